From an optimization exercise on the open Yosys and OpenROAD flow, aimed at small area, a short achievable clock period and few clock cycles per item; shortcuts taken in it are not production practice. In this exercise RTL edits were held to simulation tests only and were not proved equivalent to the original. The runs stand in the order in which they began. Some may have run side by side, so a run need not build on the results above it, and the first need not be the original design. Some runs may be left out. An edit can pass the tests and still lose a function that they never use.

**flow/run.sh**
```bash
#!/bin/bash
# synth_recipe.tcl (not shown) runs the flow's synth.tcl, then flattens the netlist and writes it again
# the make line also repeats each setting of config.mk as NAME=value (left out here)
make -C /OpenROAD-flow-scripts/flow DESIGN_CONFIG=/design/flow/config.mk WORK_HOME=/design/flow/orfs CLKGATE_MAP_FILE= SYNTH_SCRIPT=/design/flow/synth_recipe.tcl finish
```
**flow/config.mk**
```make
export PLATFORM = sky130hd
export DESIGN_NAME = div
export DESIGN_NICKNAME = div
export VERILOG_FILES = /design/flow/design.v
export SDC_FILE = /design/flow/constraint.sdc
export NUM_CORES = 4
export LEC_CHECK = 0
export CAP_MARGIN = 20
export CORE_MARGIN = 2
export CORE_UTILIZATION = 40
export SLEW_MARGIN = 20
```
**flow/constraint.sdc**
```tcl
create_clock -name core_clock -period 200.0 [get_ports {clk}]
set_input_delay 40.0000 -clock core_clock [delete_from_list [all_inputs] [get_ports {clk}]]
set_output_delay 40.0000 -clock core_clock [all_outputs]
set_load 0.01 [all_outputs]
```
**flow/design.v**
```verilog
module div_pipe_u #(
  parameter WIDTH = 32
)(
  input  logic             clk,
  input  logic             en,
  input  logic [WIDTH-1:0] a,
  input  logic [WIDTH-1:0] b,
  output logic [WIDTH-1:0] quotient,
  output logic [WIDTH-1:0] remainder,
  output logic             divide_by_0
);
  logic [WIDTH-1:0] q_c, r_c;
  logic [WIDTH:0]   rem;
  logic [WIDTH:0]   diff;
  always_comb begin
    rem = '0;
    q_c = '0;
    for (integer i = WIDTH-1; i >= 0; i--) begin
      rem  = {rem[WIDTH-1:0], a[i]};
      diff = rem - {1'b0, b};
      if (!diff[WIDTH]) begin
        rem    = diff;
        q_c[i] = 1'b1;
      end
    end
    r_c = rem[WIDTH-1:0];
  end
  always_ff @(posedge clk) begin
    if (en) begin
      quotient    <= q_c;
      remainder   <= r_c;
      divide_by_0 <= (b == '0);
    end
  end
endmodule
module div
#(
  parameter XLEN = 32,
  localparam integer NUM_ROB_ENTRIES = 32,
  localparam integer ARCH_REG_IDX    = 4,
  localparam integer PHYS_REG_IDX    = 5
)(
  input  logic clk,
  input  logic rst,
  input  logic        req_valid,
  output logic        req_ready,
  input  logic [XLEN-1:0] op_a,
  input  logic [XLEN-1:0] op_b,
  input  logic [ARCH_REG_IDX:0] rd_arch,
  input  logic [PHYS_REG_IDX:0] pd_phys,
  input  logic [$clog2(NUM_ROB_ENTRIES)-1:0] rob_idx,
  input  logic        dest_we,
  input  logic [2:0]    sub_op,
  output logic        resp_valid,
  input  logic        resp_ready,
  output logic [XLEN-1:0] resp_value,
  output logic [ARCH_REG_IDX:0] resp_rd,
  output logic [PHYS_REG_IDX:0] resp_pd,
  output logic [$clog2(NUM_ROB_ENTRIES)-1:0] resp_rob_idx,
  output logic        resp_dest_we
);
  localparam integer STAGES = 2;
  logic [XLEN-1:0] q_s, r_s;  logic div0_s;
  logic [XLEN-1:0] q_u, r_u;  logic div0_u;
  logic [2:0]       subop_pipe_q[STAGES], subop_pipe_d[STAGES];
  logic [XLEN-1:0]  a_pipe_q   [STAGES], a_pipe_d   [STAGES];
  logic             a_intmin_q [STAGES], a_intmin_d [STAGES];
  logic             b_neg1_q   [STAGES], b_neg1_d   [STAGES];
  logic             sign_a_pipe_q[STAGES], sign_a_pipe_d[STAGES];
  logic             sign_b_pipe_q[STAGES], sign_b_pipe_d[STAGES];
  logic [STAGES-1:0] valid_pipe_q, valid_pipe_d;
  logic [ARCH_REG_IDX:0] rd_pipe_q[STAGES], rd_pipe_d[STAGES];
  logic [PHYS_REG_IDX:0] pd_pipe_q[STAGES], pd_pipe_d[STAGES];
  logic [$clog2(NUM_ROB_ENTRIES)-1:0] rob_pipe_q[STAGES], rob_pipe_d[STAGES];
  logic we_pipe_q[STAGES], we_pipe_d[STAGES];
  logic buf_value_q, buf_value_d;
  logic [XLEN-1:0] buf_val_q, buf_val_d;
  logic [ARCH_REG_IDX:0] buf_rd_q, buf_rd_d;
  logic [PHYS_REG_IDX:0] buf_pd_q, buf_pd_d;
  logic [$clog2(NUM_ROB_ENTRIES)-1:0] buf_rob_q, buf_rob_d;
  logic buf_we_q, buf_we_d;
  logic [XLEN-1:0] a_q, a_d;
  logic [XLEN-1:0] b_q, b_d;
  wire pipe_out_v = valid_pipe_q[STAGES-1];
  wire stall_out = pipe_out_v && buf_value_q && !resp_ready;
  wire adv_pipe = (|valid_pipe_q || (req_valid && !stall_out)) && !stall_out;
  wire req_fire = req_valid && !stall_out;
  wire signed_op = (sub_op == 3'b100) || (sub_op == 3'b110);
  always_comb begin
    a_d = a_q;
    b_d = b_q;
    if (req_fire) begin
      if (signed_op) begin
        a_d = op_a[XLEN-1] ? -op_a : op_a;
        b_d = op_b[XLEN-1] ? -op_b : op_b;
      end else begin
        a_d = op_a;
        b_d = op_b;
      end
    end
  end
  div_pipe_u #(
    .WIDTH      (XLEN)
  ) U_div (
    .clk        (clk),
    .en         (adv_pipe),
    .a          (a_q),
    .b          (b_q),
    .quotient   (q_u),
    .remainder  (r_u),
    .divide_by_0(div0_u)
  );
  always_comb begin
    valid_pipe_d = valid_pipe_q;
    for (integer i = 0; i < STAGES; i++) begin
      rd_pipe_d[i] = rd_pipe_q[i];
      pd_pipe_d[i] = pd_pipe_q[i];
      rob_pipe_d[i] = rob_pipe_q[i];
      we_pipe_d[i] = we_pipe_q[i];
      subop_pipe_d[i] = subop_pipe_q[i];
      a_pipe_d[i] = a_pipe_q[i];
      a_intmin_d[i] = a_intmin_q[i];
      b_neg1_d[i] = b_neg1_q[i];
      sign_a_pipe_d[i] = sign_a_pipe_q[i];
      sign_b_pipe_d[i] = sign_b_pipe_q[i];
    end
    if (adv_pipe) begin
      for (integer i = STAGES-1; i > 0; i--) begin
        rd_pipe_d[i] = rd_pipe_q[i-1];
        pd_pipe_d[i] = pd_pipe_q[i-1];
        rob_pipe_d[i] = rob_pipe_q[i-1];
        we_pipe_d[i] = we_pipe_q[i-1];
        subop_pipe_d[i] = subop_pipe_q[i-1];
        a_pipe_d[i] = a_pipe_q[i-1];
        a_intmin_d[i] = a_intmin_q[i-1];
        b_neg1_d[i] = b_neg1_q[i-1];
        sign_a_pipe_d[i] = sign_a_pipe_q[i-1];
        sign_b_pipe_d[i] = sign_b_pipe_q[i-1];
      end
      if (req_fire) begin
        rd_pipe_d[0] = rd_arch;
        pd_pipe_d[0] = pd_phys;
        rob_pipe_d[0] = rob_idx;
        we_pipe_d[0] = dest_we;
        subop_pipe_d[0] = sub_op;
        a_pipe_d[0] = op_a;
        a_intmin_d[0] = (op_a == 32'h80000000);
        b_neg1_d[0] = (op_b == 32'hFFFFFFFF);
        sign_a_pipe_d[0] = op_a[XLEN-1];
        sign_b_pipe_d[0] = op_b[XLEN-1];
      end
      valid_pipe_d = {valid_pipe_q[STAGES-2:0], req_fire};
    end
  end
  wire pop = buf_value_q && resp_ready;
  wire push = pipe_out_v && (!buf_value_q || resp_ready);
  logic            is_div0_s, is_div0_u, ovf_s;
  assign is_div0_s = div0_s;
  assign is_div0_u = div0_u;
  assign ovf_s     = a_intmin_q[STAGES-1] & b_neg1_q[STAGES-1]; 
  always_comb begin
    div0_s = div0_u;
    q_s = q_u;
    r_s = r_u;
    if (!div0_u && !ovf_s) begin
      if (sign_a_pipe_q[STAGES-1] ^ sign_b_pipe_q[STAGES-1]) begin
        q_s = -q_u;
      end
      if (sign_a_pipe_q[STAGES-1]) begin
        r_s = -r_u;
      end
    end
  end
  always_comb begin
    buf_value_d = (buf_value_q & ~pop) | push;
    buf_val_d = buf_val_q;
    buf_rd_d = buf_rd_q;
    buf_pd_d = buf_pd_q;
    buf_rob_d = buf_rob_q;
    buf_we_d = buf_we_q;
    if (push) begin
      unique case(subop_pipe_q[STAGES-1])
      3'b100: begin  
        buf_val_d = is_div0_s ? 32'hFFFF_FFFF : (ovf_s ? 32'h8000_0000 : q_s);
      end
      3'b101: begin  
        buf_val_d = is_div0_u ? {XLEN{1'b1}} : q_u;
      end
      3'b110: begin  
        buf_val_d = is_div0_s ? a_pipe_q[STAGES-1] : (ovf_s ? '0 : r_s);
      end
      3'b111: begin  
        buf_val_d = is_div0_u ? a_pipe_q[STAGES-1] : r_u;
      end 
      default: ;  
      endcase
      buf_rd_d = rd_pipe_q[STAGES-1];
      buf_pd_d = pd_pipe_q[STAGES-1];
      buf_rob_d = rob_pipe_q[STAGES-1];
      buf_we_d = we_pipe_q[STAGES-1];
    end
  end
  always_ff @(posedge clk) begin
    if (rst) begin
      valid_pipe_q <= '0;
      for (integer i = 0; i < STAGES; i++) begin
        rd_pipe_q[i] <= '0;
        pd_pipe_q[i] <= '0;
        rob_pipe_q[i] <= '0;
        we_pipe_q[i] <= 1'b0;
        subop_pipe_q[i] <= '0;
        a_pipe_q[i] <= '0;
        a_intmin_q[i] <= 1'b0;
        b_neg1_q[i] <= 1'b0;
        sign_a_pipe_q[i] <= 1'b0;
        sign_b_pipe_q[i] <= 1'b0;
      end
      buf_value_q <= 1'b0;
      buf_val_q <= '0;
      buf_rd_q <= '0;
      buf_pd_q <= '0;
      buf_rob_q <= '0;
      buf_we_q <= 1'b0;
      a_q <= '0;
      b_q <= '0;
    end else begin
      valid_pipe_q <= valid_pipe_d;
      for (integer i = 0; i < STAGES; i++) begin
        rd_pipe_q[i] <= rd_pipe_d[i];
        pd_pipe_q[i] <= pd_pipe_d[i];
        rob_pipe_q[i] <= rob_pipe_d[i];
        we_pipe_q[i] <= we_pipe_d[i];
        subop_pipe_q[i] <= subop_pipe_d[i];
        a_pipe_q[i] <= a_pipe_d[i];
        a_intmin_q[i] <= a_intmin_d[i];
        b_neg1_q[i] <= b_neg1_d[i];
        sign_a_pipe_q[i] <= sign_a_pipe_d[i];
        sign_b_pipe_q[i] <= sign_b_pipe_d[i];
      end
      buf_value_q <= buf_value_d;
      buf_val_q <= buf_val_d;
      buf_rd_q <= buf_rd_d;
      buf_pd_q <= buf_pd_d;
      buf_rob_q <= buf_rob_d;
      buf_we_q <= buf_we_d;
      a_q <= a_d;
      b_q <= b_d;
    end
  end
  assign resp_valid   = buf_value_q;
  assign req_ready    = !stall_out;
  assign resp_value   = buf_val_q;
  assign resp_rd      = buf_rd_q;
  assign resp_pd      = buf_pd_q;
  assign resp_rob_idx = buf_rob_q;
  assign resp_dest_we = buf_we_q;
endmodule
```
==> results of run 1 <==
registers in the layout, indices dropped and copies added, names as in the netlist, 2 cells and up:
register	cells
a_pipe_q	64
U_div.quotient	32
U_div.remainder	32
b_q	32
buf_val_q	32
a_q	31
pd_pipe_q	12
rd_pipe_q	10
rob_pipe_q	10
buf_pd_q	6
subop_pipe_q	6
buf_rd_q	5
buf_rob_q	5
a_intmin_q	2
b_neg1_q	2
sign_b_pipe_q	2
valid_pipe_q	2
we_pipe_q	2
repair_timing:
action	in CTS	in global routing
resized for setup	0	161
hold buffers	0	0
setup buffers	0	19
endpoints found under the setup margin	0	34
per-layer routing:
layer  track usage, %  wire [µm]  vias up
met2             42.4     107000     1952
met5                0         12        -
met1             33.7     108000    33600
met4             9.22       9800        2
met3             2.34      12800      381
li1                 -          -    35800
final cells by class:
class / count / area [µm²] / share of cell area (%)
Multi-Input combinational cell: 8711 / 60200 / 79.3
Sequential cell: 290 / 6460 / 8.51
Timing Repair inverter: 3 / 15.0 / 0.0198
Timing Repair Buffer: 279 / 2620 / 3.45
Tap cell: 2325 / 2910 / 3.83
Inverter: 618 / 2380 / 3.14
Clock buffer: 48 / 1090 / 1.44
Clock inverter: 18 / 215 / 0.284
cells in the final DEF, fill, tap and decap left out, types with 51 or more instances in the layout:
cell type	synthesis	final
a31oi_1	63	60
nor2b_1	113	113
o21ai_0	788	780
mux2_2	183	183
and3_1	65	64
a21boi_0	235	233
inv_1	602	565
xnor2_1	410	401
or3_1	59	58
nand2b_1	164	164
ha_1	998	996
o21ai_1	46	51
mux2i_1	112	112
nand3_1	174	174
dfxtp_1	225	223
nand2_1	1201	1198
nor3_1	135	129
a21o_1	572	571
o211ai_1	59	59
a22oi_1	78	78
edfxtp_1	65	65
a221o_1	63	63
clkdlybuf4s50_1	0	137
xor2_1	349	348
a211oi_1	108	103
o21a_1	75	75
buf_4	5	116
a21oi_1	751	740
and2_1	70	67
o31ai_1	144	139
nor2_1	1067	1061
cells by family after synthesis:
logic type / share of synthesized area [%]
buf+inv: 5.20
fa+ha+maj: 18.8
xor+xnor: 9.80
compound gates: 31.3
flops: 9.26
simple gates: 20.5
other cells: 0.00538
mux: 5.08
stage by stage:
step / TNS (ns) / hold WS [ns] / cell area [µm²] / std cells / utilization (%)
after detailed placement: 0 / 0.443 / 73800 / 12200 / 42.6
after CTS: 0 / 0.434 / 75100 / 12300 / 43.3
after global placement: 0 / 0.437 / 73800 / 12200 / 42.6
after global routing: -7.07 / 0.465 / 75900 / 12300 / 43.8
after floorplan: 0 / 0.431 / 69800 / 9955 / -
final: 0 / 0.445 / 75900 / 12300 / 43.8
==> impl_metrics.tcl, run 1 <==
set metrics [dict create \
    cts.sinks 290 \
    synthCells 9941 \
    maxCapViolCount 0 \
    setup_ws_ns 17.10 \
    boundaryPins 139 \
    wl_mm 238 \
    cts_buffers 36 \
    drt_pass1_iterations 6 \
    maxSlewHeadroom_pct 22.6 \
    slowest_delay_ns 0.69 \
    die_h_um 422 \
    max_freq_ghz 0.00547 \
    arrival_ns 183.22 \
    netlist_top_cells_count "nand2_1, nor2_1, ha_1" \
    startpoint "b_q[25]" \
    crit_cells 886 \
    drive_gt1_share_pct 6.13 \
    gp_congestion 0.945 \
    clockBufferDepth 3 \
    core_area_um2 173000 \
    insertedDiodeCount 0 \
    synth_top_area_share_pct 17.9 \
    drc 0 \
    yosys.cell_types.count 114 \
    die_area_um2 178000 \
    insertion_delay_ns 0.61 \
    areaGrowthSynthToFinish_pct 8.83 \
    cp_slowest_cell "a2111oi_0" \
    vias_per_cell 5.84 \
    critPathLaunchType "register" \
    setup_viol 0 \
    initial_utilization_pct 40.2 \
    synthTopCellsByArea "ha_1, nand2_1, dfxtp_1" \
    grt_pass1_wl_mm 370 \
    worst_pin_slew_ns 1.13 \
    grt_antenna_before_repair 4 \
    critPathKind "reg -> reg" \
    dp.final_hpwl_mm 184 \
    whs_endpoint "buf_pd_q[4]" \
    holdPathStages 2 \
    cp.required_ns 200.32 \
    grt-ovfl-total 0 \
    fin_nets 11100 \
    min_path_type "reg -> reg" \
    ys.flop_type "dfxtp_1" \
    synth_edf_count 65 \
    preCtsSetupSlack_ns 7.94 \
    vias 71800 \
    synth.cell_area_um2 69700 \
    syn_area_per_cell_um2 7.01 \
    final-max-slew-violation-count 0 \
    fp-row-count 153 \
    yosysSeqAreaShare_pct 9.26 \
    drt_iter0_drc 5542 \
    yosysMostFrequentCell "nand2_1" \
    critPathMaxFanout 64 \
    cts_tree "yes" \
    fin_crit_sh_pct 91.4 \
    async_reset_ff_share_pct 0 \
    critPathBufInv 60 \
    critPathMostFrequentCell "a21o_1" \
    grt_pass1_vias 66800 \
    die-width_um 422 \
    hold_viol 0 \
    rr_worst_depth 937 \
    critPathTopFamily "compound AO/OA/AOI/OAI gates" \
    clkTransAtPathRegs_ns 0.06 \
    wire_per_inst_um 19.3 \
    grt_use_total_pct 25.3 \
    synth-seq-cells 290 \
    end_kind "register" \
    yosysTopAreaCell "ha_1" \
    status "no timing/DRC/antenna violations" \
    yosysWarnings 22 \
    cts_max_level 2 \
    fin_crit_ns 182.90 \
    ant_nets 0 \
    fillers 17700 \
    r2r_end "U_div.remainder[7]" \
    crit_end "U_div.remainder[7]" \
    fin_skew_ns 0.0445 \
    portBuffers 138 \
    grt_max_degree 92 \
    timing.rr.start "b_q[25]" \
    hp-start "pd_pipe_q[1][4]" \
    cts_root_buf "clkbuf_16" \
    rrSetupSlack_ns 17.10 \
]
Testbench counts, summed over its fixed seeds: cycles 3,224, ops 3,200.
Power of run 1 is not shown: the default activity estimate is doubtful for this run.
==> inputs of run 2 (changes only) <==
==> flow/design.v (replaced) <==
module div_steps #(
  parameter WIDTH = 32,
  parameter K     = 4
)(
  input  logic [WIDTH-1:0] p_i,
  input  logic [WIDTH-1:0] a_i,
  input  logic [WIDTH-1:0] d_i,
  input  logic             cin,
  output logic [WIDTH-1:0] p_o,
  output logic [WIDTH-1:0] a_o
);
  always_comb begin
    logic [WIDTH:0]   t;
    logic [WIDTH+1:0] s;
    p_o = p_i;
    a_o = a_i;
    for (integer i = 0; i < K; i++) begin
      t   = {p_o, a_o[WIDTH-1]};
      s   = {t, 1'b1} + {1'b1, d_i, cin};
      a_o = {a_o[WIDTH-2:0], !s[WIDTH+1]};
      p_o = s[WIDTH+1] ? t[WIDTH-1:0] : s[WIDTH:1];
    end
  end
endmodule
module div
#(
  parameter XLEN = 32,
  localparam integer NUM_ROB_ENTRIES = 32,
  localparam integer ARCH_REG_IDX    = 4,
  localparam integer PHYS_REG_IDX    = 5
)(
  input  logic clk,
  input  logic rst,
  input  logic        req_valid,
  output logic        req_ready,
  input  logic [XLEN-1:0] op_a,
  input  logic [XLEN-1:0] op_b,
  input  logic [ARCH_REG_IDX:0] rd_arch,
  input  logic [PHYS_REG_IDX:0] pd_phys,
  input  logic [$clog2(NUM_ROB_ENTRIES)-1:0] rob_idx,
  input  logic        dest_we,
  input  logic [2:0]    sub_op,
  output logic        resp_valid,
  input  logic        resp_ready,
  output logic [XLEN-1:0] resp_value,
  output logic [ARCH_REG_IDX:0] resp_rd,
  output logic [PHYS_REG_IDX:0] resp_pd,
  output logic [$clog2(NUM_ROB_ENTRIES)-1:0] resp_rob_idx,
  output logic        resp_dest_we
);
  localparam integer K  = 4;             
  localparam integer NM = XLEN / K;      
  localparam integer CW = $clog2(NM);
  localparam integer TW = ARCH_REG_IDX + 1 + PHYS_REG_IDX + 1 + $clog2(NUM_ROB_ENTRIES) + 1;
  logic            busy_q, first_q, one_q;
  logic [CW-1:0]   cnt_q;               
  logic            isrem_q, sa_q, sb_q;
  logic [XLEN-1:0] p_q, a_q;            
  logic [XLEN-1:0] d_q;                 
  logic [TW-1:0]   tag_q;
  logic [1:0]      ov_q;
  logic            rp_q, wp_q;
  logic [XLEN-1:0] oval_q [2];
  logic [TW-1:0]   otag_q [2];
  wire last     = busy_q && (first_q ? one_q : (cnt_q == '0));
  wire finish   = last && !ov_q[wp_q];
  assign req_ready = !busy_q || finish;
  wire take     = req_valid && req_ready;
  wire pop      = ov_q[rp_q] && resp_ready;
  function automatic logic fits_k(input logic [XLEN-1:0] ax, input logic [XLEN-1:0] bx, input logic s);
    logic [XLEN:0] z;      
    fits_k = 1'b0;
    z[XLEN] = 1'b1;
    for (integer k = XLEN-1; k >= 0; k--)
      z[k] = z[k+1] && !ax[k];
    for (integer j = 0; j < XLEN; j++) begin
      if (j + K - 1 >= XLEN) fits_k = fits_k | (bx[j]);
      else if (s) fits_k = fits_k | (bx[j] && z[j + K - 1]);
      else        fits_k = fits_k | (bx[j] && z[j + K]);
    end
  endfunction
  function automatic logic [5:0] clz32(input logic [XLEN-1:0] x);
    clz32 = 6'd32;
    for (integer i = 0; i < XLEN; i++)
      if (x[i]) clz32 = 6'(XLEN-1-i);
  endfunction
  wire sgn  = !sub_op[0];
  wire in_sa = sgn && op_a[XLEN-1];
  wire in_sb = sgn && op_b[XLEN-1];
  wire in_one = fits_k(op_a ^ {XLEN{in_sa}}, op_b ^ {XLEN{in_sb}}, in_sa);
  logic [XLEN-1:0] ma;
  always_comb begin
    logic any_a;
    any_a = 1'b0;
    for (integer i = 0; i < XLEN; i++) begin
      ma[i] = a_q[i] ^ (sa_q && any_a);
      any_a = any_a | a_q[i];
    end
  end
  wire [XLEN-1:0] bx  = ~d_q;           
  wire [5:0] cza = clz32(a_q ^ {XLEN{sa_q}});
  wire [5:0] czb = clz32(bx);
  wire [6:0] n_off = {1'b0, czb} + 7'(XLEN + 1) + {6'b0, sa_q} - {1'b0, cza};
  logic [CW-1:0] m1;    
  always_comb begin
    if (one_q)                    m1 = '0;
    else if (czb == 6'd32)        m1 = CW'(NM-1);
    else if (n_off >= 7'(2*XLEN)) m1 = CW'(NM-1);
    else if (n_off <= 7'(XLEN))   m1 = '0;
    else                          m1 = CW'((n_off - 7'(XLEN + 1)) / K);
  end
  logic [XLEN-1:0] p_s, a_s;
  always_comb begin
    logic [2*XLEN-1:0] w;
    w = {{XLEN{1'b0}}, ma} << (XLEN - K*(m1+1));
    if (first_q) begin
      p_s = w[2*XLEN-1:XLEN];
      a_s = w[XLEN-1:0];
    end else begin
      p_s = p_q;
      a_s = a_q;
    end
  end
  logic [XLEN-1:0] p_n, a_n;
  div_steps #(.WIDTH(XLEN), .K(K)) U_steps (
    .p_i(p_s), .a_i(a_s), .d_i(d_q), .cin(!sb_q), .p_o(p_n), .a_o(a_n)
  );
  wire div0 = !sb_q && (&d_q);
  wire neg  = isrem_q ? sa_q : (sa_q ^ sb_q) && !div0;
  wire [XLEN-1:0] res  = isrem_q ? p_n : a_n;
  wire [XLEN-1:0] fres = neg ? -res : res;
  always_ff @(posedge clk) begin
    if (rst) begin
      busy_q <= 1'b0;
      ov_q   <= '0;
      rp_q   <= 1'b0;
      wp_q   <= 1'b0;
    end else begin
      if (take)
        busy_q <= 1'b1;
      else if (finish)
        busy_q <= 1'b0;
      if (finish) begin
        ov_q[wp_q] <= 1'b1;
        wp_q       <= !wp_q;
      end
      if (pop) begin
        ov_q[rp_q] <= 1'b0;
        rp_q       <= !rp_q;
      end
    end
  end
  always_ff @(posedge clk) begin
    if (take) begin
      first_q <= 1'b1;
      one_q   <= in_one;
      isrem_q <= sub_op[1];
      sa_q    <= in_sa;
      sb_q    <= in_sb;
      a_q     <= op_a;
      d_q     <= op_b ^ {XLEN{!in_sb}};
      tag_q   <= {rd_arch, pd_phys, rob_idx, dest_we};
    end else if (busy_q && !last) begin
      first_q <= 1'b0;
      cnt_q   <= first_q ? m1 - 1'b1 : cnt_q - 1'b1;
      p_q     <= p_n;
      a_q     <= a_n;
    end
    if (finish) begin
      oval_q[wp_q] <= fres;
      otag_q[wp_q] <= tag_q;
    end
  end
  assign resp_valid = ov_q[rp_q];
  assign resp_value = oval_q[rp_q];
  assign {resp_rd, resp_pd, resp_rob_idx, resp_dest_we} = otag_q[rp_q];
endmodule
==> run 2 against run 1 <==
Still clean on timing, DRC and antenna; final area decreased by 66%; global-route usage rose by 4.3 points; sequential share of layout area rose by 18 points; final cell count shrank 72%; maximum frequency rose to 4.1 times the previous value; flip-flop and latch count fell by 65; hold slack improved by 0.0045 ns; wire length decreased by 63%; area after synthesis shrank 68%; via count shrank 69%; setup slack improved by 140 ns.
==> impl_metrics.tcl, run 2 <==
set metrics [dict create \
    vias 21900 \
    die-width_um 241 \
    ys.flop_type "edfxtp_1" \
    fin_nets 2971 \
    wl_met2_mm 40.1 \
    initial_utilization_pct 40.7 \
    end_kind "register" \
    fillers 5420 \
    final_common_cell "nor2_1" \
    setup_viol 0 \
    min_path_type "reg -> reg" \
    crit_chain "clkdlybuf4s50_1, nor2b_4, buf_4, xnor2_1, o21a_1, o21ai_0, nand3_1, a21boi_0, o211ai_1, a21boi_0, o211ai_1, a32o_1, a21oi_1, nor2b_1, o21ai_0, nand2b_1, a211oi_1, nor3_1, o211ai_1, nand2_1, a31oi_1" \
    cts_resized 0 \
    cts_max_level 1 \
    drc 0 \
    drt_pass1_iterations 6 \
    largest_reg_flops 64 \
    wl_mm 88.9 \
    fin_skew_ns 0.0113 \
    hp-start "tag_q[15]" \
    grt_pass1_wl_mm 129 \
    startpoint "sub_op[0]" \
    maxSlewHeadroom_pct 19.9 \
    grt_antenna_before_repair 1 \
    yosysWarnings 2 \
    max_freq_ghz 0.0226 \
    die_area_um2 58200 \
    synthSimpleGateAreaFrac_pct 17.8 \
    portBuffers 137 \
    vias_per_cell 6.26 \
    layout.area.seq_um2 6690 \
    maxCapViolCount 0 \
    synth_edf_count 218 \
    critPathMostFrequentCell "o211ai_1" \
    async_reset_ff_share_pct 0 \
    cts_setup_buffers 0 \
    core_area_um2 55400 \
    cts_hold_buffers 0 \
    gp_congestion 0.984 \
    cts_root_buf "clkbuf_16" \
    drive_gt1_share_pct 8.98 \
    synthTopCellsByArea "edfxtp_1, ha_1, xnor2_1" \
    cp_slowest_cell "clkdlybuf4s50_1" \
    grt_pass1_vias 20300 \
    cts.sinks 225 \
    dp.final_hpwl_mm 69.8 \
    netlist_top_cells_count "nor2_1, nand2_1, edfxtp_1" \
    synth_mux_area_share_pct 6.59 \
    die_h_um 241 \
    grt_max_degree 84 \
    yosysSeqAreaShare_pct 29.7 \
    critPathLaunchType "input port" \
    areaGrowthSynthToFinish_pct 13.5 \
    worst_pin_slew_ns 1.19 \
    multiInputGateArea_um2 15000 \
    syn_area_per_cell_um2 8.51 \
    ant_nets 0 \
    yosysMostFrequentCell "nor2_1" \
    synth.cell_area_um2 22500 \
    synth-seq-cells 225 \
    clkTransAtPathRegs_ns 0.07 \
    synth_xor_area_share_pct 8.70 \
    timing.rr.start "sa_q" \
    synth_top_family_by_area "compound AO/OA/AOI/OAI gates" \
    drt_iter0_drc 2379 \
    synthCells 2648 \
    grt-ovfl-total 0 \
    top_register "oval_q" \
    wire_per_inst_um 25.4 \
    wl_met3_mm 5.82 \
    status "no timing/DRC/antenna violations" \
    cts_tree "yes" \
    synthAdderAreaFrac_pct 8.44 \
    grt_use_total_pct 29.6 \
    largest_registers "oval_q (64), otag_q (34)" \
    top_layer "met4" \
    final-max-slew-violation-count 0 \
    fin_crit_ns 44.21 \
    tns_ns 0 \
    critPathKind "in -> reg" \
    boundaryPins 139 \
    yosysTopAreaCell "edfxtp_1" \
    cp.required_ns 200.34 \
    cts_buffers 25 \
    synth-compound-area-share_pct 25.0 \
    final_cell_mix "nor2_1, nand2_1, edfxtp_1" \
    hold_viol 0 \
    fin_crit_sh_pct 22.1 \
    arrival_ns 44.55 \
    critPathMaxFanout 25 \
    rsz0062_at_grt "false" \
    insertion_delay_ns 0.56 \
    fp-row-count 86 \
    yosys.cell_types.count 95 \
    slowest_delay_ns 0.52 \
    synth_top_area_share_pct 29.1 \
    wl_met1_mm 38.5 \
    clockBufferDepth 3 \
]
==> run 2: final cells by class <==
class	count	share of cell area, %
multi-input cells	2205	58.8
flip-flops and latches	225	26.2
repair buffers	179	6.60
well taps	748	3.66
clock buffers	27	2.48
inverters	98	1.44
clock inverters	17	0.803
diodes	3	0.0294
==> run 2: metrics by stage <==
stage | utilization, % | setup slack [ns] | instances | hold slack (ns) | area [µm²]
floorplan | - | 157.15 | 2648 | 0.421 | 22500
global placement | 44.6 | 155.21 | 3455 | 0.424 | 24700
detailed placement | 44.6 | 155.25 | 3455 | 0.431 | 24700
CTS | 46.1 | 155.82 | 3499 | 0.445 | 25600
global route | 46.1 | 155.46 | 3500 | 0.449 | 25600
finish | 46.1 | 155.79 | 3502 | 0.450 | 25600
==> run 2: kinds of logic (layout without fill, tap and decap cells) <==
group / Yosys count / after routing
AO/OA/AOI/OAI: 842 / 842
XOR/XNOR: 223 / 223
adder cells (fa/ha/maj): 149 / 149
buffers and inverters: 218 / 321
flip-flops: 225 / 225
multiplexers: 134 / 134
other: 0 / 3
AND/OR/NAND/NOR: 857 / 857
==> run 2: critical path, delay by kind of cell <==
family / cells / cell delay, ns
AND/OR/NAND/NOR: 6 / 0.87
AO/OA/AOI/OAI: 12 / 2.45
XOR/XNOR: 1 / 0.21
buffers and inverters: 2 / 1.01
==> run 2: final timing paths <==
| check | slack [ns] | depth (start not counted) | endpoint |
|---|---|---|---|
| worst max-delay path | 155.79 | 21 | one_q |
| worst min-delay path | 0.45 | 0 | otag_q[1][15] |
| worst max register to register | 169.24 | 99 | oval_q[1][29] |
| worst min register to register | 0.45 | 0 | otag_q[1][15] |
==> run 2: routing by layer <==
layer / vias up / track usage (%)
met5: - / 0
met4: 0 / 13.4
met3: 188 / 2.75
met2: 972 / 46.8
met1: 10700 / 41.1
li1: 10100 / -
Testbench counts for the RTL of run 2, summed over its fixed seeds: cycles 6,775, ops 3,200.
Power of run 2 is not shown: default switching activity piles up to over one toggle a cycle in this logic, so the estimate is an artifact.
==> inputs of run 3 (changes only) <==
==> flow/design.v (replaced) <==
module div_steps #(
  parameter WIDTH = 32,
  parameter AW    = 32,
  parameter K     = 4
)(
  input  logic [WIDTH-1:0] p_i,
  input  logic [AW-1:0]    a_i,
  input  logic [WIDTH-1:0] d_i,
  input  logic             cin,
  output logic [WIDTH-1:0] p_o,
  output logic [AW-1:0]    a_o
);
  always_comb begin
    logic [WIDTH:0]   t;
    logic [WIDTH+1:0] s;
    p_o = p_i;
    a_o = a_i;
    for (integer i = 0; i < K; i++) begin
      t   = {p_o, a_o[AW-1]};
      s   = {t, 1'b1} + {1'b1, d_i, cin};
      a_o = {a_o[AW-2:0], !s[WIDTH+1]};
      p_o = s[WIDTH+1] ? t[WIDTH-1:0] : s[WIDTH:1];
    end
  end
endmodule
module div
#(
  parameter XLEN = 32,
  localparam integer NUM_ROB_ENTRIES = 32,
  localparam integer ARCH_REG_IDX    = 4,
  localparam integer PHYS_REG_IDX    = 5
)(
  input  logic clk,
  input  logic rst,
  input  logic        req_valid,
  output logic        req_ready,
  input  logic [XLEN-1:0] op_a,
  input  logic [XLEN-1:0] op_b,
  input  logic [ARCH_REG_IDX:0] rd_arch,
  input  logic [PHYS_REG_IDX:0] pd_phys,
  input  logic [$clog2(NUM_ROB_ENTRIES)-1:0] rob_idx,
  input  logic        dest_we,
  input  logic [2:0]    sub_op,
  output logic        resp_valid,
  input  logic        resp_ready,
  output logic [XLEN-1:0] resp_value,
  output logic [ARCH_REG_IDX:0] resp_rd,
  output logic [PHYS_REG_IDX:0] resp_pd,
  output logic [$clog2(NUM_ROB_ENTRIES)-1:0] resp_rob_idx,
  output logic        resp_dest_we
);
  localparam integer K  = 4;                   
  localparam integer NM = (XLEN + K - 1) / K;  
  localparam integer AW = K * NM;              
  localparam integer CW = $clog2(NM);
  localparam integer TW = ARCH_REG_IDX + 1 + PHYS_REG_IDX + 1 + $clog2(NUM_ROB_ENTRIES) + 1;
  logic            busy_q, first_q, one_q, endc_q;
  logic [CW-1:0]   cnt_q;               
  logic            isrem_q, sa_q, sb_q;
  logic [XLEN-1:0] p_q;                 
  logic [AW-1:0]   a_q;                 
  logic [XLEN-1:0] d_q;                 
  logic [TW-1:0]   tag_q;
  logic [1:0]      ov_q;
  logic            rp_q, wp_q, full_q;   
  logic [XLEN-1:0] oval_q [2];
  logic [TW-1:0]   otag_q [2];
  wire last     = busy_q && (first_q ? one_q : endc_q);
  wire finish   = last && !full_q;
  assign req_ready = !busy_q || ((first_q ? one_q : endc_q) && !full_q);
  wire take     = req_valid && req_ready;
  wire pop      = ov_q[rp_q] && resp_ready;
  function automatic logic [5:0] clz32(input logic [XLEN-1:0] x);
    logic [15:0] z1; logic [15:0]      c1;
    logic [7:0]  z2; logic [7:0][1:0]  c2;
    logic [3:0]  z3; logic [3:0][2:0]  c3;
    logic [1:0]  z4; logic [1:0][3:0]  c4;
    logic        z5; logic [4:0]       c5;
    for (integer g = 0; g < 16; g++) begin
      z1[g] = !x[2*g+1] && !x[2*g];
      c1[g] = !x[2*g+1];
    end
    for (integer g = 0; g < 8; g++) begin
      z2[g] = z1[2*g+1] && z1[2*g];
      c2[g] = z1[2*g+1] ? {1'b1, c1[2*g]} : {1'b0, c1[2*g+1]};
    end
    for (integer g = 0; g < 4; g++) begin
      z3[g] = z2[2*g+1] && z2[2*g];
      c3[g] = z2[2*g+1] ? {1'b1, c2[2*g]} : {1'b0, c2[2*g+1]};
    end
    for (integer g = 0; g < 2; g++) begin
      z4[g] = z3[2*g+1] && z3[2*g];
      c4[g] = z3[2*g+1] ? {1'b1, c3[2*g]} : {1'b0, c3[2*g+1]};
    end
    z5 = z4[1] && z4[0];
    c5 = z4[1] ? {1'b1, c4[0]} : {1'b0, c4[1]};
    clz32 = z5 ? 6'd32 : {1'b0, c5};
  endfunction
  function automatic logic above(input logic [XLEN-1:0] x, input logic [XLEN-1:0] y);
    logic [XLEN-1:0] f, zx, zy;    
    f  = x & ~y;
    zx = ~x;
    zy = ~y;
    for (integer w = 1; w < XLEN; w = w * 2)
      for (integer g = 0; g < XLEN; g = g + 2 * w) begin
        f[g]  = f[g + w] | (zx[g + w] & zy[g + w] & f[g]);
        zx[g] = zx[g + w] & zx[g];
        zy[g] = zy[g + w] & zy[g];
      end
    above = f[0];
  endfunction
  wire sgn   = !sub_op[0];
  wire in_sa = sgn && op_a[XLEN-1];
  wire in_sb = sgn && op_b[XLEN-1];
  wire [XLEN-1:0] in_u = in_sa ? (~op_a >> (K - 1)) : (op_a >> K);
  wire in_one = above(op_b ^ {XLEN{in_sb}}, in_u);
  logic [XLEN-1:0] ma;
  always_comb begin
    logic any_a;
    any_a = 1'b0;
    for (integer i = 0; i < XLEN; i++) begin
      ma[i] = a_q[i] ^ (sa_q && any_a);
      any_a = any_a | a_q[i];
    end
  end
  wire [5:0] cza = clz32(a_q[XLEN-1:0] ^ {XLEN{sa_q}});
  wire [5:0] czb = clz32(~d_q);         
  wire [6:0] n_off = {1'b0, czb} + 7'(XLEN + 1) + {6'b0, sa_q} - {1'b0, cza};
  logic [CW-1:0] m1;    
  always_comb begin
    if (one_q)                    m1 = '0;
    else if (czb == 6'd32)        m1 = CW'(NM-1);
    else if (n_off >= 7'(XLEN + K*(NM-1) + 1)) m1 = CW'(NM-1);
    else if (n_off <= 7'(XLEN + 2*K)) m1 = CW'(1);
    else                          m1 = CW'((n_off - 7'(XLEN + 1)) / K);
  end
  logic [XLEN-1:0] p_s;
  logic [AW-1:0]   a_s;
  always_comb begin
    logic [XLEN+AW-1:0] w;
    w = {{AW{1'b0}}, ma} << (AW - K*(m1+1));
    if (first_q) begin
      p_s = w[XLEN+AW-1:AW];
      a_s = w[AW-1:0];
    end else begin
      p_s = p_q;
      a_s = a_q;
    end
  end
  logic [XLEN-1:0] p_n;
  logic [AW-1:0]   a_n;
  div_steps #(.WIDTH(XLEN), .AW(AW), .K(K)) U_steps (
    .p_i(p_s), .a_i(a_s), .d_i(d_q), .cin(!sb_q), .p_o(p_n), .a_o(a_n)
  );
  wire div0 = !sb_q && (&d_q);
  wire neg  = isrem_q ? sa_q : (sa_q ^ sb_q) && !div0;
  wire [XLEN-1:0] res  = isrem_q ? p_n : a_n[XLEN-1:0];
  wire [XLEN-1:0] fres = neg ? -res : res;
  wire [CW-1:0] cnt_n = first_q ? m1 - 1'b1 : cnt_q - 1'b1;
  always_ff @(posedge clk) begin
    if (rst) begin
      busy_q <= 1'b0;
      ov_q   <= '0;
      rp_q   <= 1'b0;
      wp_q   <= 1'b0;
      full_q <= 1'b0;
    end else begin
      if (take)
        busy_q <= 1'b1;
      else if (finish)
        busy_q <= 1'b0;
      if (finish) begin
        ov_q[wp_q] <= 1'b1;
        wp_q       <= !wp_q;
      end
      if (pop) begin
        ov_q[rp_q] <= 1'b0;
        rp_q       <= !rp_q;
      end
      if (finish)
        full_q <= ov_q[!wp_q] && !(pop && rp_q != wp_q);
      else
        full_q <= ov_q[wp_q] && !(pop && rp_q == wp_q);
    end
  end
  always_ff @(posedge clk) begin
    if (req_ready) begin
      first_q <= 1'b1;
      one_q   <= in_one;
      isrem_q <= sub_op[1];
      sa_q    <= in_sa;
      sb_q    <= in_sb;
      a_q     <= AW'(op_a);
      d_q     <= op_b ^ {XLEN{!in_sb}};
      tag_q   <= {rd_arch, pd_phys, rob_idx, dest_we};
    end else if (busy_q && !last) begin
      first_q <= 1'b0;
      cnt_q   <= cnt_n;
      endc_q  <= (cnt_n == '0);
      p_q     <= p_n;
      a_q     <= a_n;
    end
    if (finish) begin
      oval_q[wp_q] <= fres;
      otag_q[wp_q] <= tag_q;
    end
  end
  assign resp_valid = ov_q[rp_q];
  assign resp_value = oval_q[rp_q];
  assign {resp_rd, resp_pd, resp_rob_idx, resp_dest_we} = otag_q[rp_q];
endmodule
--- a/flow/config.mk
+++ b/flow/config.mk
@@ -6,4 +6,5 @@
 export NUM_CORES = 4
 export LEC_CHECK = 0
+export ABC_AREA = 1
 export CAP_MARGIN = 20
 export CORE_MARGIN = 2
==> run 3 against run 2 <==
Utilization down 0.052 points; global-route usage decreased by 1.4 points; highest routed layer is now met5; maximum frequency increased by 1.6%; area after synthesis down 3.7%; largest cell class unchanged; final cell count increased by 6.1%; sequential share of layout area grew 1.1 points; critical path depth decreased by 6.
==> impl_metrics.tcl, run 3 <==
set metrics [dict create \
    placed_area_um2 23700 \
    dp.final_hpwl_mm 65.6 \
    clockBufferDepth 3 \
    clkTransAtPathRegs_ns 0.06 \
    cts_setup_buffers 0 \
    critPathMaxFanout 23 \
    yosysTopAreaCell "edfxtp_1" \
    drt_iter0_drc 2013 \
    largest_registers "oval_q (64), otag_q (34)" \
    tns_ns 0 \
    netlist_top_cells_count "nand2_1, inv_1, o21ai_0" \
    synthTopCellsByArea "edfxtp_1, nand2_1, ha_1" \
    fin_skew_ns 0.0246 \
    whs_endpoint "otag_q[0][0]" \
    core_area_um2 53700 \
    grt-ovfl-total 0 \
    synthCells 2900 \
    yosysSeqAreaShare_pct 31.1 \
    multiInputGateArea_um2 13300 \
    async_reset_ff_share_pct 0 \
    critPathKind "in -> reg" \
    hold_viol 0 \
    yosysWarnings 2 \
    largest_reg_flops 64 \
    synth_mux_area_share_pct 2.73 \
    max_freq_ghz 0.0230 \
    die-width_um 237 \
    arrival_ns 43.84 \
    critPathLaunchType "input port" \
    yosysMostFrequentCell "nand2_1" \
    grt_max_degree 62 \
    ant_nets 0 \
    cts_buffers 29 \
    areaGrowthSynthToFinish_pct 14.1 \
    synthAdderAreaFrac_pct 8.86 \
    synth_top_area_share_pct 30.3 \
    wire_per_inst_um 21.9 \
    syn_area_per_cell_um2 7.48 \
    final-max-slew-violation-count 0 \
    min_path_type "reg -> reg" \
    initial_utilization_pct 40.4 \
    cp.required_ns 200.34 \
    drc 0 \
    die_h_um 237 \
    synth_top_family_by_area "simple AND/OR/NAND/NOR gates" \
    fin_crit_sh_pct 21.7 \
    cts.sinks 227 \
    top_register "oval_q" \
    grt_use_total_pct 28.3 \
    grt_antenna_before_repair 5 \
    synthSimpleGateAreaFrac_pct 25.6 \
    vias_per_cell 5.58 \
    setup_viol 0 \
    fin_nets 3233 \
    cts_max_level 1 \
    cts_resized 0 \
    die_area_um2 56100 \
    hp-start "tag_q[0]" \
    cts_hold_buffers 0 \
    fillers 5298 \
    rrSetupSlack_ns 171.29 \
    final_cell_mix "nand2_1, inv_1, o21ai_0" \
    fin_area_um2 24700 \
    grt_pass1_wl_mm 120 \
    drive_gt1_share_pct 8.58 \
    worst_pin_slew_ns 1.34 \
    synth_edf_count 219 \
    end_kind "register" \
    maxSlewHeadroom_pct 9.45 \
    synth-compound-area-share_pct 15.8 \
    vias 20700 \
    status "no timing/DRC/antenna violations" \
    portBuffers 137 \
    cts_root_buf "clkbuf_16" \
    r2r_end "oval_q[0][30]" \
    synth-seq-cells 227 \
    fin_crit_ns 43.49 \
    holdPathStages 0 \
    gp_congestion 0.998 \
    synth.cell_area_um2 21700 \
    yosys.cell_types.count 59 \
    insertion_delay_ns 0.60 \
    rsz0062_at_grt "false" \
    rr_worst_depth 160 \
    layout.area.seq_um2 6740 \
    drt_pass1_iterations 5 \
    synth_xor_area_share_pct 8.28 \
    final_common_cell "nand2_1" \
    grt_pass1_vias 19500 \
    maxCapViolCount 0 \
    wl_mm 81.3 \
    timing.rr.start "sa_q" \
    cts_tree "yes" \
    ys.flop_type "edfxtp_1" \
    boundaryPins 139 \
    fp-row-count 85 \
]
[run 3: area by class of cell]
cell class	instances	share of cell area, %
Clock buffer	32	2.98
Antenna cell	3	0.0303
Tap cell	696	3.52
Sequential cell	227	27.2
Timing Repair Buffer	160	6.32
Multi-Input combinational cell	2255	53.9
Inverter	322	4.88
Clock inverter	22	1.14
[run 3: stage by stage]
stage	setup WS [ns]	util [%]	hold WS, ns	instances
2_1_floorplan	156.41	-	0.421	2900
3_3_place_gp	155.99	44.1	0.423	3659
3_5_place_dp	155.96	44.1	0.434	3659
4_1_cts	156.57	46.0	0.448	3713
5_1_grt	156.23	46.1	0.452	3715
6_report	156.51	46.1	0.447	3717
[run 3: how the worst max path moves through the flow]
| stage | slack, ns | start | endpoint |
|---|---|---|---|
| 2_1_floorplan | 156.41 | first_q | req_ready |
| 3_3_place_gp | 155.99 | sub_op[0] | one_q |
| 3_5_place_dp | 155.96 | sub_op[0] | one_q |
| 4_1_cts | 156.57 | sub_op[0] | one_q |
| 5_1_grt | 156.23 | sub_op[0] | one_q |
| 6_report | 156.51 | sub_op[0] | one_q |
[run 3: cell families (layout without fill, tap and decap cells)]
family | after synthesis | after routing
other | 0 | 3
DFF | 227 | 227
xor gates and xnor gates | 205 | 205
buffers and inverters | 418 | 536
adders and majority gates | 150 | 150
and+or+nand+nor | 1234 | 1234
muxes | 53 | 53
AOI/OAI and AO/OA | 613 | 613
[run 3: metal layers]
layer | wire length (µm) | vias up | global-route usage [%]
li1 | - | 10000 | -
met2 | 36500 | 704 | 45.5
met5 | 26 | - | 0
met3 | 5470 | 97 | 3.67
met1 | 37400 | 9920 | 40.2
met4 | 1880 | 4 | 6.96
[run 3: worst max-delay path, cell delays in order]
cell and delay [ns]:
clkdlybuf4s50_1 0.52, inv_1 0.08, nand2_2 0.58, xor2_1 0.25
a21oi_1 0.19, nor2_1 0.06, a21oi_1 0.11, a21boi_0 0.09
o21ai_0 0.18, a31oi_1 0.10, o41ai_1 0.41, nand4_1 0.14
a2111oi_0 0.39, nor2_1 0.25, o311ai_0 0.45
Testbench counts for the RTL of run 3, summed over its fixed seeds: cycles 6,775, ops 3,200.
Power of run 3 is left out for the same reason.
==> inputs of run 4 (changes only) <==
--- a/flow/design.v
+++ b/flow/design.v
@@ -50,5 +50,5 @@
   output logic        resp_dest_we
 );
-  localparam integer K  = 4;                   
+  localparam integer K  = 8;                   
   localparam integer NM = (XLEN + K - 1) / K;  
   localparam integer AW = K * NM;              
==> run 4 against run 3 <==
Flip-flop and latch count fell by 1; clock-buffer cell count up 1; critical path type is now reg -> out; final cell count rose by 47%; hold slack lost 0.0023 ns.
==> impl_metrics.tcl, run 4 <==
set metrics [dict create \
    grt_max_degree 93 \
    synth_top_area_share_pct 22.0 \
    rr_worst_depth 144 \
    maxCapViolCount 0 \
    rsz0062_at_grt "false" \
    tns_ns 0 \
    dp.final_hpwl_mm 86.1 \
    yosysWarnings 2 \
    fp-row-count 99 \
    wl_met2_mm 47.5 \
    insertion_delay_ns 0.53 \
    grt_pass1_wl_mm 162 \
    yosysSeqAreaShare_pct 22.6 \
    yosysTopAreaCell "edfxtp_1" \
    drive_gt1_share_pct 5.58 \
    cts_setup_buffers 0 \
    async_reset_ff_share_pct 0 \
    fin_util_pct 45.1 \
    top_layer "met4" \
    drt_pass1_iterations 6 \
    wire_per_inst_um 19.9 \
    drc 0 \
    synth.cell_area_um2 29700 \
    worst_pin_slew_ns 1.09 \
    multiInputGateArea_um2 20400 \
    top_register "oval_q" \
    min_path_type "reg -> reg" \
    fin_nets 4866 \
    cts.sinks 226 \
    largest_registers "oval_q (64), otag_q (34)" \
    grt_use_total_pct 27.4 \
    die_h_um 277 \
    maxSlewHeadroom_pct 27.2 \
    yosys.cell_types.count 67 \
    clkTransAtPathRegs_ns 0.06 \
    arrival_ns 3.44 \
    placed_area_um2 32200 \
    wl_met3_mm 9.93 \
    die-width_um 277 \
    critPathLaunchType "register" \
    areaGrowthSynthToFinish_pct 11.0 \
    fin_skew_ns 0.0197 \
    fillers 7646 \
    syn_area_per_cell_um2 6.76 \
    netlist_top_cells_count "nand2_1, inv_1, a21oi_1" \
    holdPathStages 0 \
    clockBufferDepth 3 \
    vias_per_cell 5.49 \
    vias 30100 \
    final-max-slew-violation-count 0 \
    final_cell_mix "nand2_1, inv_1, a21oi_1" \
    cts_root_buf "clkbuf_16" \
    cts_max_level 1 \
    core_area_um2 73200 \
    grt-ovfl-total 0 \
    die_area_um2 76500 \
    final_common_cell "nand2_1" \
    hold_viol 0 \
    fin_crit_ns 43.44 \
    portBuffers 137 \
    cts_resized 0 \
    drt_iter0_drc 3176 \
    max_freq_ghz 0.0230 \
    crit_chain "buf_4, clkinv_1, o21ai_0, nand2_1, nand2_4, clkdlybuf4s50_1" \
    grt_antenna_before_repair 9 \
    yosysMostFrequentCell "nand2_1" \
    setup_viol 0 \
    slowest_delay_ns 0.82 \
    status "no timing/DRC/antenna violations" \
    ys.flop_type "edfxtp_1" \
    gp_congestion 1.00 \
    cts_hold_buffers 0 \
    end_kind "primary output" \
    cp.required_ns 160.00 \
    cts_tree "yes" \
    largest_reg_flops 64 \
    layout.area.seq_um2 6710 \
    synth-seq-cells 226 \
    wl_mm 109 \
    grt_pass1_vias 27300 \
    fin_area_um2 33000 \
    synth_edf_count 218 \
    critPathMaxFanout 45 \
    whs_ns 0.444 \
    synthCells 4393 \
    synthTopCellsByArea "edfxtp_1, nand2_1, ha_1" \
    cts_buffers 24 \
    boundaryPins 139 \
    wl_met1_mm 49.6 \
    initial_utilization_pct 40.6 \
    critPathKind "reg -> out" \
    fin_crit_sh_pct 21.7 \
    cp_slowest_cell "o21ai_0" \
    ant_nets 0 \
]
[run 4: cell count changes in the layout (fill, tap and decap cells not counted), moves of 19 or more]
| cell | previous run | this run |
|---|---|---|
| nand3_1 | 150 | 232 |
| xnor2_1 | 63 | 144 |
| buf_4 | 22 | 51 |
| a31oi_1 | 14 | 34 |
| nor2_1 | 170 | 291 |
| inv_1 | 310 | 547 |
| nand2_1 | 732 | 1173 |
| nand4_1 | 20 | 61 |
| a21boi_0 | 3 | 22 |
| o21ai_0 | 224 | 297 |
| a21oi_1 | 193 | 360 |
| ha_1 | 144 | 269 |
| xor2_1 | 142 | 169 |
[run 4: area by class of cell]
cell class | instances | share of cell area, %
Clock buffer | 33 | 2.05
Clock inverter | 10 | 0.463
Tap cell | 959 | 3.64
Antenna cell | 3 | 0.0228
Inverter | 564 | 6.43
Multi-Input combinational cell | 3495 | 61.8
Timing Repair Buffer | 188 | 5.32
Sequential cell | 226 | 20.3
[run 4: metrics by stage]
| stage | instances | worst slack (ns) |
|---|---|---|
| floorplan | 4393 | 156.52 |
| global placement | 5432 | 156.05 |
| detailed placement | 5432 | 156.02 |
| CTS | 5475 | 156.56 |
| global route | 5478 | 156.32 |
| finish | 5478 | 156.56 |
[run 4: worst paths after layout]
check	slack (ns)	endpoint	from
worst max register to register	168.28	oval_q[0][29]	sa_q
worst min register to register	0.44	otag_q[0][16]	tag_q[16]
worst min-delay path	0.44	otag_q[0][16]	tag_q[16]
worst max-delay path	156.56	req_ready	first_q
[run 4: worst max-delay path: cells and delay by family, from the launching register on]
family                 cells  cell delay, ns
AOI/OAI and AO/OA          1            0.82
buffers and inverters      3            1.20
and+or+nand+nor            2            0.56
DFF                        1            0.32
[run 4: kinds of logic after synthesis]
logic type	count (synthesis)	synth area share, %
compound gates	939	18.0
xor+xnor	313	9.23
fa+ha+maj	279	12.0
buf+inv	672	9.01
flops	226	22.6
mux	50	1.89
simple gates	1914	27.3
[run 4: per-layer routing]
metal  GRT usage [%]  up-vias
li1                -    15000
met1            39.7    13900
met2            43.0     1068
met3            4.14      118
met4            5.09        0
met5               0        -
Testbench counts for the RTL of run 4, summed over its fixed seeds: cycles 4,782, ops 3,200.
Power of run 4 is left out for the same reason.
==> inputs of run 5 (changes only) <==
--- a/flow/design.v
+++ b/flow/design.v
@@ -50,5 +50,5 @@
   output logic        resp_dest_we
 );
-  localparam integer K  = 8;                   
+  localparam integer K  = 4;                   
   localparam integer NM = (XLEN + K - 1) / K;  
   localparam integer AW = K * NM;              
@@ -62,13 +62,18 @@
   logic [XLEN-1:0] d_q;                 
   logic [TW-1:0]   tag_q;
-  logic [1:0]      ov_q;
-  logic            rp_q, wp_q, full_q;   
-  logic [XLEN-1:0] oval_q [2];
-  logic [TW-1:0]   otag_q [2];
-  wire last     = busy_q && (first_q ? one_q : endc_q);
-  wire finish   = last && !full_q;
-  assign req_ready = !busy_q || ((first_q ? one_q : endc_q) && !full_q);
+  logic            ov_q;
+  logic [XLEN-1:0] oval_q;
+  logic [TW-1:0]   otag_q;
+  logic            pv_q;
+  logic [TW-1:0]   ptag_q;
+  wire last_c   = first_q ? one_q : endc_q;
+  wire last     = busy_q && last_c;
+  wire finish   = last && !pv_q;
+  assign req_ready = !busy_q || (last_c && !pv_q);
   wire take     = req_valid && req_ready;
-  wire pop      = ov_q[rp_q] && resp_ready;
+  wire step     = busy_q && !last_c && !pv_q;
+  wire out_free = !ov_q || resp_ready;
+  wire to_pend  = finish && !out_free;
+  wire load_out = out_free && (finish || pv_q);
   function automatic logic [5:0] clz32(input logic [XLEN-1:0] x);
     logic [15:0] z1; logic [15:0]      c1;
@@ -161,8 +166,6 @@
     if (rst) begin
       busy_q <= 1'b0;
-      ov_q   <= '0;
-      rp_q   <= 1'b0;
-      wp_q   <= 1'b0;
-      full_q <= 1'b0;
+      ov_q   <= 1'b0;
+      pv_q   <= 1'b0;
     end else begin
       if (take)
@@ -170,16 +173,12 @@
       else if (finish)
         busy_q <= 1'b0;
-      if (finish) begin
-        ov_q[wp_q] <= 1'b1;
-        wp_q       <= !wp_q;
-      end
-      if (pop) begin
-        ov_q[rp_q] <= 1'b0;
-        rp_q       <= !rp_q;
-      end
-      if (finish)
-        full_q <= ov_q[!wp_q] && !(pop && rp_q != wp_q);
-      else
-        full_q <= ov_q[wp_q] && !(pop && rp_q == wp_q);
+      if (load_out)
+        ov_q <= 1'b1;
+      else if (resp_ready)
+        ov_q <= 1'b0;
+      if (to_pend)
+        pv_q <= 1'b1;
+      else if (out_free)
+        pv_q <= 1'b0;
     end
   end
@@ -194,18 +193,22 @@
       d_q     <= op_b ^ {XLEN{!in_sb}};
       tag_q   <= {rd_arch, pd_phys, rob_idx, dest_we};
-    end else if (busy_q && !last) begin
+    end else if (step) begin
       first_q <= 1'b0;
       cnt_q   <= cnt_n;
       endc_q  <= (cnt_n == '0);
+      a_q     <= a_n;
+    end
+    if (to_pend) begin
+      p_q     <= fres;
+      ptag_q  <= tag_q;
+    end else if (step)
       p_q     <= p_n;
-      a_q     <= a_n;
-    end
-    if (finish) begin
-      oval_q[wp_q] <= fres;
-      otag_q[wp_q] <= tag_q;
-    end
-  end
-  assign resp_valid = ov_q[rp_q];
-  assign resp_value = oval_q[rp_q];
-  assign {resp_rd, resp_pd, resp_rob_idx, resp_dest_we} = otag_q[rp_q];
+    if (load_out) begin
+      oval_q  <= pv_q ? p_q : fres;
+      otag_q  <= pv_q ? ptag_q : tag_q;
+    end
+  end
+  assign resp_valid = ov_q;
+  assign resp_value = oval_q;
+  assign {resp_rd, resp_pd, resp_rob_idx, resp_dest_we} = otag_q;
 endmodule
==> run 5 against run 4 <==
Still clean on timing, DRC and antenna; clock-buffer cell count is 16 lower; register-to-register slack better by 3.8 ns; synthesized cell count is 31% lower; die area is 28% lower; critical path depth stayed put; sequential share of layout area is 3.8 points higher; first-iteration DRC count is 33% lower; critical endpoint unchanged; highest routed layer unchanged.
==> impl_metrics.tcl, run 5 <==
set metrics [dict create \
    status "no timing/DRC/antenna violations" \
    boundaryPins 139 \
    cts_hold_buffers 0 \
    grt-ovfl-total 0 \
    crit_chain "buf_4, clkinv_1, buf_4, a21oi_4, clkinv_2, clkdlybuf4s50_1" \
    drive_gt1_share_pct 6.55 \
    grt_max_degree 76 \
    yosysTopAreaCell "edfxtp_1" \
    cts_max_level 4 \
    fin_crit_ns 42.90 \
    layout.area.seq_um2 5700 \
    grt_pass1_vias 19600 \
    arrival_ns 2.90 \
    rsz0062_at_grt "false" \
    wl_mm 81.7 \
    r2r_end "p_q[21]" \
    drt_iter0_drc 2121 \
    setup_viol 0 \
    ant_nets 0 \
    fin_util_pct 45.0 \
    final_common_cell "nand2_1" \
    fin_cells 3817 \
    rrSetupSlack_ns 172.07 \
    timing.rr.start "sa_q" \
    tns_ns 0 \
    vias 21200 \
    end_kind "primary output" \
    yosysWarnings 2 \
    cp.required_ns 160.00 \
    dp.cells 3784 \
    placed_area_um2 23000 \
    critPathKind "reg -> out" \
    wire_per_inst_um 21.4 \
    worst_pin_slew_ns 1.03 \
    clockBufferDepth 2 \
    fillers 5343 \
    cp_slowest_cell "buf_4" \
    synth_top_area_share_pct 26.6 \
    fin_crit_sh_pct 21.5 \
    synthCells 3043 \
    critPathBufInv 5 \
    multiInputGateArea_um2 13600 \
    yosysSeqAreaShare_pct 26.9 \
    synth-seq-cells 191 \
    drc 0 \
    fp-row-count 84 \
    maxSlewHeadroom_pct 30.4 \
    cts_resized 0 \
    grt_pass1_wl_mm 121 \
    critPathLaunchType "register" \
    final-max-slew-violation-count 0 \
    gp_congestion 0.980 \
    min_path_type "reg -> reg" \
    fin_skew_ns 0.0133 \
    yosysMostFrequentCell "nand2_1" \
    final_cell_mix "nand2_1, inv_1, o21ai_0" \
    portBuffers 137 \
    slowest_delay_ns 0.57 \
    critPathTopFamily "buffers and inverters" \
    drt_pass1_iterations 5 \
    synth.cell_area_um2 21100 \
    cts_setup_buffers 0 \
    netlist_top_cells_count "nand2_1, inv_1, o21ai_0" \
    insertion_delay_ns 0.50 \
    vias_per_cell 5.56 \
    die_area_um2 54700 \
    startpoint "pv_q" \
    maxCapViolCount 0 \
    areaGrowthSynthToFinish_pct 11.6 \
    fin_area_um2 23600 \
    synth_edf_count 187 \
    critPathMostFrequentCell "buf_4" \
    cts_root_buf "clkbuf_16" \
    rr_worst_depth 178 \
    syn_area_per_cell_um2 6.95 \
    clkTransAtPathRegs_ns 0.08 \
    dp.final_hpwl_mm 65.9 \
    crit_end "req_ready" \
    grt_use_total_pct 30.1 \
    grt_antenna_before_repair 1 \
    cts.sinks 191 \
    core_area_um2 52400 \
    die_h_um 234 \
    yosys.cell_types.count 66 \
    async_reset_ff_share_pct 0 \
    die-width_um 234 \
    hold_viol 0 \
    initial_utilization_pct 40.3 \
    synthTopCellsByArea "edfxtp_1, nand2_1, ha_1" \
    fin_nets 3353 \
    cts_buffers 17 \
    max_freq_ghz 0.0233 \
    crit_cells 6 \
    ys.flop_type "edfxtp_1" \
    cts_tree "yes" \
    critPathMaxFanout 63 \
]
[run 5: metal layers]
layer | vias up | GRT usage [%] | part of all wire, %
li1 | 10300 | - | -
met1 | 9918 | 42.9 | 46
met2 | 860 | 47.6 | 44
met3 | 95 | 3.64 | 7.6
met4 | 0 | 8.96 | 2.8
met5 | - | 0 | 0
[run 5: logic make-up after synthesis]
family | share of synthesized area, %
and+or+nand+nor | 30.0
adders and majority gates | 9.09
DFF | 26.9
xor gates and xnor gates | 8.37
AOI/OAI and AO/OA | 16.6
muxes | 0.284
buffers and inverters | 8.71
[run 5: final cells by class]
type,count,area share [%]
multi-input combinational,2428,57.9
sequential,191,24.2
timing repair buffer,166,6.74
inverter,311,4.95
tap,688,3.65
clock buffer,17,1.80
clock inverter,15,0.812
antenna,1,0.0106
[run 5: per-stage QoR]
step / setup slack [ns] / hold WS (ns)
2_1_floorplan: 156.70 / 0.427
3_5_place_dp: 156.63 / 0.433
5_1_grt: 156.76 / 0.449
3_3_place_gp: 156.68 / 0.432
6_report: 157.10 / 0.450
4_1_cts: 157.05 / 0.442
[run 5: how the worst min path moves through the flow]
stage	startpoint	endpoint	cells after the start
finish	tag_q[8]	ptag_q[8]	0
global route	tag_q[8]	ptag_q[8]	0
CTS	tag_q[8]	ptag_q[8]	0
detailed placement	tag_q[2]	ptag_q[2]	0
global placement	tag_q[1]	ptag_q[1]	0
floorplan	tag_q[0]	ptag_q[0]	0
Testbench counts for the RTL of run 5, summed over its fixed seeds: cycles 6,775, ops 3,200.
Power of run 5 is left out for the same reason.
==> inputs of run 6 (changes only) <==
--- a/flow/design.v
+++ b/flow/design.v
@@ -50,5 +50,5 @@
   output logic        resp_dest_we
 );
-  localparam integer K  = 4;                   
+  localparam integer K  = 8;                   
   localparam integer NM = (XLEN + K - 1) / K;  
   localparam integer AW = K * NM;              
==> run 6 against run 5 <==
Global-route usage down 0.70 points; flip-flop and latch count shrank 1; final cell count up 44%; final area increased by 34%; synthesized cell count up 46%; area after synthesis grew 35%; first-iteration DRC count grew 56%; clock-buffer cell count unchanged; hold slack improved by 0.0029 ns; maximum frequency fell by 0.80%; utilization barely moved; largest cell class unchanged.
==> impl_metrics.tcl, run 6 <==
set metrics [dict create \
    status "no timing/DRC/antenna violations" \
    yosysSeqAreaShare_pct 19.9 \
    fin_crit_ns 43.25 \
    drc 0 \
    fp-row-count 97 \
    synthTopCellsByArea "edfxtp_1, nand2_1, ha_1" \
    hold_viol 0 \
    vias_per_cell 5.52 \
    boundaryPins 139 \
    gp_congestion 1.00 \
    yosysMostFrequentCell "nand2_1" \
    clkTransAtPathRegs_ns 0.09 \
    critPathMaxFanout 20 \
    slowest_delay_ns 0.88 \
    syn_area_per_cell_um2 6.41 \
    crit_chain "clkdlybuf4s50_1, inv_1, nand2_2, buf_4, xor2_1, nand4_1, or2_2, nor4_1, o21ai_0, o311ai_0" \
    final_common_cell "nand2_1" \
    maxSlewHeadroom_pct 23.7 \
    drive_gt1_share_pct 4.55 \
    fin_crit_sh_pct 21.6 \
    clockBufferDepth 2 \
    yosysTopAreaCell "edfxtp_1" \
    grt_pass1_vias 27800 \
    final-max-slew-violation-count 0 \
    yosysWarnings 2 \
    cts_setup_buffers 0 \
    worst_pin_slew_ns 1.14 \
    grt-ovfl-total 0 \
    areaGrowthSynthToFinish_pct 10.9 \
    fin_skew_ns 0.0221 \
    core_area_um2 70300 \
    cts_buffers 17 \
    ys.flop_type "edfxtp_1" \
    rsz0062_at_grt "false" \
    die_area_um2 73400 \
    fin_nets 4906 \
    synthCells 4443 \
    r2r_end "oval_q[16]" \
    cts_tree "yes" \
    synth_edf_count 186 \
    tns_ns 0 \
    rr_worst_depth 158 \
    ant_nets 0 \
    cp.required_ns 200.27 \
    critPathLaunchType "input port" \
    final_cell_mix "nand2_1, inv_1, a21oi_1" \
    insertedDiodeCount 0 \
    cts.sinks 190 \
    die-width_um 271 \
    synth_top_area_share_pct 19.6 \
    min_path_type "reg -> reg" \
    cts_hold_buffers 0 \
    dp.final_hpwl_mm 89.2 \
    whs_endpoint "ptag_q[2]" \
    maxCapViolCount 0 \
    cp_slowest_cell "xor2_1" \
    portBuffers 137 \
    critPathKind "in -> reg" \
    cts_root_buf "clkbuf_16" \
    timing.rr.start "sa_q" \
    netlist_top_cells_count "nand2_1, inv_1, a21oi_1" \
    max_freq_ghz 0.0231 \
    vias 30300 \
    hp-start "tag_q[2]" \
    setup_viol 0 \
    cts_max_level 4 \
    grt_max_degree 79 \
    grt_use_total_pct 29.4 \
    initial_utilization_pct 40.5 \
    wl_mm 111 \
    end_kind "register" \
    yosys.cell_types.count 68 \
    synth-seq-cells 190 \
    synth.cell_area_um2 28500 \
    wire_per_inst_um 20.1 \
    drt_iter0_drc 3310 \
    holdPathStages 0 \
    grt_antenna_before_repair 2 \
    async_reset_ff_share_pct 0 \
    drt_pass1_iterations 6 \
    die_h_um 271 \
    rrSetupSlack_ns 166.02 \
    grt_pass1_wl_mm 165 \
    insertion_delay_ns 0.48 \
    arrival_ns 43.52 \
    cts_resized 0 \
]
## run 6: worst max-delay path by stage
| stage | from | end | slack (ns) | cells after the start |
|---|---|---|---|---|
| 2_1_floorplan | first_q | req_ready | 156.40 | 9 |
| 3_3_place_gp | sub_op[0] | one_q | 156.34 | 17 |
| 3_5_place_dp | sub_op[0] | one_q | 156.31 | 17 |
| 4_1_cts | sub_op[0] | one_q | 156.78 | 17 |
| 5_1_grt | sub_op[0] | one_q | 156.50 | 17 |
| 6_report | sub_op[0] | one_q | 156.75 | 10 |
## run 6: cells by family after synthesis
| group | Yosys count | synth area share (%) |
|---|---|---|
| buffers and inverters | 667 | 9.15 |
| AND/OR/NAND/NOR | 2070 | 30.5 |
| flip-flops | 190 | 19.9 |
| AO/OA/AOI/OAI | 922 | 18.3 |
| multiplexers | 4 | 0.141 |
| XOR/XNOR | 311 | 9.56 |
| adder cells (fa/ha/maj) | 279 | 12.5 |
## run 6: metal layers
layer / routed length, µm / vias up / GRT usage, %
met2: 48900 / 1068 / 47.1
met5: 0 / - / 0
li1: - / 15000 / -
met3: 8440 / 185 / 4.54
met1: 49100 / 14000 / 40.1
met4: 4090 / 0 / 9.81
## run 6: area by class of cell
cell class / instances / area (µm²)
Timing Repair Buffer: 194 / 1800
Inverter: 550 / 2070
Clock inverter: 15 / 220
Sequential cell: 190 / 5670
Tap cell: 940 / 1180
Multi-Input combinational cell: 3586 / 20300
Clock buffer: 17 / 425
Fill cell: 7454 / 38700
## run 6: critical path, delay by kind of cell
family / cells / cell delay (ns)
xor gates and xnor gates: 1 / 0.88
AOI/OAI and AO/OA: 2 / 0.25
buffers and inverters: 3 / 1.01
and+or+nand+nor: 4 / 1.32
## run 6: per-stage QoR
stage          hold slack (ns)  util, %  std cells  setup WS, ns  instance area (µm²)
2_1_floorplan            0.427        -       4443        156.40                28500
3_3_place_gp             0.431     44.0       5457        156.34                30900
3_5_place_dp             0.432     44.0       5457        156.31                30900
4_1_cts                  0.453     44.9       5489        156.78                31600
5_1_grt                  0.463     45.0       5492        156.50                31600
6_report                 0.453     45.0       5492        156.75                31600
Testbench counts for the RTL of run 6, summed over its fixed seeds: cycles 4,782, ops 3,200.
Power of run 6 is left out for the same reason.
==> inputs of run 7 (changes only) <==
--- a/flow/design.v
+++ b/flow/design.v
@@ -1,6 +1,7 @@
 module div_steps #(
-  parameter WIDTH = 32,
-  parameter AW    = 32,
-  parameter K     = 4
+  parameter WIDTH  = 32,
+  parameter AW     = 32,
+  parameter K      = 4,
+  parameter RIPPLE = 0
 )(
   input  logic [WIDTH-1:0] p_i,
@@ -11,16 +12,29 @@
   output logic [AW-1:0]    a_o
 );
-  always_comb begin
+  logic [WIDTH-1:0] pp [K+1];
+  logic [AW-1:0]    aa [K+1];
+  assign pp[0] = p_i;
+  assign aa[0] = a_i;
+  for (genvar i = 0; i < K; i++) begin : g_step
     logic [WIDTH:0]   t;
     logic [WIDTH+1:0] s;
-    p_o = p_i;
-    a_o = a_i;
-    for (integer i = 0; i < K; i++) begin
-      t   = {p_o, a_o[AW-1]};
-      s   = {t, 1'b1} + {1'b1, d_i, cin};
-      a_o = {a_o[AW-2:0], !s[WIDTH+1]};
-      p_o = s[WIDTH+1] ? t[WIDTH-1:0] : s[WIDTH:1];
-    end
-  end
+    assign t = {pp[i], aa[i][AW-1]};
+    if (RIPPLE[i]) begin : g_rc
+      logic [WIDTH:0] c;
+      assign c[0] = cin;
+      assign s[0] = 1'b0;
+      for (genvar j = 0; j < WIDTH; j++) begin : g_bit
+        assign s[j+1] = t[j] ^ d_i[j] ^ c[j];
+        assign c[j+1] = (t[j] & d_i[j]) | (t[j] & c[j]) | (d_i[j] & c[j]);
+      end
+      assign s[WIDTH+1] = !(t[WIDTH] ^ c[WIDTH]);
+    end else begin : g_bk
+      assign s = {t, 1'b1} + {1'b1, d_i, cin};
+    end
+    assign aa[i+1] = {aa[i][AW-2:0], !s[WIDTH+1]};
+    assign pp[i+1] = s[WIDTH+1] ? t[WIDTH-1:0] : s[WIDTH:1];
+  end
+  assign p_o = pp[K];
+  assign a_o = aa[K];
 endmodule
 module div
@@ -50,5 +64,5 @@
   output logic        resp_dest_we
 );
-  localparam integer K  = 8;                   
+  localparam integer K  = 4;                   
   localparam integer NM = (XLEN + K - 1) / K;  
   localparam integer AW = K * NM;              
@@ -155,5 +169,5 @@
   logic [XLEN-1:0] p_n;
   logic [AW-1:0]   a_n;
-  div_steps #(.WIDTH(XLEN), .AW(AW), .K(K)) U_steps (
+  div_steps #(.WIDTH(XLEN), .AW(AW), .K(K), .RIPPLE(8)) U_steps (
     .p_i(p_s), .a_i(a_s), .d_i(d_q), .cin(!sb_q), .p_o(p_n), .a_o(a_n)
   );
==> run 7 against run 6 <==
Critical path depth is 4 lower; utilization increased by 0.69 points; still clean; setup slack improved by 0.041 ns; final cell count fell by 33%; maximum frequency about the same; highest routed layer unchanged; synthesized cell count shrank 35%.
==> impl_metrics.tcl, run 7 <==
set metrics [dict create \
    status "no timing/DRC/antenna violations" \
    worst_pin_slew_ns 1.13 \
    grt_max_degree 68 \
    ant_nets 0 \
    fin_crit_ns 43.21 \
    cp_slowest_cell "clkdlybuf4s50_1" \
    grt_pass1_vias 18900 \
    die_h_um 229 \
    async_reset_ff_share_pct 0 \
    dp.final_hpwl_mm 61.4 \
    cts_setup_buffers 0 \
    final-max-slew-violation-count 0 \
    arrival_ns 3.21 \
    fp-row-count 82 \
    vias 20200 \
    maxCapViolCount 0 \
    setup_ws_ns 156.79 \
    timing.rr.start "sa_q" \
    yosysSeqAreaShare_pct 28.1 \
    wl_mm 77.6 \
    hp-start "tag_q[11]" \
    cts.sinks 191 \
    yosysWarnings 4 \
    critPathMaxFanout 63 \
    cts_root_buf "clkbuf_16" \
    grt_antenna_before_repair 2 \
    end_kind "primary output" \
    rsz0062_at_grt "false" \
    synth_edf_count 187 \
    holdPathStages 0 \
    fin_util_pct 45.7 \
    yosysTopAreaCell "edfxtp_1" \
    r2r_end "oval_q[9]" \
    synth_top_area_share_pct 27.7 \
    vias_per_cell 5.52 \
    fin_skew_ns 0.0215 \
    critPathMostFrequentCell "buf_4" \
    syn_area_per_cell_um2 7.00 \
    synth-seq-cells 191 \
    cts_resized 0 \
    synthCells 2896 \
    final_cell_mix "nand2_1, inv_1, o21ai_0" \
    yosys.cell_types.count 68 \
    wire_per_inst_um 21.2 \
    critPathBufInv 5 \
    critPathKind "reg -> out" \
    yosysMostFrequentCell "nand2_1" \
    cts_hold_buffers 0 \
    cp.required_ns 160.00 \
    preCtsSetupSlack_ns 156.54 \
    core_area_um2 50100 \
    grt-ovfl-total 0 \
    ys.flop_type "edfxtp_1" \
    drt_iter0_drc 2220 \
    gp_congestion 0.969 \
    tns_ns 0 \
    synth.cell_area_um2 20300 \
    insertion_delay_ns 0.51 \
    fin_nets 3209 \
    drive_gt1_share_pct 5.90 \
    grt_pass1_wl_mm 116 \
    drc 0 \
    min_path_type "reg -> reg" \
    cts_buffers 17 \
    whs_endpoint "ptag_q[11]" \
    die-width_um 229 \
    boundaryPins 139 \
    critPathLaunchType "register" \
    slowest_delay_ns 0.65 \
    die_area_um2 52500 \
    final_common_cell "nand2_1" \
    areaGrowthSynthToFinish_pct 12.8 \
    setup_viol 0 \
    cts_max_level 4 \
    crit_chain "buf_4, clkinv_1, buf_4, a21oi_4, clkinv_2, clkdlybuf4s50_1" \
    maxSlewHeadroom_pct 24.9 \
    fin_crit_sh_pct 21.6 \
    synthTopCellsByArea "edfxtp_1, nand2_1, ha_1" \
    initial_utilization_pct 40.5 \
    grt_use_total_pct 29.4 \
    max_freq_ghz 0.0231 \
    drt_pass1_iterations 7 \
    hold_viol 0 \
    rrSetupSlack_ns 163.28 \
    clockBufferDepth 2 \
    cts_tree "yes" \
    rr_worst_depth 170 \
    critPathTopFamily "buffers and inverters" \
    netlist_top_cells_count "nand2_1, inv_1, o21ai_0" \
    clkTransAtPathRegs_ns 0.08 \
    portBuffers 137 \
]
## run 7: worst max-delay path by stage
stage                     startpoint   endpoint  slack (ns)  cells past startpoint
after global placement      op_a[31]      one_q      156.57                     14
after detailed placement    op_a[31]      one_q      156.54                     14
after CTS                       pv_q  req_ready      156.67                      6
after global routing            pv_q  req_ready      156.57                      6
after floorplan              first_q  req_ready      156.39                      9
final                           pv_q  req_ready      156.79                      6
## run 7: routing by layer
layer / share of wire, % / track usage, % / wire length (µm)
met5: 0 / 0 / 0
met4: 4.0 / 12.2 / 3110
met3: 7.3 / 4.59 / 5660
met2: 43 / 44.7 / 33200
met1: 46 / 41.7 / 35600
## run 7: cells by family (layout without fill, tap and decap cells)
group | count (synthesis) | after routing | share of synthesized area (%)
AOI/OAI and AO/OA | 590 | 590 | 16.3
xor gates and xnor gates | 173 | 173 | 7.51
and+or+nand+nor | 1366 | 1366 | 29.0
buffers and inverters | 419 | 508 | 8.17
adders and majority gates | 149 | 149 | 10.6
DFF | 191 | 191 | 28.1
muxes | 8 | 8 | 0.395
other | 0 | 2 | 0
## run 7: worst register-to-register path, delay by kind of cell (launching register included)
| family | cells | cell delay [ns] |
|---|---|---|
| AND/OR/NAND/NOR | 73 | 8.91 |
| flip-flops | 1 | 0.33 |
| AO/OA/AOI/OAI | 35 | 7.99 |
| buffers and inverters | 22 | 4.63 |
| adder cells (fa/ha/maj) | 38 | 14.17 |
| XOR/XNOR | 2 | 0.36 |
## run 7: through the flow
| step | std cells | hold WS (ns) | area, µm² |
|---|---|---|---|
| floorplan | 2896 | 0.427 | 20300 |
| global placement | 3625 | 0.433 | 22300 |
| detailed placement | 3625 | 0.433 | 22300 |
| CTS | 3657 | 0.445 | 22900 |
| global route | 3657 | 0.461 | 22900 |
| finish | 3659 | 0.448 | 22900 |
## run 7: final cells by class
class	instances	area [µm²]
Antenna cell	2	5.00
Clock buffer	17	425
Clock inverter	15	179
Fill cell	5288	27200
Inverter	309	1160
Multi-Input combinational cell	2286	13000
Sequential cell	191	5700
Tap cell	672	841
Timing Repair Buffer	167	1600
Testbench counts for the RTL of run 7, summed over its fixed seeds: cycles 6,775, ops 3,200.
Power of run 7 is left out for the same reason.
==> inputs of run 8 (changes only) <==
--- a/flow/design.v
+++ b/flow/design.v
@@ -84,5 +84,6 @@
   wire last     = busy_q && last_c;
   wire finish   = last && !pv_q;
-  assign req_ready = !busy_q || (last_c && !pv_q);
+  logic rx_q, ry_q;
+  assign req_ready = rx_q || (ry_q && one_q);
   wire take     = req_valid && req_ready;
   wire step     = busy_q && !last_c && !pv_q;
@@ -143,7 +144,7 @@
     end
   end
-  wire [5:0] cza = clz32(a_q[XLEN-1:0] ^ {XLEN{sa_q}});
+  wire [5:0] cza = clz32(ma);
   wire [5:0] czb = clz32(~d_q);         
-  wire [6:0] n_off = {1'b0, czb} + 7'(XLEN + 1) + {6'b0, sa_q} - {1'b0, cza};
+  wire [6:0] n_off = {1'b0, czb} + 7'(XLEN + 1) - {1'b0, cza};
   logic [CW-1:0] m1;    
   always_comb begin
@@ -197,4 +198,17 @@
     end
   end
+  wire busy_d  = take || (busy_q && !finish);
+  wire first_d = req_ready || (first_q && !step);
+  wire endc_d  = step ? (cnt_n == '0) : endc_q;
+  wire pv_d    = to_pend || (pv_q && !out_free);
+  always_ff @(posedge clk) begin
+    if (rst) begin
+      rx_q <= 1'b1;
+      ry_q <= 1'b0;
+    end else begin
+      rx_q <= !busy_d || (!first_d && endc_d && !pv_d);
+      ry_q <= first_d && !pv_d;
+    end
+  end
   always_ff @(posedge clk) begin
     if (req_ready) begin
==> run 8 against run 7 <==
Maximum frequency shrank 0.82%; setup slack got worse by 0.36 ns; area after synthesis decreased by 1.1%; flip-flop and latch count is 2 higher; wire length is 0.27% lower; synthesized cell count fell by 1.7%; final cell count decreased by 1.4%; die area is 1.1% lower; hold slack got worse by 0.0064 ns; non-clock buffer count is 8 lower; utilization shrank 0.36 points; critical path depth grew 12; largest cell class unchanged.
==> impl_metrics.tcl, run 8 <==
set metrics [dict create \
    vias_per_cell 5.52 \
    core_area_um2 49900 \
    cts_setup_buffers 0 \
    yosysSeqAreaShare_pct 28.6 \
    layout.area.seq_um2 5740 \
    maxCapViolCount 0 \
    fin_crit_sh_pct 21.8 \
    hold_viol 0 \
    synth.cell_area_um2 20000 \
    vias 19900 \
    grt_antenna_before_repair 0 \
    dp.final_hpwl_mm 62.6 \
    synth-seq-cells 193 \
    async_reset_ff_share_pct 0 \
    fin_skew_ns 0.0227 \
    arrival_ns 43.93 \
    critPathTopFamily "compound AO/OA/AOI/OAI gates" \
    critPathKind "in -> reg" \
    synthTopCellsByArea "edfxtp_1, nand2_1, ha_1" \
    min_path_type "reg -> reg" \
    rrSetupSlack_ns 164.56 \
    busiest_layer "met2" \
    areaGrowthSynthToFinish_pct 12.7 \
    netlist_top_cells_count "nand2_1, inv_1, o21ai_0" \
    grt-ovfl-total 0 \
    critPathBufInv 2 \
    cts.sinks 193 \
    boundaryPins 139 \
    drive_gt1_share_pct 6.51 \
    yosysWarnings 4 \
    wire_per_inst_um 21.4 \
    cts_max_level 4 \
    fin_util_pct 45.3 \
    insertedDiodeCount 0 \
    die-width_um 228 \
    drt_iter0_drc 1823 \
    use_met3_pct 3.60 \
    die_area_um2 51900 \
    final-max-slew-violation-count 0 \
    wl_mm 77.4 \
    whs_ns 0.442 \
    yosysMostFrequentCell "nand2_1" \
    ys.flop_type "edfxtp_1" \
    max_freq_ghz 0.0230 \
    final_common_cell "nand2_1" \
    cts_resized 0 \
    fin_crit_ns 43.57 \
    setup_viol 0 \
    clockBufferDepth 2 \
    slowest_delay_ns 0.72 \
    fin_nets 3159 \
    cts_tree "yes" \
    clkTransAtPathRegs_ns 0.08 \
    synth_edf_count 187 \
    multiInputGateArea_um2 12700 \
    cts_root_buf "clkbuf_16" \
    critPathMostFrequentCell "nor2_1" \
    synth_top_area_share_pct 28.0 \
    synthCells 2848 \
    gp_congestion 0.980 \
    die_h_um 228 \
    cp_slowest_cell "nand2_2" \
    grt_max_degree 80 \
    end_kind "register" \
    cp.required_ns 200.36 \
    drc 0 \
    critPathMaxFanout 32 \
    grt_util_met2_pct 45.7 \
    critPathLaunchType "input port" \
    yosys.cell_types.count 66 \
    yosysTopAreaCell "edfxtp_1" \
    fillers 5214 \
    cts_hold_buffers 0 \
    final_cell_mix "nand2_1, inv_1, o21ai_0" \
    grt_use_total_pct 29.6 \
    tns_ns 0 \
    portBuffers 137 \
    crit_chain "clkdlybuf4s50_1, inv_1, nand2_2, xor2_1, a21oi_1, nor2_1, a221oi_1, o221ai_1, a221oi_1, nor2_1, o21ai_0, a31oi_1, a2111oi_0, nor2_1, o41ai_1, a32o_1, o2111ai_1, nand4_1" \
    drt_pass1_iterations 6 \
    cts_buffers 17 \
    ant_nets 0 \
    worst_pin_slew_ns 1.13 \
    status "no timing/DRC/antenna violations" \
    insertion_delay_ns 0.51 \
    grt_use_met1_pct 40.9 \
    syn_area_per_cell_um2 7.04 \
    rsz0062_at_grt "false" \
    fp-row-count 82 \
    maxSlewHeadroom_pct 25.0 \
    initial_utilization_pct 40.2 \
    grt_pass1_wl_mm 116 \
    grt_pass1_vias 18900 \
]
run 8: changes by cell type after synthesis, sizes merged, moves of 9 or more:
cell / before / now
o211ai: 28 / 12
inv: 304 / 320
a22oi: 11 / 20
nand3: 176 / 193
xnor2: 86 / 64
o22ai: 19 / 41
xor2: 87 / 102
nand2: 919 / 862
o21ai: 310 / 297
a21boi: 10 / 1
run 8: area by class of cell:
class / instances / area share (%)
Clock buffer: 18 / 1.90
Clock inverter: 14 / 0.775
Inverter: 325 / 5.41
Multi-Input combinational cell: 2227 / 56.0
Sequential cell: 193 / 25.4
Tap cell: 672 / 3.72
Timing Repair Buffer: 159 / 6.80
run 8: metal layers:
layer	part of all wire, %	wire [µm]
met1	46	35300
met2	43	33400
met3	6.1	4680
met4	5.2	4000
met5	0	0
run 8: cell families after synthesis:
logic type,synth area share [%]
DFF,28.6
and+or+nand+nor,28.4
buffers and inverters,8.43
muxes,0.300
adders and majority gates,10.6
xor gates and xnor gates,7.29
AOI/OAI and AO/OA,16.4
run 8: stage by stage:
step / instances / area (µm²) / worst slack, ns
global route: 3608 / 22600 / 156.02
detailed placement: 3576 / 22000 / 156.00
floorplan: 2848 / 20000 / 157.07
finish: 3608 / 22600 / 156.43
global placement: 3576 / 22000 / 156.01
CTS: 3608 / 22600 / 156.50
run 8: final timing paths:
path / from / to / cells past startpoint
max: sub_op[0] / one_q / 18
min: tag_q[6] / ptag_q[6] / 0
max reg2reg: a_q[0] / oval_q[8] / 183
min reg2reg: tag_q[6] / ptag_q[6] / 0
Testbench counts for the RTL of run 8, summed over its fixed seeds: cycles 6,713, ops 3,200.
Power of run 8 is left out for the same reason.
==> inputs of run 9 (changes only) <==
--- a/flow/design.v
+++ b/flow/design.v
@@ -64,5 +64,5 @@
   output logic        resp_dest_we
 );
-  localparam integer K  = 4;                   
+  localparam integer K  = 8;                   
   localparam integer NM = (XLEN + K - 1) / K;  
   localparam integer AW = K * NM;              
@@ -170,5 +170,5 @@
   logic [XLEN-1:0] p_n;
   logic [AW-1:0]   a_n;
-  div_steps #(.WIDTH(XLEN), .AW(AW), .K(K), .RIPPLE(8)) U_steps (
+  div_steps #(.WIDTH(XLEN), .AW(AW), .K(K), .RIPPLE(0)) U_steps (
     .p_i(p_s), .a_i(a_s), .d_i(d_q), .cin(!sb_q), .p_o(p_n), .a_o(a_n)
   );
==> run 9 against run 8 <==
Still clean; critical path depth down 10; clock-buffer cell count is 1 lower; flip-flop and latch count shrank 1; critical path type unchanged; highest routed layer unchanged.
==> impl_metrics.tcl, run 9 <==
set metrics [dict create \
    die_area_um2 73800 \
    cts_setup_buffers 0 \
    worst_pin_slew_ns 1.15 \
    ant_nets 0 \
    fin_skew_ns 0.0162 \
    fin_nets 4945 \
    yosys.cell_types.count 65 \
    areaGrowthSynthToFinish_pct 10.9 \
    setup_viol 0 \
    boundaryPins 139 \
    syn_area_per_cell_um2 6.39 \
    setup_ws_ns 157.03 \
    preCtsSetupSlack_ns 156.59 \
    arrival_ns 43.11 \
    gp_congestion 0.991 \
    min_path_type "reg -> reg" \
    yosysWarnings 4 \
    fp-row-count 98 \
    initial_utilization_pct 40.2 \
    cts_root_buf "clkbuf_16" \
    cp_slowest_cell "nand2_1" \
    synth_edf_count 186 \
    clockBufferDepth 2 \
    fin_crit_sh_pct 21.5 \
    fin_util_pct 44.6 \
    grt_antenna_before_repair 3 \
    rsz0062_at_grt "false" \
    cts.sinks 192 \
    async_reset_ff_share_pct 0 \
    maxCapViolCount 0 \
    grt-ovfl-total 0 \
    synthTopCellsByArea "edfxtp_1, nand2_1, ha_1" \
    yosysMostFrequentCell "nand2_1" \
    critPathMostFrequentCell "buf_4" \
    cts_max_level 4 \
    synthCells 4484 \
    grt_use_total_pct 30.7 \
    drive_gt1_share_pct 5.03 \
    grt_max_degree 71 \
    end_kind "register" \
    clkTransAtPathRegs_ns 0.09 \
    synth.cell_area_um2 28700 \
    critPathKind "in -> reg" \
    hold_viol 0 \
    die_h_um 272 \
    cts_buffers 17 \
    insertion_delay_ns 0.47 \
    tns_ns 0 \
    max_freq_ghz 0.0233 \
    synth_top_area_share_pct 19.5 \
    vias 31000 \
    synth-seq-cells 192 \
    critPathLaunchType "input port" \
    drc 0 \
    wire_per_inst_um 21.1 \
    crit_chain "clkdlybuf4s50_1, nor2_1, inv_1, nor2_4, buf_4, inv_2, nand2_1, buf_4" \
    fin_crit_ns 42.97 \
    cts_tree "yes" \
    fin_area_um2 31800 \
    netlist_top_cells_count "nand2_1, inv_1, nand3_1" \
    fillers 7643 \
    wl_mm 117 \
    ys.flop_type "edfxtp_1" \
    status "no timing/DRC/antenna violations" \
    cts_hold_buffers 0 \
    placed_area_um2 31200 \
    slowest_delay_ns 0.72 \
    grt_pass1_wl_mm 172 \
    maxSlewHeadroom_pct 22.5 \
    insertedDiodeCount 0 \
    core_area_um2 71200 \
    drt_iter0_drc 3219 \
    final-max-slew-violation-count 0 \
    final_common_cell "nand2_1" \
    cp.required_ns 200.14 \
    critPathMaxFanout 46 \
    drt_pass1_iterations 7 \
    grt_pass1_vias 28200 \
    die-width_um 272 \
    cts_resized 0 \
    final_cell_mix "nand2_1, inv_1, nand3_1" \
    portBuffers 137 \
    vias_per_cell 5.60 \
    yosysSeqAreaShare_pct 19.9 \
    yosysTopAreaCell "edfxtp_1" \
    dp.final_hpwl_mm 92.8 \
]
run 9: changes by cell type in the layout (fill, tap and decap cells not counted), moves of 51 or more:
cell	change
a21oi_1	+192
ha_1	+157
inv_1	+149
nand2_1	+519
nand3_1	+222
nor2_1	+117
o21ai_0	+83
o21ai_1	-51
xnor2_1	+63
xor2_1	+52
run 9: worst paths after layout:
| path | from | end | slack [ns] | depth (start not counted) |
|---|---|---|---|---|
| worst min register to register | tag_q[12] | ptag_q[12] | 0.45 | 0 |
| worst max register to register | a_q[0] | oval_q[31] | 160.69 | 179 |
| worst min-delay path | tag_q[12] | ptag_q[12] | 0.45 | 0 |
| worst max-delay path | resp_ready | p_q[25] | 157.03 | 8 |
run 9: cells by family after synthesis:
family / after synthesis / synth area share, %
AND/OR/NAND/NOR: 2279 / 34.4
XOR/XNOR: 281 / 8.61
adder cells (fa/ha/maj): 278 / 12.4
multiplexers: 1 / 0.0349
buffers and inverters: 588 / 7.98
flip-flops: 192 / 19.9
AO/OA/AOI/OAI: 865 / 16.7
run 9: worst max-delay path: cells and delay by family:
kind	cells	cell delay, ns
AND/OR/NAND/NOR	3	1.17
buffers and inverters	5	1.84
run 9: metrics by stage:
step | hold slack [ns] | instances
floorplan | 0.427 | 4484
global placement | 0.430 | 5510
detailed placement | 0.432 | 5510
CTS | 0.452 | 5542
global route | 0.464 | 5542
finish | 0.452 | 5542
run 9: routing by layer:
layer	vias to the layer above	track usage, %	wire [µm]
met5	-	0	0
met4	0	12.7	5570
met3	240	3.79	8450
met2	1164	50.0	52800
met1	14300	40.9	50100
li1	15300	-	-
run 9: layout make-up:
cell class	instances	area, µm²	share of cell area (%)
multi-input combinational	3704	20700	65.1
sequential	192	5710	17.9
inverter	475	1790	5.62
timing repair buffer	189	1760	5.54
tap	950	1190	3.74
clock buffer	17	425	1.34
clock inverter	15	218	0.685
Testbench counts for the RTL of run 9, summed over its fixed seeds: cycles 4,737, ops 3,200.
Power of run 9 is left out for the same reason.
==> inputs of run 10 (changes only) <==
--- a/flow/design.v
+++ b/flow/design.v
@@ -227,5 +227,5 @@
       a_q     <= a_n;
     end
-    if (to_pend) begin
+    if (finish) begin
       p_q     <= fres;
       ptag_q  <= tag_q;
==> run 10 against run 9 <==
Critical path depth up 8; sequential share of layout area down 0.11 points; setup slack better by 0.16 ns; final cell count up 0.76%; wire length up 0.15%; die area up 0.80%.
==> impl_metrics.tcl, run 10 <==
set metrics [dict create \
    ant_nets 0 \
    critPathBufInv 3 \
    cts_max_level 4 \
    async_reset_ff_share_pct 0 \
    placed_area_um2 31300 \
    synthCells 4531 \
    synth-compound-area-share_pct 17.6 \
    cts.sinks 192 \
    vias_per_cell 5.59 \
    layout.area.seq_um2 5710 \
    cts_hold_buffers 0 \
    min_path_type "reg -> reg" \
    synth_edf_count 186 \
    die-width_um 273 \
    max_freq_ghz 0.0234 \
    worst_pin_slew_ns 1.05 \
    cts_resized 0 \
    grt_antenna_before_repair 4 \
    arrival_ns 43.11 \
    boundaryPins 139 \
    initial_utilization_pct 40.4 \
    fp-row-count 98 \
    wire_per_inst_um 21.0 \
    rr_worst_depth 171 \
    grt_max_degree 84 \
    areaGrowthSynthToFinish_pct 10.7 \
    drc 0 \
    cp.required_ns 200.30 \
    yosysWarnings 4 \
    fin_crit_sh_pct 21.4 \
    drt_iter0_drc 3318 \
    whs_endpoint "ptag_q[10]" \
    final_cell_mix "nand2_1, inv_1, nand3_1" \
    fillers 7667 \
    wl_mm 117 \
    portBuffers 137 \
    cp_slowest_cell "clkdlybuf4s50_1" \
    slowest_delay_ns 0.61 \
    synthAdderAreaFrac_pct 12.3 \
    ys.flop_type "edfxtp_1" \
    synthSimpleGateAreaFrac_pct 33.6 \
    r2r_end "oval_q[12]" \
    die_area_um2 74400 \
    rrSetupSlack_ns 165.65 \
    final_common_cell "nand2_1" \
    fin_crit_ns 42.81 \
    critPathTopFamily "compound AO/OA/AOI/OAI gates" \
    final-max-slew-violation-count 0 \
    cts_root_buf "clkbuf_16" \
    cts_tree "yes" \
    hp-start "tag_q[10]" \
    die_h_um 273 \
    status "no timing/DRC/antenna violations" \
    cts_setup_buffers 0 \
    setup_viol 0 \
    rsz0062_at_grt "false" \
    critPathKind "in -> reg" \
    cts_buffers 17 \
    timing.rr.start "a_q[0]" \
    fin_skew_ns 0.0210 \
    netlist_top_cells_count "nand2_1, inv_1, nand3_1" \
    drt_pass1_iterations 6 \
    grt_use_total_pct 30.6 \
    maxCapViolCount 0 \
    fin_util_pct 44.8 \
    syn_area_per_cell_um2 6.38 \
    critPathLaunchType "input port" \
    maxSlewHeadroom_pct 30.3 \
    synth_xor_area_share_pct 8.24 \
    synth.cell_area_um2 28900 \
    clkTransAtPathRegs_ns 0.09 \
    yosysSeqAreaShare_pct 19.7 \
    clockBufferDepth 2 \
    vias 31200 \
    fin_nets 4986 \
    synth_mux_area_share_pct 0 \
    grt_pass1_vias 28300 \
    fin_area_um2 32000 \
    gp_congestion 1.00 \
    grt_pass1_wl_mm 172 \
    yosysMostFrequentCell "nand2_1" \
    critPathMaxFanout 28 \
    synth-seq-cells 192 \
    yosys.cell_types.count 67 \
    core_area_um2 71500 \
    grt-ovfl-total 0 \
    crit_chain "clkdlybuf4s50_1, nor2_1, buf_4, inv_1, nor2_1, a221oi_1, o221ai_1, nand2_1, a41oi_1, o311ai_0, a21boi_0, o41ai_1, nand4_1, nand2_1, nand4_1, o2111ai_1" \
    tns_ns 0 \
    yosysTopAreaCell "edfxtp_1" \
    drive_gt1_share_pct 5.40 \
    multiInputGateArea_um2 20800 \
    insertion_delay_ns 0.47 \
    dp.final_hpwl_mm 93.3 \
    end_kind "register" \
    synth_top_area_share_pct 19.3 \
    hold_viol 0 \
    synthTopCellsByArea "edfxtp_1, nand2_1, ha_1" \
    holdPathStages 0 \
    synth_top_family_by_area "simple AND/OR/NAND/NOR gates" \
]
==> run 10: cell types whose count changed after synthesis, moves of 7 or more <==
| cell | delta |
|---|---|
| o22ai_1 | +12 |
| nand3_1 | -40 |
| inv_1 | +40 |
| o21ai_1 | +12 |
| nand2_2 | +13 |
| nand2_1 | -11 |
| o21ai_0 | +10 |
| nand3_2 | +7 |
| xnor2_1 | -12 |
==> run 10: kinds of logic after synthesis <==
kind of cell,after synthesis
xor gates and xnor gates,272
DFF,192
buffers and inverters,630
and+or+nand+nor,2248
adders and majority gates,278
AOI/OAI and AO/OA,911
==> run 10: through the flow <==
step	cells	worst slack, ns	hold slack, ns
floorplan	4531	157.08	0.427
global placement	5551	156.76	0.431
detailed placement	5551	156.74	0.432
CTS	5583	157.20	0.444
global route	5583	156.80	0.461
finish	5584	157.19	0.448
==> run 10: area by class of cell <==
class                      count  area share (%)
multi-input combinational   3709            64.9
sequential                   192            17.8
inverter                     513            6.03
timing repair buffer         187            5.46
tap                          950            3.71
clock buffer                  17            1.33
clock inverter                15           0.723
antenna                        1         0.00782
==> run 10: metal layers <==
metal | global-route usage [%] | vias up | share of wire, %
li1 | - | 15400 | -
met1 | 41.3 | 14400 | 43
met2 | 49.1 | 1158 | 44
met3 | 5.10 | 199 | 8.1
met4 | 11.0 | 2 | 3.9
met5 | 0 | - | 0.010
==> run 10: worst register-to-register path, delay by kind of cell, from the launching register on <==
kind	cells	cell delay, ns
and+or+nand+nor	100	16.03
AOI/OAI and AO/OA	34	7.96
buffers and inverters	25	5.93
adders and majority gates	11	3.50
DFF	1	0.48
xor gates and xnor gates	1	0.15
==> run 10: worst max path at each step <==
| stage | slack [ns] | from | to | cells past startpoint |
|---|---|---|---|---|
| detailed placement | 156.74 | sub_op[0] | one_q | 16 |
| global placement | 156.76 | sub_op[0] | one_q | 16 |
| CTS | 157.20 | sub_op[0] | one_q | 16 |
| floorplan | 157.08 | resp_ready | otag_q[0] | 2 |
| global route | 156.80 | sub_op[0] | one_q | 16 |
| finish | 157.19 | sub_op[0] | one_q | 16 |
Testbench counts for the RTL of run 10, summed over its fixed seeds: cycles 4,737, ops 3,200.
Power of run 10 is left out for the same reason.
==> inputs of run 11 (changes only) <==
==> flow/flow/run.sh (new file) <==
#!/bin/bash
set -o pipefail
export SETUP_SLACK_MARGIN=157.8
bash standard.sh > standard.log 2>&1
==> flow/standard.sh (new file) <==
#!/bin/bash
# synth_recipe.tcl (not shown) runs the flow's synth.tcl, then flattens the netlist and writes it again
# the make line also repeats each setting of config.mk as NAME=value (left out here)
make -C /OpenROAD-flow-scripts/flow DESIGN_CONFIG=/design/flow/config.mk WORK_HOME=/design/flow/orfs CLKGATE_MAP_FILE= SYNTH_SCRIPT=/design/flow/synth_recipe.tcl "${@:-finish}"
removed: flow/run.sh
==> run 11 against run 10 <==
Clock skew fell by 0.0046 ns; synthesized cell count is the same; first-iteration DRC count is 2.0% higher; die area did not move; critical endpoint unchanged; largest cell class unchanged; highest routed layer unchanged.
==> impl_metrics.tcl, run 11 <==
set metrics [dict create \
    yosysSeqAreaShare_pct 19.7 \
    critPathLaunchType "input port" \
    cts_tree "yes" \
    end_kind "register" \
    critPathMaxFanout 3 \
    arrival_ns 42.39 \
    layout.area.seq_um2 5710 \
    cts_max_level 4 \
    die-width_um 273 \
    grt_antenna_before_repair 6 \
    whs_endpoint "ptag_q[9]" \
    fin_skew_ns 0.0164 \
    drc 0 \
    rr_worst_depth 180 \
    areaGrowthSynthToFinish_pct 11.3 \
    worst_pin_slew_ns 1.03 \
    async_reset_ff_share_pct 0 \
    grt_use_met1_pct 42.5 \
    final-max-slew-violation-count 0 \
    synth_edf_count 186 \
    ant_nets 0 \
    wl_mm 118 \
    hold_viol 0 \
    clkTransAtPathRegs_ns 0.08 \
    min_path_type "reg -> reg" \
    dp.final_hpwl_mm 94.7 \
    insertion_delay_ns 0.47 \
    synth-seq-cells 192 \
    drive_gt1_share_pct 6.00 \
    gp_congestion 0.998 \
    cts.sinks 192 \
    yosysWarnings 4 \
    cts_hold_buffers 0 \
    die_area_um2 74400 \
    portBuffers 137 \
    grt-ovfl-total 0 \
    cts_buffers 17 \
    rsz0062_at_grt "false" \
    initial_utilization_pct 40.4 \
    timing.rr.start "a_q[0]" \
    die_h_um 273 \
    netlist_top_cells_count "nand2_1, inv_1, nand3_1" \
    fin_nets 5004 \
    cts_root_buf "clkbuf_16" \
    final_cell_mix "nand2_1, inv_1, nand3_1" \
    hp-start "tag_q[9]" \
    cp.required_ns 200.30 \
    grt_max_degree 66 \
    grt_use_total_pct 30.9 \
    fp-row-count 98 \
    maxCapViolCount 0 \
    startpoint "op_a[8]" \
    yosys.cell_types.count 67 \
    grt_util_met2_pct 48.3 \
    boundaryPins 139 \
    fin_crit_sh_pct 21.0 \
    maxSlewHeadroom_pct 31.1 \
    synth_top_area_share_pct 19.3 \
    tns_ns 0 \
    grt_pass1_vias 28200 \
    grt_pass1_wl_mm 173 \
    vias 31400 \
    setup_viol 0 \
    core_area_um2 71500 \
    vias_per_cell 5.61 \
    drt_iter0_drc 3385 \
    status "no timing/DRC/antenna violations" \
    r2r_end "oval_q[31]" \
    drt_pass1_iterations 6 \
    yosysTopAreaCell "edfxtp_1" \
    synthCells 4531 \
    fillers 7686 \
    multiInputGateArea_um2 20800 \
    critPathKind "in -> reg" \
    holdPathStages 0 \
    wire_per_inst_um 21.1 \
    insertedDiodeCount 0 \
    fin_crit_ns 42.09 \
    synth.cell_area_um2 28900 \
    max_freq_ghz 0.0238 \
    use_met3_pct 5.92 \
    clockBufferDepth 2 \
    final_common_cell "nand2_1" \
    yosysMostFrequentCell "nand2_1" \
    ys.flop_type "edfxtp_1" \
    busiest_layer "met2" \
    rrSetupSlack_ns 165.03 \
    synthTopCellsByArea "edfxtp_1, nand2_1, ha_1" \
    syn_area_per_cell_um2 6.38 \
]
==> run 11: changes by cell type in the layout (fill, tap and decap cells not counted), sizes merged <==
cell / before / now
buf: 50 / 67
clkdlybuf4s50: 137 / 134
clkinv: 10 / 11
clkinvlp: 0 / 2
diode: 1 / 0
dlygate4sd2: 0 / 2
inv: 518 / 516
nor2: 287 / 288
==> run 11: metal layers <==
layer  vias up  routed length (µm)
met3       193               10300
li1      15500                   -
met4         4                4490
met1     14500               52000
met5         -                  22
met2      1188               51500
==> run 11: layout make-up <==
| class | instances | share of cell area, % |
|---|---|---|
| Clock buffer | 17 | 1.32 |
| Clock inverter | 15 | 0.715 |
| Inverter | 513 | 6.02 |
| Multi-Input combinational cell | 3710 | 64.7 |
| Sequential cell | 192 | 17.7 |
| Tap cell | 950 | 3.69 |
| Timing Repair Buffer | 203 | 5.79 |
| Timing Repair inverter | 1 | 0.0156 |
==> run 11: timing repair <==
action                                  CTS  global route
gates resized for setup                  20             2
pin swaps                                11             5
endpoints found under the hold margin     0             0
cloned                                    2             0
setup buffers                             7             0
endpoints found under the setup margin    2             1
==> run 11: kinds of logic (layout without fill, tap and decap cells) <==
group	count (synthesis)	count (layout)	synth area share, %
adders and majority gates	278	278	12.3
buffers and inverters	630	749	8.54
and+or+nand+nor	2248	2249	33.6
AOI/OAI and AO/OA	911	911	17.6
xor gates and xnor gates	272	272	8.24
DFF	192	192	19.7
==> run 11: how the worst max path moves through the flow <==
stage | to | slack, ns | depth (start not counted)
6_report | one_q | 157.92 | 14
3_3_place_gp | one_q | 156.02 | 14
5_1_grt | one_q | 157.76 | 18
4_1_cts | one_q | 157.81 | 18
2_1_floorplan | one_q | 157.85 | 15
3_5_place_dp | one_q | 156.01 | 14
==> run 11: worst max-delay path, cell delays in order <==
cell and delay (ns):
clkdlybuf4s50_1 0.47, o21ai_0 0.19, nand2_1 0.09, a221oi_2 0.22, o221ai_1 0.13, nand2_1 0.10
a41oi_2 0.12, o311ai_2 0.28, a21boi_2 0.11, o41ai_2 0.24, nand4_1 0.14, nand2_1 0.10
nand4_1 0.09, o2111ai_2 0.10
==> run 11: per-stage QoR <==
step                      worst slack (ns)  hold slack [ns]  area [µm²]  cells  util (%)
after floorplan                     157.85            0.427       28900   4531         -
after global placement              156.02            0.431       31400   5560      43.9
after detailed placement            156.01            0.434       31400   5560      43.9
after CTS                           157.81            0.451       32200   5601      45.0
after global routing                157.76            0.456       32200   5601      45.0
final                               157.92            0.451       32200   5601      45.0
Power of run 11 is left out for the same reason.
==> inputs of run 12 (changes only) <==
==> flow/flow/run.sh (replaced) <==
#!/bin/bash
set -o pipefail
export SETUP_SLACK_MARGIN=158.4
bash standard.sh > standard.log 2>&1
==> run 12 against run 11 <==
Non-clock buffer count rose by 6; area after synthesis did not move; clock-buffer cell count did not move; clock skew rose by 0.0016 ns; register-to-register slack got worse by 0.20 ns; critical path depth rose by 3; critical path type unchanged; highest routed layer is now met4.
==> impl_metrics.tcl, run 12 <==
set metrics [dict create \
    status "no timing/DRC/antenna violations" \
    crit_chain "buf_12, nor2_4, buf_6, nand2_2, o21ai_1, nand2_1, a221oi_2, o221ai_1, nand2_1, a41oi_2, o311ai_2, a21boi_1, o41ai_2, nand4_1, nand2_1, nand4_1, o2111ai_2" \
    setup_viol 0 \
    rsz0062_at_grt "true" \
    cts_tree "yes" \
    yosysWarnings 4 \
    ys.flop_type "edfxtp_1" \
    preCtsSetupSlack_ns 156.32 \
    vias_per_cell 5.59 \
    cp.required_ns 200.31 \
    setup_ws_ns 158.10 \
    fin_cells 5610 \
    die_h_um 273 \
    grt_use_total_pct 31.1 \
    yosys.cell_types.count 67 \
    worst_pin_slew_ns 1.10 \
    yosysMostFrequentCell "nand2_1" \
    final-max-slew-violation-count 0 \
    synth-seq-cells 192 \
    insertion_delay_ns 0.48 \
    cts_root_buf "clkbuf_16" \
    synthCells 4531 \
    grt_antenna_before_repair 2 \
    drc 0 \
    fin_crit_ns 41.90 \
    critPathMostFrequentCell "nand2_1" \
    dp.cells 5556 \
    rrSetupSlack_ns 164.83 \
    fin_crit_sh_pct 20.9 \
    r2r_end "oval_q[31]" \
    async_reset_ff_share_pct 0 \
    wl_mm 119 \
    cts.sinks 192 \
    wire_per_inst_um 21.1 \
    yosysTopAreaCell "edfxtp_1" \
    synth_edf_count 186 \
    fin_skew_ns 0.0180 \
    gp_congestion 0.990 \
    hold_viol 0 \
    placed_area_um2 31400 \
    cts_max_level 4 \
    initial_utilization_pct 40.4 \
    drt_pass1_iterations 6 \
    critPathMaxFanout 7 \
    portBuffers 137 \
    die_area_um2 74400 \
    rr_worst_depth 188 \
    yosysSeqAreaShare_pct 19.7 \
    drt_iter0_drc 3440 \
    vias 31400 \
    arrival_ns 42.21 \
    tns_ns 0 \
    netlist_top_cells_count "nand2_1, inv_1, nand3_1" \
    grt_pass1_wl_mm 175 \
    fin_nets 5011 \
    ant_nets 0 \
    slowest_delay_ns 0.26 \
    drive_gt1_share_pct 6.20 \
    critPathLaunchType "input port" \
    core_area_um2 71500 \
    clockBufferDepth 2 \
    grt_pass1_vias 28500 \
    final_common_cell "nand2_1" \
    timing.rr.start "a_q[0]" \
    max_freq_ghz 0.0239 \
    synthTopCellsByArea "edfxtp_1, nand2_1, ha_1" \
    areaGrowthSynthToFinish_pct 12.1 \
    min_path_type "reg -> reg" \
    startpoint "sub_op[0]" \
    dp.final_hpwl_mm 93.1 \
    die-width_um 273 \
    cp_slowest_cell "o311ai_2" \
    clkTransAtPathRegs_ns 0.10 \
    fin_area_um2 32400 \
    boundaryPins 139 \
    syn_area_per_cell_um2 6.38 \
    fp-row-count 98 \
    critPathKind "in -> reg" \
    grt-ovfl-total 0 \
    end_kind "register" \
    grt_max_degree 66 \
    maxSlewHeadroom_pct 26.2 \
    final_cell_mix "nand2_1, inv_1, nand3_1" \
    synth.cell_area_um2 28900 \
    synth_top_area_share_pct 19.3 \
    cts_buffers 17 \
    maxCapViolCount 0 \
    crit_end "one_q" \
]
run 12: cell counts after synthesis:
Identical to the previous run, type by type.
run 12: repair_timing:
| action | CTS | global route |
|---|---|---|
| pin swaps | 12 | 11 |
| cloned | 6 | 0 |
| hold buffers | 0 | 0 |
| setup endpoints to repair | 2 | 2 |
| buffers inserted | 12 | 2 |
| gates resized for setup | 48 | 4 |
run 12: per-stage QoR:
stage               hold slack (ns)  utilization [%]
floorplan                     0.427                -
global placement              0.431             43.9
detailed placement            0.432             43.9
CTS                           0.448             45.3
global route                  0.461             45.3
finish                        0.443             45.3
run 12: worst max-delay path: cells and delay by family:
kind                   cells  cell delay (ns)
and+or+nand+nor            7             0.70
buffers and inverters      2             0.27
AOI/OAI and AO/OA          8             1.24
run 12: kinds of logic (layout without fill, tap and decap cells):
kind of cell	after synthesis	after routing	share of synthesized area [%]
fa+ha+maj	278	278	12.3
buf+inv	630	756	8.54
xor+xnor	272	272	8.24
compound gates	911	911	17.6
simple gates	2248	2249	33.6
other cells	0	2	0
flops	192	192	19.7
run 12: worst min-delay path by stage:
stage          startpoint          to  cells past startpoint
2_1_floorplan    tag_q[0]   ptag_q[0]                      0
6_report        tag_q[15]  ptag_q[15]                      0
4_1_cts         tag_q[15]  ptag_q[15]                      0
3_5_place_dp    tag_q[15]  ptag_q[15]                      0
5_1_grt         tag_q[15]  ptag_q[15]                      0
3_3_place_gp    tag_q[10]  ptag_q[10]                      0
run 12: area by class of cell:
cell class	instances	area, µm²
Inverter	513	1960
Multi-Input combinational cell	3710	20800
Fill cell	7673	39100
Timing Repair Buffer	209	2020
Tap cell	950	1190
Clock inverter	15	228
Sequential cell	192	5710
Antenna cell	2	5.00
Clock buffer	17	425
Timing Repair inverter	2	21.3
run 12: routing by layer:
layer | vias up | global-route usage (%) | part of all wire [%]
li1 | 15500 | - | -
met1 | 14600 | 42.7 | 44
met2 | 1148 | 49.5 | 45
met3 | 179 | 5.20 | 7.5
met4 | 0 | 10.0 | 3.5
met5 | - | 0 | 0
Power of run 12 is left out for the same reason.
==> inputs of run 13 (changes only) <==
--- a/flow/config.mk
+++ b/flow/config.mk
@@ -9,4 +9,4 @@
 export CAP_MARGIN = 20
 export CORE_MARGIN = 2
-export CORE_UTILIZATION = 40
+export CORE_UTILIZATION = 55
 export SLEW_MARGIN = 20
==> run 13 against run 12 <==
Critical endpoint unchanged; maximum frequency barely moved; wire length fell by 5.0%; register-to-register slack improved by 0.87 ns; critical path depth fell by 2; global-route usage rose by 9.3 points; non-clock buffer count fell by 4; final cell count fell by 4.7%; clock skew rose by 0.0012 ns; hold slack improved by 0.013 ns; still clean on timing, DRC and antenna.
==> impl_metrics.tcl, run 13 <==
set metrics [dict create \
    min_path_type "reg -> reg" \
    synthTopCellsByArea "edfxtp_1, nand2_1, ha_1" \
    fin_nets 5006 \
    synth.cell_area_um2 28900 \
    end_kind "register" \
    yosysTopAreaCell "edfxtp_1" \
    synth_xor_area_share_pct 8.24 \
    grt-ovfl-total 0 \
    synth_edf_count 186 \
    dp.final_hpwl_mm 88.8 \
    max_freq_ghz 0.0238 \
    worst_pin_slew_ns 1.05 \
    final-max-slew-violation-count 0 \
    synthAdderAreaFrac_pct 12.3 \
    grt_max_degree 83 \
    async_reset_ff_share_pct 0 \
    cts_hold_buffers 0 \
    whs_endpoint "ptag_q[15]" \
    cp_slowest_cell "o311ai_4" \
    netlist_top_cells_count "nand2_1, inv_1, nand3_1" \
    drc 0 \
    grt_pass1_vias 27900 \
    fin_skew_ns 0.0192 \
    grt_use_total_pct 40.4 \
    insertion_delay_ns 0.47 \
    synthCells 4531 \
    synth_top_family_by_area "simple AND/OR/NAND/NOR gates" \
    portBuffers 137 \
    timing.rr.start "a_q[0]" \
    synthSimpleGateAreaFrac_pct 33.6 \
    yosysWarnings 4 \
    synth_top_area_share_pct 19.3 \
    fin_crit_ns 41.94 \
    tns_ns 0 \
    final_common_cell "nand2_1" \
    slowest_delay_ns 0.28 \
    holdPathStages 0 \
    preCtsSetupSlack_ns 156.42 \
    cts.sinks 192 \
    ant_nets 0 \
    critPathLaunchType "input port" \
    cts_max_level 4 \
    vias 32000 \
    arrival_ns 42.24 \
    clockBufferDepth 2 \
    yosysMostFrequentCell "nand2_1" \
    setup_ws_ns 158.07 \
    die_area_um2 54400 \
    wl_mm 113 \
    cts_buffers 17 \
    syn_area_per_cell_um2 6.38 \
    yosysSeqAreaShare_pct 19.7 \
    die-width_um 233 \
    synth-seq-cells 192 \
    synth-compound-area-share_pct 17.6 \
    grt_antenna_before_repair 4 \
    setup_viol 0 \
    maxCapViolCount 0 \
    drt_pass1_iterations 8 \
    rsz0062_at_grt "true" \
    die_h_um 233 \
    fp-row-count 84 \
    crit_chain "buf_12, nor2_4, clkinvlp_4, buf_6, a221oi_2, o221ai_1, nand2_1, a41oi_2, o311ai_4, a21boi_2, o41ai_2, nand4_1, nand2_1, nand4_1, o2111ai_2" \
    hp-start "tag_q[15]" \
    critPathMaxFanout 5 \
    cp.required_ns 200.30 \
    critPathKind "in -> reg" \
    vias_per_cell 5.99 \
    areaGrowthSynthToFinish_pct 10.5 \
    final_cell_mix "nand2_1, inv_1, nand3_1" \
    hold_viol 0 \
    status "no timing/DRC/antenna violations" \
    grt_pass1_wl_mm 166 \
    core_area_um2 52200 \
    ys.flop_type "edfxtp_1" \
    drt_iter0_drc 3793 \
    rrSetupSlack_ns 165.70 \
    wire_per_inst_um 21.1 \
    cts_tree "yes" \
    clkTransAtPathRegs_ns 0.08 \
    boundaryPins 139 \
    drive_gt1_share_pct 6.19 \
    cts_root_buf "clkbuf_16" \
    fin_crit_sh_pct 21.0 \
    gp_congestion 1.08 \
    yosys.cell_types.count 67 \
    synth_mux_area_share_pct 0 \
    initial_utilization_pct 55.3 \
    r2r_end "oval_q[31]" \
    rr_worst_depth 186 \
    maxSlewHeadroom_pct 29.9 \
]
run 13: cell count changes in the layout (fill, tap and decap cells not counted), sizes merged:
cell / delta
inv: -3
buf: -2
bufbuf: -2
clkinv: +2
diode: +2
clkdlybuf4s15: +1
clkdlybuf4s50: -1
run 13: final cells by class:
| cell class | instances | area (µm²) |
|---|---|---|
| Fill cell | 5172 | 20300 |
| Timing Repair inverter | 1 | 5.00 |
| Clock inverter | 15 | 201 |
| Inverter | 513 | 1940 |
| Multi-Input combinational cell | 3710 | 20900 |
| Clock buffer | 17 | 425 |
| Sequential cell | 192 | 5710 |
| Antenna cell | 4 | 10.0 |
| Tap cell | 688 | 861 |
| Timing Repair Buffer | 205 | 1930 |
run 13: stage by stage:
| step | std cells | instance area [µm²] | utilization (%) | hold WS, ns |
|---|---|---|---|---|
| after CTS | 5339 | 31900 | 61.1 | 0.454 |
| after detailed placement | 5293 | 31000 | 59.4 | 0.436 |
| after global placement | 5293 | 31000 | 59.4 | 0.429 |
| final | 5345 | 31900 | 61.2 | 0.456 |
| after global routing | 5341 | 31900 | 61.1 | 0.459 |
| after floorplan | 4531 | 28900 | - | 0.427 |
run 13: layer usage:
layer	wire length, µm	GRT usage, %	vias up
met5	145	1.47	-
met4	4530	14.6	8
met3	13200	10.3	261
met2	46300	58.9	1608
met1	48400	57.2	14700
li1	-	-	15500
run 13: cell families after synthesis:
kind of cell    Yosys count
fa+ha+maj               278
simple gates           2248
buf+inv                 630
flops                   192
xor+xnor                272
compound gates          911
run 13: how the worst max path moves through the flow:
stage                       end  slack (ns)       from
final                     one_q      158.07  sub_op[0]
after global routing      one_q      157.94  sub_op[0]
after CTS                 one_q      157.96   op_b[31]
after detailed placement  one_q      156.42  sub_op[0]
after global placement    one_q      156.58  sub_op[0]
after floorplan           one_q      157.95   op_a[31]
run 13: timing repair:
action / in CTS / in global routing
cloned: 3 / 0
buffers inserted: 11 / 2
resized for setup: 46 / 9
endpoints found under the setup margin: 2 / 2
pin swaps: 16 / 11
run 13: worst max-delay path, delay by kind of cell:
family	cells	cell delay, ns
AND/OR/NAND/NOR	5	0.57
buffers and inverters	3	0.42
AO/OA/AOI/OAI	7	1.25
Power of run 13 is left out for the same reason.
==> inputs of run 14 (changes only) <==
==> flow/flow/run.sh (replaced) <==
#!/bin/bash
# The standard layout flow (standard.sh), unchanged except for two
# settings it reads from the environment:
#  - SETUP_SLACK_MARGIN: the resizer's repair_timing keeps this much setup
#    slack. With the design's 200 ns clock the standard flow never works on
#    the input and output paths that set the achieved period.
#  - BUFFER_PORTS_ARGS: every input and output port still gets its buffer,
#    a plain buf_1 (later resized as needed) instead of the larger delay
#    buffer the resizer picks by default.
# The clock period and the timing constraints stay those of the design.
set -o pipefail
export SETUP_SLACK_MARGIN=158.1
export BUFFER_PORTS_ARGS="-buffer_cell sky130_fd_sc_hd__buf_1"
bash standard.sh > standard.log 2>&1
--- a/flow/config.mk
+++ b/flow/config.mk
@@ -9,4 +9,4 @@
 export CAP_MARGIN = 20
 export CORE_MARGIN = 2
-export CORE_UTILIZATION = 55
+export CORE_UTILIZATION = 40
 export SLEW_MARGIN = 20
==> run 14 against run 13 <==
Maximum frequency barely moved; still clean on timing, DRC and antenna; critical endpoint unchanged; first-iteration DRC count down 8.4%; largest cell class unchanged; utilization shrank 17 points; area after synthesis did not move.
==> impl_metrics.tcl, run 14 <==
set metrics [dict create \
    status "no timing/DRC/antenna violations" \
    gp_congestion 1.01 \
    dp.cells 5556 \
    rrSetupSlack_ns 165.27 \
    critPathMaxFanout 10 \
    min_path_type "reg -> reg" \
    whs_endpoint "ptag_q[4]" \
    cts_buffers 17 \
    vias 31300 \
    wl_mm 118 \
    rr_worst_depth 174 \
    drt_pass1_iterations 6 \
    ant_nets 0 \
    cts.sinks 192 \
    synthCells 4531 \
    synth_edf_count 186 \
    yosysSeqAreaShare_pct 19.7 \
    fin_crit_ns 41.94 \
    critPathKind "in -> reg" \
    cts_root_buf "clkbuf_16" \
    grt_pass1_wl_mm 173 \
    clockBufferDepth 2 \
    synth.cell_area_um2 28900 \
    netlist_top_cells_count "nand2_1, inv_1, nand3_1" \
    die_area_um2 74400 \
    ys.flop_type "edfxtp_1" \
    drc 0 \
    synth_top_area_share_pct 19.3 \
    areaGrowthSynthToFinish_pct 8.75 \
    grt_max_degree 83 \
    hp-start "tag_q[4]" \
    maxSlewHeadroom_pct 26.5 \
    boundaryPins 139 \
    arrival_ns 42.26 \
    final-max-slew-violation-count 0 \
    hold_viol 0 \
    rsz0062_at_grt "true" \
    die_h_um 273 \
    cts_hold_buffers 0 \
    tns_ns 0 \
    drt_iter0_drc 3476 \
    wire_per_inst_um 21.1 \
    grt_pass1_vias 28300 \
    cp_slowest_cell "o311ai_2" \
    fin_skew_ns 0.0196 \
    vias_per_cell 5.59 \
    die-width_um 273 \
    end_kind "register" \
    maxCapViolCount 0 \
    clkTransAtPathRegs_ns 0.09 \
    grt_antenna_before_repair 8 \
    setup_viol 0 \
    synth-seq-cells 192 \
    async_reset_ff_share_pct 0 \
    core_area_um2 71500 \
    critPathLaunchType "input port" \
    final_cell_mix "nand2_1, inv_1, nand3_1" \
    grt_use_total_pct 30.8 \
    cts_max_level 4 \
    cts_tree "yes" \
    yosysWarnings 4 \
    worst_pin_slew_ns 1.10 \
    r2r_end "oval_q[12]" \
    fin_nets 5004 \
    holdPathStages 0 \
    yosys.cell_types.count 67 \
    syn_area_per_cell_um2 6.38 \
    insertion_delay_ns 0.48 \
    fin_cells 5604 \
    timing.rr.start "a_q[1]" \
    crit_chain "buf_6, inv_2, nor2_4, buf_12, buf_4, clkinvlp_2, nor2_1, a211oi_1, nand2_1, o311ai_2, a21boi_1, o41ai_2, nand4_1, nand2_1, nand4_1, o2111ai_2" \
    yosysTopAreaCell "edfxtp_1" \
    synthTopCellsByArea "edfxtp_1, nand2_1, ha_1" \
    max_freq_ghz 0.0238 \
    fillers 7743 \
    initial_utilization_pct 40.4 \
    fin_util_pct 44.0 \
    portBuffers 137 \
    final_common_cell "nand2_1" \
    dp.final_hpwl_mm 93.5 \
    yosysMostFrequentCell "nand2_1" \
    cp.required_ns 200.31 \
    grt-ovfl-total 0 \
    drive_gt1_share_pct 6.11 \
    fin_crit_sh_pct 21.0 \
    slowest_delay_ns 0.27 \
    fp-row-count 98 \
]
-- run 14: cell counts after synthesis --
No cell type changed its count.
-- run 14: area by class of cell --
type | instances | area [µm²] | area share, %
antenna | 3 | 7.51 | 0.0239
tap | 950 | 1190 | 3.78
clock buffer | 17 | 425 | 1.35
sequential | 192 | 5710 | 18.2
clock inverter | 15 | 220 | 0.701
timing repair buffer | 203 | 1090 | 3.47
multi-input combinational | 3710 | 20900 | 66.3
inverter | 513 | 1930 | 6.15
timing repair inverter | 1 | 5.00 | 0.0159
-- run 14: worst max-delay path: cells and delay by family --
| kind | cells | cell delay, ns |
|---|---|---|
| AND/OR/NAND/NOR | 6 | 0.54 |
| buffers and inverters | 5 | 0.72 |
| AO/OA/AOI/OAI | 5 | 0.99 |
-- run 14: per-stage QoR --
stage	worst slack [ns]	area, µm²	hold slack, ns
finish	158.06	31400	0.453
detailed placement	156.67	30500	0.434
CTS	157.89	31300	0.454
global placement	156.68	30500	0.431
global route	157.93	31400	0.461
floorplan	157.95	28900	0.427
-- run 14: worst max-delay path by stage --
| stage | from | to | slack (ns) | cells after the start |
|---|---|---|---|---|
| 2_1_floorplan | op_a[31] | one_q | 157.95 | 15 |
| 3_3_place_gp | sub_op[0] | one_q | 156.68 | 14 |
| 3_5_place_dp | sub_op[0] | one_q | 156.67 | 14 |
| 4_1_cts | op_a[31] | one_q | 157.89 | 18 |
| 5_1_grt | op_a[31] | one_q | 157.93 | 16 |
| 6_report | op_a[31] | one_q | 158.06 | 16 |
-- run 14: cell families after synthesis --
group                      synth area share (%)
AOI/OAI and AO/OA                          17.6
and+or+nand+nor                            33.6
xor gates and xnor gates                   8.24
buffers and inverters                      8.54
DFF                                        19.7
adders and majority gates                  12.3
-- run 14: layer usage --
layer	part of all wire, %	track usage [%]	vias up	routed length [µm]
li1	-	-	15500	-
met4	4.2	12.0	2	4920
met5	0.015	0	-	18
met3	8.6	5.49	229	10100
met1	44	41.9	14400	51500
met2	44	48.3	1224	51600
-- run 14: timing repair --
| item | CTS | global route |
|---|---|---|
| resized for setup | 12 | 19 |
| gates cloned | 3 | 0 |
| pin swaps | 7 | 11 |
| hold endpoints to repair | 0 | 0 |
| setup buffers | 6 | 4 |
| setup endpoints to repair | 1 | 1 |
Power of run 14 is left out for the same reason.
==> inputs of run 15 (changes only) <==
--- a/flow/design.v
+++ b/flow/design.v
@@ -64,5 +64,5 @@
   output logic        resp_dest_we
 );
-  localparam integer K  = 8;                   
+  localparam integer K  = 4;                   
   localparam integer NM = (XLEN + K - 1) / K;  
   localparam integer AW = K * NM;              
@@ -170,5 +170,5 @@
   logic [XLEN-1:0] p_n;
   logic [AW-1:0]   a_n;
-  div_steps #(.WIDTH(XLEN), .AW(AW), .K(K), .RIPPLE(0)) U_steps (
+  div_steps #(.WIDTH(XLEN), .AW(AW), .K(K), .RIPPLE(8)) U_steps (
     .p_i(p_s), .a_i(a_s), .d_i(d_q), .cin(!sb_q), .p_o(p_n), .a_o(a_n)
   );
--- a/flow/config.mk
+++ b/flow/config.mk
@@ -9,4 +9,4 @@
 export CAP_MARGIN = 20
 export CORE_MARGIN = 2
-export CORE_UTILIZATION = 40
+export CORE_UTILIZATION = 55
 export SLEW_MARGIN = 20
==> run 15 against run 14 <==
Still clean on timing, DRC and antenna; non-clock buffer count shrank 32; clock-buffer cell count rose by 1; register-to-register slack got worse by 1.6 ns; hold slack worse by 0.0012 ns; wire length down 35%; first-iteration DRC count is 23% lower; die area is 48% lower; utilization up 16 points; global-route usage rose by 8.6 points; clock skew is essentially flat; flip-flop and latch count grew 1; critical path type unchanged; largest cell class unchanged.
==> impl_metrics.tcl, run 15 <==
set metrics [dict create \
    async_reset_ff_share_pct 0 \
    grt_pass1_wl_mm 113 \
    synthTopCellsByArea "edfxtp_1, nand2_1, ha_1" \
    tns_ns 0 \
    critPathLaunchType "input port" \
    core_area_um2 36600 \
    die_area_um2 38800 \
    cts_max_level 4 \
    synth.cell_area_um2 20500 \
    setup_viol 0 \
    drive_gt1_share_pct 8.07 \
    wl_mm 76.5 \
    setup_ws_ns 157.84 \
    final_cell_mix "nand2_1, inv_1, o21ai_0" \
    preCtsSetupSlack_ns 157.02 \
    yosysWarnings 4 \
    grt_pass1_vias 19400 \
    drt_iter0_drc 2666 \
    synth_top_area_share_pct 27.4 \
    die-width_um 197 \
    final-max-slew-violation-count 0 \
    yosys.cell_types.count 71 \
    rr_worst_depth 180 \
    vias 21000 \
    max_freq_ghz 0.0237 \
    wire_per_inst_um 22.1 \
    grt_use_total_pct 39.4 \
    critPathMaxFanout 40 \
    critPathKind "in -> reg" \
    synth_edf_count 187 \
    arrival_ns 42.38 \
    whs_ns 0.451 \
    ant_nets 0 \
    netlist_top_cells_count "nand2_1, inv_1, o21ai_0" \
    fin_nets 3222 \
    cp.required_ns 200.22 \
    rsz0062_at_grt "true" \
    end_kind "register" \
    dp.final_hpwl_mm 61.0 \
    gp_congestion 1.03 \
    maxCapViolCount 0 \
    areaGrowthSynthToFinish_pct 7.69 \
    yosysSeqAreaShare_pct 28.0 \
    yosysMostFrequentCell "nand2_1" \
    portBuffers 137 \
    fin_crit_sh_pct 21.1 \
    dp.cells 3430 \
    hold_viol 0 \
    insertion_delay_ns 0.48 \
    cts_tree "yes" \
    drc 0 \
    drt_pass1_iterations 6 \
    maxSlewHeadroom_pct 30.6 \
    fin_skew_ns 0.0198 \
    initial_utilization_pct 55.9 \
    min_path_type "reg -> reg" \
    cts_buffers 17 \
    boundaryPins 139 \
    syn_area_per_cell_um2 7.05 \
    worst_pin_slew_ns 1.03 \
    fin_crit_ns 42.16 \
    synth-seq-cells 193 \
    cts_root_buf "clkbuf_16" \
    grt_max_degree 81 \
    fp-row-count 70 \
    vias_per_cell 6.07 \
    clkTransAtPathRegs_ns 0.08 \
    grt-ovfl-total 0 \
    status "no timing/DRC/antenna violations" \
    clockBufferDepth 2 \
    final_common_cell "nand2_1" \
    yosysTopAreaCell "edfxtp_1" \
    ys.flop_type "edfxtp_1" \
    holdPathStages 0 \
    cts.sinks 193 \
    grt_antenna_before_repair 1 \
    synthCells 2903 \
    die_h_um 197 \
    fin_cells 3468 \
]
-- run 15: cell types whose count changed after synthesis, moves of 39 or more --
cell and delta:
xor2_1 -85, nand3_1 -170, inv_1 -185, ha_1 -157, o21ai_0 -51, a21oi_1 -198, nand2_1 -514, nand4_1 -39
nor2_1 -136
-- run 15: area by class of cell --
cell class                      instances  area (µm²)
Tap cell                              468         586
Timing Repair Buffer                  171         811
Inverter                              338        1290
Clock inverter                         14         160
Fill cell                            3480       14600
Antenna cell                            1        2.50
Sequential cell                       193        5740
Multi-Input combinational cell       2265       13000
Clock buffer                           18         429
-- run 15: path summary, 6_finish.rpt --
check	startpoint	to	slack, ns
worst max-delay path	op_a[31]	one_q	157.84
worst min-delay path	tag_q[13]	ptag_q[13]	0.45
worst max register to register	a_q[0]	p_q[30]	163.70
worst min register to register	tag_q[13]	ptag_q[13]	0.45
-- run 15: cells by family (layout without fill, tap and decap cells) --
family                   count (synthesis)  in the layout  synth area share (%)
AND/OR/NAND/NOR                       1326           1326                  28.7
adder cells (fa/ha/maj)                148            148                  10.4
other                                    0              1                     0
XOR/XNOR                               158            158                  6.83
multiplexers                             4              4                 0.196
flip-flops                             193            193                  28.0
AO/OA/AOI/OAI                          629            629                  17.2
buffers and inverters                  445            541                  8.71
-- run 15: layer usage --
| metal | routed length, µm | GRT usage, % |
|---|---|---|
| met1 | 31700 | 54.1 |
| met2 | 31800 | 58.1 |
| met3 | 8090 | 6.98 |
| met4 | 4800 | 23.4 |
| met5 | 16 | 0 |
-- run 15: worst max-delay path: stages --
cell and delay [ns]:
buf_1 0.07, inv_1 0.10, nor2_2 0.13, buf_8 0.24
clkinvlp_4 0.18, buf_4 0.16, o221ai_1 0.16, a221oi_1 0.10
o221ai_1 0.16, nand2_1 0.08, a41oi_1 0.19, a2111oi_2 0.05
nor2_1 0.15, o41ai_2 0.08, a32o_2 0.24, o2111ai_1 0.17
nand4_1 0.10
-- run 15: what timing repair did --
action | in CTS | in global routing
resized for setup | 10 | 10
setup buffers | 4 | 0
endpoints found under the setup margin | 2 | 2
hold buffers | 0 | 0
pin swaps | 0 | 1
-- run 15: per-stage QoR --
step | area (µm²) | util [%]
after global placement | 21300 | 58.3
after detailed placement | 21300 | 58.3
after CTS | 22000 | 60.1
after global routing | 22000 | 60.2
final | 22100 | 60.2
after floorplan | 20500 | -
Testbench counts for the RTL of run 15, summed over its fixed seeds: cycles 6,713, ops 3,200.
Power of run 15 is left out for the same reason.
==> inputs of run 16 (changes only) <==
--- a/flow/design.v
+++ b/flow/design.v
@@ -64,5 +64,5 @@
   output logic        resp_dest_we
 );
-  localparam integer K  = 4;                   
+  localparam integer K  = 8;                   
   localparam integer NM = (XLEN + K - 1) / K;  
   localparam integer AW = K * NM;              
@@ -170,5 +170,5 @@
   logic [XLEN-1:0] p_n;
   logic [AW-1:0]   a_n;
-  div_steps #(.WIDTH(XLEN), .AW(AW), .K(K), .RIPPLE(8)) U_steps (
+  div_steps #(.WIDTH(XLEN), .AW(AW), .K(K), .RIPPLE(0)) U_steps (
     .p_i(p_s), .a_i(a_s), .d_i(d_q), .cin(!sb_q), .p_o(p_n), .a_o(a_n)
   );
--- a/flow/config.mk
+++ b/flow/config.mk
@@ -9,4 +9,5 @@
 export CAP_MARGIN = 20
 export CORE_MARGIN = 2
-export CORE_UTILIZATION = 55
+export CORE_UTILIZATION = 70
+export PLACE_DENSITY = 0.78
 export SLEW_MARGIN = 20
==> run 16 against run 15 <==
Largest cell class unchanged; maximum frequency rose by 0.12%; area after synthesis increased by 41%; flip-flop and latch count decreased by 1; final area rose by 39%.
==> impl_metrics.tcl, run 16 <==
set metrics [dict create \
    die_h_um 207 \
    vias 33000 \
    fin_skew_ns 0.0182 \
    fin_util_pct 75.1 \
    async_reset_ff_share_pct 0 \
    fin_crit_sh_pct 21.1 \
    synth.cell_area_um2 28900 \
    arrival_ns 42.40 \
    whs_ns 0.457 \
    wl_mm 108 \
    grt_pass1_vias 29900 \
    core_area_um2 40800 \
    final_cell_mix "nand2_1, inv_1, nand3_1" \
    cts_max_level 4 \
    grt-ovfl-total 0 \
    yosys.cell_types.count 67 \
    fin_crit_ns 42.11 \
    synthTopCellsByArea "edfxtp_1, nand2_1, ha_1" \
    min_path_type "reg -> reg" \
    synthCells 4531 \
    cp_slowest_cell "o21ai_0" \
    status "no timing/DRC/antenna violations" \
    drt_iter0_drc 4836 \
    slowest_delay_ns 0.35 \
    cts.sinks 192 \
    worst_pin_slew_ns 1.15 \
    netlist_top_cells_count "nand2_1, inv_1, nand3_1" \
    insertion_delay_ns 0.47 \
    areaGrowthSynthToFinish_pct 6.11 \
    setup_viol 0 \
    ys.flop_type "edfxtp_1" \
    hold_viol 0 \
    grt_pass1_wl_mm 161 \
    cp.required_ns 200.29 \
    yosysTopAreaCell "edfxtp_1" \
    die-width_um 207 \
    fp-row-count 74 \
    yosysWarnings 4 \
    vias_per_cell 6.39 \
    fin_nets 4993 \
    gp_congestion 1.09 \
    critPathMaxFanout 10 \
    wire_per_inst_um 20.8 \
    dp.final_hpwl_mm 83.6 \
    portBuffers 137 \
    cts_root_buf "clkbuf_16" \
    clockBufferDepth 2 \
    clkTransAtPathRegs_ns 0.09 \
    final-max-slew-violation-count 0 \
    synth_edf_count 186 \
    crit_chain "buf_1, inv_2, nor2_4, buf_4, o21ai_0, inv_1, o21ai_0, a41oi_2, o311ai_2, a21boi_1, o41ai_2, nand4_1, nand2_1, nand4_1, o2111ai_2" \
    max_freq_ghz 0.0237 \
    grt_max_degree 83 \
    drt_pass1_iterations 10 \
    end_kind "register" \
    cts_hold_buffers 0 \
    yosysMostFrequentCell "nand2_1" \
    final_common_cell "nand2_1" \
    drive_gt1_share_pct 5.75 \
    synth-seq-cells 192 \
    critPathKind "in -> reg" \
    maxSlewHeadroom_pct 22.4 \
    grt_use_total_pct 48.0 \
    cts_buffers 17 \
    synth_top_area_share_pct 19.3 \
    grt_antenna_before_repair 2 \
    yosysSeqAreaShare_pct 19.7 \
    boundaryPins 139 \
    syn_area_per_cell_um2 6.38 \
    ant_nets 0 \
    tns_ns 0 \
    initial_utilization_pct 70.8 \
    maxCapViolCount 0 \
    drc 0 \
    cts_tree "yes" \
    rsz0062_at_grt "true" \
    die_area_um2 42900 \
    critPathLaunchType "input port" \
]
[run 16: worst paths after layout]
path / start / slack (ns) / end / depth (start not counted)
worst max-delay path: op_a[31] / 157.89 / one_q / 15
worst min-delay path: tag_q[11] / 0.46 / ptag_q[11] / 0
worst max register to register: a_q[0] / 164.64 / oval_q[30] / 187
worst min register to register: tag_q[11] / 0.46 / ptag_q[11] / 0
[run 16: cell families after synthesis]
| logic type | count (synthesis) | synth area share, % |
|---|---|---|
| buffers and inverters | 630 | 8.54 |
| xor gates and xnor gates | 272 | 8.24 |
| AOI/OAI and AO/OA | 911 | 17.6 |
| DFF | 192 | 19.7 |
| adders and majority gates | 278 | 12.3 |
| and+or+nand+nor | 2248 | 33.6 |
[run 16: routing by layer]
layer  global-route usage (%)  vias up  wire length, µm
met3                     13.8      556            15500
met5                    0.445        -               29
met1                     60.8    14800            39300
met4                     28.2        4             8040
li1                         -    15500                -
met2                     72.9     2213            45000
[run 16: final cells by class]
cell class	instances	area [µm²]
Timing Repair inverter	1	5.00
Inverter	513	1930
Tap cell	532	666
Antenna cell	1	2.50
Timing Repair Buffer	191	927
Clock buffer	17	425
Sequential cell	192	5710
Fill cell	3407	10200
Multi-Input combinational cell	3711	20800
Clock inverter	15	174
[run 16: per-stage QoR]
| step | setup slack, ns | std cells | cell area [µm²] |
|---|---|---|---|
| finish | 157.89 | 5173 | 30700 |
| global placement | 156.62 | 5129 | 29900 |
| detailed placement | 156.55 | 5129 | 29900 |
| CTS | 157.90 | 5169 | 30600 |
| floorplan | 157.95 | 4531 | 28900 |
| global route | 157.77 | 5172 | 30700 |
[run 16: repair_timing]
| action | in CTS | in global routing |
|---|---|---|
| setup buffers | 5 | 3 |
| endpoints found under the hold margin | 0 | 0 |
| pin swaps | 7 | 5 |
| setup endpoints to repair | 1 | 2 |
| resized for setup | 11 | 4 |
| gates cloned | 3 | 0 |
[run 16: worst max-delay path, delay by kind of cell]
kind            cells  cell delay, ns
compound gates      7            1.43
simple gates        4            0.42
buf+inv             4            0.53
Testbench counts for the RTL of run 16, summed over its fixed seeds: cycles 4,737, ops 3,200.
Power of run 16 is left out for the same reason.
==> inputs of run 17 (changes only) <==
--- a/flow/config.mk
+++ b/flow/config.mk
@@ -10,4 +10,5 @@
 export CORE_MARGIN = 2
 export CORE_UTILIZATION = 70
+export GPL_TIMING_DRIVEN = 0
 export PLACE_DENSITY = 0.78
 export SLEW_MARGIN = 20
==> run 17 against run 16 <==
Clock skew about the same; register-to-register slack got worse by 1.1 ns; maximum frequency decreased by 0.29%; wire length increased by 13%; final area increased by 1.3%; first-iteration DRC count increased by 26%; die area unchanged; sequential share of layout area decreased by 0.25 points; synthesized cell count unchanged; global-route usage increased by 5.2 points; setup slack got worse by 0.12 ns; critical endpoint unchanged.
==> impl_metrics.tcl, run 17 <==
set metrics [dict create \
    yosysMostFrequentCell "nand2_1" \
    fin_nets 5068 \
    top_layer "met5" \
    wire_per_inst_um 23.2 \
    hold_viol 0 \
    slowest_delay_ns 0.29 \
    syn_area_per_cell_um2 6.38 \
    yosysWarnings 4 \
    setup_viol 0 \
    r2r_end "oval_q[31]" \
    die_area_um2 42900 \
    netlist_top_cells_count "nand2_1, inv_1, nand3_1" \
    cts_max_level 4 \
    synth.cell_area_um2 28900 \
    synth_edf_count 186 \
    gp_congestion 1.26 \
    cp_slowest_cell "a221oi_4" \
    dp.final_hpwl_mm 93.6 \
    yosysSeqAreaShare_pct 19.7 \
    maxSlewHeadroom_pct 11.3 \
    final-max-slew-violation-count 0 \
    die-width_um 207 \
    grt_max_degree 46 \
    yosys.cell_types.count 67 \
    critPathBufInv 1 \
    final_common_cell "nand2_1" \
    wl_mm 122 \
    cts_root_buf "clkbuf_16" \
    critPathTopFamily "compound AO/OA/AOI/OAI gates" \
    clockBufferDepth 2 \
    min_path_type "reg -> reg" \
    critPathLaunchType "input port" \
    max_freq_ghz 0.0237 \
    worst_pin_slew_ns 1.33 \
    arrival_ns 42.53 \
    boundaryPins 139 \
    wl_met1_mm 42.6 \
    fillers 3301 \
    ys.flop_type "edfxtp_1" \
    timing.rr.start "a_q[0]" \
    rsz0062_at_grt "true" \
    critPathMaxFanout 4 \
    synthTopCellsByArea "edfxtp_1, nand2_1, ha_1" \
    fin_crit_ns 42.23 \
    vias 35000 \
    grt_use_total_pct 53.3 \
    portBuffers 137 \
    synth_top_family_by_area "simple AND/OR/NAND/NOR gates" \
    grt_pass1_vias 31200 \
    wl_met3_mm 21.4 \
    synth-seq-cells 192 \
    areaGrowthSynthToFinish_pct 7.51 \
    grt-ovfl-total 0 \
    whs_endpoint "ptag_q[14]" \
    rr_worst_depth 171 \
    fin_skew_ns 0.0184 \
    synthAdderAreaFrac_pct 12.3 \
    cts_hold_buffers 0 \
    holdPathStages 0 \
    hp-start "tag_q[14]" \
    die_h_um 207 \
    ant_nets 0 \
    tns_ns 0 \
    critPathKind "in -> reg" \
    grt_pass1_wl_mm 176 \
    synthSimpleGateAreaFrac_pct 33.6 \
    end_kind "register" \
    synth_xor_area_share_pct 8.24 \
    drt_iter0_drc 6078 \
    crit_chain "buf_12, nor2_4, nand2_2, o21ai_4, nand2_2, a221oi_4, o221ai_1, nand2_1, a41oi_2, o311ai_2, a21boi_1, o41ai_2, nand4_1, nand2_1, nand4_1, o2111ai_2" \
    wl_met2_mm 45.7 \
    yosysTopAreaCell "edfxtp_1" \
    fin_crit_sh_pct 21.1 \
    fin_area_um2 31100 \
    synth_mux_area_share_pct 0 \
    final_cell_mix "nand2_1, inv_1, nand3_1" \
    drive_gt1_share_pct 5.68 \
    drt_pass1_iterations 13 \
    insertion_delay_ns 0.48 \
    initial_utilization_pct 70.8 \
    async_reset_ff_share_pct 0 \
    drc 0 \
    grt_antenna_before_repair 12 \
    core_area_um2 40800 \
    maxCapViolCount 0 \
    cts.sinks 192 \
    synth_top_area_share_pct 19.3 \
    cts_buffers 17 \
    synthCells 4531 \
    fp-row-count 74 \
    cts_tree "yes" \
    synth-compound-area-share_pct 17.6 \
    status "no timing/DRC/antenna violations" \
    rrSetupSlack_ns 163.57 \
    clkTransAtPathRegs_ns 0.08 \
    vias_per_cell 6.67 \
    cp.required_ns 200.30 \
    placed_area_um2 30200 \
]
[run 17: changes by cell type in the layout (fill, tap and decap cells not counted), sizes merged]
cell | previous run | this run
clkinvlp | 4 | 1
clkinv | 14 | 12
inv | 511 | 515
clkbuf | 17 | 77
buf | 191 | 209
nor2 | 289 | 287
diode | 1 | 4
[run 17: cells by family (layout without fill, tap and decap cells)]
family                   after synthesis  count (layout)
flip-flops                           192             192
XOR/XNOR                             272             272
AO/OA/AOI/OAI                        911             911
other                                  0               4
buffers and inverters                630             814
AND/OR/NAND/NOR                     2248            2248
adder cells (fa/ha/maj)              278             278
[run 17: worst max path at each step]
stage                    from     to  slack (ns)  cells past startpoint
floorplan            op_a[31]  one_q      157.95                     15
global placement    sub_op[0]  one_q      157.14                     15
detailed placement  sub_op[0]  one_q      157.14                     15
CTS                  op_b[31]  one_q      157.96                     17
global route        sub_op[0]  one_q      157.73                     16
finish              sub_op[0]  one_q      157.77                     16
[run 17: layout make-up]
| type | count | area, µm² | area share [%] |
|---|---|---|---|
| Sequential cell | 192 | 5710 | 18.4 |
| Clock buffer | 17 | 425 | 1.37 |
| Tap cell | 532 | 666 | 2.14 |
| Multi-Input combinational cell | 3709 | 20800 | 67.1 |
| Timing Repair Buffer | 152 | 742 | 2.39 |
| Antenna cell | 4 | 10.0 | 0.0322 |
| Clock inverter | 15 | 185 | 0.596 |
| Inverter | 513 | 1930 | 6.21 |
| Buffer | 117 | 564 | 1.82 |
[run 17: metrics by stage]
step                      util (%)  std cells  worst slack (ns)  hold slack, ns
final                         76.1       5251            157.77           0.455
after global routing          76.1       5247            157.73           0.466
after CTS                     75.8       5242            157.96           0.456
after detailed placement      74.0       5204            157.14           0.437
after global placement        73.7       5200            157.14           0.427
after floorplan                  -       4531            157.95           0.427
[run 17: what timing repair did]
item / CTS / global route
gates resized for setup: 20 / 18
setup buffers: 6 / 4
endpoints found under the setup margin: 2 / 2
pin swaps: 10 / 14
[run 17: per-layer routing]
layer  vias to the layer above  global-route usage (%)
li1                      15600                       -
met1                     15300                    67.5
met2                      3162                    73.6
met3                       915                    20.6
met4                        16                    38.3
met5                         -                       0
Power of run 17 is left out for the same reason.
==> inputs of run 18 (changes only) <==
--- a/flow/design.v
+++ b/flow/design.v
@@ -64,5 +64,5 @@
   output logic        resp_dest_we
 );
-  localparam integer K  = 8;                   
+  localparam integer K  = 4;                   
   localparam integer NM = (XLEN + K - 1) / K;  
   localparam integer AW = K * NM;              
@@ -170,5 +170,5 @@
   logic [XLEN-1:0] p_n;
   logic [AW-1:0]   a_n;
-  div_steps #(.WIDTH(XLEN), .AW(AW), .K(K), .RIPPLE(0)) U_steps (
+  div_steps #(.WIDTH(XLEN), .AW(AW), .K(K), .RIPPLE(8)) U_steps (
     .p_i(p_s), .a_i(a_s), .d_i(d_q), .cin(!sb_q), .p_o(p_n), .a_o(a_n)
   );
--- a/flow/config.mk
+++ b/flow/config.mk
@@ -10,5 +10,4 @@
 export CORE_MARGIN = 2
 export CORE_UTILIZATION = 70
-export GPL_TIMING_DRIVEN = 0
 export PLACE_DENSITY = 0.78
 export SLEW_MARGIN = 20
==> run 18 against run 17 <==
Clock skew up 0.0045 ns; hold slack lost 0.0016 ns; critical path depth increased by 1; global-route usage decreased by 4.0 points; flip-flop and latch count grew 1; critical path type unchanged; critical endpoint unchanged; largest cell class unchanged.
==> impl_metrics.tcl, run 18 <==
set metrics [dict create \
    yosysWarnings 4 \
    timing.rr.start "a_q[0]" \
    final_cell_mix "nand2_1, inv_1, o21ai_0" \
    yosys.cell_types.count 71 \
    async_reset_ff_share_pct 0 \
    fin_crit_sh_pct 21.1 \
    ys.flop_type "edfxtp_1" \
    arrival_ns 42.40 \
    die_h_um 175 \
    die_area_um2 30600 \
    synth-seq-cells 193 \
    synth_edf_count 187 \
    r2r_end "p_q[30]" \
    drive_gt1_share_pct 8.08 \
    gp_congestion 1.08 \
    critPathLaunchType "input port" \
    vias 22400 \
    max_freq_ghz 0.0237 \
    end_kind "register" \
    drc 0 \
    crit_end "one_q" \
    cts_max_level 4 \
    die-width_um 175 \
    fin_skew_ns 0.0229 \
    areaGrowthSynthToFinish_pct 7.42 \
    wire_per_inst_um 22.5 \
    wl_mm 76.1 \
    hold_viol 0 \
    startpoint "op_b[31]" \
    grt-ovfl-total 0 \
    synthCells 2903 \
    grt_pass1_wl_mm 114 \
    final_common_cell "nand2_1" \
    cts_buffers 17 \
    min_path_type "reg -> reg" \
    ant_nets 0 \
    clockBufferDepth 2 \
    grt_use_total_pct 49.3 \
    fp-row-count 62 \
    cts.sinks 193 \
    grt_max_degree 82 \
    status "no timing/DRC/antenna violations" \
    critPathMaxFanout 30 \
    fin_crit_ns 42.19 \
    initial_utilization_pct 71.2 \
    vias_per_cell 6.63 \
    grt_antenna_before_repair 1 \
    yosysTopAreaCell "edfxtp_1" \
    yosysSeqAreaShare_pct 28.0 \
    netlist_top_cells_count "nand2_1, inv_1, o21ai_0" \
    maxSlewHeadroom_pct 12.8 \
    yosysMostFrequentCell "nand2_1" \
    synthTopCellsByArea "edfxtp_1, nand2_1, ha_1" \
    multiInputGateArea_um2 13100 \
    cts_tree "yes" \
    fin_nets 3219 \
    synth_top_area_share_pct 27.4 \
    layout.area.seq_um2 5740 \
    tns_ns 0 \
    cts_hold_buffers 0 \
    boundaryPins 139 \
    maxCapViolCount 0 \
    setup_viol 0 \
    grt_pass1_vias 20500 \
    clkTransAtPathRegs_ns 0.08 \
    final-max-slew-violation-count 0 \
    portBuffers 137 \
    insertion_delay_ns 0.49 \
    rrSetupSlack_ns 162.50 \
    syn_area_per_cell_um2 7.05 \
    cts_root_buf "clkbuf_16" \
    cp.required_ns 200.21 \
    core_area_um2 28800 \
    drt_iter0_drc 4122 \
    drt_pass1_iterations 9 \
    rsz0062_at_grt "true" \
    synth.cell_area_um2 20500 \
    dp.final_hpwl_mm 57.6 \
    critPathKind "in -> reg" \
    rr_worst_depth 175 \
    worst_pin_slew_ns 1.29 \
    fillers 2149 \
]
-- run 18: cell count changes after synthesis, sizes merged, moves of 33 or more --
cell,delta
nor2,-127
nand2,-519
inv,-172
nand4,-33
xor2,-83
nand3,-174
a21oi,-195
o21ai,-35
ha,-157
-- run 18: worst min-delay path by stage --
stage	start	to	slack (ns)	cells past startpoint
after floorplan	tag_q[0]	ptag_q[0]	0.43	0
after global placement	tag_q[5]	ptag_q[5]	0.43	0
after detailed placement	tag_q[13]	ptag_q[13]	0.44	0
after CTS	tag_q[3]	ptag_q[3]	0.46	0
after global routing	tag_q[3]	ptag_q[3]	0.46	0
final	tag_q[3]	ptag_q[3]	0.45	0
-- run 18: critical path: stages --
cell and delay, ns:
buf_6 0.07, inv_2 0.03, nor2_4 0.21, buf_12 0.25
xnor2_1 0.20, inv_1 0.10, o221ai_1 0.20, a221oi_2 0.08
o221ai_1 0.17, nand2_1 0.09, a41oi_2 0.16, a2111oi_2 0.05
nor2_1 0.13, o41ai_2 0.07, a32o_2 0.24, o2111ai_2 0.16
nand4_1 0.14
-- run 18: cells by family after synthesis --
logic type	share of synthesized area, %
AND/OR/NAND/NOR	28.7
AO/OA/AOI/OAI	17.2
buffers and inverters	8.71
flip-flops	28.0
XOR/XNOR	6.83
adder cells (fa/ha/maj)	10.4
multiplexers	0.196
-- run 18: repair_timing --
action	in CTS	in global routing
endpoints found under the setup margin	2	2
setup buffers	5	1
cloned	0	1
gates resized for setup	21	11
pin swaps	0	1
-- run 18: area by class of cell --
type                       instances  share of cell area [%]
timing repair buffer             168                    3.71
clock inverter                    14                   0.802
sequential                       193                    26.1
antenna                            1                  0.0114
tap                              384                    2.18
clock buffer                      18                    1.95
multi-input combinational       2265                    59.4
inverter                         338                    5.88
-- run 18: layer usage --
metal / GRT usage (%) / vias to the layer above / wire, µm
li1: - / 9930 / -
met1: 62.6 / 10100 / 26900
met2: 72.5 / 1997 / 31100
met3: 14.0 / 416 / 11500
met4: 34.6 / 2 / 6590
met5: 0 / - / 9
-- run 18: through the flow --
step	utilization, %	worst slack [ns]	instances	hold WS [ns]	instance area [µm²]
2_1_floorplan	-	157.67	2903	0.427	20500
3_3_place_gp	73.6	157.14	3341	0.431	21200
3_5_place_dp	73.6	156.97	3341	0.441	21200
4_1_cts	76.2	157.74	3378	0.458	21900
5_1_grt	76.4	157.56	3380	0.463	22000
6_report	76.4	157.81	3381	0.454	22000
Testbench counts for the RTL of run 18, summed over its fixed seeds: cycles 6,713, ops 3,200.
Power of run 18 is left out for the same reason.
==> inputs of run 19 (changes only) <==
--- a/flow/design.v
+++ b/flow/design.v
@@ -64,5 +64,5 @@
   output logic        resp_dest_we
 );
-  localparam integer K  = 4;                   
+  localparam integer K  = 8;                   
   localparam integer NM = (XLEN + K - 1) / K;  
   localparam integer AW = K * NM;              
@@ -117,5 +117,5 @@
     clz32 = z5 ? 6'd32 : {1'b0, c5};
   endfunction
-  function automatic logic above(input logic [XLEN-1:0] x, input logic [XLEN-1:0] y);
+  function automatic logic above(input logic [XLEN-1:0] x, input logic [XLEN-1:0] y, input logic zb);
     logic [XLEN-1:0] f, zx, zy;    
     f  = x & ~y;
@@ -128,5 +128,5 @@
         zy[g] = zy[g + w] & zy[g];
       end
-    above = f[0];
+    above = f[0] | (zx[0] & zb);
   endfunction
   wire sgn   = !sub_op[0];
@@ -134,5 +134,5 @@
   wire in_sb = sgn && op_b[XLEN-1];
   wire [XLEN-1:0] in_u = in_sa ? (~op_a >> (K - 1)) : (op_a >> K);
-  wire in_one = above(op_b ^ {XLEN{in_sb}}, in_u);
+  wire in_one = above(op_b ^ {XLEN{in_sb}}, in_u, !in_sb);
   logic [XLEN-1:0] ma;
   always_comb begin
@@ -170,10 +170,10 @@
   logic [XLEN-1:0] p_n;
   logic [AW-1:0]   a_n;
-  div_steps #(.WIDTH(XLEN), .AW(AW), .K(K), .RIPPLE(8)) U_steps (
+  div_steps #(.WIDTH(XLEN), .AW(AW), .K(K), .RIPPLE(0)) U_steps (
     .p_i(p_s), .a_i(a_s), .d_i(d_q), .cin(!sb_q), .p_o(p_n), .a_o(a_n)
   );
   wire div0 = !sb_q && (&d_q);
   wire neg  = isrem_q ? sa_q : (sa_q ^ sb_q) && !div0;
-  wire [XLEN-1:0] res  = isrem_q ? p_n : a_n[XLEN-1:0];
+  wire [XLEN-1:0] res  = isrem_q ? p_n : (a_n[XLEN-1:0] | {XLEN{div0}});
   wire [XLEN-1:0] fres = neg ? -res : res;
   wire [CW-1:0] cnt_n = first_q ? m1 - 1'b1 : cnt_q - 1'b1;
==> run 19 against run 18 <==
Final area rose by 39%; synthesized cell count rose by 54%; critical path depth fell by 13; flip-flop and latch count fell by 1; setup slack improved by 0.34 ns; non-clock buffer count rose by 25; critical endpoint is now req_ready; largest cell class unchanged.
==> impl_metrics.tcl, run 19 <==
set metrics [dict create \
    cts.sinks 192 \
    hold_viol 0 \
    initial_utilization_pct 70.6 \
    maxSlewHeadroom_pct 17.2 \
    critPathLaunchType "register" \
    holdPathStages 0 \
    final-max-slew-violation-count 0 \
    fillers 3407 \
    dp.final_hpwl_mm 84.1 \
    fin_skew_ns 0.0224 \
    insertion_delay_ns 0.49 \
    critPathMaxFanout 45 \
    cts_max_level 4 \
    maxCapViolCount 0 \
    fin_nets 4949 \
    grt_pass1_wl_mm 162 \
    rsz0062_at_grt "true" \
    rrSetupSlack_ns 163.83 \
    yosysMostFrequentCell "nand2_1" \
    drc 0 \
    die-width_um 206 \
    grt_antenna_before_repair 8 \
    min_path_type "reg -> reg" \
    critPathKind "reg -> out" \
    cts_hold_buffers 0 \
    fp-row-count 74 \
    yosysTopAreaCell "edfxtp_1" \
    yosys.cell_types.count 69 \
    tns_ns 0 \
    yosysSeqAreaShare_pct 19.9 \
    wire_per_inst_um 21.3 \
    drt_iter0_drc 4902 \
    end_kind "primary output" \
    async_reset_ff_share_pct 0 \
    boundaryPins 139 \
    grt_use_total_pct 49.9 \
    cts_tree "yes" \
    synthTopCellsByArea "edfxtp_1, nand2_1, ha_1" \
    ant_nets 0 \
    die_area_um2 42600 \
    wl_mm 109 \
    grt_max_degree 61 \
    worst_pin_slew_ns 1.23 \
    whs_endpoint "ptag_q[14]" \
    ys.flop_type "edfxtp_1" \
    synth-seq-cells 192 \
    portBuffers 137 \
    synth_edf_count 186 \
    r2r_end "oval_q[12]" \
    yosysWarnings 4 \
    synthCells 4483 \
    timing.rr.start "a_q[0]" \
    drive_gt1_share_pct 5.18 \
    cts_buffers 17 \
    vias_per_cell 6.44 \
    clkTransAtPathRegs_ns 0.09 \
    hp-start "tag_q[14]" \
    cts_root_buf "clkbuf_16" \
    fin_crit_ns 41.85 \
    gp_congestion 1.06 \
    areaGrowthSynthToFinish_pct 6.44 \
    rr_worst_depth 190 \
    cp.required_ns 160.00 \
    setup_viol 0 \
    synth.cell_area_um2 28700 \
    fin_crit_sh_pct 20.9 \
    synth_top_area_share_pct 19.5 \
    final_common_cell "nand2_1" \
    status "no timing/DRC/antenna violations" \
    syn_area_per_cell_um2 6.40 \
    core_area_um2 40600 \
    arrival_ns 1.85 \
    netlist_top_cells_count "nand2_1, inv_1, nand3_1" \
    clockBufferDepth 2 \
    grt-ovfl-total 0 \
    die_h_um 206 \
    grt_pass1_vias 29500 \
    final_cell_mix "nand2_1, inv_1, nand3_1" \
    max_freq_ghz 0.0239 \
    drt_pass1_iterations 10 \
    vias 33100 \
]
## run 19: changes by cell type after synthesis, sizes merged, moves of 105 or more
cell and delta:
inv +170, ha +157, nand2 +487, nand3 +187, xor2 +105, a21oi +201, nor2 +116
## run 19: timing repair
| item | in CTS | in global routing |
|---|---|---|
| gates resized for setup | 8 | 24 |
| buffers inserted | 0 | 15 |
| endpoints found under the setup margin | 2 | 2 |
| pin swaps | 0 | 6 |
| gates cloned | 0 | 2 |
## run 19: how the worst max path moves through the flow
stage / startpoint / endpoint / slack [ns] / depth (start not counted)
2_1_floorplan: op_a[31] / one_q / 158.13 / 12
3_3_place_gp: sub_op[0] / one_q / 157.35 / 15
3_5_place_dp: sub_op[0] / one_q / 157.28 / 15
4_1_cts: sub_op[0] / one_q / 158.04 / 15
5_1_grt: op_a[31] / one_q / 158.01 / 15
6_report: one_q / req_ready / 158.15 / 4
## run 19: cells by family (layout without fill, tap and decap cells)
family / after synthesis / count (layout) / synth area share (%)
flip-flops: 192 / 192 / 19.9
XOR/XNOR: 285 / 285 / 8.70
adder cells (fa/ha/maj): 278 / 278 / 12.4
AO/OA/AOI/OAI: 889 / 889 / 17.1
buffers and inverters: 623 / 735 / 8.63
AND/OR/NAND/NOR: 2216 / 2217 / 33.3
other: 0 / 4 / 0
## run 19: final cells by class
type	count	area, µm²	area share (%)
inverters	510	1930	6.31
flip-flops and latches	192	5710	18.7
diodes	4	10.0	0.0328
multi-input cells	3669	20600	67.5
well taps	532	666	2.18
repair buffers	193	987	3.23
clock inverters	15	209	0.684
clock buffers	17	425	1.39
## run 19: stage by stage
step                util (%)  worst slack (ns)  std cells  hold slack (ns)  instance area, µm²
floorplan                  -            158.13       4483            0.427               28700
detailed placement      72.9            157.28       5078            0.433               29600
finish                  75.1            158.15       5132            0.458               30500
CTS                     74.5            158.04       5110            0.458               30300
global placement        72.9            157.35       5078            0.427               29600
global route            75.1            158.01       5128            0.469               30500
## run 19: critical path: stages, from the launching register on
cell      delay (ns)
edfxtp_1        0.52
a21oi_2         0.21
buf_8           0.27
inv_4           0.18
buf_1           0.18
## run 19: routing by layer
metal  global-route usage, %  wire length [µm]  vias to the layer above
met2                    73.8             44800                     2480
met5                       0               106                        -
met3                    15.5             16700                      608
met4                    32.7              8420                       16
met1                    62.6             39300                    14600
li1                        -                 -                    15300
Testbench counts for the RTL of run 19, summed over its fixed seeds: cycles 4,656, ops 3,200.
Power of run 19 is left out for the same reason.
==> inputs of run 20 (changes only) <==
--- a/flow/design.v
+++ b/flow/design.v
@@ -64,5 +64,5 @@
   output logic        resp_dest_we
 );
-  localparam integer K  = 8;                   
+  localparam integer K  = 4;                   
   localparam integer NM = (XLEN + K - 1) / K;  
   localparam integer AW = K * NM;              
@@ -170,5 +170,5 @@
   logic [XLEN-1:0] p_n;
   logic [AW-1:0]   a_n;
-  div_steps #(.WIDTH(XLEN), .AW(AW), .K(K), .RIPPLE(0)) U_steps (
+  div_steps #(.WIDTH(XLEN), .AW(AW), .K(K), .RIPPLE(8)) U_steps (
     .p_i(p_s), .a_i(a_s), .d_i(d_q), .cin(!sb_q), .p_o(p_n), .a_o(a_n)
   );
--- a/flow/config.mk
+++ b/flow/config.mk
@@ -9,5 +9,4 @@
 export CAP_MARGIN = 20
 export CORE_MARGIN = 2
-export CORE_UTILIZATION = 70
-export PLACE_DENSITY = 0.78
+export CORE_UTILIZATION = 55
 export SLEW_MARGIN = 20
==> run 20 against run 19 <==
Final cell count fell by 32%; still clean on timing, DRC and antenna; critical path type unchanged; largest cell class unchanged; highest routed layer is now met4; via count is 37% lower; die area is 9.6% lower; flip-flop and latch count increased by 1.
==> impl_metrics.tcl, run 20 <==
set metrics [dict create \
    status "no timing/DRC/antenna violations" \
    rsz0062_at_grt "true" \
    maxSlewHeadroom_pct 16.5 \
    initial_utilization_pct 55.7 \
    fp-row-count 70 \
    final_cell_mix "nand2_1, inv_1, o21ai_0" \
    synth.cell_area_um2 20300 \
    grt_max_degree 54 \
    synth_edf_count 187 \
    critPathMaxFanout 49 \
    critPathLaunchType "register" \
    setup_viol 0 \
    die_h_um 196 \
    fin_crit_ns 41.83 \
    cts_root_buf "clkbuf_16" \
    netlist_top_cells_count "nand2_1, inv_1, o21ai_0" \
    synth-seq-cells 193 \
    yosysSeqAreaShare_pct 28.2 \
    cts_hold_buffers 0 \
    clockBufferDepth 2 \
    dp.cells 3429 \
    synth_top_area_share_pct 27.6 \
    arrival_ns 1.83 \
    gp_congestion 1.03 \
    clkTransAtPathRegs_ns 0.08 \
    drt_iter0_drc 2399 \
    fin_nets 3225 \
    cts_max_level 4 \
    top_layer "met4" \
    drive_gt1_share_pct 7.53 \
    dp.final_hpwl_mm 59.5 \
    hold_viol 0 \
    fillers 3474 \
    final_common_cell "nand2_1" \
    die-width_um 196 \
    vias 20700 \
    critPathBufInv 4 \
    grt_pass1_vias 19300 \
    yosysMostFrequentCell "nand2_1" \
    yosys.cell_types.count 70 \
    insertion_delay_ns 0.49 \
    wl_mm 73.7 \
    areaGrowthSynthToFinish_pct 8.10 \
    insertedDiodeCount 0 \
    core_area_um2 36500 \
    critPathKind "reg -> out" \
    cts_buffers 17 \
    die_area_um2 38600 \
    drt_pass1_iterations 6 \
    cts_tree "yes" \
    portBuffers 137 \
    grt-ovfl-total 0 \
    drc 0 \
    tns_ns 0 \
    synthTopCellsByArea "edfxtp_1, nand2_1, ha_1" \
    wl_met1_mm 31.6 \
    grt_use_total_pct 38.8 \
    fin_crit_sh_pct 20.9 \
    worst_pin_slew_ns 1.25 \
    fin_skew_ns 0.0279 \
    final-max-slew-violation-count 0 \
    cp.required_ns 160.00 \
    critPathTopFamily "buffers and inverters" \
    max_freq_ghz 0.0239 \
    boundaryPins 139 \
    async_reset_ff_share_pct 0 \
    cp_slowest_cell "edfxtp_1" \
    vias_per_cell 5.96 \
    wl_met2_mm 30.2 \
    wire_per_inst_um 21.2 \
    whs_ns 0.452 \
    min_path_type "reg -> reg" \
    synthCells 2904 \
    syn_area_per_cell_um2 7.01 \
    grt_pass1_wl_mm 112 \
    wl_met3_mm 7.12 \
    fin_cells 3470 \
    cts.sinks 193 \
    ant_nets 0 \
    maxCapViolCount 0 \
    crit_chain "buf_4, a21oi_4, buf_8, clkinv_2, buf_1" \
    yosysTopAreaCell "edfxtp_1" \
    grt_antenna_before_repair 0 \
    yosysWarnings 4 \
    end_kind "primary output" \
    slowest_delay_ns 0.36 \
    ys.flop_type "edfxtp_1" \
]
-- run 20: changes by cell type in the layout (fill, tap and decap cells not counted), moves of 22 or more --
cell	before	now
o21ai_0	294	264
nor2_1	259	165
a21oi_1	356	140
or2_2	36	13
ha_1	269	112
fa_1	9	36
buf_4	51	29
nand3_1	377	174
xor2_1	178	69
inv_1	489	329
nand4_1	59	26
and2_1	34	0
o21ai_1	51	75
nand2_1	1308	829
-- run 20: repair_timing --
item | CTS | global route
pin swaps | 1 | 3
setup endpoints to repair | 2 | 2
gates cloned | 1 | 0
buffers inserted | 1 | 6
gates resized for setup | 8 | 17
-- run 20: final timing paths --
kind	start	to	slack [ns]	cells past startpoint
setup / recovery	one_q	req_ready	158.17	5
hold / removal	tag_q[4]	ptag_q[4]	0.45	0
setup reg to reg	a_q[3]	oval_q[12]	162.60	198
hold reg to reg	tag_q[4]	ptag_q[4]	0.45	0
-- run 20: cell type report --
class | count | area, µm² | area share, %
multi-input cells | 2255 | 12900 | 58.7
flip-flops and latches | 193 | 5740 | 26.1
inverters | 352 | 1320 | 6.02
repair buffers | 170 | 822 | 3.74
well taps | 468 | 586 | 2.66
clock buffers | 17 | 425 | 1.93
clock inverters | 15 | 190 | 0.865
-- run 20: per-layer routing --
layer,GRT usage (%),vias to the layer above
li1,-,9856
met1,54.0,9563
met2,56.3,1084
met3,6.86,163
met4,23.6,0
met5,0,-
-- run 20: through the flow --
| step | util [%] | worst slack (ns) | cell area (µm²) |
|---|---|---|---|
| floorplan | - | 158.12 | 20400 |
| global placement | 58.0 | 157.18 | 21200 |
| detailed placement | 58.0 | 157.13 | 21200 |
| CTS | 59.9 | 158.09 | 21900 |
| global route | 60.2 | 158.02 | 22000 |
| finish | 60.2 | 158.17 | 22000 |
-- run 20: kinds of logic (layout without fill, tap and decap cells) --
family                   Yosys count  in the layout  synth area share, %
XOR/XNOR                         159            159                 6.84
AO/OA/AOI/OAI                    615            615                 17.0
flip-flops                       193            193                 28.2
adder cells (fa/ha/maj)          148            148                 10.4
AND/OR/NAND/NOR                 1328           1328                 28.4
multiplexers                       5              5                0.246
buffers and inverters            456            554                 8.92
Testbench counts for the RTL of run 20, summed over its fixed seeds: cycles 6,524, ops 3,200.
Power of run 20 is left out for the same reason.
==> inputs of run 21 (changes only) <==
--- a/flow/config.mk
+++ b/flow/config.mk
@@ -10,3 +10,4 @@
 export CORE_MARGIN = 2
 export CORE_UTILIZATION = 55
+export CTS_BUF_LIST = sky130_fd_sc_hd__clkbuf_8 sky130_fd_sc_hd__clkbuf_16
 export SLEW_MARGIN = 20
==> run 21 against run 20 <==
Die area is the same; hold slack unchanged; global-route usage did not move; synthesized cell count did not move; register-to-register slack is essentially flat; final area did not move; critical endpoint unchanged; highest routed layer unchanged.
==> impl_metrics.tcl, run 21 <==
set metrics [dict create \
    cts_max_level 4 \
    drt_pass1_iterations 6 \
    boundaryPins 139 \
    gp_congestion 1.03 \
    fin_nets 3225 \
    final_cell_mix "nand2_1, inv_1, o21ai_0" \
    hp-start "tag_q[4]" \
    grt-ovfl-total 0 \
    fin_area_um2 22000 \
    cts_buffers 17 \
    setup_viol 0 \
    insertion_delay_ns 0.49 \
    cts_tree "yes" \
    die_area_um2 38600 \
    rsz0062_at_grt "true" \
    grt_pass1_wl_mm 112 \
    core_area_um2 36500 \
    crit_chain "buf_4, a21oi_4, buf_8, clkinv_2, buf_1" \
    r2r_end "oval_q[12]" \
    ant_nets 0 \
    cts.sinks 193 \
    maxSlewHeadroom_pct 16.5 \
    wire_per_inst_um 21.2 \
    netlist_top_cells_count "nand2_1, inv_1, o21ai_0" \
    drive_gt1_share_pct 7.53 \
    cts_hold_buffers 0 \
    synth.cell_area_um2 20300 \
    critPathKind "reg -> out" \
    rrSetupSlack_ns 162.60 \
    final_common_cell "nand2_1" \
    areaGrowthSynthToFinish_pct 8.10 \
    critPathLaunchType "register" \
    startpoint "one_q" \
    insertedDiodeCount 0 \
    portBuffers 137 \
    synth_edf_count 187 \
    vias_per_cell 5.96 \
    maxCapViolCount 0 \
    synthTopCellsByArea "edfxtp_1, nand2_1, ha_1" \
    placed_area_um2 21200 \
    fin_skew_ns 0.0279 \
    synth-seq-cells 193 \
    dp.final_hpwl_mm 59.5 \
    fillers 3474 \
    grt_use_total_pct 38.8 \
    fin_crit_sh_pct 20.9 \
    cp_slowest_cell "edfxtp_1" \
    vias 20700 \
    fp-row-count 70 \
    initial_utilization_pct 55.7 \
    slowest_delay_ns 0.36 \
    die-width_um 196 \
    crit_end "req_ready" \
    end_kind "primary output" \
    wl_mm 73.7 \
    worst_pin_slew_ns 1.25 \
    die_h_um 196 \
    yosysWarnings 4 \
    yosysSeqAreaShare_pct 28.2 \
    arrival_ns 1.83 \
    ys.flop_type "edfxtp_1" \
    drt_iter0_drc 2399 \
    async_reset_ff_share_pct 0 \
    syn_area_per_cell_um2 7.01 \
    status "no timing/DRC/antenna violations" \
    timing.rr.start "a_q[3]" \
    yosysTopAreaCell "edfxtp_1" \
    layout.area.seq_um2 5740 \
    hold_viol 0 \
    final-max-slew-violation-count 0 \
    yosysMostFrequentCell "nand2_1" \
    clkTransAtPathRegs_ns 0.08 \
    cts_root_buf "clkbuf_16" \
    synthCells 2904 \
    critPathMaxFanout 49 \
    grt_max_degree 54 \
    drc 0 \
    yosys.cell_types.count 70 \
    grt_pass1_vias 19300 \
    fin_crit_ns 41.83 \
    rr_worst_depth 198 \
    tns_ns 0 \
    max_freq_ghz 0.0239 \
    cp.required_ns 160.00 \
    multiInputGateArea_um2 12900 \
    clockBufferDepth 2 \
    synth_top_area_share_pct 27.6 \
    min_path_type "reg -> reg" \
    grt_antenna_before_repair 0 \
]
-- run 21: cell counts after synthesis --
No cell type changed its count.
-- run 21: metrics by stage --
stage | instances | setup slack (ns) | hold slack [ns] | utilization, %
after floorplan | 2904 | 158.12 | 0.427 | -
after global placement | 3429 | 157.18 | 0.430 | 58.0
after detailed placement | 3429 | 157.13 | 0.434 | 58.0
after CTS | 3463 | 158.09 | 0.451 | 59.9
after global routing | 3470 | 158.02 | 0.471 | 60.2
final | 3470 | 158.17 | 0.452 | 60.2
-- run 21: worst min-delay path by stage --
stage                 end  slack [ns]  cells past startpoint
2_1_floorplan   ptag_q[0]        0.43                      0
4_1_cts        ptag_q[16]        0.45                      0
6_report        ptag_q[4]        0.45                      0
5_1_grt        ptag_q[16]        0.47                      0
3_3_place_gp    ptag_q[3]        0.43                      0
3_5_place_dp   ptag_q[16]        0.43                      0
-- run 21: what timing repair did --
item | CTS | global route
endpoints found under the setup margin | 2 | 2
buffers inserted | 1 | 6
gates resized for setup | 8 | 17
pin swaps | 1 | 3
gates cloned | 1 | 0
-- run 21: kinds of logic (layout without fill, tap and decap cells) --
logic type	Yosys count	in the layout	share of synthesized area [%]
xor gates and xnor gates	159	159	6.84
muxes	5	5	0.246
and+or+nand+nor	1328	1328	28.4
DFF	193	193	28.2
adders and majority gates	148	148	10.4
AOI/OAI and AO/OA	615	615	17.0
buffers and inverters	456	554	8.92
-- run 21: worst max-delay path, delay by kind of cell, from the launching register on --
kind | cells | cell delay, ns
compound gates | 1 | 0.14
buf+inv | 4 | 0.81
flops | 1 | 0.36
-- run 21: final cells by class --
type / count / share of cell area (%)
clock buffers: 17 / 1.93
clock inverters: 15 / 0.865
inverters: 352 / 6.02
multi-input cells: 2255 / 58.7
flip-flops and latches: 193 / 26.1
well taps: 468 / 2.66
repair buffers: 170 / 3.74
-- run 21: metal layers --
layer  track usage, %  part of all wire (%)
met5                0                     0
met4             23.6                   6.5
met3             6.86                   9.7
met2             56.3                    41
met1             54.0                    43
Power of run 21 is left out for the same reason.
==> inputs of run 22 (changes only) <==
--- a/flow/config.mk
+++ b/flow/config.mk
@@ -10,4 +10,5 @@
 export CORE_MARGIN = 2
 export CORE_UTILIZATION = 55
-export CTS_BUF_LIST = sky130_fd_sc_hd__clkbuf_8 sky130_fd_sc_hd__clkbuf_16
+export CTS_CLUSTER_DIAMETER = 200
+export CTS_CLUSTER_SIZE = 30
 export SLEW_MARGIN = 20
==> run 22 against run 21 <==
Final cell count stayed put; via count did not move; synthesized cell count unchanged; hold slack unchanged; sequential share of layout area unchanged; die area did not move; critical path depth did not move.
==> impl_metrics.tcl, run 22 <==
set metrics [dict create \
    wire_per_inst_um 21.2 \
    critPathTopFamily "buffers and inverters" \
    min_path_type "reg -> reg" \
    cts_max_level 4 \
    yosysSeqAreaShare_pct 28.2 \
    rr_worst_depth 198 \
    max_freq_ghz 0.0239 \
    arrival_ns 1.83 \
    rrSetupSlack_ns 162.60 \
    hold_viol 0 \
    synthCells 2904 \
    fp-row-count 70 \
    r2r_end "oval_q[12]" \
    cts_root_buf "clkbuf_16" \
    wl_met2_mm 30.2 \
    fin_nets 3225 \
    grt-ovfl-total 0 \
    drc 0 \
    synth-seq-cells 193 \
    synth_edf_count 187 \
    critPathLaunchType "register" \
    final-max-slew-violation-count 0 \
    drt_pass1_iterations 6 \
    worst_pin_slew_ns 1.25 \
    clockBufferDepth 2 \
    synthTopCellsByArea "edfxtp_1, nand2_1, ha_1" \
    async_reset_ff_share_pct 0 \
    maxSlewHeadroom_pct 16.5 \
    grt_use_total_pct 38.8 \
    wl_met1_mm 31.6 \
    multiInputGateArea_um2 12900 \
    yosys.cell_types.count 70 \
    top_layer "met4" \
    areaGrowthSynthToFinish_pct 8.10 \
    holdPathStages 0 \
    cts_tree "yes" \
    cp.required_ns 160.00 \
    fin_crit_ns 41.83 \
    vias 20700 \
    slowest_delay_ns 0.36 \
    critPathKind "reg -> out" \
    fillers 3474 \
    timing.rr.start "a_q[3]" \
    initial_utilization_pct 55.7 \
    rsz0062_at_grt "true" \
    dp.final_hpwl_mm 59.5 \
    synth.cell_area_um2 20300 \
    critPathBufInv 4 \
    critPathMaxFanout 49 \
    grt_max_degree 54 \
    crit_chain "buf_4, a21oi_4, buf_8, clkinv_2, buf_1" \
    tns_ns 0 \
    yosysWarnings 4 \
    insertedDiodeCount 0 \
    grt_antenna_before_repair 0 \
    wl_mm 73.7 \
    insertion_delay_ns 0.49 \
    clkTransAtPathRegs_ns 0.08 \
    fin_crit_sh_pct 20.9 \
    cp_slowest_cell "edfxtp_1" \
    netlist_top_cells_count "nand2_1, inv_1, o21ai_0" \
    vias_per_cell 5.96 \
    final_cell_mix "nand2_1, inv_1, o21ai_0" \
    ant_nets 0 \
    wl_met3_mm 7.12 \
    layout.area.seq_um2 5740 \
    fin_util_pct 60.2 \
    die_area_um2 38600 \
    status "no timing/DRC/antenna violations" \
    maxCapViolCount 0 \
    yosysMostFrequentCell "nand2_1" \
    portBuffers 137 \
    final_common_cell "nand2_1" \
    gp_congestion 1.03 \
    cts.sinks 193 \
    cts_hold_buffers 0 \
    hp-start "tag_q[4]" \
    grt_pass1_vias 19300 \
    die-width_um 196 \
    drt_iter0_drc 2399 \
    yosysTopAreaCell "edfxtp_1" \
    core_area_um2 36500 \
    boundaryPins 139 \
    synth_top_area_share_pct 27.6 \
    syn_area_per_cell_um2 7.01 \
    setup_viol 0 \
    ys.flop_type "edfxtp_1" \
    die_h_um 196 \
    drive_gt1_share_pct 7.53 \
    grt_pass1_wl_mm 112 \
    end_kind "primary output" \
    fin_skew_ns 0.0279 \
    whs_endpoint "ptag_q[4]" \
    cts_buffers 17 \
]
run 22: kinds of logic (layout without fill, tap and decap cells):
logic type / count (synthesis) / in the layout / synth area share, %
compound gates: 615 / 615 / 17.0
simple gates: 1328 / 1328 / 28.4
buf+inv: 456 / 554 / 8.92
xor+xnor: 159 / 159 / 6.84
mux: 5 / 5 / 0.246
flops: 193 / 193 / 28.2
fa+ha+maj: 148 / 148 / 10.4
run 22: worst max-delay path by stage:
| stage | start | slack [ns] | cells after the start | end |
|---|---|---|---|---|
| 2_1_floorplan | op_b[31] | 158.12 | 9 | one_q |
| 3_3_place_gp | sub_op[0] | 157.18 | 13 | one_q |
| 3_5_place_dp | sub_op[0] | 157.13 | 13 | one_q |
| 4_1_cts | op_b[31] | 158.09 | 11 | one_q |
| 5_1_grt | op_b[31] | 158.02 | 15 | one_q |
| 6_report | one_q | 158.17 | 5 | req_ready |
run 22: layout make-up:
cell class / instances / share of cell area (%)
Sequential cell: 193 / 26.1
Timing Repair Buffer: 170 / 3.74
Multi-Input combinational cell: 2255 / 58.7
Inverter: 352 / 6.02
Clock inverter: 15 / 0.865
Clock buffer: 17 / 1.93
Tap cell: 468 / 2.66
run 22: layer usage:
| layer | vias to the layer above | track usage [%] |
|---|---|---|
| li1 | 9856 | - |
| met1 | 9563 | 54.0 |
| met2 | 1084 | 56.3 |
| met3 | 163 | 6.86 |
| met4 | 0 | 23.6 |
| met5 | - | 0 |
run 22: stage by stage:
step	setup slack [ns]	instances	hold WS, ns	cell area (µm²)
after floorplan	158.12	2904	0.427	20400
after global placement	157.18	3429	0.430	21200
after detailed placement	157.13	3429	0.434	21200
after CTS	158.09	3463	0.451	21900
after global routing	158.02	3470	0.471	22000
final	158.17	3470	0.452	22000
run 22: timing repair:
action,4_1_cts,5_1_grt
resized for setup,8,17
cloned,1,0
pin swaps,1,3
buffers inserted,1,6
setup endpoints to repair,2,2
run 22: worst reg2reg max path, delay by kind of cell (launching register included):
family                   cells  cell delay, ns
AO/OA/AOI/OAI               37            6.59
XOR/XNOR                     3            0.60
adder cells (fa/ha/maj)     39           13.25
buffers and inverters       30            4.75
flip-flops                   1            0.49
AND/OR/NAND/NOR             89           11.39
Power of run 22 is left out for the same reason.

[port drivers added, routing unchanged]
No port has a modelled driver above. Below, the same layouts with a new extraction and two added sets of constraints. Step 1, drivers: a clkbuf_16 drives clk and a buf_2 each remaining input, both assumed. Step 2 moves the port delays by t, midway between the first and last clock arrival at a register: inputs arrive t later, outputs are due t later. That takes back most of the time a late clock gives input paths. a / b / c = no drivers / after step 1 / after step 2; a / b = the first two.
run | t, ns | slack for setup (ns) | clock arrival spread, ns
run 1 | 0.658 | 17.103 / 17.103 / 17.103 | 0.044 / 0.044
run 2 | 0.603 | 155.794 / 155.808 / 155.205 | 0.011 / 0.011
run 3 | 0.642 | 156.508 / 156.491 / 155.849 | 0.024 / 0.024
run 4 | 0.573 | 156.560 / 156.511 / 155.971 | 0.020 / 0.019
run 5 | 0.544 | 157.096 / 157.041 / 156.602 | 0.014 / 0.013
run 6 | 0.520 | 156.749 / 156.780 / 156.259 | 0.023 / 0.023
run 7 | 0.559 | 156.790 / 156.730 / 156.419 | 0.022 / 0.022
run 8 | 0.555 | 156.433 / 156.440 / 155.885 | 0.022 / 0.023
run 9 | 0.510 | 157.030 / 157.042 / 156.532 | 0.016 / 0.016
run 10 | 0.522 | 157.186 / 157.211 / 156.689 | 0.021 / 0.021
run 11 | 0.522 | 157.915 / 157.908 / 157.426 | 0.018 / 0.017
run 12 | 0.527 | 158.102 / 158.099 / 157.572 | 0.022 / 0.022
run 13 | 0.514 | 158.065 / 158.066 / 157.552 | 0.021 / 0.020
run 14 | 0.525 | 158.055 / 158.071 / 157.546 | 0.022 / 0.022
run 15 | 0.533 | 157.839 / 157.872 / 157.339 | 0.020 / 0.020
run 16 | 0.506 | 157.889 / 157.904 / 157.398 | 0.018 / 0.019
run 17 | 0.524 | 157.768 / 157.773 / 157.249 | 0.018 / 0.018
run 18 | 0.529 | 157.808 / 157.818 / 157.289 | 0.022 / 0.022
run 19 | 0.541 | 158.149 / 158.090 / 157.650 | 0.022 / 0.022
run 20 | 0.533 | 158.168 / 158.110 / 157.694 | 0.027 / 0.028
run 21 | 0.533 | 158.168 / 158.110 / 157.694 | 0.027 / 0.028
run 22 | 0.533 | 158.168 / 158.110 / 157.694 | 0.027 / 0.028
After both steps every run listed still meets setup and hold. The setup slack of run 3, which loses most, moves by -0.017 ns with the drivers and by -0.659 ns with both steps.
